From an optimization exercise on the open Yosys and OpenROAD flow, aimed at small area; shortcuts taken in it are not production practice.
RTL that was checked went through simulation tests only; none was proved equivalent to the original.
Order is by start time. A run may have started before the one above it ended, and the first run may already hold edits.
Some runs may be left out. An edit can pass the tests and still lose a function that they never use.
Function not checked in runs 1 to 3, 5 to 9 and 12: the RTL went through the layout flow alone.

==> design/flow/design.v <==
`timescale 1ns/1ns
`timescale 1ns/1ns
module xe_host
    (
    input               a8_clk,
    output              a8_mpd_n,
    output              a8_extsel_n,
    input       [15:0]  a8_a_IN,
    input       [7:0]   a8_d_IN,
    input               a8_rst_n_IN,
    input               a8_rw_IN,
    output      [7:0]   xio_data_OUT,
    output      [7:0]   xio_data_OE,
    output              xio_host_clk,
    output              xio_host_rts,
    input               xio_host_cts,
    output              xio_box_cts,
    input               sysclk
    );
    wire rst = ~a8_rst_n_IN;
    reg [2:0] clkDetect;
    reg       clkValid;
    reg [6:0] ticks;
    wire clkEdge    = clkDetect[2] ^ clkDetect[1];
    wire clkFalling = clkDetect[2] & ~clkDetect[1];
    always @(posedge sysclk)
        if (rst) begin
            clkDetect <= 3'b0;
            clkValid  <= 1'b0;
            ticks     <= 7'b0;
        end else begin
            clkDetect <= {clkDetect[1:0], a8_clk};
            if (clkEdge)
                clkValid <= 1'b1;
            if (clkFalling & clkValid)
                ticks <= 7'b0;
            else
                ticks <= ticks + 7'b1;
        end
    wire aStrobe = (ticks == 7'd16);
    wire wStrobe = (ticks == 7'd42);
    reg [31:0] base [0:7];
    reg [7:0]  lo   [0:7];
    reg [7:0]  hi   [0:7];
    wire cfgWrite = wStrobe & ~a8_rw_IN & (a8_a_IN[15:7] == {8'hD6, 1'b0});
    integer j;
    always @(posedge sysclk)
        for (j = 0; j < 8; j = j + 1)
            if (rst) begin
                base[j] <= 32'b0;
                lo[j]   <= 8'b0;
                hi[j]   <= 8'b0;
            end else if (cfgWrite && a8_a_IN[6:4] == j) begin
                case (a8_a_IN[3:0])
                    4'h0: base[j][31:24] <= a8_d_IN;
                    4'h1: base[j][23:16] <= a8_d_IN;
                    4'h2: base[j][15:8]  <= a8_d_IN;
                    4'h3: base[j][7:0]   <= a8_d_IN;
                    4'h4: lo[j]          <= a8_d_IN;
                    4'h5: hi[j]          <= a8_d_IN;
                    default: ;
                endcase
            end
    wire [7:0] page = a8_a_IN[15:8];
    reg  [7:0] hit;
    reg  [2:0] win;
    integer m;
    always @* begin
        win = 3'd0;
        for (m = 0; m < 8; m = m + 1) begin
            hit[m] = (lo[m] <= page) & (page <= hi[m]);
            if (hit[m])
                win = m;
        end
    end
    wire anyHit = aStrobe & (|hit);
    reg       acc;       
    reg       rise;      
    reg [2:0] sel;       
    always @(posedge sysclk) begin
        sel <= win;
        if (rst) begin
            acc  <= 1'b0;
            rise <= 1'b0;
        end else begin
            rise <= anyHit & ~acc;
            if (anyHit)
                acc <= 1'b1;
            else if (clkFalling)
                acc <= 1'b0;
        end
    end
    wire sdramRead = a8_rw_IN & acc;
    assign a8_mpd_n    = ~sdramRead;
    assign a8_extsel_n = ~sdramRead;
    assign xio_box_cts = 1'b0;
    reg [3:0]  st;
    reg [31:0] xioData;
    reg [7:0]  wData;
    reg        wEn;
    reg        wRts;
    reg        wClk;
    always @(posedge sysclk)
        if (rise)
            xioData <= base[sel] + {24'b0, a8_a_IN[7:0]};
    reg [7:0] byteSel;
    always @*
        case (st[2:1])
            2'b10:   byteSel = xioData[31:24];
            2'b11:   byteSel = xioData[23:16];
            2'b00:   byteSel = xioData[15:8];
            default: byteSel = xioData[7:0];
        endcase
    always @(posedge sysclk)
        if (rst) begin
            st    <= 4'd15;
            wData <= 8'b0;
            wEn   <= 1'b0;
            wRts  <= 1'b0;
            wClk  <= 1'b0;
        end else begin
            if (rise)
                st <= 4'd0;
            else if (st[3:1] == 3'b111 || (st == 4'd2 && !xio_host_cts))
                st <= st;
            else
                st <= st + 4'd1;
            if (st == 4'd1)
                wRts <= 1'b1;
            if (st == 4'd2 && xio_host_cts)
                wEn <= 1'b1;
            if (st == 4'd13) begin
                wRts <= 1'b0;
                wEn  <= 1'b0;
            end
            if (st >= 4'd3 && st <= 4'd12) begin
                wClk <= st[0];
                if (st == 4'd3)
                    wData <= 8'h01;
                else if (st[0])
                    wData <= byteSel;
            end
        end
    assign xio_data_OUT = wData;
    assign xio_data_OE  = {8{wEn}};
    assign xio_host_clk = wClk;
    assign xio_host_rts = wRts;
endmodule
==> design/flow/run.sh <==
#!/bin/bash
# synth_recipe.tcl (not shown) runs the flow's synth.tcl, then flattens the netlist and writes it again
# the make line also repeats each setting of config.mk as NAME=value (left out here)
make -C /OpenROAD-flow-scripts/flow DESIGN_CONFIG=/design/flow/config.mk WORK_HOME=/design/flow/orfs CLKGATE_MAP_FILE= SYNTH_SCRIPT=/design/flow/synth_recipe.tcl finish
==> design/flow/config.mk <==
export PLATFORM = sky130hd
export DESIGN_NAME = xe_host
export DESIGN_NICKNAME = xe_host
export VERILOG_FILES = /design/flow/design.v
export SDC_FILE = /design/flow/constraint.sdc
export NUM_CORES = 4
export LEC_CHECK = 0
export CAP_MARGIN = 20
export CORE_MARGIN = 2
export CORE_UTILIZATION = 40
export SLEW_MARGIN = 20
==> design/flow/constraint.sdc <==
create_clock -name core_clock -period 10.0 [get_ports {sysclk}]
set_input_delay 2.0000 -clock core_clock [delete_from_list [all_inputs] [get_ports {sysclk}]]
set_output_delay 2.0000 -clock core_clock [all_outputs]
set_load 0.01 [all_outputs]
==> qor.yml, run 1 <==
die:
  die_w_um: 244.4
  start_util_pct: 40.30
  die_area_um2: 59730
  core_area_um2: 57370
  die_h_um: 244.4
  top_level_ports: 50
  placementRows: 88
clock_network:
  worstSkewPairLatency_ps: 590
  cts_made_buffers: 48
  htree_num_levels: 2
  cts_resized: 0
  ctsHoldBuffers: 0
  clock-root-buffer: "clkbuf_16"
  cts_tree: "built"
  clock-sinks: 447
  clockBufferDepth: 3
  post_cts_buffers: 0
  clk_pin_slew_ps: 60
critical_path:
  path_max_fanout: 25
  required_ps: 10360
  slowest_delay_ps: 960
  crit_family: "compound AO/OA/AOI/OAI gates"
  crit_path_end_kind: "flip-flop"
  crit_top_cell: "a21oi_1"
  path_cells: "clkinv_1, a221oi_1, nor2_1, o22a_1, ha_1, a21oi_1, o21ai_0, o31ai_1, a21oi_1, nand4_2, nand3b_4, nand2b_1, xnor2_1"
  crit_type: "flip-flop to flip-flop"
  path_buf_inv: 1
  cp_slowest_cell: "clkinv_1"
  cp-start-kind: "flip-flop"
  reg2reg_from: "sel[1]$_SDFF_PP1_"
  arrival_ps: 5670
  crit_path_start: "sel[1]$_SDFF_PP1_"
timing:
  slew_violations: 0
  finalSetupTns_ps: 0
  fin_crit_sh_pct: 53.10
  layout_min_cycle_time_ps: 5310
  tightest_slew_ps: 1110
  rsz0062_at_grt: "false"
  hold_viol: 0
  fin_skew_ps: 17.09
  finalSetupViolCount: 0
  slew_headroom_pct: 25.30
  max_freq_mhz: 188.3
routing:
  final_antenna_net_count: 0
  drt_iter0_drc: 972
  num_vias: 16300
  wl_per_cell_um: 20.30
  wl_mm: 62.47
  drc: 0
  viasPerCell: 5.298
  drt_pass1_iterations: 5
placement:
  gp_congestion: 0.8350
  dpl.hpwl_mm: 38.40
  numPortBuffers: 48
logic_synthesis:
  ys_seq_elements: 447
  synth_fa_ha_area_share_pct: 7.881
  synth_ff_type: "dfxtp_1"
  synth-seq-area-share_pct: 40.10
  async_reset_ff_share_pct: 0
  synth_cells: 2290
  yosysWarnings: 4
  yosysTopAreaCellShare_pct: 35.94
  synth_top_family_by_area: "multiplexers"
  yosys.area_share.simple_pct: 18.23
  syn_area_um2: 23120
  synth_most_common_cell: "mux2i_1"
  synth_top_area_cell: "dfxtp_1"
  synth_area_leaders: "dfxtp_1, mux2i_1, nor2b_1"
  syn_avg_cell_area_um2: 10.09
  synthXorXnorAreaFrac_pct: 1.364
  ys_top_cells_by_count: "mux2i_1, nor2b_1, dfxtp_1"
  synth_compound_area_share_pct: 7.448
  ys_types: 81
  synth_edf_count: 32
  post_synth_mux_area_share_pct: 20.68
finish:
  syn_to_final_growth_pct: 10.79
  layout.nets: 2450
  drive_above_1_share_pct: 8.218
  fin_util_pct: 44.64
  diodes: 0
global_route:
  grt_pass1_vias: 16180
  grt_use_total_pct: 20.82
  grt_max_degree: 148
  grt-ovfl-total: 0
  antenna_found_initial: 1
  grt_pass1_wl_mm: 96.74
min_path:
  min-delay-start: "clkDetect[0]$_SDFF_PN0_"
  min_path_type: "flip-flop to flip-flop"
outcome:
  outcome: "timing/DRC/antenna clean"
flow_run:
  max-cap-violations: 0
-- metal layers --
layer | wire (um) | part of all wire (%) | GRT usage [%] | up-vias
met4 | 1240 | 2.0 | 5.219 | 2
met1 | 30300 | 49 | 28.47 | 7995
met5 | 13 | 0.021 | 0 | -
li1 | - | - | - | 7930
met3 | 2207 | 3.5 | 2.755 | 85
met2 | 28700 | 46 | 34.65 | 289
-- worst paths after layout --
check | to | slack (ps) | depth (start not counted)
max | xioData[29]$_DFFE_PP_ | 4690 | 13
min | clkDetect[1]$_SDFF_PN0_ | 440 | 1
max reg2reg | xioData[29]$_DFFE_PP_ | 4690 | 13
min reg2reg | clkDetect[1]$_SDFF_PN0_ | 440 | 1
-- flip-flops by register name (all words and copies together), names as in the netlist, 3 cells and up --
signal and count:
wData 8, base 256, xioData 32, hi 64, clkDetect 3, sel 3, st 4, lo 64
ticks 7
-- layout make-up --
type	instances	area [um2]
clock buffer	73	1446
inverter	93	349.1
sequential	447	9273
multi-input combinational	1614	12860
fill	5318	31760
tap	765	957.2
clock inverter	13	96.34
timing repair buffer	72	628.1
-- layout by cell type, fill, tap and decap left out, drive strengths merged, types with 6 or more instances in the layout --
master         synthesis  layout
nor2                  87      87
nand3                 12      12
clkinv                 1      12
nor2b                420     420
o21ai                 54      54
nand2                 92      92
nand4                 35      35
nand2b                14      14
clkdlybuf4s50          0      39
mux4                  16      16
mux2i                427     427
edfxtp                32      32
buf                   36      32
a32o                   7       7
xnor2                 23      23
a221oi                22      22
nor3                  13      13
dfxtp                415     415
o211ai                11      11
a21oi                 72      72
inv                   92      92
a22oi                 12      12
mux2                  13      13
o221ai                 6       6
ha                   144     144
nor3b                  6       6
clkbuf               100      74
o22ai                 28      28
xor2                  13      13
and2                  10      10
o21a                   8       8
-- cells by family (layout without fill, tap and decap cells) --
kind of cell    count (synthesis)  in the layout
other cells                     1              1
simple gates                  713            713
flops                         447            447
buf+inv                       229            251
compound gates                263            263
mux                           456            456
xor+xnor                       36             36
fa+ha+maj                     145            145
-- through the flow --
stage          area (um2)  hold WS (ps)  setup WS, ps  cells
4_1_cts             25610         448.7          4788   3077
6_report            25610         439.9          4690   3077
3_3_place_gp        24060         430.0          4579   2991
2_1_floorplan       23120         411.9          5757   2290
5_1_grt             25610         467.7          4345   3077
3_5_place_dp        24060         427.4          4595   2991
Power of run 1 is not shown: the default activity estimate is doubtful for this run.
==> inputs of run 2 (changes only) <==
--- a/design/flow/design.v
+++ b/design/flow/design.v
@@ -44,22 +44,32 @@
     reg [7:0]  hi   [0:7];
     wire cfgWrite = wStrobe & ~a8_rw_IN & (a8_a_IN[15:7] == {8'hD6, 1'b0});
+    wire [7:0] wrData = a8_d_IN & {8{a8_rst_n_IN}};
     integer j;
+    reg [5:0] ld;
     always @(posedge sysclk)
-        for (j = 0; j < 8; j = j + 1)
-            if (rst) begin
-                base[j] <= 32'b0;
-                lo[j]   <= 8'b0;
-                hi[j]   <= 8'b0;
-            end else if (cfgWrite && a8_a_IN[6:4] == j) begin
-                case (a8_a_IN[3:0])
-                    4'h0: base[j][31:24] <= a8_d_IN;
-                    4'h1: base[j][23:16] <= a8_d_IN;
-                    4'h2: base[j][15:8]  <= a8_d_IN;
-                    4'h3: base[j][7:0]   <= a8_d_IN;
-                    4'h4: lo[j]          <= a8_d_IN;
-                    4'h5: hi[j]          <= a8_d_IN;
-                    default: ;
-                endcase
-            end
+        for (j = 0; j < 8; j = j + 1) begin
+            ld[0] = rst | (cfgWrite && a8_a_IN[6:4] == j && a8_a_IN[3:0] == 4'h0);
+            ld[1] = rst | (cfgWrite && a8_a_IN[6:4] == j && a8_a_IN[3:0] == 4'h1);
+            ld[2] = rst | (cfgWrite && a8_a_IN[6:4] == j && a8_a_IN[3:0] == 4'h2);
+            ld[3] = rst | (cfgWrite && a8_a_IN[6:4] == j && a8_a_IN[3:0] == 4'h3);
+            ld[4] = rst | (cfgWrite && a8_a_IN[6:4] == j && a8_a_IN[3:0] == 4'h4);
+            ld[5] = rst | (cfgWrite && a8_a_IN[6:4] == j && a8_a_IN[3:0] == 4'h5);
+            base[j][31:24] <= (base[j][31:24] & {8{~ld[0]}}) | (wrData & {8{ld[0]}});
+            base[j][23:16] <= (base[j][23:16] & {8{~ld[1]}}) | (wrData & {8{ld[1]}});
+            base[j][15:8]  <= (base[j][15:8]  & {8{~ld[2]}}) | (wrData & {8{ld[2]}});
+            base[j][7:0]   <= (base[j][7:0]   & {8{~ld[3]}}) | (wrData & {8{ld[3]}});
+            lo[j]          <= (lo[j]          & {8{~ld[4]}}) | (wrData & {8{ld[4]}});
+            hi[j]          <= (hi[j]          & {8{~ld[5]}}) | (wrData & {8{ld[5]}});
+        end
+    function le8;
+        input [7:0] a;
+        input [7:0] b;
+        integer k;
+        begin
+            le8 = 1'b1;
+            for (k = 0; k < 8; k = k + 1)
+                le8 = (~a[k] & b[k]) | ((~a[k] | b[k]) & le8);
+        end
+    endfunction
     wire [7:0] page = a8_a_IN[15:8];
     reg  [7:0] hit;
@@ -69,5 +79,5 @@
         win = 3'd0;
         for (m = 0; m < 8; m = m + 1) begin
-            hit[m] = (lo[m] <= page) & (page <= hi[m]);
+            hit[m] = le8(lo[m], page) & le8(page, hi[m]);
             if (hit[m])
                 win = m;
--- a/design/flow/config.mk
+++ b/design/flow/config.mk
@@ -8,4 +8,5 @@
 export CAP_MARGIN = 20
 export CORE_MARGIN = 2
-export CORE_UTILIZATION = 40
+export CORE_UTILIZATION = 65
+export CTS_BUF_LIST = sky130_fd_sc_hd__clkbuf_2
 export SLEW_MARGIN = 20
==> qor.yml, run 2 <==
routing:
  drt_pass1_iterations: 5  # unchanged
  wl_per_cell_um: 26.24  # +29%
  wl_mm: 49.70  # -20%
  drt_iter0_drc: 1602  # +65%
  num_vias: 12280  # -25%
  final_antenna_net_count: 0  # unchanged
  viasPerCell: 6.482  # +22%
  drc: 0  # unchanged
clock_network:
  clockBufferDepth: 3  # unchanged
  cts_made_buffers: 108  # +130%
  cts_tree: "built"
  worstSkewPairLatency_ps: 1030  # +440 ps
  clk_pin_slew_ps: 100  # +40 ps
  clock-sinks: 447  # unchanged
  ctsHoldBuffers: 0  # unchanged
  post_cts_buffers: 0  # unchanged
  htree_num_levels: 3  # +1
  clock-root-buffer: "clkbuf_2"
  cts_resized: 0  # unchanged
min_path:
  min_path_type: "flip-flop to flip-flop"
  hold_depth: 1  # unchanged
  min-delay-start: "clkDetect[0]$_SDFF_PN0_"
  min_to: "clkDetect[1]$_SDFF_PN0_"
outcome:
  outcome: "timing/DRC/antenna clean"
timing:
  rsz0062_at_grt: "false"
  hold_viol: 0  # unchanged
  slew_headroom_pct: 25.74  # +0.45 points
  max_freq_mhz: 195.5  # +3.8%
  slew_violations: 0  # unchanged
  fin_skew_ps: 101.6  # +84.53 ps
  fin_crit_sh_pct: 51.15  # -1.9 points
  layout_min_cycle_time_ps: 5115  # -194.8 ps
  tightest_slew_ps: 1102  # -8.110 ps
  finalSetupViolCount: 0  # unchanged
  holdWs_ps: 449.3  # +9.410 ps
  finalSetupTns_ps: 0  # unchanged
logic_synthesis:
  async_reset_ff_share_pct: 0  # unchanged
  synth_fa_ha_area_share_pct: 2.473  # -5.4 points
  ys_types: 89  # +9.9%
  yosys.area_share.simple_pct: 8.422  # -9.8 points
  synth_most_common_cell: "edfxtp_1"
  synth_top_area_cell: "edfxtp_1"
  ys_top_cells_by_count: "edfxtp_1, o21ai_0, nand2_1"
  syn_avg_cell_area_um2: 14.64  # +45%
  yosysTopAreaCellShare_pct: 64.63  # +29 points
  synth_cells: 1320  # -42%
  yosysWarnings: 4  # unchanged
  ys_seq_elements: 447  # unchanged
  synth-seq-area-share_pct: 67.84  # +28 points
  synth_top_family_by_area: "compound AO/OA/AOI/OAI gates"
  synth_edf_count: 416  # +1200%
  synth_area_leaders: "edfxtp_1, dfxtp_1, mux4_2"
  synthXorXnorAreaFrac_pct: 1.586  # +0.22 points
  syn_area_um2: 19330  # -16%
  synth_compound_area_share_pct: 11.89  # +4.4 points
  post_synth_mux_area_share_pct: 4.674  # -16 points
  synth_ff_type: "edfxtp_1"
die:
  top_level_ports: 50  # unchanged
  start_util_pct: 65.56  # +25 points
  die_area_um2: 31130  # -48%
  placementRows: 63  # -28%
  die_w_um: 176.4  # -28%
  core_area_um2: 29480  # -49%
  die_h_um: 176.4  # -28%
critical_path:
  crit_path_end_kind: "flip-flop"
  r2r-end: "xioData[17]$_DFFE_PP_"
  arrival_ps: 5750  # +80 ps
  path_cells: "clkdlybuf4s50_1, inv_2, and4_1, nand4_1, nor4_1, nand3_1, o21ai_0"
  slowest_delay_ps: 1070  # +110 ps
  required_ps: 10630  # +270 ps
  rr_worst_depth: 15  # +2
  path_max_fanout: 28  # +12%
  crit_type: "primary input to flip-flop"
  reg2reg_from: "sel[1]$_SDFF_PP1_"
  cp_slowest_cell: "o21ai_0"
  r2r_setup_slack_ps: 4890  # +190 ps
  cp-start-kind: "primary input"
global_route:
  grt_pass1_vias: 11920  # -26%
  antenna_found_initial: 2  # +1
  grt_pass1_wl_mm: 73.44  # -24%
  grt_use_total_pct: 32.67  # +12 points
  grt-busiest-layer: "met2"
  met3_usage_pct: 6.869  # +4.1 points
  grt_max_degree: 80  # -46%
  grt_util_met2_pct: 51.65  # +17 points
  grt-ovfl-total: 0  # unchanged
  grt_use_met1_pct: 44.88  # +16 points
placement:
  place_area_um2: 20020  # -17%
  numPortBuffers: 48  # unchanged
  gp_congestion: 0.8533  # +2.2%
  placed_cells: 1703  # -43%
  dpl.hpwl_mm: 29.89  # -22%
finish:
  layout.nets: 1469  # -40%
  stdcell_count: 1894  # -38%
  syn_to_final_growth_pct: 8.603
  layout_common_cells: "edfxtp_1, clkbuf_2, nand2_1"
  drive_above_1_share_pct: 18.64  # +10 points
  layout_commonest_cell: "edfxtp_1"
  fin_area_um2: 20990  # -18%
flow_run:
  max-cap-violations: 0  # unchanged
[run 2: critical path, delay by kind of cell]
family / cells / cell delay (ps)
and+or+nand+nor: 4 / 1620
AOI/OAI and AO/OA: 1 / 1070
buffers and inverters: 2 / 1050
[run 2: routing by layer]
layer | routed length (um) | part of all wire [%] | vias up
li1 | - | - | 5428
met1 | 19590 | 39 | 6022
met2 | 23560 | 47 | 728
met3 | 5139 | 10 | 99
met4 | 1401 | 2.8 | 0
met5 | 0 | 0 | -
[run 2: layout make-up]
type                       count  area [um2]
antenna                        2       5.005
clock buffer                 157       785.8
clock inverter                32       172.7
fill                        2069        8491
inverter                      42       157.7
multi-input combinational    756        5637
sequential                   447       13120
tap                          390       488.0
timing repair buffer          68       628.1
[run 2: cell families after synthesis]
kind of cell	count (synthesis)
AOI/OAI and AO/OA	323
xor gates and xnor gates	35
adders and majority gates	42
buffers and inverters	117
DFF	447
muxes	62
other	1
and+or+nand+nor	293
[run 2: how the worst max path moves through the flow]
stage / cells after the start / to / from / slack, ps
2_1_floorplan: 9 / flip-flop / a8_a_IN[11] / 5340
3_3_place_gp: 7 / flip-flop / a8_a_IN[11] / 4020
3_5_place_dp: 7 / flip-flop / a8_a_IN[11] / 3940
4_1_cts: 3 / a8_mpd_n / a8_rw_IN / 4940
5_1_grt: 15 / xioData[17]$_DFFE_PP_ / sel[1]$_SDFF_PP1_ / 4630
6_report: 7 / flip-flop / a8_a_IN[11] / 4890
[run 2: per-stage QoR]
| stage | util [%] | setup WS (ps) |
|---|---|---|
| detailed placement | 67.90 | 3938 |
| CTS | 71.15 | 4938 |
| finish | 71.20 | 4885 |
| global placement | 67.90 | 4022 |
| floorplan | - | 5337 |
| global route | 71.20 | 4627 |
Power of run 2 is not shown: the default activity estimate is doubtful for this run.
==> inputs of run 3 (changes only) <==
--- a/design/flow/config.mk
+++ b/design/flow/config.mk
@@ -8,5 +8,5 @@
 export CAP_MARGIN = 20
 export CORE_MARGIN = 2
-export CORE_UTILIZATION = 65
-export CTS_BUF_LIST = sky130_fd_sc_hd__clkbuf_2
+export CORE_UTILIZATION = 40
+export CTS_BUF_LIST = sky130_fd_sc_hd__clkbuf_4
 export SLEW_MARGIN = 20
==> qor.yml, run 3 <==
placement:
  dpl.hpwl_mm: 30.29  # +1.4%
  numPortBuffers: 48  # unchanged
  placed_cells: 1933  # +14%
  gp_congestion: 0.8213  # -3.8%
global_route:
  grt_use_total_pct: 20.47  # -12 points
  grt_pass1_vias: 12110  # +1.6%
  grt-ovfl-total: 0  # unchanged
  antenna_found_initial: 1  # -1
  grt_pass1_wl_mm: 75.42  # +2.7%
  grt_max_degree: 80  # unchanged
logic_synthesis:
  synth_most_common_cell: "edfxtp_1"
  syn_area_um2: 19330  # unchanged
  ys_seq_elements: 447  # unchanged
  ys_types: 89  # unchanged
  ys_top_cells_by_count: "edfxtp_1, o21ai_0, nand2_1"
  syn_avg_cell_area_um2: 14.64  # unchanged
  synth_edf_count: 416  # unchanged
  yosysTopAreaCellShare_pct: 64.63  # unchanged
  yosysWarnings: 4  # unchanged
  async_reset_ff_share_pct: 0  # unchanged
  synth-seq-area-share_pct: 67.84  # unchanged
  synth_top_area_cell: "edfxtp_1"
  synth_ff_type: "edfxtp_1"
  synth_area_leaders: "edfxtp_1, dfxtp_1, mux4_2"
  synth_cells: 1320  # unchanged
critical_path:
  r2r_setup_slack_ps: 5280  # +400 ps
  r2r-end: "xioData[28]$_DFFE_PP_"
  cp-start-kind: "primary input"
  crit_path_end_kind: "flip-flop"
  slowest_delay_ps: 970  # -100 ps
  path_buf_inv: 2  # unchanged
  required_ps: 10440  # -190 ps
  cp_slowest_cell: "o21ai_0"
  arrival_ps: 5850  # +100 ps
  rr_worst_depth: 17  # +2
  path_cells: "clkdlybuf4s50_1, inv_2, and4_1, nand4_1, nor4_1, nand2_1, o21ai_0"
  path_max_fanout: 21  # -25%
  crit_family: "simple AND/OR/NAND/NOR gates"
  crit_type: "primary input to flip-flop"
  reg2reg_from: "sel[1]$_SDFF_PP1_"
min_path:
  min_path_type: "flip-flop to flip-flop"
  min-delay-start: "clkDetect[0]$_SDFF_PN0_"
  min_to: "clkDetect[1]$_SDFF_PN0_"
  hold_depth: 1  # unchanged
timing:
  fin_skew_ps: 49.38  # -52.24 ps
  finalSetupTns_ps: 0  # unchanged
  finalSetupViolCount: 0  # unchanged
  slew_violations: 0  # unchanged
  slew_headroom_pct: 26.06  # +0.31 points
  max_freq_mhz: 184.8  # -5.5%
  layout_min_cycle_time_ps: 5411  # +296.1 ps
  tightest_slew_ps: 1098  # -4.646 ps
  fin_crit_sh_pct: 54.11  # +3.0 points
  hold_viol: 0  # unchanged
  rsz0062_at_grt: "false"
die:
  core_area_um2: 47750  # +62%
  die_h_um: 223.8  # +27%
  start_util_pct: 40.48  # -25 points
  top_level_ports: 50  # unchanged
  placementRows: 80  # +27%
  die_w_um: 223.8  # +27%
  die_area_um2: 50090  # +61%
routing:
  final_antenna_net_count: 0  # unchanged
  drt_pass1_iterations: 8  # +3
  viasPerCell: 5.733  # -12%
  drt_iter0_drc: 1295  # -19%
  num_vias: 12220  # -0.50%
  drc: 0  # unchanged
  wl_mm: 51.10  # +2.8%
  wl_per_cell_um: 23.98  # -8.6%
finish:
  stdcell_count: 2131  # +13%
  layout_commonest_cell: "edfxtp_1"
  layout_common_cells: "edfxtp_1, clkbuf_4, nand2_1"
  syn_to_final_growth_pct: 12.68
  nFillCells: 4213  # +100%
  drive_above_1_share_pct: 18.48  # -0.16 points
  layout.nets: 1477  # +0.54%
flow_run:
  max-cap-violations: 0  # unchanged
clock_network:
  clock-sinks: 447  # unchanged
  ctsHoldBuffers: 0  # unchanged
  clk_pin_slew_ps: 60  # -40 ps
  cts_tree: "built"
  post_cts_buffers: 0  # unchanged
  cts_resized: 0  # unchanged
  cts_made_buffers: 110  # +1.9%
  clock-root-buffer: "clkbuf_4"
  htree_num_levels: 3  # unchanged
  clockBufferDepth: 3  # unchanged
  worstSkewPairLatency_ps: 860  # -170 ps
outcome:
  outcome: "timing/DRC/antenna clean"
==> run 3: per-stage QoR <==
step | hold slack, ps | utilization, % | cell area, um2 | setup slack [ps]
after detailed placement | 431.8 | 42.59 | 20340 | 3830
after floorplan | 411.9 | - | 19330 | 5337
final | 438.6 | 45.61 | 21780 | 4589
after CTS | 451.3 | 45.60 | 21770 | 4691
after global routing | 463.6 | 45.61 | 21780 | 4249
after global placement | 423.9 | 42.59 | 20340 | 3955
==> run 3: how the worst max path moves through the flow <==
stage / end / slack (ps) / depth (start not counted) / startpoint
floorplan: flip-flop / 5340 / 9 / a8_a_IN[11]
global placement: flip-flop / 3960 / 7 / a8_a_IN[13]
detailed placement: flip-flop / 3830 / 7 / a8_a_IN[13]
CTS: flip-flop / 4690 / 7 / a8_a_IN[13]
global route: flip-flop / 4250 / 7 / a8_a_IN[13]
finish: flip-flop / 4590 / 7 / a8_a_IN[13]
==> run 3: logic make-up (layout without fill, tap and decap cells) <==
family / Yosys count / after routing / synth area share [%]
other: 1 / 2 / 0.01940
AND/OR/NAND/NOR: 293 / 293 / 8.422
adder cells (fa/ha/maj): 42 / 42 / 2.473
flip-flops: 447 / 447 / 67.84
XOR/XNOR: 35 / 35 / 1.586
multiplexers: 62 / 62 / 4.674
buffers and inverters: 117 / 312 / 3.094
AO/OA/AOI/OAI: 323 / 323 / 11.89
==> run 3: area by class of cell <==
| type | count | area (um2) | share of cell area [%] |
|---|---|---|---|
| flip-flops and latches | 447 | 13120 | 60.24 |
| repair buffers | 74 | 668.1 | 3.068 |
| clock inverters | 51 | 346.6 | 1.591 |
| multi-input cells | 756 | 5627 | 25.84 |
| clock buffers | 145 | 1089 | 4.998 |
| inverters | 42 | 157.7 | 0.7239 |
| well taps | 615 | 769.5 | 3.533 |
| diodes | 1 | 2.502 | 0.01149 |
==> run 3: layer usage <==
layer	global-route usage [%]	up-vias	part of all wire, %
met2	33.01	605	47
li1	-	5453	-
met3	4.512	79	9.0
met5	0	-	0
met4	7.527	0	2.1
met1	27.27	6079	42
Power of run 3 is not shown: the default activity estimate is doubtful for this run.
==> inputs of run 4 (changes only) <==
--- a/design/flow/design.v
+++ b/design/flow/design.v
@@ -40,28 +40,32 @@
     wire aStrobe = (ticks == 7'd16);
     wire wStrobe = (ticks == 7'd42);
-    reg [31:0] base [0:7];
-    reg [7:0]  lo   [0:7];
-    reg [7:0]  hi   [0:7];
+    wire [31:0] base [0:7];
+    wire [7:0]  loN  [0:7];      
+    wire [7:0]  hi   [0:7];
     wire cfgWrite = wStrobe & ~a8_rw_IN & (a8_a_IN[15:7] == {8'hD6, 1'b0});
-    wire [7:0] wrData = a8_d_IN & {8{a8_rst_n_IN}};
-    integer j;
-    reg [5:0] ld;
-    always @(posedge sysclk)
-        for (j = 0; j < 8; j = j + 1) begin
-            ld[0] = rst | (cfgWrite && a8_a_IN[6:4] == j && a8_a_IN[3:0] == 4'h0);
-            ld[1] = rst | (cfgWrite && a8_a_IN[6:4] == j && a8_a_IN[3:0] == 4'h1);
-            ld[2] = rst | (cfgWrite && a8_a_IN[6:4] == j && a8_a_IN[3:0] == 4'h2);
-            ld[3] = rst | (cfgWrite && a8_a_IN[6:4] == j && a8_a_IN[3:0] == 4'h3);
-            ld[4] = rst | (cfgWrite && a8_a_IN[6:4] == j && a8_a_IN[3:0] == 4'h4);
-            ld[5] = rst | (cfgWrite && a8_a_IN[6:4] == j && a8_a_IN[3:0] == 4'h5);
-            base[j][31:24] <= (base[j][31:24] & {8{~ld[0]}}) | (wrData & {8{ld[0]}});
-            base[j][23:16] <= (base[j][23:16] & {8{~ld[1]}}) | (wrData & {8{ld[1]}});
-            base[j][15:8]  <= (base[j][15:8]  & {8{~ld[2]}}) | (wrData & {8{ld[2]}});
-            base[j][7:0]   <= (base[j][7:0]   & {8{~ld[3]}}) | (wrData & {8{ld[3]}});
-            lo[j]          <= (lo[j]          & {8{~ld[4]}}) | (wrData & {8{ld[4]}});
-            hi[j]          <= (hi[j]          & {8{~ld[5]}}) | (wrData & {8{ld[5]}});
+    wire [7:0] wrData  = a8_d_IN & {8{a8_rst_n_IN}};
+    wire [7:0] wrDataN = ~a8_d_IN | {8{rst}};
+    wire [47:0] ld;
+    wire [47:0] hold;
+    wire [7:0]  baseQ [0:31];
+    genvar g, r;
+    generate
+        for (g = 0; g < 8; g = g + 1) begin : ap
+            for (r = 0; r < 6; r = r + 1) begin : rg
+                wire sel = cfgWrite & (a8_a_IN[6:4] == g) & (a8_a_IN[3:0] == r);
+                assign ld[g*6+r]   = rst | sel;
+                assign hold[g*6+r] = ~(rst | sel);
+            end
+            CfgByte b3 (.clk(sysclk), .ld(ld[g*6+0]), .hold(hold[g*6+0]), .d(wrData),  .q(baseQ[g*4+3]));
+            CfgByte b2 (.clk(sysclk), .ld(ld[g*6+1]), .hold(hold[g*6+1]), .d(wrData),  .q(baseQ[g*4+2]));
+            CfgByte b1 (.clk(sysclk), .ld(ld[g*6+2]), .hold(hold[g*6+2]), .d(wrData),  .q(baseQ[g*4+1]));
+            CfgByte b0 (.clk(sysclk), .ld(ld[g*6+3]), .hold(hold[g*6+3]), .d(wrData),  .q(baseQ[g*4+0]));
+            CfgByte bl (.clk(sysclk), .ld(ld[g*6+4]), .hold(hold[g*6+4]), .d(wrDataN), .q(loN[g]));
+            CfgByte bh (.clk(sysclk), .ld(ld[g*6+5]), .hold(hold[g*6+5]), .d(wrData),  .q(hi[g]));
+            assign base[g] = {baseQ[g*4+3], baseQ[g*4+2], baseQ[g*4+1], baseQ[g*4+0]};
         end
+    endgenerate
     function le8;
-        input [7:0] a;
+        input [7:0] an;
         input [7:0] b;
         integer k;
@@ -69,5 +73,5 @@
             le8 = 1'b1;
             for (k = 0; k < 8; k = k + 1)
-                le8 = (~a[k] & b[k]) | ((~a[k] | b[k]) & le8);
+                le8 = (an[k] & b[k]) | ((an[k] | b[k]) & le8);
         end
     endfunction
@@ -79,5 +83,5 @@
         win = 3'd0;
         for (m = 0; m < 8; m = m + 1) begin
-            hit[m] = le8(lo[m], page) & le8(page, hi[m]);
+            hit[m] = le8(loN[m], page) & le8(~page, hi[m]);
             if (hit[m])
                 win = m;
@@ -106,19 +110,27 @@
     assign xio_box_cts = 1'b0;
     reg [3:0]  st;
-    reg [31:0] xioData;
+    reg [31:0] xioData;      
+    reg        xioCarry;     
     reg [7:0]  wData;
     reg        wEn;
     reg        wRts;
     reg        wClk;
+    wire [31:0] selBase = base[sel];
+    wire [8:0]  lowSum  = {1'b0, selBase[7:0]} + {1'b0, a8_a_IN[7:0]};
     always @(posedge sysclk)
-        if (rise)
-            xioData <= base[sel] + {24'b0, a8_a_IN[7:0]};
+        if (rise) begin
+            xioData  <= {selBase[31:8], lowSum[7:0]};
+            xioCarry <= lowSum[8];
+        end
+    wire b1Full = &xioData[15:8];
+    wire b2Full = &xioData[23:16];
     reg [7:0] byteSel;
+    reg       byteInc;
     always @*
         case (st[2:1])
-            2'b10:   byteSel = xioData[31:24];
-            2'b11:   byteSel = xioData[23:16];
-            2'b00:   byteSel = xioData[15:8];
-            default: byteSel = xioData[7:0];
+            2'b10:   begin byteSel = xioData[31:24]; byteInc = xioCarry & b1Full & b2Full; end
+            2'b11:   begin byteSel = xioData[23:16]; byteInc = xioCarry & b1Full; end
+            2'b00:   begin byteSel = xioData[15:8];  byteInc = xioCarry; end
+            default: begin byteSel = xioData[7:0];   byteInc = 1'b0; end
         endcase
     always @(posedge sysclk)
@@ -149,5 +161,5 @@
                     wData <= 8'h01;
                 else if (st[0])
-                    wData <= byteSel;
+                    wData <= byteSel + {7'b0, byteInc};
             end
         end
@@ -157,2 +169,28 @@
     assign xio_host_rts = wRts;
 endmodule
+module CfgByte
+    (
+    input               clk,
+    input               ld,
+    input               hold,
+    input       [7:0]   d,
+    output      [7:0]   q
+    );
+    genvar i;
+    generate
+        for (i = 0; i < 8; i = i + 1) begin : bit_
+            CfgBit b (.clk(clk), .ld(ld), .hold(hold), .d(d[i]), .q(q[i]));
+        end
+    endgenerate
+endmodule
+module CfgBit
+    (
+    input               clk,
+    input               ld,
+    input               hold,
+    input               d,
+    output reg          q
+    );
+    always @(posedge clk)
+        q <= (q & hold) | (d & ld);
+endmodule
--- a/design/flow/config.mk
+++ b/design/flow/config.mk
@@ -8,5 +8,7 @@
 export CAP_MARGIN = 20
 export CORE_MARGIN = 2
-export CORE_UTILIZATION = 40
+export CORE_UTILIZATION = 65
 export CTS_BUF_LIST = sky130_fd_sc_hd__clkbuf_4
 export SLEW_MARGIN = 20
+export SYNTH_HIERARCHICAL = 1
+export SYNTH_MINIMUM_KEEP_SIZE = 0
==> qor.yml, run 4 <==
outcome:
  outcome: "timing/DRC/antenna clean"
routing:
  drc: 0  # unchanged
  viasPerCell: 6.699  # +17%
  num_vias: 15540  # +27%
  wl_per_cell_um: 22.98  # -4.2%
  drt_iter0_drc: 1802  # +39%
  wl_mm: 53.32  # +4.4%
  final_antenna_net_count: 0  # unchanged
  drt_pass1_iterations: 6  # -2
timing:
  fin_crit_sh_pct: 57.08  # +3.0 points
  tightest_slew_ps: 1131  # +33.04 ps
  finalSetupTns_ps: 0  # unchanged
  rsz0062_at_grt: "false"
  fin_skew_ps: 73.31  # +23.93 ps
  layout_min_cycle_time_ps: 5708  # +296.4 ps
  finalSetupViolCount: 0  # unchanged
  max_freq_mhz: 175.2  # -5.2%
  slew_violations: 0  # unchanged
  slew_headroom_pct: 23.83  # -2.2 points
  hold_viol: 0  # unchanged
logic_synthesis:
  synth_top_area_cell: "dfxtp_1"
  synth_most_common_cell: "dfxtp_1"
  syn_avg_cell_area_um2: 10.72  # -27%
  ys_seq_elements: 448  # +0.22%
  synth_area_leaders: "dfxtp_1, a22o_1, edfxtp_1"
  yosysWarnings: 8  # +4
  yosysTopAreaCellShare_pct: 45.04  # -20 points
  ys_top_cells_by_count: "dfxtp_1, a22o_1, o21ai_0"
  syn_area_um2: 18440  # -4.6%
  synth_ff_type: "dfxtp_1"
  synth_edf_count: 33  # -92%
  async_reset_ff_share_pct: 0  # unchanged
  synth_cells: 1720  # +30%
  synth-seq-area-share_pct: 50.42  # -17 points
  ys_types: 69  # -22%
critical_path:
  required_ps: 10590  # +150 ps
  rr_worst_depth: 15  # -2
  arrival_ps: 6300  # +450 ps
  r2r_setup_slack_ps: 5680  # +400 ps
  reg2reg_from: "sel[2]$_SDFF_PP1_"
  crit_path_end_kind: "flip-flop"
  crit_type: "primary input to flip-flop"
  critPathCapture: "ap[3].b3.bit_[6].b.q$_DFF_P_"
  r2r-end: "xioCarry$_DFFE_PP_"
  path_max_fanout: 12  # -43%
  crit_path_start: "a8_a_IN[9]"
  cp-start-kind: "primary input"
clock_network:
  cts_made_buffers: 107  # -2.7%
  worstSkewPairLatency_ps: 770  # -90 ps
  htree_num_levels: 3  # unchanged
  post_cts_buffers: 0  # unchanged
  ctsHoldBuffers: 0  # unchanged
  clk_pin_slew_ps: 60  # about the same
  clock-root-buffer: "clkbuf_4"
  cts_tree: "built"
  clockBufferDepth: 3  # unchanged
  cts_resized: 0  # unchanged
  clock-sinks: 448  # +0.22%
global_route:
  grt-ovfl-total: 0  # unchanged
  grt_pass1_wl_mm: 82.07  # +8.8%
  grt_max_degree: 80  # unchanged
  antenna_found_initial: 2  # +1
  grt_pass1_vias: 14640  # +21%
  grt_use_total_pct: 36.07  # +16 points
die:
  top_level_ports: 50  # unchanged
  core_area_um2: 27860  # -42%
  placementRows: 61  # -24%
  die_h_um: 172.5  # -23%
  start_util_pct: 66.21  # +26 points
  die_w_um: 172.5  # -23%
  die_area_um2: 29740  # -41%
finish:
  layout_common_cells: "dfxtp_1, a22o_1, clkbuf_4"
  drive_above_1_share_pct: 14.38  # -4.1 points
  layout.nets: 1899  # +29%
  layout_commonest_cell: "dfxtp_1"
  syn_to_final_growth_pct: 12.96
flow_run:
  max-cap-violations: 0  # unchanged
min_path:
  min-delay-start: "clkDetect[0]$_SDFF_PN0_"
  min_path_type: "flip-flop to flip-flop"
placement:
  numPortBuffers: 48  # unchanged
  gp_congestion: 0.9144  # +11%
  dpl.hpwl_mm: 33.79  # +12%
[run 4: cell types whose count changed in the layout (fill, tap and decap cells not counted), sizes merged, moves of 11 or more]
| cell | delta |
|---|---|
| inv | +54 |
| nor2b | -28 |
| o2bb2ai | -11 |
| o221ai | -11 |
| clkbuf | +13 |
| nand2 | +15 |
| edfxtp | -383 |
| a21oi | +13 |
| buf | +21 |
| dfxtp | +384 |
| o21ai | +41 |
| a22o | +374 |
[run 4: cell type report]
class | instances | area, um2
antenna | 2 | 5.005
clock buffer | 158 | 1186
clock inverter | 40 | 217.7
fill | 2068 | 7024
inverter | 94 | 352.8
multi-input combinational | 1105 | 8472
sequential | 448 | 9301
tap | 378 | 473.0
timing repair buffer | 95 | 825.8
[run 4: per-stage QoR]
stage | util (%) | setup slack (ps) | hold slack [ps] | cell area, um2 | instances
3_3_place_gp | 69.68 | 3777 | 422.3 | 19410 | 2118
3_5_place_dp | 69.71 | 3766 | 438.9 | 19420 | 2119
4_1_cts | 74.75 | 4539 | 451.7 | 20820 | 2317
6_report | 74.79 | 4292 | 442.9 | 20830 | 2320
5_1_grt | 74.78 | 4228 | 451.3 | 20830 | 2319
2_1_floorplan | - | 5414 | 411.9 | 18440 | 1720
[run 4: cell families (layout without fill, tap and decap cells)]
kind of cell	after synthesis	after routing	synth area share (%)
AO/OA/AOI/OAI	746	746	31.00
adder cells (fa/ha/maj)	39	39	2.449
buffers and inverters	167	387	3.650
other	1	3	0.02033
AND/OR/NAND/NOR	238	238	6.133
multiplexers	65	65	5.569
flip-flops	448	448	50.42
XOR/XNOR	16	16	0.7598
[run 4: per-layer routing]
layer | global-route usage (%) | share of wire [%]
met5 | 0 | 0.024
met4 | 17.61 | 3.8
met3 | 6.935 | 9.7
met2 | 55.39 | 45
met1 | 49.06 | 42
[run 4: Yosys stat by module, one instance, submodules excluded, excerpt]
module	flip-flops and latches	cells inside	copies in the design	area (um2)
CfgBit	1	2	384	28.78
xe_host	64	952	1	7393
[run 4: worst min-delay path by stage]
stage | endpoint | cells past startpoint | slack, ps
CTS | clkDetect[1]$_SDFF_PN0_ | 1 | 450
global placement | clkDetect[1]$_SDFF_PN0_ | 1 | 420
detailed placement | clkDetect[1]$_SDFF_PN0_ | 1 | 440
floorplan | clkDetect[1]$_SDFF_PN0_ | 1 | 410
global route | clkDetect[1]$_SDFF_PN0_ | 1 | 450
finish | clkDetect[1]$_SDFF_PN0_ | 1 | 440
[run 4: critical path, stage by stage]
cell and delay, ps:
clkdlybuf4s50_1 860, inv_2 270, nor4_1 330, nand4_1 170, nor3_1 450, nand3_1 510, o21ai_0 1010, inv_1 370
a22o_1 310
Power of run 4 is not shown: the default activity estimate is doubtful for this run.
==> inputs of run 5 (changes only) <==
--- a/design/flow/design.v
+++ b/design/flow/design.v
@@ -46,45 +46,49 @@
     wire [7:0] wrData  = a8_d_IN & {8{a8_rst_n_IN}};
     wire [7:0] wrDataN = ~a8_d_IN | {8{rst}};
-    wire [47:0] ld;
-    wire [47:0] hold;
-    wire [7:0]  baseQ [0:31];
+    wire [7:0] apSel;
+    wire [5:0] rgSel;
     genvar g, r;
     generate
+        for (g = 0; g < 8; g = g + 1) begin : aps
+            assign apSel[g] = rst | (cfgWrite & (a8_a_IN[6:4] == g));
+        end
+        for (r = 0; r < 6; r = r + 1) begin : rgs
+            assign rgSel[r] = rst | (a8_a_IN[3:0] == r);
+        end
+    endgenerate
+    wire [7:0] baseQ [0:31];
+    generate
         for (g = 0; g < 8; g = g + 1) begin : ap
+            wire [5:0] hold, ld;
             for (r = 0; r < 6; r = r + 1) begin : rg
-                wire sel = cfgWrite & (a8_a_IN[6:4] == g) & (a8_a_IN[3:0] == r);
-                assign ld[g*6+r]   = rst | sel;
-                assign hold[g*6+r] = ~(rst | sel);
-            end
-            CfgByte b3 (.clk(sysclk), .ld(ld[g*6+0]), .hold(hold[g*6+0]), .d(wrData),  .q(baseQ[g*4+3]));
-            CfgByte b2 (.clk(sysclk), .ld(ld[g*6+1]), .hold(hold[g*6+1]), .d(wrData),  .q(baseQ[g*4+2]));
-            CfgByte b1 (.clk(sysclk), .ld(ld[g*6+2]), .hold(hold[g*6+2]), .d(wrData),  .q(baseQ[g*4+1]));
-            CfgByte b0 (.clk(sysclk), .ld(ld[g*6+3]), .hold(hold[g*6+3]), .d(wrData),  .q(baseQ[g*4+0]));
-            CfgByte bl (.clk(sysclk), .ld(ld[g*6+4]), .hold(hold[g*6+4]), .d(wrDataN), .q(loN[g]));
-            CfgByte bh (.clk(sysclk), .ld(ld[g*6+5]), .hold(hold[g*6+5]), .d(wrData),  .q(hi[g]));
+                Nand2 hn (.a(apSel[g]), .b(rgSel[r]), .y(hold[r]));
+                Inv   li (.a(hold[r]), .y(ld[r]));
+            end
+            CfgByte b3 (.clk(sysclk), .ld(ld[0]), .hold(hold[0]), .d(wrData),  .q(baseQ[g*4+3]));
+            CfgByte b2 (.clk(sysclk), .ld(ld[1]), .hold(hold[1]), .d(wrData),  .q(baseQ[g*4+2]));
+            CfgByte b1 (.clk(sysclk), .ld(ld[2]), .hold(hold[2]), .d(wrData),  .q(baseQ[g*4+1]));
+            CfgByte b0 (.clk(sysclk), .ld(ld[3]), .hold(hold[3]), .d(wrData),  .q(baseQ[g*4+0]));
+            CfgByte bl (.clk(sysclk), .ld(ld[4]), .hold(hold[4]), .d(wrDataN), .q(loN[g]));
+            CfgByte bh (.clk(sysclk), .ld(ld[5]), .hold(hold[5]), .d(wrData),  .q(hi[g]));
             assign base[g] = {baseQ[g*4+3], baseQ[g*4+2], baseQ[g*4+1], baseQ[g*4+0]};
         end
     endgenerate
-    function le8;
-        input [7:0] an;
-        input [7:0] b;
-        integer k;
-        begin
-            le8 = 1'b1;
-            for (k = 0; k < 8; k = k + 1)
-                le8 = (an[k] & b[k]) | ((an[k] | b[k]) & le8);
-        end
-    endfunction
-    wire [7:0] page = a8_a_IN[15:8];
-    reg  [7:0] hit;
+    wire [7:0] page  = a8_a_IN[15:8];
+    wire [7:0] pageN = ~page;
+    wire [7:0] geLo, leHi;
+    generate
+        for (g = 0; g < 8; g = g + 1) begin : cmp
+            LessEq8 cl (.an(loN[g]), .b(page),  .le(geLo[g]));    
+            LessEq8 ch (.an(pageN),  .b(hi[g]), .le(leHi[g]));    
+        end
+    endgenerate
+    wire [7:0] hit = geLo & leHi;
     reg  [2:0] win;
     integer m;
     always @* begin
         win = 3'd0;
-        for (m = 0; m < 8; m = m + 1) begin
-            hit[m] = le8(loN[m], page) & le8(~page, hi[m]);
+        for (m = 0; m < 8; m = m + 1)
             if (hit[m])
                 win = m;
-        end
     end
     wire anyHit = aStrobe & (|hit);
@@ -109,18 +113,37 @@
     assign a8_extsel_n = ~sdramRead;
     assign xio_box_cts = 1'b0;
+    wire [7:0] pick;                     
+    wire       keep = ~rise;
+    generate
+        for (g = 0; g < 8; g = g + 1) begin : pk
+            assign pick[g] = rise & (sel == g);
+        end
+    endgenerate
+    wire [31:0] xioData;
+    wire        xioCarry;
+    wire [7:0]  baseLo;
+    wire [8:0]  carry;
+    wire [7:0]  lowSum;
+    assign carry[0] = 1'b0;
+    genvar b;
+    generate
+        for (b = 0; b < 32; b = b + 1) begin : xd
+            wire [7:0] col = {base[7][b], base[6][b], base[5][b], base[4][b],
+                              base[3][b], base[2][b], base[1][b], base[0][b]};
+            if (b >= 8) begin : up
+                XioBit x (.clk(sysclk), .d(col), .pick(pick), .keep(keep), .q(xioData[b]));
+            end else begin : lo
+                SelAO8 s (.d(col), .pick(pick), .y(baseLo[b]));
+                FullAdd fa (.a(baseLo[b]), .b(a8_a_IN[b]), .ci(carry[b]), .s(lowSum[b]), .co(carry[b+1]));
+                CfgBit x (.clk(sysclk), .ld(rise), .hold(keep), .d(lowSum[b]), .q(xioData[b]));
+            end
+        end
+    endgenerate
+    CfgBit xc (.clk(sysclk), .ld(rise), .hold(keep), .d(carry[8]), .q(xioCarry));
     reg [3:0]  st;
-    reg [31:0] xioData;      
-    reg        xioCarry;     
     reg [7:0]  wData;
     reg        wEn;
     reg        wRts;
     reg        wClk;
-    wire [31:0] selBase = base[sel];
-    wire [8:0]  lowSum  = {1'b0, selBase[7:0]} + {1'b0, a8_a_IN[7:0]};
-    always @(posedge sysclk)
-        if (rise) begin
-            xioData  <= {selBase[31:8], lowSum[7:0]};
-            xioCarry <= lowSum[8];
-        end
     wire b1Full = &xioData[15:8];
     wire b2Full = &xioData[23:16];
@@ -195,2 +218,71 @@
         q <= (q & hold) | (d & ld);
 endmodule
+module XioBit
+    (
+    input               clk,
+    input       [7:0]   d,
+    input       [7:0]   pick,
+    input               keep,
+    output reg          q
+    );
+    wire n0, n1, n2;
+    Aoi222 a0 (.a1(d[0]), .a2(pick[0]), .b1(d[1]), .b2(pick[1]), .c1(d[2]), .c2(pick[2]), .y(n0));
+    Aoi222 a1 (.a1(d[3]), .a2(pick[3]), .b1(d[4]), .b2(pick[4]), .c1(d[5]), .c2(pick[5]), .y(n1));
+    Aoi222 a2 (.a1(d[6]), .a2(pick[6]), .b1(d[7]), .b2(pick[7]), .c1(q),    .c2(keep),    .y(n2));
+    wire nx;
+    Nand3 o (.a(n0), .b(n1), .c(n2), .y(nx));
+    always @(posedge clk)
+        q <= nx;
+endmodule
+module SelAO8
+    (
+    input       [7:0]   d,
+    input       [7:0]   pick,
+    output              y
+    );
+    wire n0, n1, n2;
+    Aoi222 a0 (.a1(d[0]), .a2(pick[0]), .b1(d[1]), .b2(pick[1]), .c1(d[2]), .c2(pick[2]), .y(n0));
+    Aoi222 a1 (.a1(d[3]), .a2(pick[3]), .b1(d[4]), .b2(pick[4]), .c1(d[5]), .c2(pick[5]), .y(n1));
+    Aoi22  a2 (.a1(d[6]), .a2(pick[6]), .b1(d[7]), .b2(pick[7]), .y(n2));
+    Nand3 o (.a(n0), .b(n1), .c(n2), .y(y));
+endmodule
+module LessEq8
+    (
+    input       [7:0]   an,
+    input       [7:0]   b,
+    output              le
+    );
+    wire [8:1] c;
+    Or2 c0 (.a(an[0]), .b(b[0]), .y(c[1]));
+    genvar k;
+    generate
+        for (k = 1; k < 8; k = k + 1) begin : rip
+            Maj3 m (.a(an[k]), .b(b[k]), .c(c[k]), .y(c[k+1]));
+        end
+    endgenerate
+    assign le = c[8];
+endmodule
+module FullAdd (input a, input b, input ci, output s, output co);
+    assign {co, s} = {1'b0, a} + {1'b0, b} + {1'b0, ci};
+endmodule
+module Maj3 (input a, input b, input c, output y);
+    assign y = (a & b) | (c & (a | b));
+endmodule
+module Aoi222 (input a1, input a2, input b1, input b2, input c1, input c2, output y);
+    assign y = ~((a1 & a2) | (b1 & b2) | (c1 & c2));
+endmodule
+module Aoi22 (input a1, input a2, input b1, input b2, output y);
+    assign y = ~((a1 & a2) | (b1 & b2));
+endmodule
+module Nand3 (input a, input b, input c, output y);
+    assign y = ~(a & b & c);
+endmodule
+module Nand2 (input a, input b, output y);
+    assign y = ~(a & b);
+endmodule
+module Or2 (input a, input b, output y);
+    assign y = a | b;
+endmodule
+module Inv (input a, output y);
+    assign y = ~a;
+endmodule
--- a/design/flow/config.mk
+++ b/design/flow/config.mk
@@ -9,5 +9,7 @@
 export CORE_MARGIN = 2
 export CORE_UTILIZATION = 65
-export CTS_BUF_LIST = sky130_fd_sc_hd__clkbuf_4
+export CTS_BUF_LIST = sky130_fd_sc_hd__clkbuf_8
+export CTS_CLUSTER_DIAMETER = 60
+export CTS_CLUSTER_SIZE = 20
 export SLEW_MARGIN = 20
 export SYNTH_HIERARCHICAL = 1
==> qor.yml, run 5 <==
outcome:
  outcome: "timing/DRC/antenna clean"
clock_network:
  htree_num_levels: 2  # -1
  worstSkewPairLatency_ps: 570  # -200 ps
  cts_tree: "built"
  ctsHoldBuffers: 0  # unchanged
  cts_made_buffers: 34  # -68%
  post_cts_buffers: 0  # unchanged
  cts_resized: 0  # unchanged
  clk_pin_slew_ps: 110  # +50 ps
  clock-root-buffer: "clkbuf_8"
  clock-sinks: 448  # unchanged
  clockBufferDepth: 3  # unchanged
die:
  start_util_pct: 65.46  # -0.74 points
  die_h_um: 165.3  # -4.1%
  die_w_um: 165.3  # -4.1%
  core_area_um2: 25840  # -7.3%
  die_area_um2: 27330  # -8.1%
  placementRows: 59  # -3.3%
  top_level_ports: 50  # unchanged
placement:
  gp_congestion: 0.8487  # -7.2%
  numPortBuffers: 48  # unchanged
  dpl.hpwl_mm: 29.31  # -13%
logic_synthesis:
  synth_area_leaders: "dfxtp_1, a22o_1, maj3_2"
  synth_cells: 1427  # -17%
  syn_area_um2: 16910  # -8.3%
  ys_types: 51  # -26%
  async_reset_ff_share_pct: 0  # unchanged
  ys_seq_elements: 448  # unchanged
  yosysWarnings: 9  # +1
  yosysTopAreaCellShare_pct: 53.03  # +8.0 points
  synth_ff_type: "dfxtp_1"
  syn_avg_cell_area_um2: 11.85  # +11%
  synth_most_common_cell: "dfxtp_1"
  synth_edf_count: 0  # -100%
  synth-seq-area-share_pct: 53.03  # +2.6 points
  synth_top_area_cell: "dfxtp_1"
  ys_top_cells_by_count: "dfxtp_1, a22o_1, maj3_2"
timing:
  slew_headroom_pct: 21.30  # -2.5 points
  fin_crit_sh_pct: 57.72  # +0.64 points
  finalSetupViolCount: 0  # unchanged
  finalSetupTns_ps: 0  # unchanged
  layout_min_cycle_time_ps: 5772  # +64.08 ps
  hold_viol: 0  # unchanged
  fin_skew_ps: 18.33  # -54.98 ps
  tightest_slew_ps: 1173  # +42.02 ps
  slew_violations: 0  # unchanged
  rsz0062_at_grt: "false"
  max_freq_mhz: 173.3  # -1.1%
global_route:
  grt_pass1_vias: 12440  # -15%
  grt_pass1_wl_mm: 69.71  # -15%
  grt_max_degree: 41  # -49%
  antenna_found_initial: 1  # -1
  grt-ovfl-total: 0  # unchanged
  grt_use_total_pct: 32.98  # -3.1 points
routing:
  viasPerCell: 6.940  # +3.6%
  wl_per_cell_um: 24.43  # +6.3%
  num_vias: 13000  # -16%
  final_antenna_net_count: 0  # unchanged
  wl_mm: 45.75  # -14%
  drt_pass1_iterations: 7  # +1
  drc: 0  # unchanged
  drt_iter0_drc: 1430  # -21%
finish:
  drive_above_1_share_pct: 14.18  # -0.20 points
  layout_commonest_cell: "dfxtp_1"
  layout.nets: 1564  # -18%
  syn_to_final_growth_pct: 10.41
  layout_common_cells: "dfxtp_1, a22o_1, maj3_2"
  nFillCells: 1884  # -8.9%
critical_path:
  cp_slowest_cell: "clkdlybuf4s50_1"
  arrival_ps: 6220  # -80 ps
  crit_top_cell: "maj3_2"
  crit_path_end_kind: "flip-flop"
  slowest_delay_ps: 730  # -280 ps
  path_cells: "clkdlybuf4s50_1, inv_1, or2_1, maj3_2, maj3_2, maj3_2, maj3_2, maj3_2, maj3_2, maj3_2, a22oi_1, nand3_1, o21ai_0, a21oi_1"
  required_ps: 10440  # -150 ps
  crit_family: "adder cells"
  path_buf_inv: 2  # -1
  cp-start-kind: "primary input"
  crit_type: "primary input to flip-flop"
  path_max_fanout: 10  # -2
flow_run:
  max-cap-violations: 0  # unchanged
min_path:
  min_path_type: "flip-flop to flip-flop"
==> run 5: changes by cell type in the layout (fill, tap and decap cells not counted), moves of 35 or more <==
cell and change:
o21ai_0 -103, nor2_1 -42, dfxtp_1 +35, clkbuf_8 +36
maj3_2 +107, a222oi_1 +84, a21oi_1 -48, clkbuf_4 -158
==> run 5: path summary, 6_finish.rpt <==
check | from | to | slack (ps) | cells after the start
hold reg to reg | clkDetect[1]$_SDFF_PN0_ | clkDetect[2]$_SDFF_PN0_ | 450 | 2
hold / removal | clkDetect[1]$_SDFF_PN0_ | clkDetect[2]$_SDFF_PN0_ | 450 | 2
setup reg to reg | rise$_SDFF_PN0_ | xd[7].lo.x.q$_DFF_P_ | 4490 | 14
setup / recovery | a8_a_IN[8] | acc$_SDFFE_PN0P_ | 4230 | 14
==> run 5: cell families after synthesis <==
family                     Yosys count  synth area share (%)
AOI/OAI and AO/OA                  536                 27.90
xor gates and xnor gates            10                0.5178
adders and majority gates          130                 9.143
buffers and inverters               94                 2.412
DFF                                448                 53.03
muxes                                9                 1.147
other                                1               0.02217
and+or+nand+nor                    199                 5.829
==> run 5: metrics by stage <==
stage / area, um2 / hold WS, ps / setup WS, ps / instances / utilization [%]
after floorplan: 16920 / 411.9 / 4603 / 1428 / -
after global placement: 17900 / 420.5 / 3764 / 1815 / 69.28
after detailed placement: 17900 / 432.2 / 3702 / 1815 / 69.28
after CTS: 18640 / 450.6 / 4297 / 1871 / 72.16
after global routing: 18670 / 470.7 / 4057 / 1872 / 72.27
final: 18670 / 452.8 / 4228 / 1873 / 72.28
==> run 5: tightest hold or removal path, delay by kind of cell (launching register included) <==
kind | cells | cell delay (ps)
buf+inv | 1 | 70
flops | 1 | 310
simple gates | 1 | 40
==> run 5: cell type report <==
cell class                      count  area, um2  area share (%)
Sequential cell                   448       8969           48.03
Multi-Input combinational cell    886       7581           40.60
Timing Repair Buffer               71      673.1           3.605
Clock buffer                       36      495.5           2.653
Tap cell                          335      419.2           2.245
Inverter                           76      285.3           1.528
Clock inverter                     20      249.0           1.333
Antenna cell                        1      2.502         0.01340
==> run 5: Yosys stat by module, one instance, submodules excluded, excerpt <==
module,flip-flops and latches,copies in the design,cells inside,area (um2)
Aoi222,0,88,1,10.01
XioBit,1,24,1,20.02
Inv,0,48,1,3.754
Nand3,0,32,1,5.005
xe_host,31,1,257,2101
Or2,0,16,1,6.256
Maj3,0,112,1,11.26
Aoi22,0,8,1,12.51
Nand2,0,48,1,3.754
CfgBit,1,393,2,28.78
==> run 5: layer usage <==
metal  part of all wire [%]  vias up  global-route usage (%)  wire (um)
li1                       -     5897                       -          -
met1                     41     6414                   42.21      18680
met5                      0        -                       0          0
met2                     48      562                   55.13      21950
met4                    4.6        0                   15.36       2089
met3                    6.6      125                   5.020       3026
Power of run 5 is not shown: the default activity estimate is doubtful for this run.
==> inputs of run 6 (changes only) <==
==> design/flow/flow/run.sh (new file) <==
#!/bin/bash
# Standard ORFS layout (standard.sh, unchanged synthesis), with two
# changes to later steps:
#  - port buffers use the smallest buffer cell instead of the default pick;
#  - clock tree synthesis runs without dummy loads and with set sink clusters.
# Each tool's output goes to the ORFS logs under orfs/logs; make's own output
# goes to standard.log.
set -euo pipefail
bash standard.sh \
  BUFFER_PORTS_ARGS="-buffer_cell sky130_fd_sc_hd__buf_1" \
  CTS_ARGS="-sink_clustering_enable -repair_clock_nets -dont_use_dummy_load -buf_list sky130_fd_sc_hd__clkbuf_4 -sink_clustering_size 12 -sink_clustering_max_diameter 40" \
  finish > standard.log 2>&1
==> design/flow/standard.sh (new file) <==
#!/bin/bash
# synth_recipe.tcl (not shown) runs the flow's synth.tcl, then flattens the netlist and writes it again
# the make line also repeats each setting of config.mk as NAME=value (left out here)
make -C /OpenROAD-flow-scripts/flow DESIGN_CONFIG=/design/flow/config.mk WORK_HOME=/design/flow/orfs CLKGATE_MAP_FILE= SYNTH_SCRIPT=/design/flow/synth_recipe.tcl "${@:-finish}"
--- a/design/flow/config.mk
+++ b/design/flow/config.mk
@@ -9,7 +9,4 @@
 export CORE_MARGIN = 2
 export CORE_UTILIZATION = 65
-export CTS_BUF_LIST = sky130_fd_sc_hd__clkbuf_8
-export CTS_CLUSTER_DIAMETER = 60
-export CTS_CLUSTER_SIZE = 20
 export SLEW_MARGIN = 20
 export SYNTH_HIERARCHICAL = 1
removed: design/flow/run.sh
==> qor.yml, run 6 <==
critical_path:
  crit_path_end_kind: "flip-flop"
  path_max_fanout: 32  # +22
  crit_type: "flip-flop to flip-flop"
  critPathCapture: "xd[7].lo.x.q$_DFF_P_"
  rr_worst_depth: 14  # unchanged
  r2r_setup_slack_ps: 4640  # +150 ps
  required_ps: 10590  # +150 ps
  r2r-end: "xd[7].lo.x.q$_DFF_P_"
  cp-start-kind: "flip-flop"
  reg2reg_from: "rise$_SDFF_PN0_"
  arrival_ps: 5960  # -260 ps
  crit_path_start: "rise$_SDFF_PN0_"
logic_synthesis:
  yosysTopAreaCellShare_pct: 53.03  # unchanged
  synth_most_common_cell: "dfxtp_1"
  synth_cells: 1427  # unchanged
  synth-seq-area-share_pct: 53.03  # unchanged
  synth_area_leaders: "dfxtp_1, a22o_1, maj3_2"
  synth_top_area_cell: "dfxtp_1"
  ys_types: 51  # unchanged
  ys_seq_elements: 448  # unchanged
  yosysWarnings: 9  # unchanged
  synth_edf_count: 0  # unchanged
  syn_avg_cell_area_um2: 11.85  # unchanged
  syn_area_um2: 16910  # unchanged
  ys_top_cells_by_count: "dfxtp_1, a22o_1, maj3_2"
  async_reset_ff_share_pct: 0  # unchanged
  synth_ff_type: "dfxtp_1"
global_route:
  grt_pass1_wl_mm: 68.50  # -1.7%
  antenna_found_initial: 1  # unchanged
  grt-ovfl-total: 0  # unchanged
  grt_use_total_pct: 32.45  # -0.53 points
  grt_max_degree: 41  # unchanged
  grt_pass1_vias: 12140  # -2.4%
clock_network:
  ctsHoldBuffers: 0  # unchanged
  clockBufferDepth: 3  # unchanged
  cts_made_buffers: 51  # +50%
  clock-sinks: 448  # unchanged
  clock-root-buffer: "clkbuf_4"
  cts_tree: "built"
  post_cts_buffers: 0  # unchanged
  clk_pin_slew_ps: 110  # about the same
  htree_num_levels: 2  # unchanged
  cts_resized: 0  # unchanged
  worstSkewPairLatency_ps: 720  # +150 ps
die:
  placementRows: 59  # unchanged
  core_area_um2: 25840  # unchanged
  die_h_um: 165.3  # unchanged
  die_w_um: 165.3  # unchanged
  start_util_pct: 65.46  # unchanged
  top_level_ports: 50  # unchanged
  die_area_um2: 27330  # unchanged
placement:
  gp_congestion: 0.8413  # -0.87%
  numPortBuffers: 48  # unchanged
  dpl.hpwl_mm: 28.99  # -1.1%
  pre_cts_ws_ps: 4051  # +349.1 ps
routing:
  final_antenna_net_count: 0  # unchanged
  drc: 0  # unchanged
  viasPerCell: 6.916  # -0.34%
  num_vias: 12940  # -0.45%
  wl_per_cell_um: 24.05  # -1.6%
  drt_iter0_drc: 1472  # +2.9%
  drt_pass1_iterations: 14  # +7
  wl_mm: 44.99  # -1.7%
timing:
  fin_crit_sh_pct: 53.62  # -4.1 points
  slew_violations: 0  # unchanged
  slew_headroom_pct: 23.32  # +2.0 points
  fin_ws_ps: 4638  # +409.7 ps
  layout_min_cycle_time_ps: 5362  # -409.7 ps
  hold_viol: 0  # unchanged
  finalSetupTns_ps: 0  # unchanged
  max_freq_mhz: 186.5  # +7.6%
  rsz0062_at_grt: "false"
  tightest_slew_ps: 1143  # -30.07 ps
  fin_skew_ps: 63.18  # +44.85 ps
  finalSetupViolCount: 0  # unchanged
finish:
  drive_above_1_share_pct: 14.14  # -0.047 points
  layout_common_cells: "dfxtp_1, a22o_1, maj3_2"
  syn_to_final_growth_pct: 6.540
  layout_commonest_cell: "dfxtp_1"
  layout.nets: 1584  # +1.3%
outcome:
  outcome: "timing/DRC/antenna clean"
min_path:
  min_path_type: "flip-flop to flip-flop"
flow_run:
  max-cap-violations: 0  # unchanged
run 6: area by class of cell:
| cell class | count | area [um2] |
|---|---|---|
| inverters | 76 | 285.3 |
| well taps | 335 | 419.2 |
| fillers | 2022 | 7818 |
| diodes | 1 | 2.502 |
| flip-flops and latches | 448 | 8969 |
| repair buffers | 74 | 375.4 |
| clock buffers | 51 | 382.9 |
| multi-input cells | 886 | 7586 |
run 6: per-module statistics from Yosys, one instance, submodules excluded, excerpt:
module / flops+latches / cell area, um2 / cells inside / times used
xe_host: 31 / 2101 / 257 / 1
Or2: 0 / 6.256 / 1 / 16
XioBit: 1 / 20.02 / 1 / 24
FullAdd: 0 / 20.02 / 1 / 8
Nand3: 0 / 5.005 / 1 / 32
Nand2: 0 / 3.754 / 1 / 48
Inv: 0 / 3.754 / 1 / 48
Maj3: 0 / 11.26 / 1 / 112
CfgBit: 1 / 28.78 / 2 / 393
Aoi222: 0 / 10.01 / 1 / 88
Aoi22: 0 / 12.51 / 1 / 8
run 6: worst min path at each step:
stage	startpoint	end	slack, ps	depth (start not counted)
final	clkDetect[1]$_SDFF_PN0_	clkDetect[2]$_SDFF_PN0_	420	2
after floorplan	clkDetect[0]$_SDFF_PN0_	clkDetect[1]$_SDFF_PN0_	410	1
after CTS	clkDetect[1]$_SDFF_PN0_	clkDetect[2]$_SDFF_PN0_	430	2
after global routing	clkDetect[1]$_SDFF_PN0_	clkDetect[2]$_SDFF_PN0_	450	2
after global placement	clkValid$_SDFFE_PN0P_	clkValid$_SDFFE_PN0P_	430	2
after detailed placement	clkDetect[0]$_SDFF_PN0_	clkDetect[1]$_SDFF_PN0_	430	1
run 6: metal layers:
metal,vias up,track usage [%],part of all wire (%)
met3,122,5.120,7.2
met5,-,0,0
li1,5920,-,-
met4,0,12.97,3.8
met2,532,52.35,47
met1,6366,43.90,42
run 6: cell families after synthesis:
logic type               Yosys count  share of synthesized area, %
AND/OR/NAND/NOR                  199                         5.829
XOR/XNOR                          10                        0.5178
buffers and inverters             94                         2.412
AO/OA/AOI/OAI                    536                         27.90
flip-flops                       448                         53.03
other                              1                       0.02217
adder cells (fa/ha/maj)          130                         9.143
multiplexers                       9                         1.147
run 6: stage by stage:
| step | cells | util (%) | hold slack [ps] | instance area [um2] |
|---|---|---|---|---|
| after floorplan | 1428 | - | 411.9 | 16920 |
| after global placement | 1819 | 68.23 | 433.6 | 17630 |
| after detailed placement | 1819 | 68.23 | 431.5 | 17630 |
| after CTS | 1870 | 69.71 | 429.5 | 18010 |
| after global routing | 1871 | 69.74 | 452.8 | 18020 |
| final | 1871 | 69.74 | 416.4 | 18020 |
run 6: critical path, stage by stage, from the launching register on:
cell,delay (ps)
dfxtp_1,550
nand2b_1,340
nor3_2,60
buf_4,260
a222oi_1,450
nand3_1,170
fa_1,460
fa_1,390
fa_1,390
fa_1,390
fa_1,380
fa_1,380
fa_1,390
fa_1,430
a22o_1,200
Power of run 6 is not shown: the default activity estimate is doubtful for this run.
==> inputs of run 7 (changes only) <==
==> design/flow/flow/run.sh (replaced) <==
#!/bin/bash
# Standard ORFS layout (standard.sh, unchanged synthesis), with two
# changes to later steps (three):
#  - port buffers use the smallest buffer cell instead of the default pick;
#  - clock tree synthesis runs without dummy loads and with set sink clusters;
#  - after floorplan, logic cells upsized by synthesis go back to drive 1
#    (flow/downsize.tcl); later repair steps resize where needed.
# Each tool's output goes to the ORFS logs under orfs/logs; make's own output
# goes to standard.log.
set -euo pipefail
bash standard.sh \
  BUFFER_PORTS_ARGS="-buffer_cell sky130_fd_sc_hd__buf_1" \
  CTS_ARGS="-sink_clustering_enable -repair_clock_nets -dont_use_dummy_load -buf_list sky130_fd_sc_hd__clkbuf_4 -sink_clustering_size 10 -sink_clustering_max_diameter 35" \
  POST_FLOORPLAN_TCL="$(pwd)/flow/downsize.tcl" \
  finish > standard.log 2>&1
==> design/flow/flow/downsize.tcl (new file) <==
# Swap logic cells that synthesis picked at a higher drive strength back to
# the smallest (and smaller-area) variant of the same function. The clock
# period leaves several ns of slack; later repair steps still upsize or buffer
# where slew, capacitance or timing need it. Flip-flops are left alone.
set db [ord::get_db]
set nswap 0
foreach inst [[ord::get_db_block] getInsts] {
  set m [$inst getMaster]
  set name [$m getName]
  if {![regexp {^(sky130_fd_sc_hd__(\w+?))_(\d+)$} $name -> stem fn drive]} { continue }
  if {$drive <= 1} { continue }
  if {[regexp {^(df|edf|sdf|sedf|dl|clk|buf|inv|tap|fill|decap|conb|diode)} $fn]} { continue }
  set small [$db findMaster ${stem}_1]
  if {$small eq "NULL" || $small eq ""} { continue }
  if {[$small getWidth] >= [$m getWidth]} { continue }
  $inst swapMaster $small
  incr nswap
}
puts "downsize: swapped $nswap instances to their _1 variant"
--- a/design/flow/config.mk
+++ b/design/flow/config.mk
@@ -8,5 +8,5 @@
 export CAP_MARGIN = 20
 export CORE_MARGIN = 2
-export CORE_UTILIZATION = 65
+export CORE_UTILIZATION = 70
 export SLEW_MARGIN = 20
 export SYNTH_HIERARCHICAL = 1
==> qor.yml, run 7 <==
placement:
  place_area_um2: 17420  # -1.2%
  numPortBuffers: 48  # unchanged
  gp_congestion: 0.8434  # +0.25%
  dpl.hpwl_mm: 28.89  # -0.36%
  placed_cells: 1803  # -0.88%
routing:
  final_antenna_net_count: 0  # unchanged
  drc: 0  # unchanged
  viasPerCell: 7.044  # +1.8%
  wl_mm: 43.98  # -2.2%
  drt_pass1_iterations: 10  # -4
  num_vias: 13120  # +1.4%
  wl_per_cell_um: 23.62  # -1.8%
  drt_iter0_drc: 1692  # +15%
die:
  die_w_um: 159.4  # -3.6%
  die_area_um2: 25420  # -7.0%
  core_area_um2: 23610  # -8.6%
  start_util_pct: 71.63  # +6.2 points
  top_level_ports: 50  # unchanged
  placementRows: 56  # -5.1%
  die_h_um: 159.4  # -3.6%
logic_synthesis:
  yosysWarnings: 9  # unchanged
  syn_avg_cell_area_um2: 11.85  # unchanged
  ys_top_cells_by_count: "dfxtp_1, a22o_1, maj3_2"
  ys_seq_elements: 448  # unchanged
  synth_ff_type: "dfxtp_1"
  synth_edf_count: 0  # unchanged
  syn_area_um2: 16910  # unchanged
  synth_cells: 1427  # unchanged
  ys_types: 51  # unchanged
  synth_area_leaders: "dfxtp_1, a22o_1, maj3_2"
  synth-seq-area-share_pct: 53.03  # unchanged
  synth_top_area_cell: "dfxtp_1"
  yosysTopAreaCellShare_pct: 53.03  # unchanged
  synth_most_common_cell: "dfxtp_1"
  async_reset_ff_share_pct: 0  # unchanged
timing:
  fin_crit_sh_pct: 57.08  # +3.5 points
  tightest_slew_ps: 1147  # +4.547 ps
  hold_viol: 0  # unchanged
  fin_skew_ps: 58.25  # -4.929 ps
  finalSetupViolCount: 0  # unchanged
  slew_violations: 0  # unchanged
  slew_headroom_pct: 23.02  # -0.31 points
  layout_min_cycle_time_ps: 5708  # +346.0 ps
  rsz0062_at_grt: "false"
  finalSetupTns_ps: 0  # unchanged
  max_freq_mhz: 175.2  # -6.1%
finish:
  layout.nets: 1591  # +0.44%
  stdcell_count: 1862  # -0.48%
  syn_to_final_growth_pct: 5.696
  nFillCells: 1679  # -17%
  drive_above_1_share_pct: 6.744  # -7.4 points
  seq_area_um2: 8969  # unchanged
  layout_commonest_cell: "dfxtp_1"
  fin_area_um2: 17880  # -0.79%
  layout_common_cells: "dfxtp_1, a22o_1, maj3_1"
  multiInputGateArea_um2: 7411  # -2.3%
global_route:
  grt-ovfl-total: 0  # unchanged
  antenna_found_initial: 1  # unchanged
  grt_use_total_pct: 34.05  # +1.6 points
  grt_pass1_vias: 12560  # +3.5%
  grt_max_degree: 41  # unchanged
  grt_pass1_wl_mm: 69.41  # +1.3%
critical_path:
  cp_slowest_cell: "a222oi_1"
  path_max_fanout: 17  # -47%
  crit_top_cell: "fa_1"
  crit_path_end_kind: "flip-flop"
  slowest_delay_ps: 540  # about the same
  cp-start-kind: "flip-flop"
  reg2reg_from: "rise$_SDFF_PN0_"
  arrival_ps: 6320  # +360 ps
  required_ps: 10620  # +30 ps
  r2r_setup_slack_ps: 4290  # -350 ps
  crit_path_start: "rise$_SDFF_PN0_"
  rr_worst_depth: 14  # unchanged
  r2r-end: "xd[7].lo.x.q$_DFF_P_"
  critPathCapture: "xd[7].lo.x.q$_DFF_P_"
  crit_type: "flip-flop to flip-flop"
  path_cells: "nand2b_1, nor3_4, buf_4, a222oi_1, nand3_1, fa_1, fa_1, fa_1, fa_1, fa_1, fa_1, fa_1, fa_1, a22o_1"
clock_network:
  ctsHoldBuffers: 0  # unchanged
  clock-sinks: 448  # unchanged
  htree_num_levels: 2  # unchanged
  clockBufferDepth: 3  # unchanged
  worstSkewPairLatency_ps: 740  # +20 ps
  post_cts_buffers: 0  # unchanged
  cts_resized: 0  # unchanged
  cts_made_buffers: 58  # +14%
  cts_tree: "built"
  clk_pin_slew_ps: 100  # about the same
  clock-root-buffer: "clkbuf_4"
outcome:
  outcome: "timing/DRC/antenna clean"
flow_run:
  max-cap-violations: 0  # unchanged
min_path:
  min_path_type: "flip-flop to flip-flop"
[run 7: cell counts after synthesis]
No cell type changed its count.
[run 7: layout make-up]
class	count	area share, %
Timing Repair Buffer	74	2.100
Antenna cell	1	0.01400
Multi-Input combinational cell	886	41.45
Tap cell	319	2.233
Clock buffer	58	2.436
Inverter	76	1.596
Sequential cell	448	50.17
[run 7: worst min path at each step]
| stage | slack (ps) | cells after the start | endpoint | from |
|---|---|---|---|---|
| 2_1_floorplan | 410 | 1 | clkDetect[1]$_SDFF_PN0_ | clkDetect[0]$_SDFF_PN0_ |
| 3_3_place_gp | 430 | 1 | clkDetect[1]$_SDFF_PN0_ | clkDetect[0]$_SDFF_PN0_ |
| 3_5_place_dp | 440 | 1 | clkDetect[1]$_SDFF_PN0_ | clkDetect[0]$_SDFF_PN0_ |
| 4_1_cts | 460 | 2 | clkValid$_SDFFE_PN0P_ | clkValid$_SDFFE_PN0P_ |
| 5_1_grt | 470 | 2 | clkDetect[2]$_SDFF_PN0_ | clkDetect[1]$_SDFF_PN0_ |
| 6_report | 450 | 2 | clkDetect[2]$_SDFF_PN0_ | clkDetect[1]$_SDFF_PN0_ |
[run 7: modules after synthesis, one instance, submodules excluded, excerpt]
module   copies in the design  cell area (um2)
xe_host                     1             2101
FullAdd                     8            20.02
Maj3                      112            11.26
Inv                        48            3.754
Nand2                      48            3.754
Aoi222                     88            10.01
Or2                        16            6.256
Nand3                      32            5.005
CfgBit                    393            28.78
Aoi22                       8            12.51
XioBit                     24            20.02
[run 7: worst max-delay path: cells and delay by family (launching register included)]
kind / cells / cell delay [ps]
AO/OA/AOI/OAI: 2 / 740
AND/OR/NAND/NOR: 3 / 720
buffers and inverters: 1 / 250
flip-flops: 1 / 520
adder cells (fa/ha/maj): 8 / 3360
[run 7: routing by layer]
layer	track usage, %	up-vias	part of all wire, %
li1	-	5955	-
met1	49.87	6410	44
met2	50.47	653	43
met3	6.382	97	10
met4	12.60	0	3.0
met5	0	-	0
[run 7: cells by family after synthesis]
family                   count (synthesis)  synth area share (%)
multiplexers                             9                 1.147
adder cells (fa/ha/maj)                130                 9.143
other                                    1               0.02217
XOR/XNOR                                10                0.5178
flip-flops                             448                 53.03
AND/OR/NAND/NOR                        199                 5.829
buffers and inverters                   94                 2.412
AO/OA/AOI/OAI                          536                 27.90
[run 7: stage by stage]
step	util, %	setup WS [ps]	hold WS, ps
floorplan	-	4603	411.9
global placement	73.74	3811	426.9
detailed placement	73.79	3724	435.3
CTS	75.64	4360	458.0
global route	75.71	4078	470.1
finish	75.71	4292	454.6
Power of run 7 is not shown: the default activity estimate is doubtful for this run.
==> inputs of run 8 (changes only) <==
--- a/design/flow/flow/run.sh
+++ b/design/flow/flow/run.sh
@@ -11,5 +11,5 @@
 bash standard.sh \
   BUFFER_PORTS_ARGS="-buffer_cell sky130_fd_sc_hd__buf_1" \
-  CTS_ARGS="-sink_clustering_enable -repair_clock_nets -dont_use_dummy_load -buf_list sky130_fd_sc_hd__clkbuf_4 -sink_clustering_size 10 -sink_clustering_max_diameter 35" \
+  CTS_ARGS="-sink_clustering_enable -repair_clock_nets -dont_use_dummy_load -buf_list sky130_fd_sc_hd__clkbuf_8 -sink_clustering_size 18 -sink_clustering_max_diameter 50" \
   POST_FLOORPLAN_TCL="$(pwd)/flow/downsize.tcl" \
   finish > standard.log 2>&1
==> qor.yml, run 8 <==
logic_synthesis:
  synth_ff_type: "dfxtp_1"
  synth_most_common_cell: "dfxtp_1"
  synth_cells: 1427  # unchanged
  yosysWarnings: 9  # unchanged
  synth_compound_area_share_pct: 27.90  # unchanged
  synth-seq-area-share_pct: 53.03  # unchanged
  synth_top_area_cell: "dfxtp_1"
  synthXorXnorAreaFrac_pct: 0.5178  # unchanged
  synth_top_family_by_area: "compound AO/OA/AOI/OAI gates"
  synth_edf_count: 0  # unchanged
  yosys.area_share.simple_pct: 5.829  # unchanged
  ys_types: 51  # unchanged
  synth_fa_ha_area_share_pct: 9.143  # unchanged
  ys_top_cells_by_count: "dfxtp_1, a22o_1, maj3_2"
  syn_avg_cell_area_um2: 11.85  # unchanged
  ys_seq_elements: 448  # unchanged
  syn_area_um2: 16910  # unchanged
  synth_area_leaders: "dfxtp_1, a22o_1, maj3_2"
  yosysTopAreaCellShare_pct: 53.03  # unchanged
  post_synth_mux_area_share_pct: 1.147  # unchanged
  async_reset_ff_share_pct: 0  # unchanged
routing:
  final_antenna_net_count: 0  # unchanged
  drc: 0  # unchanged
  num_vias: 13010  # -0.77%
  wl_per_cell_um: 23.88  # +1.1%
  drt_iter0_drc: 1859  # +9.9%
  viasPerCell: 7.065  # +0.31%
  drt_pass1_iterations: 9  # -1
  wl_mm: 43.98  # about the same
timing:
  slew_violations: 0  # unchanged
  layout_min_cycle_time_ps: 5729  # +21.24 ps
  finalSetupViolCount: 0  # unchanged
  max_freq_mhz: 174.5  # -0.37%
  rsz0062_at_grt: "false"
  hold_viol: 0  # unchanged
  slew_headroom_pct: 22.46  # -0.56 points
  finalSetupTns_ps: 0  # unchanged
  fin_skew_ps: 39.22  # -19.02 ps
  tightest_slew_ps: 1155  # +8.290 ps
  fin_crit_sh_pct: 57.29  # +0.21 points
clock_network:
  clock-root-buffer: "clkbuf_8"
  clock-sinks: 448  # unchanged
  clockBufferDepth: 3  # unchanged
  htree_num_levels: 2  # unchanged
  clk_pin_slew_ps: 100  # about the same
  cts_made_buffers: 36  # -38%
  cts_tree: "built"
  cts_resized: 0  # unchanged
  worstSkewPairLatency_ps: 570  # -170 ps
  post_cts_buffers: 0  # unchanged
  ctsHoldBuffers: 0  # unchanged
placement:
  dpl.hpwl_mm: 28.89  # unchanged
  numPortBuffers: 48  # unchanged
  gp_congestion: 0.8434  # unchanged
critical_path:
  crit_path_end_kind: "flip-flop"
  cp-start-kind: "flip-flop"
  crit_type: "flip-flop to flip-flop"
  required_ps: 10460  # -160 ps
  path_max_fanout: 17  # unchanged
  arrival_ps: 6180  # -140 ps
finish:
  seq_area_um2: 8969  # unchanged
  layout.nets: 1572  # -1.2%
  nFillCells: 1652  # -1.6%
  multiInputGateArea_um2: 7407  # about the same
  layout_commonest_cell: "dfxtp_1"
  layout_common_cells: "dfxtp_1, a22o_1, maj3_1"
  drive_above_1_share_pct: 5.515  # -1.2 points
  syn_to_final_growth_pct: 6.177
  diodes: 0  # -1
die:
  die_area_um2: 25420  # unchanged
  placementRows: 56  # unchanged
  die_h_um: 159.4  # unchanged
  start_util_pct: 71.63  # unchanged
  top_level_ports: 50  # unchanged
  core_area_um2: 23610  # unchanged
  die_w_um: 159.4  # unchanged
global_route:
  antenna_found_initial: 0  # -1
  grt-ovfl-total: 0  # unchanged
  grt_max_degree: 41  # unchanged
  grt_pass1_vias: 12330  # -1.9%
  grt_pass1_wl_mm: 69.26  # -0.23%
  grt_use_total_pct: 33.97  # -0.079 points
min_path:
  min_path_type: "flip-flop to flip-flop"
outcome:
  outcome: "timing/DRC/antenna clean"
flow_run:
  max-cap-violations: 0  # unchanged
run 8: cell counts after synthesis:
Identical to the previous run, type by type.
run 8: layout make-up:
type                            count  area share, %
Clock buffer                       36          2.759
Inverter                           76          1.589
Multi-Input combinational cell    886          41.25
Sequential cell                   448          49.94
Tap cell                          319          2.223
Timing Repair Buffer               77          2.243
run 8: path summary, 6_finish.rpt:
check	from	to	slack [ps]	cells past startpoint
worst min register to register	clkDetect[0]$_SDFF_PN0_	clkDetect[1]$_SDFF_PN0_	450	1
worst max-delay path	rise$_SDFF_PN0_	xd[7].lo.x.q$_DFF_P_	4270	14
worst min-delay path	clkDetect[0]$_SDFF_PN0_	clkDetect[1]$_SDFF_PN0_	450	1
worst max register to register	rise$_SDFF_PN0_	xd[7].lo.x.q$_DFF_P_	4270	14
run 8: critical path, cell delays in order (launching register included):
cell      delay [ps]
dfxtp_1          530
nand2b_1         340
nor3_4           180
buf_4            250
a222oi_1         530
nand3_1          210
fa_1             480
fa_1             410
fa_1             400
fa_1             410
fa_1             400
fa_1             410
fa_1             420
fa_1             440
a22o_1           200
run 8: cell families (layout without fill, tap and decap cells):
kind of cell | Yosys count | count (layout)
other | 1 | 2
buffers and inverters | 94 | 189
AND/OR/NAND/NOR | 199 | 199
flip-flops | 448 | 448
multiplexers | 9 | 9
XOR/XNOR | 10 | 10
adder cells (fa/ha/maj) | 130 | 130
AO/OA/AOI/OAI | 536 | 536
run 8: stage by stage:
stage	util, %	cells	hold slack (ps)	area (um2)	setup WS [ps]
CTS	75.89	1839	455.8	17920	4338
floorplan	-	1428	411.9	16920	4603
global route	76.05	1842	474.6	17960	4053
finish	76.05	1842	452.9	17960	4271
global placement	73.74	1803	426.9	17410	3811
detailed placement	73.79	1803	435.3	17420	3724
run 8: modules after synthesis, one instance, submodules excluded, a selection:
module,cells,copies in the design
Inv,1,48
Nand2,1,48
xe_host,257,1
Aoi22,1,8
Maj3,1,112
Nand3,1,32
FullAdd,1,8
XioBit,1,24
Or2,1,16
Aoi222,1,88
CfgBit,2,393
run 8: metal layers:
layer	track usage [%]	share of wire, %	up-vias	wire length, um
met1	50.17	44	6385	19250
met3	5.288	9.7	93	4261
met4	10.95	2.9	0	1271
met2	51.46	44	647	19200
met5	0	0	-	0
li1	-	-	5889	-
Power of run 8 is not shown: the default activity estimate is doubtful for this run.
==> inputs of run 9 (changes only) <==
--- a/design/flow/design.v
+++ b/design/flow/design.v
@@ -142,23 +142,11 @@
     CfgBit xc (.clk(sysclk), .ld(rise), .hold(keep), .d(carry[8]), .q(xioCarry));
     reg [3:0]  st;
-    reg [7:0]  wData;
+    wire [7:0] wData;
     reg        wEn;
     reg        wRts;
     reg        wClk;
-    wire b1Full = &xioData[15:8];
-    wire b2Full = &xioData[23:16];
-    reg [7:0] byteSel;
-    reg       byteInc;
-    always @*
-        case (st[2:1])
-            2'b10:   begin byteSel = xioData[31:24]; byteInc = xioCarry & b1Full & b2Full; end
-            2'b11:   begin byteSel = xioData[23:16]; byteInc = xioCarry & b1Full; end
-            2'b00:   begin byteSel = xioData[15:8];  byteInc = xioCarry; end
-            default: begin byteSel = xioData[7:0];   byteInc = 1'b0; end
-        endcase
     always @(posedge sysclk)
         if (rst) begin
             st    <= 4'd15;
-            wData <= 8'b0;
             wEn   <= 1'b0;
             wRts  <= 1'b0;
@@ -179,12 +167,30 @@
                 wEn  <= 1'b0;
             end
-            if (st >= 4'd3 && st <= 4'd12) begin
+            if (st >= 4'd3 && st <= 4'd12)
                 wClk <= st[0];
-                if (st == 4'd3)
-                    wData <= 8'h01;
-                else if (st[0])
-                    wData <= byteSel + {7'b0, byteInc};
+        end
+    wire ldCmd  = a8_rst_n_IN & (st == 4'd3);
+    wire ldByte = a8_rst_n_IN & st[0] & (st[3] ^ st[2]);
+    wire wHold  = ~(rst | (st == 4'd3) | (st[0] & (st[3] ^ st[2])));
+    wire b1Full = &xioData[15:8];
+    wire b2Full = &xioData[23:16];
+    wire byteInc = xioCarry & ((st[2:1] == 2'b00) |
+                               (st[2:1] == 2'b11 & b1Full) |
+                               (st[2:1] == 2'b10 & b1Full & b2Full));
+    wire [8:0] incC;
+    assign incC[0] = byteInc;
+    generate
+        for (b = 0; b < 8; b = b + 1) begin : wd
+            wire pickB, sum;
+            Mux4 mx (.d0(xioData[8+b]), .d1(xioData[b]), .d2(xioData[24+b]), .d3(xioData[16+b]),
+                     .s(st[2:1]), .y(pickB));
+            HalfAdd ha (.a(pickB), .b(incC[b]), .s(sum), .co(incC[b+1]));
+            if (b == 0) begin : b0
+                CfgBit1 r (.clk(sysclk), .ld(ldByte), .hold(wHold), .set(ldCmd), .d(sum), .q(wData[b]));
+            end else begin : bn
+                CfgBit r (.clk(sysclk), .ld(ldByte), .hold(wHold), .d(sum), .q(wData[b]));
             end
         end
+    endgenerate
     assign xio_data_OUT = wData;
     assign xio_data_OE  = {8{wEn}};
@@ -263,4 +269,22 @@
     assign le = c[8];
 endmodule
+module CfgBit1
+    (
+    input               clk,
+    input               ld,
+    input               hold,
+    input               set,
+    input               d,
+    output reg          q
+    );
+    always @(posedge clk)
+        q <= (q & hold) | (d & ld) | set;
+endmodule
+module Mux4 (input d0, input d1, input d2, input d3, input [1:0] s, output y);
+    assign y = s[1] ? (s[0] ? d3 : d2) : (s[0] ? d1 : d0);
+endmodule
+module HalfAdd (input a, input b, output s, output co);
+    assign {co, s} = {1'b0, a} + {1'b0, b};
+endmodule
 module FullAdd (input a, input b, input ci, output s, output co);
     assign {co, s} = {1'b0, a} + {1'b0, b} + {1'b0, ci};
==> design/flow/flow/run.sh (replaced) <==
#!/bin/bash
# Standard ORFS layout (standard.sh, unchanged synthesis), with three
# changes to later steps:
#  - port buffers use the smallest buffer cell instead of the default pick;
#  - clock tree synthesis runs without dummy loads and with set sink clusters;
#  - after floorplan, logic cells go to their smallest-area drive strength
#    (flow/downsize.tcl); later repair steps resize where needed.
# Each tool's output goes to the ORFS logs under orfs/logs; make's own output
# goes to standard.log.
set -euo pipefail
bash standard.sh \
  BUFFER_PORTS_ARGS="-buffer_cell sky130_fd_sc_hd__buf_1" \
  CTS_ARGS="-sink_clustering_enable -repair_clock_nets -dont_use_dummy_load -buf_list sky130_fd_sc_hd__clkbuf_4 -sink_clustering_size 10 -sink_clustering_max_diameter 35" \
  POST_FLOORPLAN_TCL="$(pwd)/flow/downsize.tcl" \
  finish > standard.log 2>&1
==> design/flow/flow/downsize.tcl (replaced) <==
# Swap each logic cell to the smallest-area drive strength of the same
# function (e.g. maj3_2 -> maj3_1, mux4_1 -> mux4_2), since the clock period
# leaves several ns of slack. Later repair steps still upsize or buffer where
# slew, capacitance or timing need it. Flip-flops, clock cells, buffers and
# inverters are left alone.
set db [ord::get_db]
set variants [dict create]
foreach lib [$db getLibs] {
  foreach m [$lib getMasters] {
    if {[regexp {^(sky130_fd_sc_hd__\w+?)_(\d+)$} [$m getName] -> stem drive]} {
      dict lappend variants $stem $m
    }
  }
}
set nswap 0
foreach inst [[ord::get_db_block] getInsts] {
  set m [$inst getMaster]
  if {![regexp {^(sky130_fd_sc_hd__(\w+?))_(\d+)$} [$m getName] -> stem fn drive]} { continue }
  if {[regexp {^(df|edf|sdf|sedf|dl|clk|buf|inv|tap|fill|decap|conb|diode|lpflow|probe)} $fn]} { continue }
  set best $m
  foreach v [dict get $variants $stem] {
    if {[$v getWidth] < [$best getWidth]} { set best $v }
  }
  if {$best ne $m} {
    $inst swapMaster $best
    incr nswap
  }
}
puts "downsize: swapped $nswap instances to a smaller variant"
--- a/design/flow/config.mk
+++ b/design/flow/config.mk
@@ -8,5 +8,5 @@
 export CAP_MARGIN = 20
 export CORE_MARGIN = 2
-export CORE_UTILIZATION = 70
+export CORE_UTILIZATION = 80
 export SLEW_MARGIN = 20
 export SYNTH_HIERARCHICAL = 1
==> qor.yml, run 9 <==
outcome:
  outcome: "timing/DRC/antenna clean"
clock_network:
  post_cts_buffers: 0  # unchanged
  clk_pin_slew_ps: 110  # about the same
  clock-sinks: 448  # unchanged
  cts_resized: 0  # unchanged
  htree_num_levels: 2  # unchanged
  cts_made_buffers: 55  # +53%
  clock-root-buffer: "clkbuf_4"
  cts_tree: "built"
  worstSkewPairLatency_ps: 710  # +140 ps
  clockBufferDepth: 3  # unchanged
  ctsHoldBuffers: 0  # unchanged
finish:
  layout_commonest_cell: "dfxtp_1"
  syn_to_final_growth_pct: 5.486
  layout_common_cells: "dfxtp_1, a22o_1, maj3_1"
  fin_area_um2: 17830  # -0.73%
  layout.nets: 1586  # +0.89%
  drive_above_1_share_pct: 7.003  # +1.5 points
  nFillCells: 1160  # -30%
logic_synthesis:
  yosysTopAreaCellShare_pct: 53.07  # about the same
  yosysWarnings: 10  # +1
  synth_ff_type: "dfxtp_1"
  synth_top_area_cell: "dfxtp_1"
  synth_edf_count: 0  # unchanged
  syn_area_um2: 16900  # about the same
  ys_top_cells_by_count: "dfxtp_1, a22o_1, maj3_2"
  synth-seq-area-share_pct: 53.07  # about the same
  ys_types: 56  # +9.8%
  ys_seq_elements: 448  # unchanged
  syn_avg_cell_area_um2: 12.00  # +1.3%
  synth_most_common_cell: "dfxtp_1"
  synth_cells: 1408  # -1.3%
  async_reset_ff_share_pct: 0  # unchanged
  synth_area_leaders: "dfxtp_1, a22o_1, maj3_2"
timing:
  finalSetupTns_ps: 0  # unchanged
  layout_min_cycle_time_ps: 5892  # +162.7 ps
  holdWs_ps: 429.1  # -23.83 ps
  slew_violations: 0  # unchanged
  fin_skew_ps: 43.58  # +4.356 ps
  rsz0062_at_grt: "false"
  fin_ws_ps: 4108  # -162.7 ps
  max_freq_mhz: 169.7  # -2.8%
  finalSetupViolCount: 0  # unchanged
  tightest_slew_ps: 1229  # +73.54 ps
  hold_viol: 0  # unchanged
  slew_headroom_pct: 17.52  # -4.9 points
  fin_crit_sh_pct: 58.92  # +1.6 points
routing:
  viasPerCell: 7.457  # +5.5%
  drt_iter0_drc: 1760  # -5.3%
  num_vias: 13450  # +3.4%
  final_antenna_net_count: 0  # unchanged
  drt_pass1_iterations: 8  # -1
  wl_mm: 45.64  # +3.8%
  drc: 0  # unchanged
  wl_per_cell_um: 25.30  # +6.0%
die:
  core_area_um2: 20890  # -12%
  die_area_um2: 22300  # -12%
  placementRows: 53  # -5.4%
  top_level_ports: 50  # unchanged
  die_w_um: 149.3  # -6.3%
  start_util_pct: 80.90  # +9.3 points
  die_h_um: 149.3  # -6.3%
global_route:
  grt_max_degree: 41  # unchanged
  grt-ovfl-total: 0  # unchanged
  grt_pass1_wl_mm: 70.52  # +1.8%
  grt_use_total_pct: 40.38  # +6.4 points
  grt_pass1_vias: 12940  # +4.9%
  antenna_found_initial: 1  # +1
placement:
  gp_congestion: 0.9136  # +8.3%
  pre_cts_ws_ps: 3674  # -50.42 ps
  place_area_um2: 17400  # -0.11%
  dpl.hpwl_mm: 29.49  # +2.1%
  numPortBuffers: 48  # unchanged
critical_path:
  cp-start-kind: "flip-flop"
  path_max_fanout: 18  # +1
  crit_path_end_kind: "flip-flop"
  crit_type: "flip-flop to flip-flop"
  arrival_ps: 6510  # +330 ps
  crit_path_start: "rise$_SDFF_PN0_"
  reg2reg_from: "rise$_SDFF_PN0_"
  required_ps: 10620  # +160 ps
min_path:
  min-delay-start: "clkDetect[1]$_SDFF_PN0_"
  min_path_type: "flip-flop to flip-flop"
flow_run:
  max-cap-violations: 0  # unchanged
-- run 9: cell types whose count changed after synthesis, sizes merged, moves of 5 or more --
cell   previous run  this run
a22o            393       404
a22oi            13         8
ha               10        19
nand3            48        38
nor2             19        14
o21ai            18        12
-- run 9: cell families (layout without fill, tap and decap cells) --
family                   after synthesis  after routing  synth area share [%]
adder cells (fa/ha/maj)              139            139                 9.817
buffers and inverters                 91            210                 2.243
AND/OR/NAND/NOR                      179            179                 5.294
multiplexers                           8              8                 1.066
flip-flops                           448            448                 53.07
other                                  1              3               0.02219
AO/OA/AOI/OAI                        539            539                 28.33
XOR/XNOR                               3              3                0.1555
-- run 9: worst paths after layout --
path	endpoint	slack [ps]	cells past startpoint
worst max register to register	xd[7].lo.x.q$_DFF_P_	4110	14
worst min-delay path	clkDetect[2]$_SDFF_PN0_	430	2
worst min register to register	clkDetect[2]$_SDFF_PN0_	430	2
worst max-delay path	xd[7].lo.x.q$_DFF_P_	4110	14
-- run 9: area by class of cell --
class                   count  area, um2  area share, %
inverters                  76      285.3          1.600
well taps                 275      344.1          1.930
clock buffers              55      412.9          2.316
repair buffers             79      412.9          2.316
multi-input cells         870       7401          41.51
diodes                      1      2.502        0.01404
flip-flops and latches    448       8969          50.31
-- run 9: layer usage --
| metal | global-route usage [%] | vias to the layer above | wire [um] |
|---|---|---|---|
| met5 | 0 | - | 0 |
| met3 | 7.584 | 135 | 5253 |
| li1 | - | 5923 | - |
| met1 | 56.79 | 6517 | 18250 |
| met2 | 62.00 | 877 | 20440 |
| met4 | 16.10 | 0 | 1700 |
-- run 9: per-module statistics from Yosys (local to each module, per instance), excerpt --
module / flops+latches / area [um2] / copies in the design / cells inside
Or2: 0 / 6.256 / 16 / 1
Nand3: 0 / 5.005 / 32 / 1
Nand2: 0 / 3.754 / 48 / 1
CfgBit1: 1 / 30.03 / 1 / 2
HalfAdd: 0 / 12.51 / 8 / 1
Inv: 0 / 3.754 / 48 / 1
xe_host: 23 / 1575 / 1 / 206
Mux4: 0 / 22.52 / 8 / 1
Maj3: 0 / 11.26 / 112 / 1
XioBit: 1 / 20.02 / 24 / 1
FullAdd: 0 / 20.02 / 8 / 1
-- run 9: stage by stage --
step / instances / utilization, %
6_report: 1804 / 85.34
5_1_grt: 1804 / 85.34
4_1_cts: 1803 / 85.30
3_5_place_dp: 1748 / 83.32
3_3_place_gp: 1748 / 83.29
2_1_floorplan: 1409 / -
-- run 9: critical path: stages (launching register included) --
cell and delay [ps]:
dfxtp_1 570, nand2_1 310, nor2_2 220, buf_4 280, a222oi_1 520, nand3_1 250, fa_1 490, fa_1 400
fa_1 400, fa_1 410, fa_1 410, fa_1 410, fa_1 430, fa_1 460, a22o_1 210
Power of run 9 is not shown: the default activity estimate is doubtful for this run.
==> inputs of run 10 (changes only) <==
--- a/design/flow/design.v
+++ b/design/flow/design.v
@@ -40,36 +40,76 @@
     wire aStrobe = (ticks == 7'd16);
     wire wStrobe = (ticks == 7'd42);
-    wire [31:0] base [0:7];
-    wire [7:0]  loN  [0:7];      
-    wire [7:0]  hi   [0:7];
+    wire [7:0]  loN   [0:7];     
+    wire [7:0]  hi    [0:7];
+    wire [7:0]  ring0 [0:7];     
     wire cfgWrite = wStrobe & ~a8_rw_IN & (a8_a_IN[15:7] == {8'hD6, 1'b0});
     wire [7:0] wrData  = a8_d_IN & {8{a8_rst_n_IN}};
     wire [7:0] wrDataN = ~a8_d_IN | {8{rst}};
+    reg [1:0] ph;
+    reg [1:0] clrCnt;
+    wire      clearing = rst | (|clrCnt);
+    always @(posedge sysclk)
+        if (rst) begin
+            ph     <= 2'd0;
+            clrCnt <= 2'd3;
+        end else begin
+            ph     <= ph - 2'd1;
+            clrCnt <= (clrCnt == 2'd0) ? 2'd0 : clrCnt - 2'd1;
+        end
+    wire       baseWrite = cfgWrite & (a8_a_IN[3:2] == 2'b00);
+    wire       pendHold  = ~(rst | baseWrite);
+    wire       pendLd    = a8_rst_n_IN & baseWrite;
+    wire [7:0] pendData;
+    wire [2:0] pendAp;
+    wire [1:0] pendPh;
+    wire       pendDue;
+    reg        pend;
+    wire [1:0] wrPh = 2'd0 - a8_a_IN[1:0];
+    CfgByte pdat (.clk(sysclk), .ld(pendLd), .hold(pendHold), .d(a8_d_IN), .q(pendData));
+    genvar g, r, k;
+    generate
+        for (k = 0; k < 3; k = k + 1) begin : pa
+            CfgBit b (.clk(sysclk), .ld(pendLd), .hold(pendHold), .d(a8_a_IN[4+k]), .q(pendAp[k]));
+        end
+        for (k = 0; k < 2; k = k + 1) begin : pp
+            CfgBit b (.clk(sysclk), .ld(pendLd), .hold(pendHold), .d(wrPh[k]), .q(pendPh[k]));
+        end
+    endgenerate
+    assign pendDue = pend & (ph == pendPh);
+    always @(posedge sysclk)
+        if (rst)
+            pend <= 1'b0;
+        else if (baseWrite)
+            pend <= 1'b1;
+        else if (pendDue)
+            pend <= 1'b0;
+    wire [7:0] injData = pendData & {8{~clearing}};
     wire [7:0] apSel;
-    wire [5:0] rgSel;
-    genvar g, r;
+    wire [5:4] rgSel;
     generate
         for (g = 0; g < 8; g = g + 1) begin : aps
             assign apSel[g] = rst | (cfgWrite & (a8_a_IN[6:4] == g));
         end
-        for (r = 0; r < 6; r = r + 1) begin : rgs
+        for (r = 4; r < 6; r = r + 1) begin : rgs
             assign rgSel[r] = rst | (a8_a_IN[3:0] == r);
         end
     endgenerate
-    wire [7:0] baseQ [0:31];
     generate
         for (g = 0; g < 8; g = g + 1) begin : ap
-            wire [5:0] hold, ld;
-            for (r = 0; r < 6; r = r + 1) begin : rg
+            wire [5:4] hold, ld;
+            for (r = 4; r < 6; r = r + 1) begin : rg
                 Nand2 hn (.a(apSel[g]), .b(rgSel[r]), .y(hold[r]));
                 Inv   li (.a(hold[r]), .y(ld[r]));
             end
-            CfgByte b3 (.clk(sysclk), .ld(ld[0]), .hold(hold[0]), .d(wrData),  .q(baseQ[g*4+3]));
-            CfgByte b2 (.clk(sysclk), .ld(ld[1]), .hold(hold[1]), .d(wrData),  .q(baseQ[g*4+2]));
-            CfgByte b1 (.clk(sysclk), .ld(ld[2]), .hold(hold[2]), .d(wrData),  .q(baseQ[g*4+1]));
-            CfgByte b0 (.clk(sysclk), .ld(ld[3]), .hold(hold[3]), .d(wrData),  .q(baseQ[g*4+0]));
             CfgByte bl (.clk(sysclk), .ld(ld[4]), .hold(hold[4]), .d(wrDataN), .q(loN[g]));
             CfgByte bh (.clk(sysclk), .ld(ld[5]), .hold(hold[5]), .d(wrData),  .q(hi[g]));
-            assign base[g] = {baseQ[g*4+3], baseQ[g*4+2], baseQ[g*4+1], baseQ[g*4+0]};
+            wire injN, inj;
+            wire [7:0] ring1, ring2, ring3;
+            assign injN = ~(clearing | (pendDue & (pendAp == g)));
+            Inv ii (.a(injN), .y(inj));
+            RingByte s0 (.clk(sysclk), .ld(inj), .hold(injN), .d(injData), .prev(ring3), .q(ring0[g]));
+            DffByte  s1 (.clk(sysclk), .d(ring0[g]), .q(ring1));
+            DffByte  s2 (.clk(sysclk), .d(ring1),    .q(ring2));
+            DffByte  s3 (.clk(sysclk), .d(ring2),    .q(ring3));
         end
     endgenerate
@@ -93,9 +133,11 @@
     end
     wire anyHit = aStrobe & (|hit);
+    reg [3:0] st;        
     reg       acc;       
     reg       rise;      
     reg [2:0] sel;       
     always @(posedge sysclk) begin
-        sel <= win;
+        if (anyHit)
+            sel <= win;
         if (rst) begin
             acc  <= 1'b0;
@@ -114,13 +156,23 @@
     assign xio_box_cts = 1'b0;
     wire [7:0] pick;                     
-    wire       keep = ~rise;
     generate
         for (g = 0; g < 8; g = g + 1) begin : pk
-            assign pick[g] = rise & (sel == g);
+            assign pick[g] = (sel == g);
+        end
+    endgenerate
+    reg  [4:1] riseD;
+    always @(posedge sysclk)
+        riseD <= {riseD[3:1], rise};
+    wire       snap = |riseD;
+    wire [3:0] upLd, upHold;
+    generate
+        for (k = 0; k < 4; k = k + 1) begin : ul
+            assign upLd[k]   = snap & (ph == k);
+            assign upHold[k] = ~(snap & (ph == k));
         end
     endgenerate
+    wire lowHold = ~(rise | upLd[0]);
     wire [31:0] xioData;
     wire        xioCarry;
-    wire [7:0]  baseLo;
     wire [8:0]  carry;
     wire [7:0]  lowSum;
@@ -128,18 +180,18 @@
     genvar b;
     generate
-        for (b = 0; b < 32; b = b + 1) begin : xd
-            wire [7:0] col = {base[7][b], base[6][b], base[5][b], base[4][b],
-                              base[3][b], base[2][b], base[1][b], base[0][b]};
-            if (b >= 8) begin : up
-                XioBit x (.clk(sysclk), .d(col), .pick(pick), .keep(keep), .q(xioData[b]));
-            end else begin : lo
-                SelAO8 s (.d(col), .pick(pick), .y(baseLo[b]));
-                FullAdd fa (.a(baseLo[b]), .b(a8_a_IN[b]), .ci(carry[b]), .s(lowSum[b]), .co(carry[b+1]));
-                CfgBit x (.clk(sysclk), .ld(rise), .hold(keep), .d(lowSum[b]), .q(xioData[b]));
-            end
+        for (b = 0; b < 8; b = b + 1) begin : xd
+            wire ringB;
+            SelAO8 sr (.d({ring0[7][b], ring0[6][b], ring0[5][b], ring0[4][b],
+                           ring0[3][b], ring0[2][b], ring0[1][b], ring0[0][b]}),
+                       .pick(pick), .y(ringB));
+            FullAdd fa (.a(ringB), .b(xioData[b]), .ci(carry[b]), .s(lowSum[b]), .co(carry[b+1]));
+            LowBit xl (.clk(sysclk), .ldA(rise), .a(a8_a_IN[b]), .ldS(upLd[0]), .s(lowSum[b]),
+                       .hold(lowHold), .q(xioData[b]));
+            CfgBit x1 (.clk(sysclk), .ld(upLd[1]), .hold(upHold[1]), .d(ringB), .q(xioData[8+b]));
+            CfgBit x2 (.clk(sysclk), .ld(upLd[2]), .hold(upHold[2]), .d(ringB), .q(xioData[16+b]));
+            CfgBit x3 (.clk(sysclk), .ld(upLd[3]), .hold(upHold[3]), .d(ringB), .q(xioData[24+b]));
         end
     endgenerate
-    CfgBit xc (.clk(sysclk), .ld(rise), .hold(keep), .d(carry[8]), .q(xioCarry));
-    reg [3:0]  st;
+    CfgBit xc (.clk(sysclk), .ld(upLd[0]), .hold(upHold[0]), .d(carry[8]), .q(xioCarry));
     wire [7:0] wData;
     reg        wEn;
@@ -269,4 +321,56 @@
     assign le = c[8];
 endmodule
+module RingByte
+    (
+    input               clk,
+    input               ld,
+    input               hold,
+    input       [7:0]   d,
+    input       [7:0]   prev,
+    output      [7:0]   q
+    );
+    genvar i;
+    generate
+        for (i = 0; i < 8; i = i + 1) begin : bit_
+            RingBit b (.clk(clk), .ld(ld), .hold(hold), .d(d[i]), .prev(prev[i]), .q(q[i]));
+        end
+    endgenerate
+endmodule
+module RingBit
+    (
+    input               clk,
+    input               ld,
+    input               hold,
+    input               d,
+    input               prev,
+    output reg          q
+    );
+    always @(posedge clk)
+        q <= (prev & hold) | (d & ld);
+endmodule
+module LowBit
+    (
+    input               clk,
+    input               ldA,
+    input               a,
+    input               ldS,
+    input               s,
+    input               hold,
+    output reg          q
+    );
+    wire n;
+    Aoi222 g (.a1(a), .a2(ldA), .b1(s), .b2(ldS), .c1(q), .c2(hold), .y(n));
+    always @(posedge clk)
+        q <= ~n;
+endmodule
+module DffByte
+    (
+    input               clk,
+    input       [7:0]   d,
+    output reg  [7:0]   q
+    );
+    always @(posedge clk)
+        q <= d;
+endmodule
 module CfgBit1
     (
--- a/design/flow/config.mk
+++ b/design/flow/config.mk
@@ -8,5 +8,5 @@
 export CAP_MARGIN = 20
 export CORE_MARGIN = 2
-export CORE_UTILIZATION = 80
+export CORE_UTILIZATION = 70
 export SLEW_MARGIN = 20
 export SYNTH_HIERARCHICAL = 1
==> qor.yml, run 10 <==
timing:
  slew_violations: 0  # unchanged
  rsz0062_at_grt: "false"
  tightest_slew_ps: 965.5  # -263.4 ps
  finalSetupViolCount: 0  # unchanged
  finalSetupTns_ps: 0  # unchanged
  layout_min_cycle_time_ps: 5893  # +1.030 ps
  fin_skew_ps: 93.73  # +50.15 ps
  hold_viol: 0  # unchanged
  slew_headroom_pct: 34.78  # +17 points
  fin_ws_ps: 4107  # -1.030 ps
  max_freq_mhz: 169.7  # about the same
  fin_crit_sh_pct: 58.93  # about the same
logic_synthesis:
  ys_top_cells_by_count: "dfxtp_1, a22o_1, maj3_2"
  post_synth_mux_area_share_pct: 1.170  # +0.10 points
  synth_top_family_by_area: "compound AO/OA/AOI/OAI gates"
  ys_seq_elements: 470  # +4.9%
  ys_types: 61  # +8.9%
  synth_top_area_cell: "dfxtp_1"
  synth_ff_type: "dfxtp_1"
  synthXorXnorAreaFrac_pct: 0.2843  # +0.13 points
  yosysTopAreaCellShare_pct: 60.69  # +7.6 points
  syn_area_um2: 15400  # -8.9%
  synth_edf_count: 3  # +3
  synth_fa_ha_area_share_pct: 11.26  # +1.4 points
  synth_area_leaders: "dfxtp_1, a22o_1, maj3_2"
  syn_avg_cell_area_um2: 12.98  # +8.1%
  async_reset_ff_share_pct: 0  # unchanged
  synth_compound_area_share_pct: 17.89  # -10 points
  yosys.area_share.simple_pct: 5.694  # +0.40 points
  synth_cells: 1187  # -16%
  synth_most_common_cell: "dfxtp_1"
  synth-seq-area-share_pct: 61.28  # +8.2 points
  yosysWarnings: 12  # +2
routing:
  viasPerCell: 6.213  # -17%
  final_antenna_net_count: 0  # unchanged
  drt_pass1_iterations: 8  # unchanged
  drt_iter0_drc: 755  # -57%
  wl_per_cell_um: 20.92  # -17%
  num_vias: 9723  # -28%
  wl_mm: 32.74  # -28%
  drc: 0  # unchanged
placement:
  pre_cts_ws_ps: 3450  # -224.1 ps
  dpl.hpwl_mm: 22.52  # -24%
  numPortBuffers: 48  # unchanged
  gp_congestion: 0.8159  # -11%
clock_network:
  cts_tree: "built"
  post_cts_buffers: 0  # unchanged
  clk_pin_slew_ps: 100  # about the same
  clock-sinks: 470  # +4.9%
  ctsHoldBuffers: 0  # unchanged
  cts_resized: 0  # unchanged
  worstSkewPairLatency_ps: 730  # +20 ps
  htree_num_levels: 2  # unchanged
  clockBufferDepth: 3  # unchanged
  cts_made_buffers: 58  # +5.5%
  clock-root-buffer: "clkbuf_4"
critical_path:
  crit_path_end_kind: "flip-flop"
  crit_type: "primary input to flip-flop"
  r2r-end: "xd[7].xl.q$_DFF_P_"
  arrival_ps: 6320  # -190 ps
  reg2reg_from: "sel[0]$_SDFFCE_PP1P_"
  cp-start-kind: "primary input"
  required_ps: 10430  # -190 ps
  path_max_fanout: 11  # -7
  r2r_setup_slack_ps: 4570  # +460 ps
  rr_worst_depth: 13  # -1
min_path:
  min-delay-start: "ap[7].s2.q[5]$_DFF_P_"
  min_to: "ap[7].s3.q[5]$_DFF_P_"
  min_path_type: "flip-flop to flip-flop"
  hold_depth: 0  # -2
die:
  core_area_um2: 21690  # +3.8%
  die_h_um: 152.3  # +2.0%
  placementRows: 54  # +1.9%
  top_level_ports: 50  # unchanged
  start_util_pct: 71.02  # -9.9 points
  die_area_um2: 23210  # +4.1%
  die_w_um: 152.3  # +2.0%
flow_run:
  max-cap-violations: 0  # unchanged
finish:
  syn_to_final_growth_pct: 4.662
  layout_commonest_cell: "dfxtp_1"
  drive_above_1_share_pct: 6.153  # -0.85 points
  layout_common_cells: "dfxtp_1, a22o_1, maj3_1"
  layout.nets: 1348  # -15%
outcome:
  outcome: "timing/DRC/antenna clean"
global_route:
  grt-ovfl-total: 0  # unchanged
  antenna_found_initial: 1  # unchanged
  grt_max_degree: 36  # -12%
  grt_use_total_pct: 27.93  # -12 points
  grt_pass1_wl_mm: 51.83  # -27%
  grt_pass1_vias: 9417  # -27%
## run 10: cell count changes after synthesis, sizes merged, moves of 4 or more
cell / previous run / this run
nor2b: 1 / 5
dfxtp: 448 / 467
nand2: 73 / 49
inv: 76 / 68
nand3: 38 / 15
a31oi: 1 / 7
nand2b: 6 / 2
and2: 2 / 12
a22o: 404 / 241
a222oi: 88 / 24
ha: 19 / 25
## run 10: layout make-up
| cell class | instances | area (um2) |
|---|---|---|
| Antenna cell | 1 | 2.502 |
| Inverter | 68 | 255.2 |
| Tap cell | 280 | 350.3 |
| Sequential cell | 470 | 9439 |
| Timing Repair Buffer | 56 | 237.7 |
| Multi-Input combinational cell | 632 | 5401 |
| Fill cell | 1563 | 5567 |
| Clock buffer | 58 | 435.4 |
## run 10: critical path: stages
cell and delay [ps]:
buf_1 380, inv_1 240, or2_1 270, maj3_1 360
maj3_1 360, maj3_1 360, maj3_1 370, maj3_1 390
maj3_1 370, maj3_1 390, a22o_1 220, nor4_1 470
nor2_1 150
## run 10: modules after synthesis (local to each module, per instance), a selection
module,cells inside,times used
Inv,1,24
LowBit,2,8
xe_host,271,1
Nand3,1,8
Mux4,1,8
Maj3,1,112
Aoi222,1,24
Aoi22,1,8
DffByte,8,24
CfgBit1,2,1
HalfAdd,1,8
## run 10: metrics by stage
stage	hold slack [ps]	util [%]	instance area [um2]	instances
2_1_floorplan	309.6	-	15410	1188
3_3_place_gp	309.5	72.25	15670	1505
3_5_place_dp	312.1	72.25	15670	1505
4_1_cts	314.9	74.26	16110	1563
5_1_grt	311.3	74.33	16120	1565
6_report	289.0	74.33	16120	1565
## run 10: worst max path at each step
| stage | cells after the start | to | slack [ps] | start |
|---|---|---|---|---|
| global route | 13 | sel[0]$_SDFFCE_PP1P_ | 3880 | a8_a_IN[8] |
| detailed placement | 13 | sel[2]$_SDFFCE_PP1P_ | 3450 | a8_a_IN[8] |
| CTS | 13 | sel[0]$_SDFFCE_PP1P_ | 4210 | a8_a_IN[8] |
| global placement | 13 | sel[0]$_SDFFCE_PP1P_ | 3520 | a8_a_IN[8] |
| finish | 13 | sel[0]$_SDFFCE_PP1P_ | 4110 | a8_a_IN[8] |
| floorplan | 12 | sel[0]$_SDFFCE_PP1P_ | 4590 | a8_a_IN[8] |
## run 10: layer usage
metal	up-vias	part of all wire [%]	global-route usage [%]
met5	-	0	0
met4	0	2.8	9.435
met3	68	5.7	4.067
met2	317	46	44.83
met1	4712	45	39.32
li1	4626	-	-
## run 10: cell families (layout without fill, tap and decap cells)
family / Yosys count / count (layout)
compound gates: 316 / 316
mux: 8 / 8
other cells: 1 / 3
xor+xnor: 5 / 5
simple gates: 156 / 156
buf+inv: 86 / 182
flops: 470 / 470
fa+ha+maj: 145 / 145
Power of run 10 is not shown: the default activity estimate is doubtful for this run.
==> inputs of run 11 (changes only) <==
--- a/design/flow/design.v
+++ b/design/flow/design.v
@@ -42,18 +42,19 @@
     wire [7:0]  loN   [0:7];     
     wire [7:0]  hi    [0:7];
-    wire [7:0]  ring0 [0:7];     
+    wire [7:0]  tap   [0:7];     
     wire cfgWrite = wStrobe & ~a8_rw_IN & (a8_a_IN[15:7] == {8'hD6, 1'b0});
     wire [7:0] wrData  = a8_d_IN & {8{a8_rst_n_IN}};
     wire [7:0] wrDataN = ~a8_d_IN | {8{rst}};
-    reg [1:0] ph;
-    reg [1:0] clrCnt;
-    wire      clearing = rst | (|clrCnt);
+    reg [3:0] ph;
+    reg       clrFlag;
+    wire      clearing = rst | clrFlag;
     always @(posedge sysclk)
         if (rst) begin
-            ph     <= 2'd0;
-            clrCnt <= 2'd3;
+            ph      <= 4'd0;
+            clrFlag <= 1'b1;
         end else begin
-            ph     <= ph - 2'd1;
-            clrCnt <= (clrCnt == 2'd0) ? 2'd0 : clrCnt - 2'd1;
+            ph      <= ph - 4'd1;
+            if (ph == 4'd2)
+                clrFlag <= 1'b0;
         end
     wire       baseWrite = cfgWrite & (a8_a_IN[3:2] == 2'b00);
@@ -61,16 +62,14 @@
     wire       pendLd    = a8_rst_n_IN & baseWrite;
     wire [7:0] pendData;
-    wire [2:0] pendAp;
-    wire [1:0] pendPh;
+    wire       pendRing;
+    wire [3:0] pendPh;
     wire       pendDue;
     reg        pend;
-    wire [1:0] wrPh = 2'd0 - a8_a_IN[1:0];
+    wire [3:0] wrPh = {a8_a_IN[5:4], ~a8_a_IN[1:0]} + 4'd1;
     CfgByte pdat (.clk(sysclk), .ld(pendLd), .hold(pendHold), .d(a8_d_IN), .q(pendData));
+    CfgBit  pr (.clk(sysclk), .ld(pendLd), .hold(pendHold), .d(a8_a_IN[6]), .q(pendRing));
     genvar g, r, k;
     generate
-        for (k = 0; k < 3; k = k + 1) begin : pa
-            CfgBit b (.clk(sysclk), .ld(pendLd), .hold(pendHold), .d(a8_a_IN[4+k]), .q(pendAp[k]));
-        end
-        for (k = 0; k < 2; k = k + 1) begin : pp
+        for (k = 0; k < 4; k = k + 1) begin : pp
             CfgBit b (.clk(sysclk), .ld(pendLd), .hold(pendHold), .d(wrPh[k]), .q(pendPh[k]));
         end
@@ -104,12 +103,17 @@
             CfgByte bl (.clk(sysclk), .ld(ld[4]), .hold(hold[4]), .d(wrDataN), .q(loN[g]));
             CfgByte bh (.clk(sysclk), .ld(ld[5]), .hold(hold[5]), .d(wrData),  .q(hi[g]));
+        end
+        for (g = 0; g < 2; g = g + 1) begin : rng
             wire injN, inj;
-            wire [7:0] ring1, ring2, ring3;
-            assign injN = ~(clearing | (pendDue & (pendAp == g)));
+            wire [7:0] slot [0:15];
+            assign injN = ~(clearing | (pendDue & (pendRing == g)));
             Inv ii (.a(injN), .y(inj));
-            RingByte s0 (.clk(sysclk), .ld(inj), .hold(injN), .d(injData), .prev(ring3), .q(ring0[g]));
-            DffByte  s1 (.clk(sysclk), .d(ring0[g]), .q(ring1));
-            DffByte  s2 (.clk(sysclk), .d(ring1),    .q(ring2));
-            DffByte  s3 (.clk(sysclk), .d(ring2),    .q(ring3));
+            RingByte s0 (.clk(sysclk), .ld(inj), .hold(injN), .d(injData), .prev(slot[15]), .q(slot[0]));
+            for (k = 1; k < 16; k = k + 1) begin : sl
+                DffByte s (.clk(sysclk), .d(slot[k-1]), .q(slot[k]));
+            end
+            for (k = 0; k < 4; k = k + 1) begin : tp
+                assign tap[4*g + k] = slot[4*k];
+            end
         end
     endgenerate
@@ -156,7 +160,8 @@
     assign xio_box_cts = 1'b0;
     wire [7:0] pick;                     
+    wire [1:0] selTap = sel[1:0] - ph[3:2];
     generate
         for (g = 0; g < 8; g = g + 1) begin : pk
-            assign pick[g] = (sel == g);
+            assign pick[g] = (sel[2] == g[2]) & (selTap == g[1:0]);
         end
     endgenerate
@@ -168,6 +173,6 @@
     generate
         for (k = 0; k < 4; k = k + 1) begin : ul
-            assign upLd[k]   = snap & (ph == k);
-            assign upHold[k] = ~(snap & (ph == k));
+            assign upLd[k]   = snap & (ph[1:0] == k);
+            assign upHold[k] = ~(snap & (ph[1:0] == k));
         end
     endgenerate
@@ -182,6 +187,6 @@
         for (b = 0; b < 8; b = b + 1) begin : xd
             wire ringB;
-            SelAO8 sr (.d({ring0[7][b], ring0[6][b], ring0[5][b], ring0[4][b],
-                           ring0[3][b], ring0[2][b], ring0[1][b], ring0[0][b]}),
+            SelAO8 sr (.d({tap[7][b], tap[6][b], tap[5][b], tap[4][b],
+                           tap[3][b], tap[2][b], tap[1][b], tap[0][b]}),
                        .pick(pick), .y(ringB));
             FullAdd fa (.a(ringB), .b(xioData[b]), .ci(carry[b]), .s(lowSum[b]), .co(carry[b+1]));
==> qor.yml, run 11 <==
timing:
  fin_skew_ps: 79.83  # -13.90 ps
  layout_min_cycle_time_ps: 5901  # +8.170 ps
  slew_headroom_pct: 32.59  # -2.2 points
  tightest_slew_ps: 1011  # +45.58 ps
  slew_violations: 0  # unchanged
  rsz0062_at_grt: "false"
  hold_viol: 0  # unchanged
  max_freq_mhz: 169.5  # -0.14%
  fin_crit_sh_pct: 59.01  # +0.082 points
  finalSetupViolCount: 0  # unchanged
  finalSetupTns_ps: 0  # unchanged
finish:
  layout_commonest_cell: "dfxtp_1"
  largest_reg_flops: 240
  layout.nets: 1294  # -4.0%
  layout_common_cells: "dfxtp_1, a22o_1, maj3_1"
  reg_top3: "rng.sl.s.q x240, ap.bh.bit_.b.q x64, ap.bl.bit_.b.q x64"
  nFillCells: 1449  # -7.3%
  drive_above_1_share_pct: 5.940  # -0.21 points
  syn_to_final_growth_pct: 4.761  # about the same
  largest_register: "rng.sl.s.q"
  fin_util_pct: 74.50  # +0.16 points
logic_synthesis:
  ys_types: 50  # -18%
  synth-seq-area-share_pct: 63.48  # +2.2 points
  synth_most_common_cell: "dfxtp_1"
  syn_avg_cell_area_um2: 13.19  # +1.6%
  async_reset_ff_share_pct: 0  # unchanged
  yosysTopAreaCellShare_pct: 62.87  # +2.2 points
  ys_seq_elements: 471  # +0.21%
  synth_top_area_cell: "dfxtp_1"
  synth_ff_type: "dfxtp_1"
  synth_edf_count: 3  # unchanged
  syn_area_um2: 14900  # -3.3%
  ys_top_cells_by_count: "dfxtp_1, a22o_1, maj3_2"
  yosysWarnings: 12  # unchanged
  synth_cells: 1130  # -4.8%
  synth_area_leaders: "dfxtp_1, a22o_1, maj3_2"
critical_path:
  cp_slowest_cell: "fa_1"
  crit_path_end_kind: "flip-flop"
  crit_top_cell: "fa_1"
  slowest_delay_ps: 510  # +40 ps
  cp-start-kind: "flip-flop"
  required_ps: 10620  # +190 ps
  path_max_fanout: 8  # -3
  crit_type: "flip-flop to flip-flop"
  arrival_ps: 6520  # +200 ps
  path_cells: "ha_1, xnor2_1, xor2_1, nor3_1, buf_4, a222oi_1, nand3_1, fa_1, fa_1, fa_1, fa_1, fa_1, fa_1, fa_1, fa_1, a222oi_1, inv_1"
placement:
  gp_congestion: 0.8069  # -1.1%
  numPortBuffers: 48  # unchanged
  dpl.hpwl_mm: 20.98  # -6.8%
clock_network:
  cts_made_buffers: 58  # unchanged
  worstSkewPairLatency_ps: 720  # about the same
  htree_num_levels: 2  # unchanged
  post_cts_buffers: 0  # unchanged
  clockBufferDepth: 3  # unchanged
  clk_pin_slew_ps: 110  # about the same
  ctsHoldBuffers: 0  # unchanged
  cts_resized: 0  # unchanged
  clock-sinks: 471  # +0.21%
  cts_tree: "built"
  clock-root-buffer: "clkbuf_4"
routing:
  wl_mm: 30.17  # -7.8%
  final_antenna_net_count: 0  # unchanged
  drc: 0  # unchanged
  viasPerCell: 5.962  # -4.0%
  num_vias: 8973  # -7.7%
  wl_per_cell_um: 20.05  # -4.2%
  drt_pass1_iterations: 6  # -2
  drt_iter0_drc: 523  # -31%
outcome:
  outcome: "timing/DRC/antenna clean"
global_route:
  antenna_found_initial: 1  # unchanged
  grt_pass1_wl_mm: 48.34  # -6.7%
  grt_pass1_vias: 8999  # -4.4%
  grt_max_degree: 31  # -14%
  grt_use_total_pct: 27.70  # -0.23 points
  grt-ovfl-total: 0  # unchanged
die:
  start_util_pct: 71.11  # +0.091 points
  die_h_um: 149.9  # -1.6%
  placementRows: 53  # -1.9%
  core_area_um2: 20960  # -3.4%
  top_level_ports: 50  # unchanged
  die_area_um2: 22470  # -3.2%
  die_w_um: 149.9  # -1.6%
min_path:
  min_path_type: "flip-flop to flip-flop"
flow_run:
  max-cap-violations: 0  # unchanged
run 11: cell type report:
cell class / count / area [um2] / share of cell area [%]
inverter: 62 / 232.7 / 1.491
sequential: 471 / 9459 / 60.59
clock buffer: 58 / 435.4 / 2.789
antenna: 1 / 2.502 / 0.01603
multi-input combinational: 583 / 4905 / 31.42
tap: 275 / 344.1 / 2.204
timing repair buffer: 55 / 232.7 / 1.491
run 11: Yosys stat by module (local to each module, per instance), excerpt:
module	area (um2)	copies in the design	flip-flops and latches
Aoi22	12.51	8	0
Aoi222	10.01	24	0
CfgBit	28.78	173	1
CfgBit1	30.03	1	1
DffByte	160.2	30	8
FullAdd	20.02	8	0
HalfAdd	12.51	8	0
Inv	3.754	18	0
LowBit	23.77	8	1
Maj3	11.26	112	0
Mux4	22.52	8	0
Nand2	3.754	16	0
Nand3	5.005	8	0
Or2	6.256	16	0
RingBit	28.78	16	1
xe_host	2128	1	33
run 11: worst max-delay path, delay by kind of cell, from the launching register on:
family	cells	cell delay [ps]
flip-flops	1	380
XOR/XNOR	2	560
AND/OR/NAND/NOR	2	370
adder cells (fa/ha/maj)	9	3620
AO/OA/AOI/OAI	2	610
buffers and inverters	2	250
run 11: worst paths after layout:
kind / from / endpoint / slack (ps) / cells after the start
max: ph[2]$_SDFF_PN0_ / xd[7].xl.q$_DFF_P_ / 4100 / 17
min: riseD[2]$_DFF_P_ / riseD[3]$_DFF_P_ / 300 / 0
max reg2reg: ph[2]$_SDFF_PN0_ / xd[7].xl.q$_DFF_P_ / 4100 / 17
min reg2reg: riseD[2]$_DFF_P_ / riseD[3]$_DFF_P_ / 300 / 0
run 11: cells by family after synthesis:
kind of cell / after synthesis / synth area share (%)
other: 1 / 0.02516
XOR/XNOR: 17 / 0.9992
AND/OR/NAND/NOR: 150 / 5.239
multiplexers: 10 / 1.343
buffers and inverters: 77 / 2.191
AO/OA/AOI/OAI: 258 / 15.00
adder cells (fa/ha/maj): 146 / 11.72
flip-flops: 471 / 63.48
run 11: metrics by stage:
step                      worst slack [ps]  hold WS (ps)  cells  area (um2)
after CTS                             4128         296.1   1504       15610
after detailed placement              3449         312.1   1446       15170
after global placement                3535         309.7   1446       15170
after global routing                  3742         290.6   1505       15610
final                                 4099         295.5   1505       15610
after floorplan                       4575         309.6   1131       14910
run 11: layer usage:
layer / GRT usage (%) / vias to the layer above / share of wire [%]
met4: 9.717 / 0 / 3.1
met3: 4.939 / 64 / 5.0
met2: 46.89 / 250 / 48
met1: 35.92 / 4338 / 44
met5: 0 / - / 0
li1: - / 4321 / -
Power of run 11 is not shown: the default activity estimate is doubtful for this run.
==> inputs of run 12 (changes only) <==
--- a/design/flow/design.v
+++ b/design/flow/design.v
@@ -24,4 +24,5 @@
     wire clkEdge    = clkDetect[2] ^ clkDetect[1];
     wire clkFalling = clkDetect[2] & ~clkDetect[1];
+    wire tickFb     = ticks[6] ^ ticks[5] ^ (ticks[5:0] == 6'd0);
     always @(posedge sysclk)
         if (rst) begin
@@ -36,8 +37,8 @@
                 ticks <= 7'b0;
             else
-                ticks <= ticks + 7'b1;
+                ticks <= {ticks[5:0], tickFb};
         end
-    wire aStrobe = (ticks == 7'd16);
-    wire wStrobe = (ticks == 7'd42);
+    wire aStrobe = (ticks == 7'b0001010);    
+    wire wStrobe = (ticks == 7'b1101010);    
     wire [7:0]  loN   [0:7];     
     wire [7:0]  hi    [0:7];
@@ -49,4 +50,5 @@
     reg       clrFlag;
     wire      clearing = rst | clrFlag;
+    wire [3:0] phNext = ph - 4'd1;
     always @(posedge sysclk)
         if (rst) begin
@@ -54,5 +56,5 @@
             clrFlag <= 1'b1;
         end else begin
-            ph      <= ph - 4'd1;
+            ph      <= phNext;
             if (ph == 4'd2)
                 clrFlag <= 1'b0;
@@ -63,8 +65,8 @@
     wire [7:0] pendData;
     wire       pendRing;
-    wire [3:0] pendPh;
+    wire [3:0] pendItem;
     wire       pendDue;
     reg        pend;
-    wire [3:0] wrPh = {a8_a_IN[5:4], ~a8_a_IN[1:0]} + 4'd1;
+    wire [3:0] wrItem = {a8_a_IN[5:4], ~a8_a_IN[1:0]};
     CfgByte pdat (.clk(sysclk), .ld(pendLd), .hold(pendHold), .d(a8_d_IN), .q(pendData));
     CfgBit  pr (.clk(sysclk), .ld(pendLd), .hold(pendHold), .d(a8_a_IN[6]), .q(pendRing));
@@ -72,8 +74,8 @@
     generate
         for (k = 0; k < 4; k = k + 1) begin : pp
-            CfgBit b (.clk(sysclk), .ld(pendLd), .hold(pendHold), .d(wrPh[k]), .q(pendPh[k]));
+            CfgBit b (.clk(sysclk), .ld(pendLd), .hold(pendHold), .d(wrItem[k]), .q(pendItem[k]));
         end
     endgenerate
-    assign pendDue = pend & (ph == pendPh);
+    assign pendDue = pend & (phNext == pendItem);
     always @(posedge sysclk)
         if (rst)
--- a/design/flow/flow/run.sh
+++ b/design/flow/flow/run.sh
@@ -11,5 +11,5 @@
 bash standard.sh \
   BUFFER_PORTS_ARGS="-buffer_cell sky130_fd_sc_hd__buf_1" \
-  CTS_ARGS="-sink_clustering_enable -repair_clock_nets -dont_use_dummy_load -buf_list sky130_fd_sc_hd__clkbuf_4 -sink_clustering_size 10 -sink_clustering_max_diameter 35" \
+  CTS_ARGS="-sink_clustering_enable -repair_clock_nets -dont_use_dummy_load -buf_list sky130_fd_sc_hd__clkbuf_2 -sink_clustering_size 6 -sink_clustering_max_diameter 25" \
   POST_FLOORPLAN_TCL="$(pwd)/flow/downsize.tcl" \
   finish > standard.log 2>&1
==> qor.yml, run 12 <==
outcome:
  outcome: "timing/DRC/antenna clean"
timing:
  max_freq_mhz: 168.8  # -0.37%
  slew_headroom_pct: 29.05  # -3.5 points
  fin_crit_sh_pct: 59.23  # +0.22 points
  slew_violations: 0  # unchanged
  hold_viol: 0  # unchanged
  fin_skew_ps: 146.3  # +66.46 ps
  rsz0062_at_grt: "false"
  tightest_slew_ps: 1059  # +48.16 ps
  holdWs_ps: 229.5  # -65.95 ps
  layout_min_cycle_time_ps: 5923  # +21.75 ps
  finalSetupViolCount: 0  # unchanged
  finalSetupTns_ps: 0  # unchanged
global_route:
  grt_pass1_wl_mm: 48.82  # +0.98%
  grt-ovfl-total: 0  # unchanged
  grt_use_total_pct: 28.34  # +0.63 points
  grt_max_degree: 46  # +48%
  antenna_found_initial: 1  # unchanged
  grt_pass1_vias: 9277  # +3.1%
logic_synthesis:
  synth_ff_type: "dfxtp_1"
  async_reset_ff_share_pct: 0  # unchanged
  syn_area_um2: 14800  # -0.65%
  ys_top_cells_by_count: "dfxtp_1, a22o_1, maj3_2"
  syn_avg_cell_area_um2: 13.25  # +0.50%
  ys_types: 47  # -6.0%
  synth_area_leaders: "dfxtp_1, a22o_1, maj3_2"
  synth_cells: 1117  # -1.2%
  synth_most_common_cell: "dfxtp_1"
  yosysWarnings: 12  # unchanged
  ys_seq_elements: 471  # unchanged
  yosysTopAreaCellShare_pct: 63.29  # +0.41 points
  synth-seq-area-share_pct: 63.89  # +0.42 points
  synth_top_area_cell: "dfxtp_1"
  synth_edf_count: 3  # unchanged
routing:
  num_vias: 9160  # +2.1%
  wl_per_cell_um: 20.04  # about the same
  drt_iter0_drc: 574  # +9.8%
  drc: 0  # unchanged
  viasPerCell: 5.960  # about the same
  drt_pass1_iterations: 5  # -1
  final_antenna_net_count: 0  # unchanged
  wl_mm: 30.80  # +2.1%
critical_path:
  arrival_ps: 6460  # -60 ps
  required_ps: 10540  # -80 ps
  rr_worst_depth: 17  # unchanged
  critPathCapture: "sel[0]$_SDFFCE_PP1P_"
  r2r-end: "xd[7].xl.q$_DFF_P_"
  crit_type: "primary input to flip-flop"
  reg2reg_from: "ph[2]$_SDFF_PN0_"
  path_max_fanout: 10  # +2
  crit_path_end_kind: "flip-flop"
  crit_path_start: "a8_a_IN[8]"
  r2r_setup_slack_ps: 4080  # -20 ps
  cp-start-kind: "primary input"
finish:
  layout_commonest_cell: "dfxtp_1"
  nFillCells: 1441  # -0.55%
  reg_top3: "rng.sl.s.q x240, ap.bh.bit_.b.q x64, ap.bl.bit_.b.q x64"
  syn_to_final_growth_pct: 5.392
  fin_area_um2: 15600  # about the same
  fin_util_pct: 74.69  # +0.19 points
  layout_common_cells: "dfxtp_1, a22o_1, maj3_1"
  drive_above_1_share_pct: 9.516  # +3.6 points
  largest_register: "rng.sl.s.q"
  largest_reg_flops: 240  # unchanged
  layout.nets: 1321  # +2.1%
die:
  start_util_pct: 70.87  # -0.24 points
  top_level_ports: 50  # unchanged
  core_area_um2: 20890  # -0.32%
  die_area_um2: 22330  # -0.64%
  placementRows: 53  # unchanged
  die_w_um: 149.4  # -0.32%
  die_h_um: 149.4  # -0.32%
placement:
  dpl.hpwl_mm: 21.05  # +0.33%
  place_area_um2: 15090  # -0.52%
  gp_congestion: 0.8072  # about the same
  numPortBuffers: 48  # unchanged
flow_run:
  max-cap-violations: 0  # unchanged
clock_network:
  worstSkewPairLatency_ps: 940  # +220 ps
  cts_resized: 0  # unchanged
  clockBufferDepth: 3  # unchanged
  clock-sinks: 471  # unchanged
  ctsHoldBuffers: 0  # unchanged
  clk_pin_slew_ps: 100  # about the same
  cts_made_buffers: 101  # +74%
  htree_num_levels: 3  # +1
  clock-root-buffer: "clkbuf_2"
  cts_tree: "built"
  post_cts_buffers: 0  # unchanged
min_path:
  min_path_type: "flip-flop to flip-flop"
-- run 12: cell count changes after synthesis, sizes merged, moves of 3 or more --
cell / previous run / this run
a21boi: 0 / 3
a21oi: 7 / 3
and2: 10 / 20
ha: 26 / 21
nand3: 15 / 10
nor2: 26 / 13
nor2b: 3 / 8
xor2: 9 / 5
-- run 12: worst min path at each step --
stage / startpoint / end / depth (start not counted)
2_1_floorplan: rng[0].sl[9].s.q[0]$_DFF_P_ / rng[0].sl[10].s.q[0]$_DFF_P_ / 0
3_3_place_gp: rng[1].sl[10].s.q[0]$_DFF_P_ / rng[1].sl[11].s.q[0]$_DFF_P_ / 0
3_5_place_dp: rng[1].sl[14].s.q[4]$_DFF_P_ / rng[1].sl[15].s.q[4]$_DFF_P_ / 0
4_1_cts: rng[0].sl[9].s.q[1]$_DFF_P_ / rng[0].sl[10].s.q[1]$_DFF_P_ / 0
5_1_grt: rng[0].sl[9].s.q[1]$_DFF_P_ / rng[0].sl[10].s.q[1]$_DFF_P_ / 0
6_report: rng[0].sl[9].s.q[1]$_DFF_P_ / rng[0].sl[10].s.q[1]$_DFF_P_ / 0
-- run 12: modules after synthesis (local to each module, per instance), excerpt --
module / flip-flops and latches / cells / cell area (um2)
CfgBit1: 1 / 2 / 30.03
RingBit: 1 / 2 / 28.78
Maj3: 0 / 1 / 11.26
LowBit: 1 / 2 / 23.77
Inv: 0 / 1 / 3.754
Nand3: 0 / 1 / 5.005
Or2: 0 / 1 / 6.256
Mux4: 0 / 1 / 22.52
Nand2: 0 / 1 / 3.754
DffByte: 8 / 8 / 160.2
CfgBit: 1 / 2 / 28.78
Aoi222: 0 / 1 / 10.01
FullAdd: 0 / 1 / 20.02
HalfAdd: 0 / 1 / 12.51
-- run 12: cells by family (layout without fill, tap and decap cells) --
| kind of cell | count (synthesis) | count (layout) | synth area share [%] |
|---|---|---|---|
| buffers and inverters | 75 | 218 | 2.155 |
| muxes | 10 | 10 | 1.352 |
| xor gates and xnor gates | 12 | 12 | 0.7099 |
| AOI/OAI and AO/OA | 259 | 259 | 15.29 |
| and+or+nand+nor | 148 | 148 | 5.198 |
| DFF | 471 | 471 | 63.89 |
| other | 1 | 3 | 0.02533 |
| adders and majority gates | 141 | 141 | 11.38 |
-- run 12: area by class of cell --
cell class	count	area [um2]	share of cell area [%]
Inverter	60	225.2	1.443
Antenna cell	1	2.502	0.01604
Multi-Input combinational cell	572	4817	30.87
Clock buffer	101	505.5	3.240
Sequential cell	471	9459	60.63
Timing Repair Buffer	57	249.0	1.596
Tap cell	275	344.1	2.205
-- run 12: critical path, cell delays in order --
cell and delay (ps):
buf_1 340, inv_1 210, or2_1 250, maj3_1 360, maj3_1 360, maj3_1 360
maj3_1 370, maj3_1 370, maj3_1 360, maj3_1 370, a22oi_1 260, nand2_1 100
o311ai_0 560, inv_1 180
-- run 12: per-stage QoR --
step | instances | setup WS (ps)
2_1_floorplan | 1118 | 4427
3_3_place_gp | 1435 | 3368
3_5_place_dp | 1435 | 3249
4_1_cts | 1536 | 4076
5_1_grt | 1537 | 3819
6_report | 1537 | 4077
-- run 12: metal layers --
| metal | part of all wire [%] | global-route usage, % |
|---|---|---|
| met1 | 43 | 36.47 |
| met2 | 48 | 46.06 |
| met3 | 5.6 | 6.311 |
| met4 | 2.8 | 12.71 |
| met5 | 0 | 0 |
Power of run 12 is not shown: the default activity estimate is doubtful for this run.
==> inputs of run 13 (changes only) <==
--- a/design/flow/design.v
+++ b/design/flow/design.v
@@ -41,10 +41,8 @@
     wire aStrobe = (ticks == 7'b0001010);    
     wire wStrobe = (ticks == 7'b1101010);    
-    wire [7:0]  loN   [0:7];     
-    wire [7:0]  hi    [0:7];
     wire [7:0]  tap   [0:7];     
+    wire [7:0]  loS   [0:7];     
+    wire [7:0]  hiS   [0:7];     
     wire cfgWrite = wStrobe & ~a8_rw_IN & (a8_a_IN[15:7] == {8'hD6, 1'b0});
-    wire [7:0] wrData  = a8_d_IN & {8{a8_rst_n_IN}};
-    wire [7:0] wrDataN = ~a8_d_IN | {8{rst}};
     reg [3:0] ph;
     reg       clrFlag;
@@ -60,15 +58,19 @@
                 clrFlag <= 1'b0;
         end
-    wire       baseWrite = cfgWrite & (a8_a_IN[3:2] == 2'b00);
-    wire       pendHold  = ~(rst | baseWrite);
-    wire       pendLd    = a8_rst_n_IN & baseWrite;
+    wire [3:0] r4 = a8_a_IN[3:0];
+    wire       regWrite = cfgWrite & ~r4[3] & ~(r4[2] & r4[1]);
+    wire       pendHold = ~(rst | regWrite);
+    wire       pendLd   = a8_rst_n_IN & regWrite;
     wire [7:0] pendData;
-    wire       pendRing;
+    wire       pendLH, pendSel;
     wire [3:0] pendItem;
     wire       pendDue;
     reg        pend;
-    wire [3:0] wrItem = {a8_a_IN[5:4], ~a8_a_IN[1:0]};
+    wire       wrLH   = r4[2];
+    wire       wrSel  = r4[2] ? r4[0] : a8_a_IN[6];
+    wire [3:0] wrItem = r4[2] ? {1'b0, a8_a_IN[6:4]} : {a8_a_IN[5:4], ~r4[1:0]};
     CfgByte pdat (.clk(sysclk), .ld(pendLd), .hold(pendHold), .d(a8_d_IN), .q(pendData));
-    CfgBit  pr (.clk(sysclk), .ld(pendLd), .hold(pendHold), .d(a8_a_IN[6]), .q(pendRing));
+    CfgBit  plh  (.clk(sysclk), .ld(pendLd), .hold(pendHold), .d(wrLH),  .q(pendLH));
+    CfgBit  psl  (.clk(sysclk), .ld(pendLd), .hold(pendHold), .d(wrSel), .q(pendSel));
     genvar g, r, k;
     generate
@@ -77,37 +79,19 @@
         end
     endgenerate
-    assign pendDue = pend & (phNext == pendItem);
+    assign pendDue = pend & (phNext[2:0] == pendItem[2:0]) & (pendLH | (phNext[3] == pendItem[3]));
     always @(posedge sysclk)
         if (rst)
             pend <= 1'b0;
-        else if (baseWrite)
+        else if (regWrite)
             pend <= 1'b1;
         else if (pendDue)
             pend <= 1'b0;
-    wire [7:0] injData = pendData & {8{~clearing}};
-    wire [7:0] apSel;
-    wire [5:4] rgSel;
+    wire [7:0] injData  = pendData & {8{~clearing}};
+    wire [7:0] injDataN = ~pendData | {8{clearing}};
     generate
-        for (g = 0; g < 8; g = g + 1) begin : aps
-            assign apSel[g] = rst | (cfgWrite & (a8_a_IN[6:4] == g));
-        end
-        for (r = 4; r < 6; r = r + 1) begin : rgs
-            assign rgSel[r] = rst | (a8_a_IN[3:0] == r);
-        end
-    endgenerate
-    generate
-        for (g = 0; g < 8; g = g + 1) begin : ap
-            wire [5:4] hold, ld;
-            for (r = 4; r < 6; r = r + 1) begin : rg
-                Nand2 hn (.a(apSel[g]), .b(rgSel[r]), .y(hold[r]));
-                Inv   li (.a(hold[r]), .y(ld[r]));
-            end
-            CfgByte bl (.clk(sysclk), .ld(ld[4]), .hold(hold[4]), .d(wrDataN), .q(loN[g]));
-            CfgByte bh (.clk(sysclk), .ld(ld[5]), .hold(hold[5]), .d(wrData),  .q(hi[g]));
-        end
         for (g = 0; g < 2; g = g + 1) begin : rng
             wire injN, inj;
             wire [7:0] slot [0:15];
-            assign injN = ~(clearing | (pendDue & (pendRing == g)));
+            assign injN = ~(clearing | (pendDue & ~pendLH & (pendSel == g)));
             Inv ii (.a(injN), .y(inj));
             RingByte s0 (.clk(sysclk), .ld(inj), .hold(injN), .d(injData), .prev(slot[15]), .q(slot[0]));
@@ -120,23 +104,50 @@
         end
     endgenerate
+    wire loInjN = ~(clearing | (pendDue & pendLH & ~pendSel));
+    wire hiInjN = ~(clearing | (pendDue & pendLH & pendSel));
+    wire loInj, hiInj;
+    Inv li (.a(loInjN), .y(loInj));
+    Inv hj (.a(hiInjN), .y(hiInj));
+    RingByte l0 (.clk(sysclk), .ld(loInj), .hold(loInjN), .d(injDataN), .prev(loS[7]), .q(loS[0]));
+    RingByte h0 (.clk(sysclk), .ld(hiInj), .hold(hiInjN), .d(injData),  .prev(hiS[7]), .q(hiS[0]));
+    generate
+        for (k = 1; k < 8; k = k + 1) begin : lhs
+            DffByte ls (.clk(sysclk), .d(loS[k-1]), .q(loS[k]));
+            DffByte hs (.clk(sysclk), .d(hiS[k-1]), .q(hiS[k]));
+        end
+    endgenerate
     wire [7:0] page  = a8_a_IN[15:8];
     wire [7:0] pageN = ~page;
     wire [7:0] geLo, leHi;
     generate
-        for (g = 0; g < 8; g = g + 1) begin : cmp
-            LessEq8 cl (.an(loN[g]), .b(page),  .le(geLo[g]));    
-            LessEq8 ch (.an(pageN),  .b(hi[g]), .le(leHi[g]));    
+        for (k = 0; k < 8; k = k + 1) begin : cmp
+            LessEq8 cl (.an(loS[k]), .b(page),  .le(geLo[k]));    
+            LessEq8 ch (.an(pageN),  .b(hiS[k]), .le(leHi[k]));   
+        end
+    endgenerate
+    wire [7:0] hitS = geLo & leHi;       
+    wire [2:0] p3 = ph[2:0];
+    wire [7:0] noWrap;
+    generate
+        for (k = 0; k < 8; k = k + 1) begin : nw
+            assign noWrap[k] = ({1'b0, p3} + k) <= 4'd7;
         end
     endgenerate
-    wire [7:0] hit = geLo & leHi;
-    reg  [2:0] win;
+    wire [7:0] hitHi = hitS & noWrap;
+    wire [7:0] hitLo = hitS & ~noWrap;
+    reg  [2:0] jHi, jLo;
     integer m;
     always @* begin
-        win = 3'd0;
-        for (m = 0; m < 8; m = m + 1)
-            if (hit[m])
-                win = m;
+        jHi = 3'd0;
+        jLo = 3'd0;
+        for (m = 0; m < 8; m = m + 1) begin
+            if (hitHi[m])
+                jHi = m;
+            if (hitLo[m])
+                jLo = m;
+        end
     end
-    wire anyHit = aStrobe & (|hit);
+    wire [2:0] win = ((|hitHi) ? jHi : jLo) + p3;
+    wire anyHit = aStrobe & (|hitS);
     reg [3:0] st;        
     reg       acc;       
--- a/design/flow/flow/run.sh
+++ b/design/flow/flow/run.sh
@@ -11,5 +11,5 @@
 bash standard.sh \
   BUFFER_PORTS_ARGS="-buffer_cell sky130_fd_sc_hd__buf_1" \
-  CTS_ARGS="-sink_clustering_enable -repair_clock_nets -dont_use_dummy_load -buf_list sky130_fd_sc_hd__clkbuf_2 -sink_clustering_size 6 -sink_clustering_max_diameter 25" \
+  CTS_ARGS="-sink_clustering_enable -repair_clock_nets -dont_use_dummy_load -buf_list sky130_fd_sc_hd__clkbuf_4 -sink_clustering_size 10 -sink_clustering_max_diameter 35" \
   POST_FLOORPLAN_TCL="$(pwd)/flow/downsize.tcl" \
   finish > standard.log 2>&1
==> qor.yml, run 13 <==
logic_synthesis:
  synth_most_common_cell: "dfxtp_1"
  synth_ff_type: "dfxtp_1"
  synth_cells: 1003  # -10%
  ys_seq_elements: 472  # +0.21%
  syn_area_um2: 13930  # -5.9%
  yosysTopAreaCellShare_pct: 67.42  # +4.1 points
  synth_area_leaders: "dfxtp_1, maj3_2, a22o_1"
  ys_types: 60  # +28%
  synth_edf_count: 3  # unchanged
  async_reset_ff_share_pct: 0  # unchanged
  ys_top_cells_by_count: "dfxtp_1, maj3_2, a22o_1"
  synth-seq-area-share_pct: 68.07  # +4.2 points
  yosysWarnings: 12  # unchanged
  syn_avg_cell_area_um2: 13.88  # +4.8%
  synth_top_area_cell: "dfxtp_1"
critical_path:
  reg2reg_from: "ph[2]$_SDFF_PN0_"
  path_buf_inv: 3  # unchanged
  cp-start-kind: "primary input"
  r2r_setup_slack_ps: 3490  # -590 ps
  path_cells: "buf_1, inv_1, or2_1, maj3_1, maj3_1, maj3_1, maj3_1, maj3_1, maj3_1, maj3_1, and2_1, a32o_1, nor4_1, a31oi_1, a22oi_1, ha_1, inv_1, fa_1, xor2_1, xnor2_1"
  path_max_fanout: 10  # unchanged
  crit_top_cell: "maj3_1"
  crit_family: "adder cells"
  crit_path_end_kind: "flip-flop"
  required_ps: 10370  # -170 ps
  rr_worst_depth: 17  # unchanged
  crit_path_start: "a8_a_IN[8]"
  cp_slowest_cell: "maj3_1"
  r2r-end: "xd[7].xl.q$_DFF_P_"
  crit_type: "primary input to flip-flop"
  slowest_delay_ps: 380  # -180 ps
  arrival_ps: 7120  # +660 ps
finish:
  syn_to_final_growth_pct: 5.085
  largest_register: "rng.sl.s.q"
  fin_util_pct: 75.19  # +0.50 points
  reg_top3: "rng.sl.s.q x240, lhs.hs.q x56, lhs.ls.q x56"
  layout.nets: 1167  # -12%
  drive_above_1_share_pct: 7.065  # -2.5 points
  layout_commonest_cell: "dfxtp_1"
  layout_common_cells: "dfxtp_1, maj3_1, a22o_1"
  largest_reg_flops: 240  # unchanged
clock_network:
  clock-sinks: 472  # +0.21%
  clk_pin_slew_ps: 100  # about the same
  htree_num_levels: 2  # -1
  clock-root-buffer: "clkbuf_4"
  cts_tree: "built"
  ctsHoldBuffers: 0  # unchanged
  cts_resized: 0  # unchanged
  cts_made_buffers: 57  # -44%
  post_cts_buffers: 0  # unchanged
  clockBufferDepth: 3  # unchanged
  worstSkewPairLatency_ps: 700  # -240 ps
global_route:
  grt_util_met2_pct: 39.88  # -6.2 points
  grt_pass1_wl_mm: 41.19  # -16%
  antenna_found_initial: 2  # +1
  grt-busiest-layer: "met2"
  grt_pass1_vias: 7871  # -15%
  grt_max_degree: 19  # -59%
  grt-ovfl-total: 0  # unchanged
  grt_use_total_pct: 24.95  # -3.4 points
  met3_usage_pct: 4.969  # -1.3 points
  grt_use_met1_pct: 34.09  # -2.4 points
timing:
  hold_viol: 0  # unchanged
  max_freq_mhz: 148.3  # -12%
  rsz0062_at_grt: "false"
  slew_violations: 0  # unchanged
  finalSetupViolCount: 0  # unchanged
  tightest_slew_ps: 1098  # +38.27 ps
  fin_skew_ps: 75.72  # -70.57 ps
  fin_crit_sh_pct: 67.44  # +8.2 points
  finalSetupTns_ps: 0  # unchanged
  slew_headroom_pct: 26.56  # -2.5 points
  layout_min_cycle_time_ps: 6744  # +820.8 ps
routing:
  viasPerCell: 5.669  # -4.9%
  drt_iter0_drc: 605  # +5.4%
  wl_mm: 25.68  # -17%
  wl_per_cell_um: 18.73  # -6.5%
  drc: 0  # unchanged
  drt_pass1_iterations: 7  # +2
  num_vias: 7772  # -15%
  final_antenna_net_count: 0  # unchanged
min_path:
  hold_depth: 0  # unchanged
  min_path_type: "flip-flop to flip-flop"
  min-delay-start: "rng[0].sl[5].s.q[1]$_DFF_P_"
  min_to: "rng[0].sl[6].s.q[1]$_DFF_P_"
placement:
  numPortBuffers: 48  # unchanged
  gp_congestion: 0.8791  # +8.9%
  dpl.hpwl_mm: 18.38  # -13%
die:
  die_area_um2: 21040  # -5.8%
  start_util_pct: 71.55  # +0.68 points
  placementRows: 51  # -3.8%
  core_area_um2: 19460  # -6.8%
  die_w_um: 145.0  # -2.9%
  die_h_um: 145.0  # -2.9%
  top_level_ports: 50  # unchanged
flow_run:
  max-cap-violations: 0  # unchanged
outcome:
  outcome: "timing/DRC/antenna clean"
-- run 13: worst max path at each step --
| stage | to | slack, ps | depth (start not counted) |
|---|---|---|---|
| final | sel[2]$_DFFE_PP_ | 3260 | 20 |
| after CTS | sel[2]$_DFFE_PP_ | 3260 | 20 |
| after global placement | sel[2]$_DFFE_PP_ | 2650 | 20 |
| after floorplan | sel[2]$_DFFE_PP_ | 3670 | 19 |
| after global routing | sel[2]$_DFFE_PP_ | 2930 | 20 |
| after detailed placement | sel[2]$_DFFE_PP_ | 2590 | 20 |
-- run 13: cell families (layout without fill, tap and decap cells) --
group,after synthesis,in the layout,synth area share [%]
buffers and inverters,68,168,2.192
other,1,4,0.02693
adder cells (fa/ha/maj),144,144,12.42
AO/OA/AOI/OAI,160,160,9.731
AND/OR/NAND/NOR,132,132,4.996
flip-flops,472,472,68.07
XOR/XNOR,14,14,0.9793
multiplexers,12,12,1.590
-- run 13: metal layers --
layer  wire length (um)  part of all wire (%)  vias to the layer above
li1                   -                     -                     3758
met1              11810                    46                     3757
met2              12000                    47                      214
met3               1337                   5.2                       43
met4                532                   2.1                        0
met5                  0                     0                        -
-- run 13: Yosys stat by module, one instance, submodules excluded, excerpt --
module	times used	flip-flops and latches
Aoi222	24	0
DffByte	44	8
Inv	4	0
LowBit	8	1
Mux4	8	0
Or2	16	0
RingBit	32	1
-- run 13: final cells by class --
cell class	instances	area (um2)
antenna	2	5.005
clock buffer	57	427.9
fill	1325	4828
inverter	51	191.4
multi-input combinational	464	3929
sequential	472	9479
tap	265	331.6
timing repair buffer	60	270.3
-- run 13: metrics by stage --
step | cell area (um2) | hold slack [ps] | setup WS (ps) | cells
after global placement | 14200 | 309.5 | 2648 | 1312
after detailed placement | 14200 | 312.1 | 2587 | 1312
final | 14630 | 272.9 | 3256 | 1371
after CTS | 14630 | 276.3 | 3257 | 1369
after global routing | 14630 | 268.1 | 2935 | 1370
after floorplan | 13930 | 309.6 | 3670 | 1004
Power of run 13 is not shown: the default activity estimate is doubtful for this run.
==> inputs of run 14 (changes only) <==
--- a/design/flow/flow/run.sh
+++ b/design/flow/flow/run.sh
@@ -11,5 +11,5 @@
 bash standard.sh \
   BUFFER_PORTS_ARGS="-buffer_cell sky130_fd_sc_hd__buf_1" \
-  CTS_ARGS="-sink_clustering_enable -repair_clock_nets -dont_use_dummy_load -buf_list sky130_fd_sc_hd__clkbuf_4 -sink_clustering_size 10 -sink_clustering_max_diameter 35" \
+  CTS_ARGS="-sink_clustering_enable -repair_clock_nets -dont_use_dummy_load -buf_list sky130_fd_sc_hd__clkbuf_8 -sink_clustering_size 18 -sink_clustering_max_diameter 30" \
   POST_FLOORPLAN_TCL="$(pwd)/flow/downsize.tcl" \
   finish > standard.log 2>&1
==> qor.yml, run 14 <==
critical_path:
  path_cells: "buf_1, inv_1, or2_1, maj3_1, maj3_1, maj3_1, maj3_1, maj3_1, maj3_1, maj3_1, and2_1, a32o_1, nor4_1, a31oi_1, a22oi_1, ha_1, inv_1, fa_1, xor2_1, xnor2_1"
  path_max_fanout: 10  # unchanged
  r2r-end: "xd[7].xl.q$_DFF_P_"
  crit_path_start: "a8_a_IN[8]"
  crit_path_end_kind: "flip-flop"
  reg2reg_from: "ph[2]$_SDFF_PN0_"
  cp_slowest_cell: "maj3_1"
  required_ps: 10300  # -70 ps
  arrival_ps: 7140  # +20 ps
  crit_top_cell: "maj3_1"
  crit_type: "primary input to flip-flop"
  r2r_setup_slack_ps: 3440  # -50 ps
  rr_worst_depth: 17  # unchanged
  cp-start-kind: "primary input"
  slowest_delay_ps: 380  # about the same
  critPathCapture: "sel[2]$_DFFE_PP_"
timing:
  max_freq_mhz: 146.2  # -1.4%
  rsz0062_at_grt: "false"
  fin_crit_sh_pct: 68.42  # +0.98 points
  layout_min_cycle_time_ps: 6842  # +98.12 ps
  holdWs_ps: 283.8  # +10.90 ps
  hold_viol: 0  # unchanged
  slew_violations: 0  # unchanged
  tightest_slew_ps: 1142  # +44.42 ps
  finalSetupViolCount: 0  # unchanged
  slew_headroom_pct: 23.59  # -3.0 points
  finalSetupTns_ps: 0  # unchanged
  fin_skew_ps: 68.73  # -6.992 ps
logic_synthesis:
  syn_area_um2: 13930  # unchanged
  yosysTopAreaCellShare_pct: 67.42  # unchanged
  yosysWarnings: 12  # unchanged
  synth_most_common_cell: "dfxtp_1"
  ys_types: 60  # unchanged
  synth_area_leaders: "dfxtp_1, maj3_2, a22o_1"
  ys_top_cells_by_count: "dfxtp_1, maj3_2, a22o_1"
  synth-seq-area-share_pct: 68.07  # unchanged
  async_reset_ff_share_pct: 0  # unchanged
  synth_edf_count: 3  # unchanged
  ys_seq_elements: 472  # unchanged
  syn_avg_cell_area_um2: 13.88  # unchanged
  synth_cells: 1003  # unchanged
  synth_ff_type: "dfxtp_1"
  synth_top_area_cell: "dfxtp_1"
die:
  die_area_um2: 21040  # unchanged
  placementRows: 51  # unchanged
  die_w_um: 145.0  # unchanged
  die_h_um: 145.0  # unchanged
  top_level_ports: 50  # unchanged
  start_util_pct: 71.55  # unchanged
  core_area_um2: 19460  # unchanged
global_route:
  grt_pass1_wl_mm: 42.07  # +2.1%
  grt_max_degree: 19  # unchanged
  grt_use_total_pct: 25.56  # +0.62 points
  grt-ovfl-total: 0  # unchanged
  antenna_found_initial: 0  # -2
  grt_pass1_vias: 7979  # +1.4%
clock_network:
  post_cts_buffers: 0  # unchanged
  htree_num_levels: 2  # unchanged
  clock-root-buffer: "clkbuf_8"
  clock-sinks: 472  # unchanged
  worstSkewPairLatency_ps: 620  # -80 ps
  cts_resized: 0  # unchanged
  cts_made_buffers: 60  # +5.3%
  clockBufferDepth: 3  # unchanged
  ctsHoldBuffers: 0  # unchanged
  cts_tree: "built"
  clk_pin_slew_ps: 90  # about the same
routing:
  met2_length_mm: 12.49  # +4.1%
  drt_iter0_drc: 506  # -16%
  wl_met3_mm: 1.478  # +11%
  drt_pass1_iterations: 8  # +1
  num_vias: 7774  # +0.026%
  topRoutingLayerUsed: "met4"
  wl_per_cell_um: 19.26  # +2.8%
  drc: 0  # unchanged
  met1Wirelength_mm: 11.86  # +0.47%
  final_antenna_net_count: 0  # unchanged
  wl_mm: 26.42  # +2.9%
  viasPerCell: 5.666  # about the same
finish:
  layout_common_cells: "dfxtp_1, maj3_1, a22o_1"
  layout_commonest_cell: "dfxtp_1"
  largest_register: "rng.sl.s.q"
  largest_reg_flops: 240  # unchanged
  layout.nets: 1170  # +0.26%
  seq_area_um2: 9479  # unchanged
  fin_area_um2: 15030  # +2.7%
  syn_to_final_growth_pct: 7.906
  drive_above_1_share_pct: 7.317  # +0.25 points
  reg_top3: "rng.sl.s.q x240, lhs.hs.q x56, lhs.ls.q x56"
  nFillCells: 1255  # -5.3%
  fin_util_pct: 77.21  # +2.0 points
  multiInputGateArea_um2: 3929  # unchanged
  diodes: 0  # -2
min_path:
  min_path_type: "flip-flop to flip-flop"
  min-delay-start: "rng[1].sl[7].s.q[4]$_DFF_P_"
flow_run:
  max-cap-violations: 0  # unchanged
placement:
  dpl.hpwl_mm: 18.38  # unchanged
  numPortBuffers: 48  # unchanged
  gp_congestion: 0.8791  # unchanged
  place_area_um2: 14200  # unchanged
outcome:
  outcome: "timing/DRC/antenna clean"
-- run 14: cell counts after synthesis --
Identical to the previous run, type by type.
-- run 14: worst min-delay path by stage --
stage                              endpoint  slack [ps]  cells past startpoint
2_1_floorplan  rng[0].sl[10].s.q[0]$_DFF_P_         310                      0
3_3_place_gp   rng[1].sl[12].s.q[6]$_DFF_P_         310                      0
3_5_place_dp   rng[0].sl[12].s.q[1]$_DFF_P_         310                      0
4_1_cts         rng[1].sl[8].s.q[4]$_DFF_P_         280                      0
5_1_grt         rng[1].sl[8].s.q[4]$_DFF_P_         290                      0
6_report        rng[1].sl[8].s.q[4]$_DFF_P_         280                      0
-- run 14: layout make-up --
| cell class | count | share of cell area (%) |
|---|---|---|
| multi-input cells | 464 | 26.14 |
| well taps | 265 | 2.206 |
| flip-flops and latches | 472 | 63.08 |
| repair buffers | 60 | 1.799 |
| clock buffers | 60 | 5.495 |
| inverters | 51 | 1.274 |
-- run 14: cells by family (layout without fill, tap and decap cells) --
family | after synthesis | after routing | share of synthesized area, %
xor+xnor | 14 | 14 | 0.9793
fa+ha+maj | 144 | 144 | 12.42
simple gates | 132 | 132 | 4.996
buf+inv | 68 | 171 | 2.192
compound gates | 160 | 160 | 9.731
flops | 472 | 472 | 68.07
other cells | 1 | 2 | 0.02693
mux | 12 | 12 | 1.590
-- run 14: modules after synthesis (local to each module, per instance), a selection --
module / cell area [um2] / flops+latches
Aoi22: 12.51 / 0
Aoi222: 10.01 / 0
CfgBit: 28.78 / 1
CfgBit1: 30.03 / 1
DffByte: 160.2 / 8
FullAdd: 20.02 / 0
HalfAdd: 12.51 / 0
Inv: 3.754 / 0
LowBit: 23.77 / 1
Maj3: 11.26 / 0
Mux4: 22.52 / 0
Nand3: 5.005 / 0
Or2: 6.256 / 0
RingBit: 28.78 / 1
xe_host: 2217 / 33
-- run 14: stage by stage --
step,worst slack (ps),cells
floorplan,3670,1004
global placement,2648,1312
detailed placement,2587,1312
CTS,3159,1372
global route,2839,1372
finish,3158,1372
-- run 14: layer usage --
layer  global-route usage [%]  vias up
li1                         -     3739
met1                    34.23     3748
met2                    42.10      228
met3                    5.126       59
met4                    8.317        0
met5                        0        -
-- run 14: worst max-delay path, delay by kind of cell --
kind                     cells  cell delay, ps
XOR/XNOR                     2             320
AO/OA/AOI/OAI                3             540
buffers and inverters        3             480
AND/OR/NAND/NOR              3             710
adder cells (fa/ha/maj)      9            3090
Power of run 14 is not shown: the default activity estimate is doubtful for this run.
==> inputs of run 15 (changes only) <==
--- a/design/flow/flow/run.sh
+++ b/design/flow/flow/run.sh
@@ -11,5 +11,5 @@
 bash standard.sh \
   BUFFER_PORTS_ARGS="-buffer_cell sky130_fd_sc_hd__buf_1" \
-  CTS_ARGS="-sink_clustering_enable -repair_clock_nets -dont_use_dummy_load -buf_list sky130_fd_sc_hd__clkbuf_8 -sink_clustering_size 18 -sink_clustering_max_diameter 30" \
+  CTS_ARGS="-sink_clustering_enable -repair_clock_nets -dont_use_dummy_load -buf_list sky130_fd_sc_hd__clkbuf_4 -sink_clustering_size 12 -sink_clustering_max_diameter 25" \
   POST_FLOORPLAN_TCL="$(pwd)/flow/downsize.tcl" \
   finish > standard.log 2>&1
==> qor.yml, run 15 <==
clock_network:
  cts_made_buffers: 86  # +43%
  worstSkewPairLatency_ps: 680  # +60 ps
  clock-sinks: 472  # unchanged
  htree_num_levels: 3  # +1
  clk_pin_slew_ps: 90  # about the same
  clockBufferDepth: 3  # unchanged
  ctsHoldBuffers: 0  # unchanged
  post_cts_buffers: 0  # unchanged
  cts_resized: 0  # unchanged
  cts_tree: "built"
  clock-root-buffer: "clkbuf_4"
finish:
  largest_register: "rng.sl.s.q"
  layout.nets: 1196  # +2.2%
  reg_top3: "rng.sl.s.q x240, lhs.hs.q x56, lhs.ls.q x56"
  largest_reg_flops: 240  # unchanged
  nFillCells: 1286  # +2.5%
  layout_commonest_cell: "dfxtp_1"
  layout_common_cells: "dfxtp_1, maj3_1, clkbuf_4"
  drive_above_1_share_pct: 9.444  # +2.1 points
  syn_to_final_growth_pct: 6.648
critical_path:
  r2r_setup_slack_ps: 3530  # +90 ps
  path_max_fanout: 10  # unchanged
  cp.depth: 20  # unchanged
  slowest_delay_ps: 380  # about the same
  cp-start-kind: "primary input"
  crit_top_cell: "maj3_1"
  reg2reg_from: "ph[2]$_SDFF_PN0_"
  path_cells: "buf_1, inv_1, or2_1, maj3_1, maj3_1, maj3_1, maj3_1, maj3_1, maj3_1, maj3_1, and2_1, a32o_1, nor4_1, a31oi_1, a22oi_1, ha_1, inv_1, fa_1, xor2_1, xnor2_1"
  r2r-end: "xd[7].xl.q$_DFF_P_"
  path_buf_inv: 3  # unchanged
  crit_type: "primary input to flip-flop"
  rr_worst_depth: 17  # unchanged
  required_ps: 10330  # +30 ps
  critPathCapture: "sel[2]$_DFFE_PP_"
  arrival_ps: 7130  # about the same
  cp_slowest_cell: "maj3_1"
  crit_path_end_kind: "flip-flop"
  crit_family: "adder cells"
  crit_path_start: "a8_a_IN[8]"
die:
  die_area_um2: 21040  # unchanged
  start_util_pct: 71.55  # unchanged
  top_level_ports: 50  # unchanged
  die_w_um: 145.0  # unchanged
  die_h_um: 145.0  # unchanged
  placementRows: 51  # unchanged
  core_area_um2: 19460  # unchanged
logic_synthesis:
  synth-seq-area-share_pct: 68.07  # unchanged
  ys_top_cells_by_count: "dfxtp_1, maj3_2, a22o_1"
  ys_types: 60  # unchanged
  synth_cells: 1003  # unchanged
  syn_area_um2: 13930  # unchanged
  ys_seq_elements: 472  # unchanged
  synth_top_area_cell: "dfxtp_1"
  async_reset_ff_share_pct: 0  # unchanged
  synth_ff_type: "dfxtp_1"
  yosysWarnings: 12  # unchanged
  synth_edf_count: 3  # unchanged
  synth_most_common_cell: "dfxtp_1"
  syn_avg_cell_area_um2: 13.88  # unchanged
  synth_area_leaders: "dfxtp_1, maj3_2, a22o_1"
  yosysTopAreaCellShare_pct: 67.42  # unchanged
timing:
  finalSetupViolCount: 0  # unchanged
  tightest_slew_ps: 1086  # -56.11 ps
  fin_ws_ps: 3205  # +47.04 ps
  max_freq_mhz: 147.2  # +0.69%
  layout_min_cycle_time_ps: 6795  # -47.04 ps
  fin_skew_ps: 91.16  # +22.43 ps
  hold_viol: 0  # unchanged
  fin_crit_sh_pct: 67.95  # -0.47 points
  finalSetupTns_ps: 0  # unchanged
  slew_headroom_pct: 27.34  # +3.8 points
  slew_violations: 0  # unchanged
  rsz0062_at_grt: "false"
flow_run:
  max-cap-violations: 0  # unchanged
routing:
  drc: 0  # unchanged
  final_antenna_net_count: 0  # unchanged
  wl_mm: 26.98  # +2.1%
  viasPerCell: 5.678  # +0.21%
  drt_pass1_iterations: 8  # unchanged
  num_vias: 7949  # +2.3%
  wl_per_cell_um: 19.27  # about the same
  drt_iter0_drc: 674  # +33%
global_route:
  grt_pass1_wl_mm: 42.98  # +2.2%
  grt_max_degree: 19  # unchanged
  antenna_found_initial: 2  # +2
  grt_use_total_pct: 26.29  # +0.73 points
  grt-ovfl-total: 0  # unchanged
  grt_pass1_vias: 8234  # +3.2%
placement:
  dpl.hpwl_mm: 18.38  # unchanged
  gp_congestion: 0.8791  # unchanged
  numPortBuffers: 48  # unchanged
  pre_cts_ws_ps: 2587  # unchanged
outcome:
  outcome: "timing/DRC/antenna clean"
min_path:
  min_path_type: "flip-flop to flip-flop"
-- run 15: Yosys stat by module (local to each module, per instance), excerpt --
module | cell area [um2] | cells | flip-flops and latches
CfgBit | 28.78 | 2 | 1
DffByte | 160.2 | 8 | 8
Nand3 | 5.005 | 1 | 0
Inv | 3.754 | 1 | 0
FullAdd | 20.02 | 1 | 0
Aoi222 | 10.01 | 1 | 0
Aoi22 | 12.51 | 1 | 0
LowBit | 23.77 | 2 | 1
Mux4 | 22.52 | 1 | 0
xe_host | 2217 | 281 | 33
-- run 15: worst min-delay path by stage --
stage | cells after the start | startpoint | to | slack, ps
final | 0 | rng[1].sl[14].s.q[1]$_DFF_P_ | rng[1].sl[15].s.q[1]$_DFF_P_ | 260
after global routing | 0 | rng[1].sl[14].s.q[1]$_DFF_P_ | rng[1].sl[15].s.q[1]$_DFF_P_ | 260
after CTS | 0 | rng[1].sl[14].s.q[1]$_DFF_P_ | rng[1].sl[15].s.q[1]$_DFF_P_ | 270
after detailed placement | 0 | rng[0].sl[11].s.q[1]$_DFF_P_ | rng[0].sl[12].s.q[1]$_DFF_P_ | 310
after global placement | 0 | rng[1].sl[11].s.q[6]$_DFF_P_ | rng[1].sl[12].s.q[6]$_DFF_P_ | 310
after floorplan | 0 | rng[0].sl[9].s.q[0]$_DFF_P_ | rng[0].sl[10].s.q[0]$_DFF_P_ | 310
-- run 15: per-stage QoR --
step | instances | area, um2 | utilization [%] | hold slack, ps
final | 1400 | 14850 | 76.31 | 264.0
after global routing | 1399 | 14850 | 76.30 | 258.9
after CTS | 1398 | 14850 | 76.28 | 265.7
after detailed placement | 1312 | 14200 | 72.97 | 312.1
after global placement | 1312 | 14200 | 72.97 | 309.5
after floorplan | 1004 | 13930 | - | 309.6
-- run 15: cell type report --
class | count | area [um2] | area share [%]
flip-flops and latches | 472 | 9479 | 63.82
diodes | 2 | 5.005 | 0.03370
repair buffers | 60 | 270.3 | 1.820
clock buffers | 86 | 645.6 | 4.347
multi-input cells | 464 | 3929 | 26.45
well taps | 265 | 331.6 | 2.233
inverters | 51 | 191.4 | 1.289
-- run 15: cell families after synthesis --
group                    Yosys count  synth area share (%)
flip-flops                       472                 68.07
AO/OA/AOI/OAI                    160                 9.731
adder cells (fa/ha/maj)          144                 12.42
AND/OR/NAND/NOR                  132                 4.996
buffers and inverters             68                 2.192
XOR/XNOR                          14                0.9793
multiplexers                      12                 1.590
other                              1               0.02693
-- run 15: routing by layer --
| layer | track usage, % | wire [um] | up-vias |
|---|---|---|---|
| met5 | 0 | 0 | - |
| met4 | 10.59 | 647 | 0 |
| met3 | 6.572 | 1763 | 56 |
| met2 | 42.26 | 12860 | 274 |
| met1 | 34.40 | 11710 | 3800 |
| li1 | - | - | 3819 |
Power of run 15 is not shown: the default activity estimate is doubtful for this run.
==> inputs of run 16 (changes only) <==
--- a/design/flow/design.v
+++ b/design/flow/design.v
@@ -191,4 +191,11 @@
     endgenerate
     wire lowHold = ~(rise | upLd[0]);
+    wire shiftB = st[0] & (st[3] ^ st[2]);
+    wire [3:1] shHold;
+    generate
+        for (k = 1; k < 4; k = k + 1) begin : shh
+            assign shHold[k] = ~(upLd[k] | shiftB);
+        end
+    endgenerate
     wire [31:0] xioData;
     wire        xioCarry;
@@ -206,7 +213,10 @@
             LowBit xl (.clk(sysclk), .ldA(rise), .a(a8_a_IN[b]), .ldS(upLd[0]), .s(lowSum[b]),
                        .hold(lowHold), .q(xioData[b]));
-            CfgBit x1 (.clk(sysclk), .ld(upLd[1]), .hold(upHold[1]), .d(ringB), .q(xioData[8+b]));
-            CfgBit x2 (.clk(sysclk), .ld(upLd[2]), .hold(upHold[2]), .d(ringB), .q(xioData[16+b]));
-            CfgBit x3 (.clk(sysclk), .ld(upLd[3]), .hold(upHold[3]), .d(ringB), .q(xioData[24+b]));
+            ShiftBit x1 (.clk(sysclk), .ld(upLd[1]), .d(ringB), .sh(shiftB), .s(xioData[b]),
+                         .hold(shHold[1]), .q(xioData[8+b]));
+            ShiftBit x2 (.clk(sysclk), .ld(upLd[2]), .d(ringB), .sh(shiftB), .s(xioData[8+b]),
+                         .hold(shHold[2]), .q(xioData[16+b]));
+            ShiftBit x3 (.clk(sysclk), .ld(upLd[3]), .d(ringB), .sh(shiftB), .s(xioData[16+b]),
+                         .hold(shHold[3]), .q(xioData[24+b]));
         end
     endgenerate
@@ -243,17 +253,15 @@
     wire ldByte = a8_rst_n_IN & st[0] & (st[3] ^ st[2]);
     wire wHold  = ~(rst | (st == 4'd3) | (st[0] & (st[3] ^ st[2])));
-    wire b1Full = &xioData[15:8];
-    wire b2Full = &xioData[23:16];
+    wire full2 = &xioData[23:16];
+    wire full1 = &xioData[15:8];
     wire byteInc = xioCarry & ((st[2:1] == 2'b00) |
-                               (st[2:1] == 2'b11 & b1Full) |
-                               (st[2:1] == 2'b10 & b1Full & b2Full));
+                               (st[2:1] == 2'b11 & full2) |
+                               (st[2:1] == 2'b10 & full2 & full1));
     wire [8:0] incC;
     assign incC[0] = byteInc;
     generate
         for (b = 0; b < 8; b = b + 1) begin : wd
-            wire pickB, sum;
-            Mux4 mx (.d0(xioData[8+b]), .d1(xioData[b]), .d2(xioData[24+b]), .d3(xioData[16+b]),
-                     .s(st[2:1]), .y(pickB));
-            HalfAdd ha (.a(pickB), .b(incC[b]), .s(sum), .co(incC[b+1]));
+            wire sum;
+            HalfAdd ha (.a(xioData[24+b]), .b(incC[b]), .s(sum), .co(incC[b+1]));
             if (b == 0) begin : b0
                 CfgBit1 r (.clk(sysclk), .ld(ldByte), .hold(wHold), .set(ldCmd), .d(sum), .q(wData[b]));
@@ -294,21 +302,4 @@
         q <= (q & hold) | (d & ld);
 endmodule
-module XioBit
-    (
-    input               clk,
-    input       [7:0]   d,
-    input       [7:0]   pick,
-    input               keep,
-    output reg          q
-    );
-    wire n0, n1, n2;
-    Aoi222 a0 (.a1(d[0]), .a2(pick[0]), .b1(d[1]), .b2(pick[1]), .c1(d[2]), .c2(pick[2]), .y(n0));
-    Aoi222 a1 (.a1(d[3]), .a2(pick[3]), .b1(d[4]), .b2(pick[4]), .c1(d[5]), .c2(pick[5]), .y(n1));
-    Aoi222 a2 (.a1(d[6]), .a2(pick[6]), .b1(d[7]), .b2(pick[7]), .c1(q),    .c2(keep),    .y(n2));
-    wire nx;
-    Nand3 o (.a(n0), .b(n1), .c(n2), .y(nx));
-    always @(posedge clk)
-        q <= nx;
-endmodule
 module SelAO8
     (
@@ -382,4 +373,19 @@
         q <= ~n;
 endmodule
+module ShiftBit
+    (
+    input               clk,
+    input               ld,
+    input               d,
+    input               sh,
+    input               s,
+    input               hold,
+    output reg          q
+    );
+    wire n;
+    Aoi222 g (.a1(d), .a2(ld), .b1(s), .b2(sh), .c1(q), .c2(hold), .y(n));
+    always @(posedge clk)
+        q <= ~n;
+endmodule
 module DffByte
     (
@@ -403,7 +409,4 @@
         q <= (q & hold) | (d & ld) | set;
 endmodule
-module Mux4 (input d0, input d1, input d2, input d3, input [1:0] s, output y);
-    assign y = s[1] ? (s[0] ? d3 : d2) : (s[0] ? d1 : d0);
-endmodule
 module HalfAdd (input a, input b, output s, output co);
     assign {co, s} = {1'b0, a} + {1'b0, b};
@@ -424,7 +427,4 @@
     assign y = ~(a & b & c);
 endmodule
-module Nand2 (input a, input b, output y);
-    assign y = ~(a & b);
-endmodule
 module Or2 (input a, input b, output y);
     assign y = a | b;
--- a/design/flow/flow/run.sh
+++ b/design/flow/flow/run.sh
@@ -11,5 +11,5 @@
 bash standard.sh \
   BUFFER_PORTS_ARGS="-buffer_cell sky130_fd_sc_hd__buf_1" \
-  CTS_ARGS="-sink_clustering_enable -repair_clock_nets -dont_use_dummy_load -buf_list sky130_fd_sc_hd__clkbuf_4 -sink_clustering_size 12 -sink_clustering_max_diameter 25" \
+  CTS_ARGS="-sink_clustering_enable -repair_clock_nets -dont_use_dummy_load -buf_list sky130_fd_sc_hd__clkbuf_4 -sink_clustering_size 10 -sink_clustering_max_diameter 35" \
   POST_FLOORPLAN_TCL="$(pwd)/flow/downsize.tcl" \
   finish > standard.log 2>&1
==> qor.yml, run 16 <==
timing:
  max_freq_mhz: 142.1  # -3.4%
  fin_skew_ps: 81.67  # -9.489 ps
  finalSetupTns_ps: 0  # unchanged
  slew_violations: 0  # unchanged
  layout_min_cycle_time_ps: 7037  # +242.3 ps
  hold_viol: 0  # unchanged
  finalSetupViolCount: 0  # unchanged
  slew_headroom_pct: 36.72  # +9.4 points
  rsz0062_at_grt: "false"
  tightest_slew_ps: 949.3  # -136.6 ps
  holdWs_ps: 267.6  # +3.630 ps
  fin_crit_sh_pct: 70.37  # +2.4 points
die:
  core_area_um2: 19460  # unchanged
  top_level_ports: 50  # unchanged
  die_area_um2: 20940  # -0.46%
  die_w_um: 144.7  # -0.23%
  start_util_pct: 71.21  # -0.34 points
  die_h_um: 144.7  # -0.23%
  placementRows: 51  # unchanged
clock_network:
  cts_made_buffers: 57  # -34%
  cts_resized: 0  # unchanged
  cts_tree: "built"
  worstSkewPairLatency_ps: 690  # about the same
  clk_pin_slew_ps: 100  # about the same
  ctsHoldBuffers: 0  # unchanged
  clock-sinks: 472  # unchanged
  post_cts_buffers: 0  # unchanged
  clockBufferDepth: 3  # unchanged
  htree_num_levels: 2  # -1
  clock-root-buffer: "clkbuf_4"
finish:
  layout_common_cells: "dfxtp_1, maj3_1, inv_1"
  reg_top3: "rng.sl.s.q x240, lhs.hs.q x56, lhs.ls.q x56"
  syn_to_final_growth_pct: 4.965
  layout.nets: 1177  # -1.6%
  fin_util_pct: 74.75  # -1.6 points
  stdcell_count: 1382  # -1.3%
  largest_register: "rng.sl.s.q"
  drive_above_1_share_pct: 6.452  # -3.0 points
  largest_reg_flops: 240  # unchanged
  layout_commonest_cell: "dfxtp_1"
critical_path:
  arrival_ps: 7370  # +240 ps
  slowest_delay_ps: 430  # +50 ps
  cp_slowest_cell: "maj3_1"
  r2r_setup_slack_ps: 3710  # +180 ps
  path_cells: "buf_1, inv_1, or2_1, maj3_1, maj3_1, maj3_1, maj3_1, maj3_1, maj3_1, maj3_1, and3b_1, a31o_1, nor4_1, a32oi_1, ha_1, fa_1, xnor2_1, xnor2_1"
  r2r-end: "xd[7].xl.q$_DFF_P_"
  crit_path_end_kind: "flip-flop"
  crit_top_cell: "maj3_1"
  reg2reg_from: "ph[2]$_SDFF_PN0_"
  crit_type: "primary input to flip-flop"
  path_max_fanout: 10  # unchanged
  cp-start-kind: "primary input"
  required_ps: 10330  # about the same
  rr_worst_depth: 17  # unchanged
logic_synthesis:
  ys_seq_elements: 472  # unchanged
  ys_types: 57  # -5.0%
  ys_top_cells_by_count: "dfxtp_1, maj3_2, inv_1"
  async_reset_ff_share_pct: 0  # unchanged
  synth_ff_type: "dfxtp_1"
  syn_avg_cell_area_um2: 13.65  # -1.7%
  yosysTopAreaCellShare_pct: 67.74  # +0.32 points
  synth_most_common_cell: "dfxtp_1"
  synth-seq-area-share_pct: 68.39  # +0.33 points
  synth_cells: 1015  # +1.2%
  synth_top_area_cell: "dfxtp_1"
  synth_area_leaders: "dfxtp_1, maj3_2, a222oi_1"
  yosysWarnings: 13  # +1
  synth_edf_count: 3  # unchanged
  syn_area_um2: 13860  # -0.48%
routing:
  drc: 0  # unchanged
  wl_mm: 26.15  # -3.1%
  drt_iter0_drc: 683  # +1.3%
  num_vias: 7866  # -1.0%
  wl_per_cell_um: 18.92  # -1.8%
  drt_pass1_iterations: 9  # +1
  viasPerCell: 5.692  # +0.24%
  final_antenna_net_count: 0  # unchanged
global_route:
  grt-ovfl-total: 0  # unchanged
  grt_use_total_pct: 25.87  # -0.42 points
  grt_max_degree: 29  # +10
  antenna_found_initial: 1  # -1
  grt_pass1_vias: 7787  # -5.4%
  grt_pass1_wl_mm: 40.72  # -5.3%
placement:
  placed_cells: 1323  # +0.84%
  dpl.hpwl_mm: 18.33  # -0.26%
  numPortBuffers: 48  # unchanged
  gp_congestion: 0.8601  # -2.2%
min_path:
  min_path_type: "flip-flop to flip-flop"
  min_to: "rng[0].sl[7].s.q[2]$_DFF_P_"
  min-delay-start: "rng[0].sl[6].s.q[2]$_DFF_P_"
  hold_depth: 0  # unchanged
flow_run:
  max-cap-violations: 0  # unchanged
outcome:
  outcome: "timing/DRC/antenna clean"
-- run 16: changes by cell type after synthesis, moves of 3 or more --
cell | previous run | this run
a222oi_1 | 24 | 48
a22o_1 | 78 | 54
inv_1 | 51 | 70
mux4_2 | 8 | 0
a32oi_1 | 0 | 3
-- run 16: through the flow --
| stage | area, um2 | setup WS, ps |
|---|---|---|
| floorplan | 13860 | 3677 |
| global placement | 14110 | 2554 |
| detailed placement | 14110 | 2389 |
| CTS | 14540 | 3026 |
| global route | 14550 | 2700 |
| finish | 14550 | 2963 |
-- run 16: layer usage --
| metal | vias to the layer above | routed length [um] | track usage [%] |
|---|---|---|---|
| li1 | 3810 | - | - |
| met2 | 207 | 12490 | 42.88 |
| met4 | 0 | 536 | 8.176 |
| met1 | 3799 | 11730 | 35.13 |
| met5 | - | 0 | 0 |
| met3 | 50 | 1397 | 4.376 |
-- run 16: how the worst max path moves through the flow --
stage	from	to	slack, ps	cells past startpoint
floorplan	a8_a_IN[8]	sel[2]$_DFFE_PP_	3680	17
global placement	a8_a_IN[8]	sel[2]$_DFFE_PP_	2550	18
detailed placement	a8_a_IN[8]	sel[2]$_DFFE_PP_	2390	18
CTS	a8_a_IN[8]	sel[2]$_DFFE_PP_	3030	18
global route	a8_a_IN[8]	sel[2]$_DFFE_PP_	2700	18
finish	a8_a_IN[8]	sel[2]$_DFFE_PP_	2960	18
-- run 16: cell type report --
class,instances,area (um2)
repair buffers,62,282.8
inverters,70,262.8
flip-flops and latches,472,9479
clock buffers,57,427.9
multi-input cells,455,3761
diodes,1,2.502
well taps,265,331.6
fillers,1295,4915
-- run 16: cell families (layout without fill, tap and decap cells) --
group | Yosys count | after routing | synth area share (%)
fa+ha+maj | 142 | 142 | 12.30
other cells | 1 | 3 | 0.02706
xor+xnor | 14 | 14 | 0.9840
mux | 4 | 4 | 0.2979
simple gates | 132 | 132 | 5.002
buf+inv | 89 | 189 | 2.844
flops | 472 | 472 | 68.39
compound gates | 161 | 161 | 10.16
-- run 16: modules after synthesis, one instance, submodules excluded, excerpt --
module / area, um2 / times used / flip-flops and latches
CfgBit1: 30.03 / 1 / 1
FullAdd: 20.02 / 8 / 0
Aoi222: 10.01 / 48 / 0
Inv: 3.754 / 4 / 0
Maj3: 11.26 / 112 / 0
ShiftBit: 23.77 / 24 / 1
xe_host: 2211 / 1 / 33
Aoi22: 12.51 / 8 / 0
Nand3: 5.005 / 8 / 0
CfgBit: 28.78 / 22 / 1
LowBit: 23.77 / 8 / 1
Or2: 6.256 / 16 / 0
RingBit: 28.78 / 32 / 1
DffByte: 160.2 / 44 / 8
HalfAdd: 12.51 / 8 / 0
-- run 16: worst max-delay path, delay by kind of cell --
kind / cells / cell delay (ps)
compound gates: 2 / 410
xor+xnor: 2 / 320
fa+ha+maj: 9 / 3220
buf+inv: 2 / 590
simple gates: 3 / 840
Power of run 16 is not shown: the default activity estimate is doubtful for this run.
==> inputs of run 17 (changes only) <==
--- a/design/flow/flow/run.sh
+++ b/design/flow/flow/run.sh
@@ -11,5 +11,5 @@
 bash standard.sh \
   BUFFER_PORTS_ARGS="-buffer_cell sky130_fd_sc_hd__buf_1" \
-  CTS_ARGS="-sink_clustering_enable -repair_clock_nets -dont_use_dummy_load -buf_list sky130_fd_sc_hd__clkbuf_4 -sink_clustering_size 10 -sink_clustering_max_diameter 35" \
+  CTS_ARGS="-sink_clustering_enable -repair_clock_nets -dont_use_dummy_load -buf_list sky130_fd_sc_hd__clkbuf_4 -sink_clustering_size 11 -sink_clustering_max_diameter 35" \
   POST_FLOORPLAN_TCL="$(pwd)/flow/downsize.tcl" \
   finish > standard.log 2>&1
--- a/design/flow/config.mk
+++ b/design/flow/config.mk
@@ -8,5 +8,5 @@
 export CAP_MARGIN = 20
 export CORE_MARGIN = 2
-export CORE_UTILIZATION = 70
+export CORE_UTILIZATION = 76
 export SLEW_MARGIN = 20
 export SYNTH_HIERARCHICAL = 1
==> qor.yml, run 17 <==
outcome:
  outcome: "timing/DRC/antenna clean"
global_route:
  met3_usage_pct: 4.662  # +0.29 points
  grt-busiest-layer: "met2"
  grt_pass1_vias: 8150  # +4.7%
  grt_use_met1_pct: 36.69  # +1.6 points
  grt_use_total_pct: 28.32  # +2.4 points
  grt-ovfl-total: 0  # unchanged
  grt_max_degree: 29  # unchanged
  antenna_found_initial: 1  # unchanged
  grt_util_met2_pct: 48.12  # +5.2 points
  grt_pass1_wl_mm: 42.57  # +4.5%
timing:
  finalSetupViolCount: 0  # unchanged
  tightest_slew_ps: 999.1  # +49.84 ps
  layout_min_cycle_time_ps: 6901  # -136.4 ps
  hold_viol: 0  # unchanged
  fin_skew_ps: 63.64  # -18.04 ps
  fin_ws_ps: 3099  # +136.4 ps
  finalSetupTns_ps: 0  # unchanged
  slew_headroom_pct: 33.39  # -3.3 points
  fin_crit_sh_pct: 69.01  # -1.4 points
  rsz0062_at_grt: "false"
  slew_violations: 0  # unchanged
  max_freq_mhz: 144.9  # +2.0%
clock_network:
  worstSkewPairLatency_ps: 690  # about the same
  clock-sinks: 472  # unchanged
  cts_made_buffers: 52  # -8.8%
  ctsHoldBuffers: 0  # unchanged
  htree_num_levels: 2  # unchanged
  cts_tree: "built"
  clockBufferDepth: 3  # unchanged
  clk_pin_slew_ps: 100  # about the same
  clock-root-buffer: "clkbuf_4"
  cts_resized: 0  # unchanged
  post_cts_buffers: 0  # unchanged
die:
  die_h_um: 139.0  # -3.9%
  placementRows: 49  # -3.9%
  die_area_um2: 19330  # -7.7%
  start_util_pct: 77.42  # +6.2 points
  top_level_ports: 50  # unchanged
  die_w_um: 139.0  # -3.9%
  core_area_um2: 17900  # -8.0%
finish:
  largest_reg_flops: 240  # unchanged
  layout.nets: 1171  # -0.51%
  syn_to_final_growth_pct: 4.369
  nFillCells: 1064  # -18%
  largest_register: "rng.sl.s.q"
  drive_above_1_share_pct: 6.036  # -0.42 points
  layout_commonest_cell: "dfxtp_1"
  layout_common_cells: "dfxtp_1, maj3_1, inv_1"
  stdcell_count: 1340  # -3.0%
  reg_top3: "rng.sl.s.q x240, lhs.hs.q x56, lhs.ls.q x56"
routing:
  drc: 0  # unchanged
  drt_pass1_iterations: 12  # +3
  wl_per_cell_um: 20.43  # +8.0%
  viasPerCell: 5.909  # +3.8%
  drt_iter0_drc: 835  # +22%
  wl_mm: 27.38  # +4.7%
  num_vias: 7918  # +0.66%
  final_antenna_net_count: 0  # unchanged
critical_path:
  crit_top_cell: "maj3_1"
  cp_slowest_cell: "maj3_1"
  crit_type: "primary input to flip-flop"
  path_cells: "buf_1, inv_1, or2_1, maj3_1, maj3_1, maj3_1, maj3_1, maj3_1, maj3_1, maj3_1, and3b_1, a31o_1, nor4_1, a32oi_1, ha_1, fa_1, xnor2_1, xnor2_1"
  reg2reg_from: "ph[2]$_SDFF_PN0_"
  cp-start-kind: "primary input"
  arrival_ps: 7290  # -80 ps
  slowest_delay_ps: 430  # about the same
  r2r_setup_slack_ps: 3640  # -70 ps
  rr_worst_depth: 17  # unchanged
  path_buf_inv: 2  # unchanged
  path_max_fanout: 10  # unchanged
  r2r-end: "xd[7].xl.q$_DFF_P_"
  crit_path_end_kind: "flip-flop"
  required_ps: 10390  # +60 ps
  crit_family: "adder cells"
logic_synthesis:
  syn_avg_cell_area_um2: 13.65  # unchanged
  ys_seq_elements: 472  # unchanged
  synth_edf_count: 3  # unchanged
  syn_area_um2: 13860  # unchanged
  async_reset_ff_share_pct: 0  # unchanged
  synth_most_common_cell: "dfxtp_1"
  synth_top_area_cell: "dfxtp_1"
  ys_types: 57  # unchanged
  synth_ff_type: "dfxtp_1"
  yosysWarnings: 13  # unchanged
  yosysTopAreaCellShare_pct: 67.74  # unchanged
  synth-seq-area-share_pct: 68.39  # unchanged
  synth_area_leaders: "dfxtp_1, maj3_2, a222oi_1"
  synth_cells: 1015  # unchanged
  ys_top_cells_by_count: "dfxtp_1, maj3_2, inv_1"
flow_run:
  max-cap-violations: 0  # unchanged
placement:
  numPortBuffers: 48  # unchanged
  dpl.hpwl_mm: 19.22  # +4.9%
  gp_congestion: 0.8429  # -2.0%
  placed_cells: 1287  # -2.7%
  pre_cts_ws_ps: 2446  # +56.78 ps
min_path:
  min-delay-start: "rng[1].sl[11].s.q[2]$_DFF_P_"
  min_path_type: "flip-flop to flip-flop"
  hold_depth: 0  # unchanged
  min_to: "rng[1].sl[12].s.q[2]$_DFF_P_"
-- run 17: metal layers --
layer | wire [um] | part of all wire [%]
met5 | 0 | 0
met4 | 806 | 2.9
met3 | 1474 | 5.4
met2 | 13450 | 49
met1 | 11650 | 43
-- run 17: final cells by class --
| class | instances | area [um2] | area share, % |
|---|---|---|---|
| Multi-Input combinational cell | 455 | 3766 | 26.04 |
| Tap cell | 229 | 286.5 | 1.981 |
| Clock buffer | 52 | 390.4 | 2.699 |
| Antenna cell | 1 | 2.502 | 0.01730 |
| Inverter | 70 | 262.8 | 1.816 |
| Sequential cell | 472 | 9479 | 65.53 |
| Timing Repair Buffer | 61 | 277.8 | 1.920 |
-- run 17: metrics by stage --
stage               hold slack (ps)  area, um2  utilization [%]
detailed placement            312.1      14070            78.58
global placement              309.6      14070            78.58
global route                  316.8      14470            80.80
finish                        311.0      14470            80.80
floorplan                     309.6      13860                -
CTS                           313.0      14460            80.76
-- run 17: worst reg2reg max path, stage by stage, from the launching register on --
cell	delay (ps)
dfxtp_1	730
ha_1	270
xnor2_1	180
xor2_1	340
nor2_1	100
buf_4	200
a222oi_1	320
nand3_1	360
fa_1	530
fa_1	380
fa_1	390
fa_1	390
fa_1	390
fa_1	410
fa_1	410
fa_1	480
a222oi_1	270
inv_1	90
-- run 17: modules after synthesis (local to each module, per instance), a selection --
module | times used | area [um2] | cells
CfgBit | 22 | 28.78 | 2
RingBit | 32 | 28.78 | 2
Inv | 4 | 3.754 | 1
Maj3 | 112 | 11.26 | 1
Nand3 | 8 | 5.005 | 1
FullAdd | 8 | 20.02 | 1
Aoi222 | 48 | 10.01 | 1
xe_host | 1 | 2211 | 277
-- run 17: worst max-delay path by stage --
stage                     from               end  slack [ps]  depth (start not counted)
floorplan           a8_a_IN[8]  sel[2]$_DFFE_PP_        3680                         17
global placement    a8_a_IN[8]  sel[2]$_DFFE_PP_        2580                         18
detailed placement  a8_a_IN[8]  sel[2]$_DFFE_PP_        2450                         18
CTS                 a8_a_IN[8]  sel[2]$_DFFE_PP_        3140                         18
global route        a8_a_IN[8]  sel[2]$_DFFE_PP_        2880                         18
finish              a8_a_IN[8]  sel[2]$_DFFE_PP_        3100                         18
-- run 17: kinds of logic (layout without fill, tap and decap cells) --
logic type / Yosys count / in the layout / share of synthesized area [%]
fa+ha+maj: 142 / 142 / 12.30
buf+inv: 89 / 183 / 2.844
mux: 4 / 4 / 0.2979
xor+xnor: 14 / 14 / 0.9840
simple gates: 132 / 132 / 5.002
flops: 472 / 472 / 68.39
other cells: 1 / 3 / 0.02706
compound gates: 161 / 161 / 10.16
Power of run 17 is not shown: the default activity estimate is doubtful for this run.
==> inputs of run 18 (changes only) <==
--- a/design/flow/design.v
+++ b/design/flow/design.v
@@ -110,5 +110,5 @@
     Inv hj (.a(hiInjN), .y(hiInj));
     RingByte l0 (.clk(sysclk), .ld(loInj), .hold(loInjN), .d(injDataN), .prev(loS[7]), .q(loS[0]));
-    RingByte h0 (.clk(sysclk), .ld(hiInj), .hold(hiInjN), .d(injData),  .prev(hiS[7]), .q(hiS[0]));
+    RingByte h0 (.clk(sysclk), .ld(hiInj), .hold(hiInjN), .d(injDataN), .prev(hiS[7]), .q(hiS[0]));
     generate
         for (k = 1; k < 8; k = k + 1) begin : lhs
@@ -118,13 +118,12 @@
     endgenerate
     wire [7:0] page  = a8_a_IN[15:8];
-    wire [7:0] pageN = ~page;
-    wire [7:0] geLo, leHi;
+    wire [7:0] geLo, gtHi;
     generate
         for (k = 0; k < 8; k = k + 1) begin : cmp
             LessEq8 cl (.an(loS[k]), .b(page),  .le(geLo[k]));    
-            LessEq8 ch (.an(pageN),  .b(hiS[k]), .le(leHi[k]));   
+            Greater8 ch (.a(page), .bn(hiS[k]), .gt(gtHi[k]));    
         end
     endgenerate
-    wire [7:0] hitS = geLo & leHi;       
+    wire [7:0] hitS = geLo & ~gtHi;      
     wire [2:0] p3 = ph[2:0];
     wire [7:0] noWrap;
@@ -179,8 +178,8 @@
         end
     endgenerate
-    reg  [4:1] riseD;
+    reg  [1:0] afterWrts;
     always @(posedge sysclk)
-        riseD <= {riseD[3:1], rise};
-    wire       snap = |riseD;
+        afterWrts <= {afterWrts[0], st == 4'd1};
+    wire       snap = (st[3:1] == 3'b000) | (|afterWrts);
     wire [3:0] upLd, upHold;
     generate
@@ -412,4 +411,20 @@
     assign {co, s} = {1'b0, a} + {1'b0, b};
 endmodule
+module Greater8
+    (
+    input       [7:0]   a,
+    input       [7:0]   bn,
+    output              gt
+    );
+    wire [8:1] c;
+    And2 c0 (.a(a[0]), .b(bn[0]), .y(c[1]));
+    genvar k;
+    generate
+        for (k = 1; k < 8; k = k + 1) begin : rip
+            Maj3 m (.a(a[k]), .b(bn[k]), .c(c[k]), .y(c[k+1]));
+        end
+    endgenerate
+    assign gt = c[8];
+endmodule
 module FullAdd (input a, input b, input ci, output s, output co);
     assign {co, s} = {1'b0, a} + {1'b0, b} + {1'b0, ci};
@@ -427,4 +442,7 @@
     assign y = ~(a & b & c);
 endmodule
+module And2 (input a, input b, output y);
+    assign y = a & b;
+endmodule
 module Or2 (input a, input b, output y);
     assign y = a | b;
--- a/design/flow/flow/run.sh
+++ b/design/flow/flow/run.sh
@@ -11,5 +11,5 @@
 bash standard.sh \
   BUFFER_PORTS_ARGS="-buffer_cell sky130_fd_sc_hd__buf_1" \
-  CTS_ARGS="-sink_clustering_enable -repair_clock_nets -dont_use_dummy_load -buf_list sky130_fd_sc_hd__clkbuf_4 -sink_clustering_size 11 -sink_clustering_max_diameter 35" \
+  CTS_ARGS="-sink_clustering_enable -repair_clock_nets -dont_use_dummy_load -buf_list sky130_fd_sc_hd__clkbuf_4 -sink_clustering_size 10 -sink_clustering_max_diameter 35" \
   POST_FLOORPLAN_TCL="$(pwd)/flow/downsize.tcl" \
   finish > standard.log 2>&1
--- a/design/flow/config.mk
+++ b/design/flow/config.mk
@@ -8,5 +8,5 @@
 export CAP_MARGIN = 20
 export CORE_MARGIN = 2
-export CORE_UTILIZATION = 76
+export CORE_UTILIZATION = 70
 export SLEW_MARGIN = 20
 export SYNTH_HIERARCHICAL = 1
==> qor.yml, run 18 <==
timing:
  fin_crit_sh_pct: 65.11  # -3.9 points
  finalSetupTns_ps: 0  # unchanged
  rsz0062_at_grt: "false"
  fin_skew_ps: 89.48  # +25.84 ps
  slew_violations: 0  # unchanged
  finalSetupViolCount: 0  # unchanged
  hold_viol: 0  # unchanged
  layout_min_cycle_time_ps: 6511  # -389.1 ps
  holdWs_ps: 307.7  # -3.364 ps
  slew_headroom_pct: 33.39  # about the same
  max_freq_mhz: 153.6  # +6.0%
  tightest_slew_ps: 999.1  # +0.02098 ps
finish:
  layout_commonest_cell: "dfxtp_1"
  layout.nets: 1168  # -0.26%
  fin_util_pct: 74.84  # -6.0 points
  largest_reg_flops: 240  # unchanged
  drive_above_1_share_pct: 6.594  # +0.56 points
  stdcell_count: 1373  # +2.5%
  layout_common_cells: "dfxtp_1, maj3_1, inv_1"
  largest_register: "rng.sl.s.q"
  reg_top3: "rng.sl.s.q x240, lhs.hs.q x56, lhs.ls.q x56"
  syn_to_final_growth_pct: 5.081
die:
  start_util_pct: 71.22  # -6.2 points
  die_area_um2: 20880  # +8.0%
  top_level_ports: 50  # unchanged
  die_h_um: 144.5  # +3.9%
  die_w_um: 144.5  # +3.9%
  placementRows: 51  # +4.1%
  core_area_um2: 19400  # +8.4%
critical_path:
  crit_type: "primary input to flip-flop"
  required_ps: 10370  # -20 ps
  crit_path_end_kind: "flip-flop"
  path_max_fanout: 17  # +7
  cp-start-kind: "primary input"
  arrival_ps: 6890  # -400 ps
logic_synthesis:
  syn_area_um2: 13820  # -0.32%
  async_reset_ff_share_pct: 0  # unchanged
  ys_top_cells_by_count: "dfxtp_1, maj3_2, inv_1"
  syn_avg_cell_area_um2: 13.69  # +0.28%
  yosysWarnings: 13  # unchanged
  synth_ff_type: "dfxtp_1"
  ys_types: 59  # +3.5%
  synth_top_area_cell: "dfxtp_1"
  synth_edf_count: 3  # unchanged
  synth-seq-area-share_pct: 68.32  # -0.073 points
  synth_area_leaders: "dfxtp_1, maj3_2, a222oi_1"
  yosysTopAreaCellShare_pct: 67.67  # -0.075 points
  ys_seq_elements: 470  # -0.42%
  synth_most_common_cell: "dfxtp_1"
  synth_cells: 1009  # -0.59%
clock_network:
  post_cts_buffers: 0  # unchanged
  clock-sinks: 470  # -0.42%
  clk_pin_slew_ps: 100  # about the same
  clock-root-buffer: "clkbuf_4"
  worstSkewPairLatency_ps: 710  # +20 ps
  cts_tree: "built"
  cts_resized: 0  # unchanged
  ctsHoldBuffers: 0  # unchanged
  htree_num_levels: 2  # unchanged
  cts_made_buffers: 56  # +7.7%
  clockBufferDepth: 3  # unchanged
routing:
  drc: 0  # unchanged
  num_vias: 7792  # -1.6%
  viasPerCell: 5.675  # -4.0%
  drt_pass1_iterations: 7  # -5
  wl_per_cell_um: 18.69  # -8.5%
  drt_iter0_drc: 599  # -28%
  wl_mm: 25.66  # -6.3%
  final_antenna_net_count: 0  # unchanged
flow_run:
  max-cap-violations: 0  # unchanged
placement:
  gp_congestion: 0.9391  # +11%
  placed_cells: 1316  # +2.3%
  numPortBuffers: 48  # unchanged
  dpl.hpwl_mm: 17.71  # -7.8%
global_route:
  grt-ovfl-total: 0  # unchanged
  grt_pass1_wl_mm: 40.00  # -6.0%
  antenna_found_initial: 1  # unchanged
  grt_pass1_vias: 7637  # -6.3%
  grt_max_degree: 29  # unchanged
  grt_use_total_pct: 25.42  # -2.9 points
min_path:
  min_path_type: "flip-flop to flip-flop"
outcome:
  outcome: "timing/DRC/antenna clean"
[run 18: cell count changes after synthesis, moves of 4 or more]
cell / delta
a21oi_1: -5
and2_1: +8
inv_1: -11
nand2_1: -5
nand2b_1: +6
nand4_1: -4
nor2b_1: +5
or2_1: -8
[run 18: metal layers]
metal | track usage [%] | up-vias | wire [um]
met5 | 0 | - | 0
li1 | - | 3801 | -
met4 | 10.42 | 0 | 747
met1 | 35.23 | 3731 | 12050
met2 | 39.41 | 217 | 11540
met3 | 5.166 | 43 | 1321
[run 18: worst paths after layout]
check,cells past startpoint,startpoint,slack [ps],end
worst max-delay path,17,a8_a_IN[8],3490,sel[2]$_DFFE_PP_
worst min-delay path,0,rng[0].sl[14].s.q[6]$_DFF_P_,310,rng[0].sl[15].s.q[6]$_DFF_P_
worst max register to register,17,ph[2]$_SDFF_PN0_,3630,xd[7].xl.q$_DFF_P_
worst min register to register,0,rng[0].sl[14].s.q[6]$_DFF_P_,310,rng[0].sl[15].s.q[6]$_DFF_P_
[run 18: cell type report]
class	count	area (um2)
Antenna cell	1	2.502
Clock buffer	56	420.4
Fill cell	1343	4881
Inverter	61	229.0
Multi-Input combinational cell	461	3832
Sequential cell	470	9439
Tap cell	265	331.6
Timing Repair Buffer	59	262.8
[run 18: worst max-delay path, stage by stage]
cell	delay, ps
buf_1	270
and2_1	270
maj3_1	360
maj3_1	370
maj3_1	370
maj3_1	360
maj3_1	360
maj3_1	370
maj3_1	400
or3b_2	480
o32ai_1	150
o22a_1	170
mux2i_1	70
ha_1	200
fa_1	380
xnor2_1	150
xnor2_1	150
[run 18: cells by family (layout without fill, tap and decap cells)]
group | after synthesis | in the layout | share of synthesized area (%)
simple gates | 139 | 139 | 5.380
flops | 470 | 470 | 68.32
other cells | 1 | 3 | 0.02714
buf+inv | 79 | 176 | 2.490
mux | 5 | 5 | 0.3713
fa+ha+maj | 142 | 142 | 12.33
xor+xnor | 13 | 13 | 0.9782
compound gates | 160 | 160 | 10.10
[run 18: per-stage QoR]
stage	setup slack, ps	instance area [um2]
after global routing	3226	14520
final	3489	14520
after CTS	3554	14510
after floorplan	3855	13820
after detailed placement	2836	14090
after global placement	2906	14090
[run 18: modules after synthesis (local to each module, per instance), a selection]
module,cells inside,flip-flops and latches,times used,cell area [um2]
Or2,1,0,8,6.256
LowBit,2,1,8,23.77
CfgBit,2,1,22,28.78
ShiftBit,2,1,24,23.77
xe_host,271,31,1,2167
HalfAdd,1,0,8,12.51
Nand3,1,0,8,5.005
RingBit,2,1,32,28.78
Aoi222,1,0,48,10.01
Power of run 18 is not shown: the default activity estimate is doubtful for this run.
==> inputs of run 19 (changes only) <==
--- a/design/flow/config.mk
+++ b/design/flow/config.mk
@@ -8,5 +8,5 @@
 export CAP_MARGIN = 20
 export CORE_MARGIN = 2
-export CORE_UTILIZATION = 70
+export CORE_UTILIZATION = 76
 export SLEW_MARGIN = 20
 export SYNTH_HIERARCHICAL = 1
==> qor.yml, run 19 <==
critical_path:
  path_max_fanout: 17  # unchanged
  crit_family: "adder cells"
  slowest_delay_ps: 530  # +50 ps
  arrival_ps: 7080  # +190 ps
  cp_slowest_cell: "fa_1"
  path_cells: "ha_1, xnor2_1, xor2_1, nor2_1, a222oi_1, nand3_1, fa_1, fa_1, fa_1, fa_1, fa_1, fa_1, fa_1, fa_1, a222oi_1, inv_1"
  crit_path_end_kind: "flip-flop"
  crit_top_cell: "fa_1"
  cp-start-kind: "flip-flop"
  required_ps: 10560  # +190 ps
  crit_type: "flip-flop to flip-flop"
  path_buf_inv: 1  # unchanged
logic_synthesis:
  synth-seq-area-share_pct: 68.32  # unchanged
  syn_avg_cell_area_um2: 13.69  # unchanged
  synth_top_area_cell: "dfxtp_1"
  synth_area_leaders: "dfxtp_1, maj3_2, a222oi_1"
  synth_cells: 1009  # unchanged
  syn_area_um2: 13820  # unchanged
  yosysWarnings: 13  # unchanged
  synth_edf_count: 3  # unchanged
  ys_seq_elements: 470  # unchanged
  yosysTopAreaCellShare_pct: 67.67  # unchanged
  async_reset_ff_share_pct: 0  # unchanged
  synth_ff_type: "dfxtp_1"
  synth_most_common_cell: "dfxtp_1"
  ys_types: 59  # unchanged
  ys_top_cells_by_count: "dfxtp_1, maj3_2, inv_1"
finish:
  reg_top3: "rng.sl.s.q x240, lhs.hs.q x56, lhs.ls.q x56"
  layout.nets: 1168  # unchanged
  largest_register: "rng.sl.s.q"
  largest_reg_flops: 240  # unchanged
  fin_area_um2: 14470  # -0.33%
  layout_common_cells: "dfxtp_1, maj3_1, inv_1"
  fin_util_pct: 80.83  # +6.0 points
  layout_commonest_cell: "dfxtp_1"
  syn_to_final_growth_pct: 4.736
  drive_above_1_share_pct: 6.504  # -0.090 points
  nFillCells: 1051  # -22%
clock_network:
  post_cts_buffers: 0  # unchanged
  htree_num_levels: 2  # unchanged
  clk_pin_slew_ps: 100  # about the same
  clock-root-buffer: "clkbuf_4"
  ctsHoldBuffers: 0  # unchanged
  cts_resized: 0  # unchanged
  clockBufferDepth: 3  # unchanged
  worstSkewPairLatency_ps: 720  # about the same
  clock-sinks: 470  # unchanged
  cts_tree: "built"
  cts_made_buffers: 58  # +3.6%
routing:
  met2_length_mm: 13.43  # +16%
  wl_per_cell_um: 20.73  # +11%
  wl_mm: 27.71  # +8.0%
  final_antenna_net_count: 0  # unchanged
  drt_iter0_drc: 902  # +51%
  drt_pass1_iterations: 9  # +2
  topRoutingLayerUsed: "met4"
  wl_met3_mm: 1.663  # +26%
  drc: 0  # unchanged
  num_vias: 7997  # +2.6%
  viasPerCell: 5.981  # +5.4%
  met1Wirelength_mm: 11.77  # -2.4%
timing:
  hold_viol: 0  # unchanged
  fin_skew_ps: 91.16  # +1.680 ps
  rsz0062_at_grt: "false"
  fin_ws_ps: 3472  # -16.79 ps
  layout_min_cycle_time_ps: 6528  # +16.79 ps
  slew_violations: 0  # unchanged
  finalSetupViolCount: 0  # unchanged
  max_freq_mhz: 153.2  # -0.26%
  slew_headroom_pct: 24.37  # -9.0 points
  tightest_slew_ps: 1130  # +131.1 ps
  fin_crit_sh_pct: 65.28  # +0.17 points
  finalSetupTns_ps: 0  # unchanged
placement:
  numPortBuffers: 48  # unchanged
  pre_cts_ws_ps: 2861  # +24.96 ps
  place_area_um2: 14030  # -0.43%
  dpl.hpwl_mm: 18.90  # +6.7%
  gp_congestion: 0.9068  # -3.4%
die:
  die_area_um2: 19270  # -7.7%
  die_w_um: 138.8  # -3.9%
  top_level_ports: 50  # unchanged
  start_util_pct: 77.17  # +6.0 points
  core_area_um2: 17900  # -7.7%
  placementRows: 49  # -3.9%
  die_h_um: 138.8  # -3.9%
global_route:
  grt-ovfl-total: 0  # unchanged
  antenna_found_initial: 1  # unchanged
  grt_max_degree: 29  # unchanged
  grt_use_total_pct: 28.97  # +3.6 points
  grt_pass1_vias: 8225  # +7.7%
  grt_pass1_wl_mm: 43.33  # +8.3%
flow_run:
  max-cap-violations: 0  # unchanged
outcome:
  outcome: "timing/DRC/antenna clean"
min_path:
  min_path_type: "flip-flop to flip-flop"
==> run 19: worst paths after layout <==
kind                               startpoint                          end  slack, ps  cells past startpoint
hold / removal    rng[0].sl[8].s.q[6]$_DFF_P_  rng[0].sl[9].s.q[6]$_DFF_P_        300                      0
hold reg to reg   rng[0].sl[8].s.q[6]$_DFF_P_  rng[0].sl[9].s.q[6]$_DFF_P_        300                      0
setup reg to reg             ph[2]$_SDFF_PN0_           xd[7].xl.q$_DFF_P_       3470                     16
setup / recovery             ph[2]$_SDFF_PN0_           xd[7].xl.q$_DFF_P_       3470                     16
==> run 19: logic make-up after synthesis <==
family | synth area share [%]
compound gates | 10.10
xor+xnor | 0.9782
fa+ha+maj | 12.33
buf+inv | 2.490
flops | 68.32
mux | 0.3713
other cells | 0.02714
simple gates | 5.380
==> run 19: final cells by class <==
class / instances / area, um2 / area share, %
flip-flops and latches: 470 / 9439 / 65.23
repair buffers: 57 / 247.7 / 1.712
multi-input cells: 461 / 3830 / 26.47
diodes: 1 / 2.502 / 0.01729
well taps: 229 / 286.5 / 1.980
inverters: 61 / 229.0 / 1.582
clock buffers: 58 / 435.4 / 3.009
==> run 19: per-layer routing <==
metal | global-route usage, % | vias up
met4 | 10.69 | 0
met1 | 37.62 | 3877
met5 | 0 | -
met2 | 48.66 | 273
met3 | 5.905 | 62
li1 | - | 3785
==> run 19: metrics by stage <==
| step | hold slack, ps | instances |
|---|---|---|
| after floorplan | 309.6 | 1010 |
| after global placement | 310.1 | 1278 |
| after detailed placement | 312.1 | 1278 |
| after CTS | 296.5 | 1336 |
| after global routing | 295.5 | 1337 |
| final | 304.0 | 1337 |
==> run 19: modules after synthesis (local to each module, per instance), excerpt <==
module   flip-flops and latches  cells  copies in the design  cell area, um2
xe_host                      31    271                     1            2167
FullAdd                       0      1                     8           20.02
CfgBit                        1      2                    22           28.78
And2                          0      1                     8           6.256
CfgBit1                       1      2                     1           30.03
Aoi22                         0      1                     8           12.51
Nand3                         0      1                     8           5.005
Power of run 19 is not shown: the default activity estimate is doubtful for this run.
==> inputs of run 20 (changes only) <==
--- a/design/flow/config.mk
+++ b/design/flow/config.mk
@@ -6,8 +6,8 @@
 export NUM_CORES = 4
 export LEC_CHECK = 0
-export CAP_MARGIN = 20
+export CAP_MARGIN = 0
 export CORE_MARGIN = 2
-export CORE_UTILIZATION = 76
-export SLEW_MARGIN = 20
+export CORE_UTILIZATION = 70
+export SLEW_MARGIN = 0
 export SYNTH_HIERARCHICAL = 1
 export SYNTH_MINIMUM_KEEP_SIZE = 0
==> qor.yml, run 20 <==
timing:
  layout_min_cycle_time_ps: 6496  # -32.22 ps
  holdWs_ps: 308.4  # +4.445 ps
  fin_crit_sh_pct: 64.96  # -0.32 points
  tightest_slew_ps: 1243  # +113.0 ps
  finalSetupTns_ps: 0  # unchanged
  fin_ws_ps: 3504  # +32.22 ps
  max_freq_mhz: 153.9  # +0.50%
  finalSetupViolCount: 0  # unchanged
  hold_viol: 0  # unchanged
  fin_skew_ps: 85.49  # -5.671 ps
  slew_headroom_pct: 16.62  # -7.8 points
  rsz0062_at_grt: "false"
  slew_violations: 0  # unchanged
clock_network:
  worstSkewPairLatency_ps: 710  # about the same
  post_cts_buffers: 0  # unchanged
  ctsHoldBuffers: 0  # unchanged
  cts_made_buffers: 56  # -3.4%
  htree_num_levels: 2  # unchanged
  cts_resized: 0  # unchanged
  cts_tree: "built"
  clock-sinks: 470  # unchanged
  clock-root-buffer: "clkbuf_4"
  clk_pin_slew_ps: 100  # about the same
  clockBufferDepth: 3  # unchanged
flow_run:
  max-cap-violations: 0  # unchanged
global_route:
  grt_max_degree: 29  # unchanged
  grt-ovfl-total: 0  # unchanged
  grt_pass1_vias: 7637  # -7.1%
  grt_pass1_wl_mm: 40.00  # -7.7%
  antenna_found_initial: 1  # unchanged
  grt_use_total_pct: 25.42  # -3.6 points
logic_synthesis:
  syn_avg_cell_area_um2: 13.69  # unchanged
  synth_most_common_cell: "dfxtp_1"
  synth_edf_count: 3  # unchanged
  ys_seq_elements: 470  # unchanged
  synth_top_area_cell: "dfxtp_1"
  synth_area_leaders: "dfxtp_1, maj3_2, a222oi_1"
  async_reset_ff_share_pct: 0  # unchanged
  yosysTopAreaCellShare_pct: 67.67  # unchanged
  synth_ff_type: "dfxtp_1"
  ys_types: 59  # unchanged
  ys_top_cells_by_count: "dfxtp_1, maj3_2, inv_1"
  synth_cells: 1009  # unchanged
  synth-seq-area-share_pct: 68.32  # unchanged
  yosysWarnings: 13  # unchanged
  syn_area_um2: 13820  # unchanged
die:
  start_util_pct: 71.22  # -6.0 points
  top_level_ports: 50  # unchanged
  placementRows: 51  # +4.1%
  core_area_um2: 19400  # +8.4%
  die_w_um: 144.5  # +4.1%
  die_h_um: 144.5  # +4.1%
  die_area_um2: 20880  # +8.3%
placement:
  gp_congestion: 0.9391  # +3.6%
  pre_cts_ws_ps: 2836  # -24.96 ps
  place_area_um2: 14090  # +0.43%
  numPortBuffers: 48  # unchanged
  dpl.hpwl_mm: 17.71  # -6.3%
finish:
  layout.nets: 1168  # unchanged
  largest_register: "rng.sl.s.q"
  largest_reg_flops: 240  # unchanged
  layout_commonest_cell: "dfxtp_1"
  syn_to_final_growth_pct: 5.027
  reg_top3: "rng.sl.s.q x240, lhs.hs.q x56, lhs.ls.q x56"
  fin_area_um2: 14510  # +0.28%
  drive_above_1_share_pct: 6.414  # -0.090 points
  layout_common_cells: "dfxtp_1, maj3_1, inv_1"
critical_path:
  path_cells: "buf_1, and2_1, maj3_1, maj3_1, maj3_1, maj3_1, maj3_1, maj3_1, maj3_1, or3b_2, o21ai_1, nor3_1, mux2i_1, ha_1, fa_1, xnor2_1, xnor2_1"
  cp.depth: 17  # +1
  cp-start-kind: "primary input"
  path_buf_inv: 1  # unchanged
  crit_family: "adder cells"
  path_max_fanout: 17  # unchanged
  slowest_delay_ps: 480  # -50 ps
  crit_type: "primary input to flip-flop"
  crit_path_end_kind: "flip-flop"
  cp_slowest_cell: "or3b_2"
  arrival_ps: 6880  # -200 ps
  required_ps: 10380  # -180 ps
  rr_worst_depth: 17  # +1
  crit_top_cell: "maj3_1"
routing:
  num_vias: 7821  # -2.2%
  drt_iter0_drc: 592  # -34%
  drc: 0  # unchanged
  viasPerCell: 5.696  # -4.8%
  final_antenna_net_count: 0  # unchanged
  wl_mm: 25.70  # -7.3%
  drt_pass1_iterations: 13  # +4
  wl_per_cell_um: 18.72  # -9.7%
min_path:
  hold_depth: 0  # unchanged
  min_path_type: "flip-flop to flip-flop"
outcome:
  outcome: "timing/DRC/antenna clean"
[run 20: final timing paths]
kind	slack, ps	startpoint	to
worst max-delay path	3500	a8_a_IN[8]	sel[2]$_DFFE_PP_
worst min-delay path	310	rng[0].sl[14].s.q[6]$_DFF_P_	rng[0].sl[15].s.q[6]$_DFF_P_
worst max register to register	3620	ph[2]$_SDFF_PN0_	xd[7].xl.q$_DFF_P_
worst min register to register	310	rng[0].sl[14].s.q[6]$_DFF_P_	rng[0].sl[15].s.q[6]$_DFF_P_
[run 20: logic make-up after synthesis]
kind of cell    Yosys count  synth area share [%]
other cells               1               0.02714
xor+xnor                 13                0.9782
compound gates          160                 10.10
fa+ha+maj               142                 12.33
flops                   470                 68.32
mux                       5                0.3713
simple gates            139                 5.380
buf+inv                  79                 2.490
[run 20: layout make-up]
cell class | count | area (um2)
antenna | 1 | 2.502
clock buffer | 56 | 420.4
fill | 1342 | 4888
inverter | 61 | 229.0
multi-input combinational | 461 | 3825
sequential | 470 | 9439
tap | 265 | 331.6
timing repair buffer | 59 | 262.8
[run 20: through the flow]
stage                     util, %  instances
after floorplan                 -       1010
after global placement      72.62       1316
after detailed placement    72.62       1316
after CTS                   74.79       1372
after global routing        74.80       1373
final                       74.80       1373
[run 20: worst register-to-register path, cell delays in order, from the launching register on]
cell and delay (ps):
dfxtp_1 490, ha_1 310, xnor2_1 440, xor2_1 340, nor2_1 100, buf_4 200
a222oi_1 400, nand3_1 400, fa_1 540, fa_1 390, fa_1 400, fa_1 390
fa_1 390, fa_1 390, fa_1 390, fa_1 450, a222oi_1 250, inv_1 70
[run 20: per-layer routing]
layer	vias up	wire [um]	track usage, %
met4	0	770	10.42
li1	3796	-	-
met1	3753	11870	35.23
met3	44	1475	5.166
met5	-	0	0
met2	228	11580	39.41
[run 20: Yosys stat by module, one instance, submodules excluded, excerpt]
module | copies in the design | flip-flops and latches
CfgBit1 | 1 | 1
DffByte | 44 | 8
Aoi22 | 8 | 0
Inv | 4 | 0
xe_host | 1 | 31
ShiftBit | 24 | 1
Maj3 | 112 | 0
Power of run 20 is not shown: the default activity estimate is doubtful for this run.
==> inputs of run 21 (changes only) <==
--- a/design/flow/flow/run.sh
+++ b/design/flow/flow/run.sh
@@ -11,5 +11,5 @@
 bash standard.sh \
   BUFFER_PORTS_ARGS="-buffer_cell sky130_fd_sc_hd__buf_1" \
-  CTS_ARGS="-sink_clustering_enable -repair_clock_nets -dont_use_dummy_load -buf_list sky130_fd_sc_hd__clkbuf_4 -sink_clustering_size 10 -sink_clustering_max_diameter 35" \
+  CTS_ARGS="-sink_clustering_enable -repair_clock_nets -dont_use_dummy_load -buf_list sky130_fd_sc_hd__clkbuf_4 -sink_clustering_size 12 -sink_clustering_max_diameter 35" \
   POST_FLOORPLAN_TCL="$(pwd)/flow/downsize.tcl" \
   finish > standard.log 2>&1
--- a/design/flow/config.mk
+++ b/design/flow/config.mk
@@ -6,8 +6,8 @@
 export NUM_CORES = 4
 export LEC_CHECK = 0
-export CAP_MARGIN = 0
+export CAP_MARGIN = 20
 export CORE_MARGIN = 2
 export CORE_UTILIZATION = 70
-export SLEW_MARGIN = 0
+export SLEW_MARGIN = 20
 export SYNTH_HIERARCHICAL = 1
 export SYNTH_MINIMUM_KEEP_SIZE = 0
==> qor.yml, run 21 <==
timing:
  finalSetupTns_ps: 0  # unchanged
  tightest_slew_ps: 982.9  # -260.3 ps
  max_freq_mhz: 154.4  # +0.27%
  fin_skew_ps: 121.1  # +35.59 ps
  rsz0062_at_grt: "false"
  finalSetupViolCount: 0  # unchanged
  fin_crit_sh_pct: 64.79  # -0.17 points
  slew_headroom_pct: 34.47  # +18 points
  layout_min_cycle_time_ps: 6479  # -17.39 ps
  hold_viol: 0  # unchanged
  slew_violations: 0  # unchanged
logic_synthesis:
  synth_cells: 1009  # unchanged
  synth_ff_type: "dfxtp_1"
  yosysWarnings: 13  # unchanged
  yosysTopAreaCellShare_pct: 67.67  # unchanged
  synth_edf_count: 3  # unchanged
  synth_area_leaders: "dfxtp_1, maj3_2, a222oi_1"
  ys_top_cells_by_count: "dfxtp_1, maj3_2, inv_1"
  syn_area_um2: 13820  # unchanged
  synth_most_common_cell: "dfxtp_1"
  syn_avg_cell_area_um2: 13.69  # unchanged
  ys_types: 59  # unchanged
  synth-seq-area-share_pct: 68.32  # unchanged
  async_reset_ff_share_pct: 0  # unchanged
  ys_seq_elements: 470  # unchanged
  synth_top_area_cell: "dfxtp_1"
global_route:
  grt_max_degree: 29  # unchanged
  grt_pass1_vias: 7591  # -0.60%
  antenna_found_initial: 2  # +1
  grt_pass1_wl_mm: 39.76  # -0.61%
  grt_use_total_pct: 25.27  # -0.15 points
  grt-ovfl-total: 0  # unchanged
finish:
  reg_top3: "rng.sl.s.q x240, lhs.hs.q x56, lhs.ls.q x56"
  syn_to_final_growth_pct: 4.863
  drive_above_1_share_pct: 6.256  # -0.16 points
  layout_common_cells: "dfxtp_1, maj3_1, inv_1"
  layout.nets: 1164  # -0.34%
  layout_commonest_cell: "dfxtp_1"
  largest_reg_flops: 240  # unchanged
  largest_register: "rng.sl.s.q"
critical_path:
  cp-start-kind: "primary input"
  crit_family: "adder cells"
  path_buf_inv: 1  # unchanged
  crit_top_cell: "maj3_1"
  crit_path_end_kind: "flip-flop"
  crit_type: "primary input to flip-flop"
  arrival_ps: 6880  # about the same
  cp_slowest_cell: "or3b_2"
  path_cells: "buf_1, and2_1, maj3_1, maj3_1, maj3_1, maj3_1, maj3_1, maj3_1, maj3_1, or3b_2, o21ai_1, nor3_1, mux2i_1, ha_1, fa_1, xnor2_1, xnor2_1"
  crit_path_start: "a8_a_IN[8]"
  path_max_fanout: 17  # unchanged
  reg2reg_from: "ph[2]$_SDFF_PN0_"
  required_ps: 10400  # +20 ps
  slowest_delay_ps: 480  # about the same
placement:
  gp_congestion: 0.9391  # unchanged
  numPortBuffers: 48  # unchanged
  dpl.hpwl_mm: 17.71  # unchanged
clock_network:
  clock-root-buffer: "clkbuf_4"
  cts_made_buffers: 52  # -7.1%
  cts_resized: 0  # unchanged
  htree_num_levels: 2  # unchanged
  cts_tree: "built"
  worstSkewPairLatency_ps: 710  # about the same
  clk_pin_slew_ps: 100  # about the same
  post_cts_buffers: 0  # unchanged
  clockBufferDepth: 3  # unchanged
  clock-sinks: 470  # unchanged
  ctsHoldBuffers: 0  # unchanged
die:
  placementRows: 51  # unchanged
  die_w_um: 144.5  # unchanged
  die_h_um: 144.5  # unchanged
  start_util_pct: 71.22  # unchanged
  top_level_ports: 50  # unchanged
  core_area_um2: 19400  # unchanged
  die_area_um2: 20880  # unchanged
min_path:
  min_path_type: "flip-flop to flip-flop"
  min-delay-start: "lhs[1].ls.q[6]$_DFF_P_"
routing:
  wl_mm: 25.61  # -0.33%
  drt_iter0_drc: 669  # +13%
  drt_pass1_iterations: 8  # -5
  final_antenna_net_count: 0  # unchanged
  viasPerCell: 5.683  # -0.23%
  num_vias: 7780  # -0.52%
  wl_per_cell_um: 18.71  # about the same
  drc: 0  # unchanged
flow_run:
  max-cap-violations: 0  # unchanged
outcome:
  outcome: "timing/DRC/antenna clean"
run 21: changes by cell type in the layout (fill, tap and decap cells not counted), sizes merged:
cell / change
clkbuf: -4
run 21: logic make-up after synthesis:
family	after synthesis	synth area share (%)
flip-flops	470	68.32
AO/OA/AOI/OAI	160	10.10
XOR/XNOR	13	0.9782
other	1	0.02714
adder cells (fa/ha/maj)	142	12.33
multiplexers	5	0.3713
buffers and inverters	79	2.490
AND/OR/NAND/NOR	139	5.380
run 21: cell type report:
type / count / area [um2]
clock buffers: 52 / 390.4
well taps: 265 / 331.6
diodes: 1 / 2.502
inverters: 61 / 229.0
repair buffers: 59 / 262.8
multi-input cells: 461 / 3832
flip-flops and latches: 470 / 9439
fillers: 1355 / 4911
run 21: path summary, 6_finish.rpt:
| check | to | slack [ps] | cells after the start |
|---|---|---|---|
| min reg2reg | lhs[2].ls.q[6]$_DFF_P_ | 270 | 0 |
| min | lhs[2].ls.q[6]$_DFF_P_ | 270 | 0 |
| max | sel[2]$_DFFE_PP_ | 3520 | 17 |
| max reg2reg | xd[7].xl.q$_DFF_P_ | 3600 | 17 |
run 21: routing by layer:
layer / vias up / track usage, % / wire, um
met5: - / 0 / 0
met4: 0 / 9.607 / 671
met3: 46 / 5.497 / 1359
met2: 197 / 39.21 / 11590
met1: 3749 / 35.07 / 11990
li1: 3788 / - / -
run 21: modules after synthesis, one instance, submodules excluded, excerpt:
module / copies in the design / cells / flops+latches
CfgBit1: 1 / 2 / 1
CfgBit: 22 / 2 / 1
FullAdd: 8 / 1 / 0
HalfAdd: 8 / 1 / 0
Maj3: 112 / 1 / 0
Aoi222: 48 / 1 / 0
And2: 8 / 1 / 0
Or2: 8 / 1 / 0
Nand3: 8 / 1 / 0
Inv: 4 / 1 / 0
run 21: stage by stage:
step	instances	hold WS (ps)	util [%]	instance area (um2)	setup slack (ps)
2_1_floorplan	1010	309.6	-	13820	3855
3_3_place_gp	1316	309.7	72.62	14090	2906
3_5_place_dp	1316	312.1	72.62	14090	2836
4_1_cts	1368	277.6	74.63	14480	3569
5_1_grt	1369	300.1	74.68	14490	3256
6_report	1369	272.9	74.68	14490	3521
Power of run 21 is not shown: the default activity estimate is doubtful for this run.

afterwards: timing with drivers on the ports:
Ports are ideal in the flow. The routed layouts listed here were re-timed in OpenROAD.
Step 1 sets driving cells, clkbuf_16 on the clock port and buf_2 on the other inputs (assumed; they add their load-dependent delay and slew).
Step 2, shift: input delay + t, output delay - t, t = (earliest + latest rising clock arrival at the registers) / 2. This alone moves slack from input paths to output paths.
a / b / c = ideal ports / drivers / drivers and shift; a / b = the first two.
| run | t, ns | setup WS [ns] | hold slack, ns | clock arrival spread, ns | worst data-port slew with drivers (ns) |
|---|---|---|---|---|---|
| run 1 | 0.637 | 4.690 / 4.690 / 4.483 | 0.440 / 0.440 / 0.440 | 0.017 / 0.017 | 0.04 |
| run 2 | 1.026 | 4.885 / 4.892 / 3.876 | 0.449 / 0.449 / 0.449 | 0.107 / 0.107 | 0.09 |
| run 3 | 0.879 | 4.589 / 4.616 / 3.736 | 0.439 / 0.439 / 0.439 | 0.050 / 0.049 | 0.06 |
| run 4 | 0.780 | 4.292 / 4.317 / 3.536 | 0.443 / 0.443 / 0.443 | 0.076 / 0.075 | 0.08 |
| run 5 | 0.611 | 4.228 / 4.251 / 3.641 | 0.453 / 0.453 / 0.453 | 0.024 / 0.025 | 0.04 |
| run 6 | 0.743 | 4.638 / 4.638 / 4.024 | 0.416 / 0.416 / 0.416 | 0.063 / 0.064 | 0.05 |
| run 7 | 0.761 | 4.292 / 4.292 / 3.702 | 0.455 / 0.455 / 0.455 | 0.059 / 0.058 | 0.06 |
| run 8 | 0.595 | 4.271 / 4.271 / 3.704 | 0.453 / 0.453 / 0.453 | 0.040 / 0.039 | 0.06 |
| run 9 | 0.738 | 4.108 / 4.108 / 3.614 | 0.429 / 0.429 / 0.429 | 0.054 / 0.055 | 0.06 |
| run 10 | 0.730 | 4.107 / 4.132 / 3.402 | 0.289 / 0.289 / 0.289 | 0.097 / 0.097 | 0.04 |
| run 11 | 0.729 | 4.099 / 4.099 / 3.405 | 0.295 / 0.295 / 0.295 | 0.098 / 0.098 | 0.05 |
| run 12 | 0.907 | 4.077 / 4.081 / 3.193 | 0.230 / 0.229 / 0.229 | 0.155 / 0.154 | 0.04 |
| run 13 | 0.709 | 3.256 / 3.276 / 2.567 | 0.273 / 0.273 / 0.273 | 0.079 / 0.079 | 0.04 |
| run 14 | 0.623 | 3.158 / 3.175 / 2.552 | 0.284 / 0.284 / 0.284 | 0.074 / 0.073 | 0.04 |
| run 15 | 0.675 | 3.205 / 3.218 / 2.543 | 0.264 / 0.264 / 0.264 | 0.093 / 0.092 | 0.04 |
| run 16 | 0.682 | 2.963 / 2.977 / 2.295 | 0.268 / 0.268 / 0.268 | 0.098 / 0.097 | 0.04 |
| run 17 | 0.700 | 3.099 / 3.115 / 2.416 | 0.311 / 0.311 / 0.311 | 0.073 / 0.073 | 0.05 |
| run 18 | 0.710 | 3.489 / 3.516 / 2.807 | 0.308 / 0.308 / 0.308 | 0.098 / 0.099 | 0.06 |
| run 19 | 0.716 | 3.472 / 3.472 / 2.779 | 0.304 / 0.304 / 0.304 | 0.109 / 0.109 | 0.06 |
| run 20 | 0.714 | 3.504 / 3.532 / 2.818 | 0.308 / 0.308 / 0.308 | 0.095 / 0.095 | 0.06 |
| run 21 | 0.690 | 3.521 / 3.538 / 2.849 | 0.273 / 0.273 / 0.273 | 0.124 / 0.123 | 0.06 |
After both steps setup and hold are still met in every run listed. The setup slack of run 2, which loses most, moves by +0.007 ns with the drivers and by -1.009 ns with both steps.
